Source: an optimization exercise on an open RTL-to-GDS flow (aim: small area). Production flows keep margins and buffers that such runs may drop. Only simulation tests tie the RTL to the original design; equivalence was not proved. The runs stand in the order in which they began. Some may have run side by side, so a run need not build on the results above it, and the first need not be the original design. Not every run is shown, and edits may drop behaviour that the tests do not exercise. Power figures rest on the tool's default switching activity, not on a simulated workload.

$ cat flow/run.sh
#!/bin/bash
# synth_recipe.tcl (not shown) runs the flow's synth.tcl, then flattens the netlist and writes it again
# the make line also repeats each setting of config.mk as NAME=value (left out here)
make -C /OpenROAD-flow-scripts/flow DESIGN_CONFIG=/design/flow/config.mk WORK_HOME=/design/flow/orfs CLKGATE_MAP_FILE= SYNTH_SCRIPT=/design/flow/synth_recipe.tcl finish
$ cat flow/config.mk
export PLATFORM = sky130hd
export DESIGN_NAME = project
export DESIGN_NICKNAME = project
export VERILOG_FILES = /design/flow/design.v
export SDC_FILE = /design/flow/constraint.sdc
export NUM_CORES = 4
export LEC_CHECK = 0
export CAP_MARGIN = 20
export CORE_MARGIN = 2
export CORE_UTILIZATION = 40
export SLEW_MARGIN = 20
$ cat flow/constraint.sdc
create_clock -name core_clock -period 10.0 [get_ports {clk}]
set_input_delay 2.0000 -clock core_clock [delete_from_list [all_inputs] [get_ports {clk}]]
set_output_delay 2.0000 -clock core_clock [all_outputs]
set_load 0.01 [all_outputs]
$ cat flow/design.v
module alu (input signed [31:0] in1, input signed [31:0] in2, input [3:0] opCode, input [4:0] shiftAmt, output signed [31:0] result);
	assign result = opCode == 0 ? in1 + in2 :
			opCode == 1 ? in1 - in2 :
			opCode == 2 ? in1 & in2 :
			opCode == 3 ? in1 | in2 :
			opCode == 4 ? in1 << shiftAmt :
			opCode == 5 ? in1 >> shiftAmt :
			opCode == 6 ? in1 >>> shiftAmt :
			opCode == 7 ? in1 > in2 ? 1 : 0 :
			opCode == 8 ? in1 < in2 ? 1 : 0 : 0;
endmodule
module mux (input selCh, input [31:0] inCh0, input [31:0] inCh1, output [31:0] selData);
	assign selData = selCh == 0 ? inCh0 :
			  selCh == 1 ? inCh1 : 0;
endmodule
module registerFile (input wrEnable, input [4:0] wrReg, input [31:0] wrData, input [4:0] rdReg1, output [31:0] rdData1, input [4:0] rdReg2, output [31:0] rdData2, input clk);
	reg [31:0] regFile [31:0];
	assign rdData1 = regFile[rdReg1];
	assign rdData2 = regFile[rdReg2];
	always @(posedge clk) begin if (wrEnable) begin regFile[wrReg] <= wrData; end end
endmodule
module project (input wrEnable, input [4:0] wrReg, input [4:0] rdReg1, input [4:0] rdReg2, input clk, input [3:0] opCode, input [4:0] shiftAmt, output signed [31:0] result, input selCh, input [31:0] selData);
	wire [31:0] selected;
	wire signed [31:0] rdData1;
	wire signed [31:0] rdData2;
	registerFile regFile1 (wrEnable, wrReg, selected, rdReg1, rdData1, rdReg2, rdData2, clk);
	alu alu1 (rdData1, rdData2, opCode, shiftAmt, result);
	mux m1 (selCh, selData, result, selected);
endmodule
==> results_dict.tcl, run 1 <==
set metrics [dict create \
    biggest_register "regFile1.regFile" \
    yosysWarnings 1 \
    timing.critical_path.from_type "input port" \
    final-instance-count-excl-fill 6011 \
    hold_path_depth 9 \
    cpLargestDelayFamily "buffers and inverters" \
    final_cell_area_um2 65530 \
    setup-violations-final 0 \
    final_layout_size_suffix_gt1_frac 0.2736 \
    post_cts_clock_slew_at_the_launch_and_capture_registers_of_the_worst_setup_and_hold_paths_ns 0.06 \
    power.combinational.fraction 0.203 \
    p_sw_frac 0.2831 \
    worstHoldEndpoint "regFile1.regFile[0][22]$_DFFE_PP_" \
    setup_slack_ns 0.1904 \
    unrepaired_setup_endpoints_after_global_routing "no" \
    crit_chain "buf_8, buf_12, buf_4, mux4_2, mux4_2, mux2i_1, buf_4, ha_1, or4_1, nor4_1, buf_4, nand3_1, nor3_1, buf_4, nor4_1, a21oi_1, and2_1, o31ai_1, a221oi_2, buf_4, nor2_1, clkdlybuf4s50_1" \
    detailedRoute.firstIterationViolations 6084 \
    crit-reg2reg-capture "regFile1.regFile[25][31]$_DFFE_PP_" \
    registers_with_the_highest_flip_flop_counts "regFile1.regFile (1024)" \
    grt_first_pass_wirelength_mm 300.3 \
    placement_rows 137 \
    pwr_density_cell_nw_per_um2 169.3 \
    post_synth_instance_area_um2 56550 \
    synth-main-ff-cell "sky130_fd_sc_hd__edfxtp_1" \
    synth.avg_cell_area_um2 15.01 \
    die_height_um 380.0 \
    antenna_found_initial 8 \
    finClkSkew_ns 0.05499 \
    worst_pin_slew_ns 1.110 \
    cp.required_ns 8.00 \
    largest_register_ff_count 1024 \
    timing.final.crit_share 0.9810 \
    timing.setup.tns_ns 0 \
    yosys.area.top_type_share 0.5437 \
    cts_tree "yes" \
    crit_path_time_final_ns 9.810 \
    crit_slowest_cell "sky130_fd_sc_hd__or4_1" \
    synth_sequential_area_ratio 0.5437 \
    timing.critical_path.slowest_cell_delay_ns 0.70 \
    cellLeakagePower_nw 22.65 \
    drc 0 \
    postRouteWirelength_mm 214.8 \
    crit_arrival_ns 7.81 \
    critPathMaxFanout 31 \
    switchingPower_mw 3.141 \
    maxCapViolCount 0 \
    status "timing/DRC/antenna clean" \
    postCtsSetupBuffers 0 \
    cp-end-kind "output port" \
    port_buffers 90 \
    route.vias.total 40126 \
    postRouteAntennaNets 0 \
    avgViaCountPerCell 6.675 \
    cell_internal_pwr_mw 7.955 \
    clkPwrFrac 0.357 \
    rrSetupSlack_ns 4.13 \
    finalCoreUtilization 0.4685 \
    grt_remaining_overflow 0 \
    cts.root.buffer_cell "sky130_fd_sc_hd__clkbuf_16" \
    hold_path_startpoint "regFile1.regFile[10][22]$_DFFE_PP_" \
    placeableCoreArea_um2 139900 \
    clk_latency_ns 0.75 \
    maximum_clock_insertion_buffer_count 3 \
    origin_of_the_critical_flop_to_flop_path "regFile1.regFile[7][1]$_DFFE_PP_" \
    dp.cells 5811 \
    fmax_mhz 101.9 \
    rr_worst_depth 19 \
    sequential_cell_area_in_the_final_layout_um2 30750 \
    detail_route.first_pass.iterations 9 \
    seq_power_share 0.440 \
    number_of_buffers_inserted_during_clock_tree_synthesis 106 \
    die_area_um2 144400 \
    path_common_cell "sky130_fd_sc_hd__buf_4" \
    grt_usage 0.2920 \
    yosys.cell_types.count 89 \
    hold_class "reg -> reg" \
    gp_congestion 1.055 \
    post_synth_main_area_contributors "sky130_fd_sc_hd__edfxtp_1 54%, sky130_fd_sc_hd__mux4_2 18%, sky130_fd_sc_hd__mux2i_1 7.3%" \
    cell_taking_the_most_area_after_synthesis "sky130_fd_sc_hd__edfxtp_1" \
    final_net_count 4200 \
    multi_input_comb_area_um2 24390 \
    dpl.hpwl_mm 141.2 \
    synth_async_sr_flop_share 0 \
    routedWlPerCell_um 35.74 \
    drv_slew 0 \
    worstPathBufferInverterCount 8 \
    area_growth_syn_to_layout_pct 15.87 \
    top_level_ports 91 \
    pre_cts_ws_ns -0.04996 \
    die_x_um 380.0 \
    vdd_ir_drop_max_mv 0.1293 \
    grt_start_max_net_pins 61 \
    htree_num_levels 3 \
    worstSetupPathType "in -> out" \
    placedInstanceArea_um2 62020 \
    clock_tree_sinks 1024 \
    initial_core_util 0.4043 \
    synthesis.instances 3769 \
    synth-edff-count 1024 \
    yosys_reg_bits 1024 \
    hold_violations 0 \
    relSlewSlack 0.2579 \
    grt_pass1_vias 39025 \
    fill_cell_total_of_the_finished_layout 12251 \
]
[worst max path at each step]
stage / startpoint / end / slack [ns] / cells after the start
after global routing: rdReg2[0] / result[28] / 0.006 / 20
after CTS: rdReg1[4] / result[31] / 0.06 / 21
after detailed placement: rdReg1[4] / result[31] / -0.05 / 23
final: rdReg2[0] / result[0] / 0.19 / 22
after floorplan: rdReg2[0] / result[31] / 0.91 / 17
after global placement: rdReg1[3] / result[31] / -0.03 / 21
[per-layer routing]
metal | track usage | share of wire | up-vias
met5 | 0 | 0.00029 | -
met4 | 0.09392 | 0.035 | 10
li1 | - | - | 16048
met2 | 0.4394 | 0.45 | 2642
met3 | 0.06297 | 0.11 | 444
met1 | 0.4223 | 0.41 | 20982
[placed cells by master (no fill, tap or decap), types with 29 or more instances in the layout]
| cell type | n |
|---|---|
| sky130_fd_sc_hd__a21oi_1 | 116 |
| sky130_fd_sc_hd__clkdlybuf4s50_1 | 76 |
| sky130_fd_sc_hd__nand3_1 | 75 |
| sky130_fd_sc_hd__a22o_1 | 29 |
| sky130_fd_sc_hd__buf_12 | 38 |
| sky130_fd_sc_hd__nor2_4 | 34 |
| sky130_fd_sc_hd__ha_1 | 96 |
| sky130_fd_sc_hd__nor2_1 | 153 |
| sky130_fd_sc_hd__a22oi_1 | 177 |
| sky130_fd_sc_hd__nand2_1 | 168 |
| sky130_fd_sc_hd__a211oi_1 | 29 |
| sky130_fd_sc_hd__o22ai_1 | 44 |
| sky130_fd_sc_hd__inv_1 | 88 |
| sky130_fd_sc_hd__a31oi_1 | 42 |
| sky130_fd_sc_hd__mux4_2 | 447 |
| sky130_fd_sc_hd__o21ai_0 | 83 |
| sky130_fd_sc_hd__clkbuf_16 | 107 |
| sky130_fd_sc_hd__buf_4 | 337 |
| sky130_fd_sc_hd__mux2i_1 | 414 |
| sky130_fd_sc_hd__nor3_1 | 38 |
| sky130_fd_sc_hd__mux2_2 | 32 |
| sky130_fd_sc_hd__edfxtp_1 | 1024 |
[logic make-up (layout without fill, tap and decap cells)]
group,Yosys count,in the layout,synth area share
muxes,896,896,0.2584
adders and majority gates,98,98,0.02195
and+or+nand+nor,600,600,0.04916
buffers and inverters,398,763,0.03252
xor gates and xnor gates,31,31,0.004801
DFF,1024,1024,0.5437
AOI/OAI and AO/OA,722,722,0.08949
other,0,1,0
[worst register-to-register path, delay by kind of cell, from the launching register on]
family | cells | cell delay, ns
multiplexers | 4 | 1.65
AND/OR/NAND/NOR | 1 | 0.21
flip-flops | 1 | 0.39
adder cells (fa/ha/maj) | 1 | 0.29
AO/OA/AOI/OAI | 9 | 2.29
buffers and inverters | 4 | 0.75
[synth_stat cells, types with 44 or more instances]
library cell	number
sky130_fd_sc_hd__o21ai_0	84
sky130_fd_sc_hd__a21oi_1	116
sky130_fd_sc_hd__ha_1	96
sky130_fd_sc_hd__mux2i_1	415
sky130_fd_sc_hd__nor2_1	188
sky130_fd_sc_hd__a22oi_1	178
sky130_fd_sc_hd__nand2_1	169
sky130_fd_sc_hd__o22ai_1	44
sky130_fd_sc_hd__buf_1	48
sky130_fd_sc_hd__mux4_2	447
sky130_fd_sc_hd__nand3_1	75
sky130_fd_sc_hd__a31oi_1	46
sky130_fd_sc_hd__inv_1	91
sky130_fd_sc_hd__buf_2	56
sky130_fd_sc_hd__clkbuf_1	152
sky130_fd_sc_hd__edfxtp_1	1024
[layout make-up]
cell class	instances	area share
sequential	1024	0.4693
multi-input combinational	2347	0.3722
timing repair buffer	465	0.06416
clock buffer	123	0.04178
tap	1876	0.03582
clock inverter	76	0.01102
inverter	99	0.005671
antenna	1	0.00003819
[power by group through the flow]
| stage | combinational (mW) | clock, mW | sequential [mW] |
|---|---|---|---|
| floorplan | 1.25 | 0 | 4.96 |
| global placement | 2.19 | 0 | 4.97 |
| detailed placement | 2.19 | 0 | 4.97 |
| CTS | 2.20 | 4.01 | 4.88 |
| global route | 2.36 | 4.17 | 4.88 |
| finish | 2.25 | 3.97 | 4.88 |
[timing repair]
item,CTS,global route
gates resized for setup,5,9
setup endpoints to repair,1,4
endpoints found under the hold margin,0,0
hold buffers,0,0
[through the flow]
step,hold slack (ns),total power [mW]
after global routing,2.187,11.41
after global placement,2.042,7.162
final,2.046,11.10
after floorplan,1.712,6.213
after CTS,2.050,11.08
after detailed placement,2.036,7.160
==> run 2, diff against run 1 <==
--- a/flow/design.v
+++ b/flow/design.v
@@ -1,11 +1,70 @@
+module addBK (input [31:0] a, input [31:0] b, input cin, output [31:0] sum, output [31:0] g, output [31:0] p);
+	assign g = a & b;
+	assign p = a ^ b;
+	wire [31:0] gg [0:9];
+	wire [31:0] pp [0:9];
+	assign gg[0] = {g[31:1], g[0] | (p[0] & cin)};
+	assign pp[0] = p;
+	genvar l, i;
+	generate
+		for (l = 1; l <= 5; l = l + 1) begin : up
+			for (i = 0; i < 32; i = i + 1) begin : b
+				if (((i + 1) % (1 << l)) == 0) begin : c
+					assign gg[l][i] = gg[l-1][i] | (pp[l-1][i] & gg[l-1][i - (1 << (l-1))]);
+					assign pp[l][i] = pp[l-1][i] & pp[l-1][i - (1 << (l-1))];
+				end else begin : n
+					assign gg[l][i] = gg[l-1][i];
+					assign pp[l][i] = pp[l-1][i];
+				end
+			end
+		end
+		for (l = 6; l <= 9; l = l + 1) begin : dn
+			for (i = 0; i < 32; i = i + 1) begin : b
+				if (((i + 1) % (2 << (9 - l))) == (1 << (9 - l)) && i > (1 << (9 - l))) begin : c
+					assign gg[l][i] = gg[l-1][i] | (pp[l-1][i] & gg[l-1][i - (1 << (9 - l))]);
+					assign pp[l][i] = pp[l-1][i] & pp[l-1][i - (1 << (9 - l))];
+				end else begin : n
+					assign gg[l][i] = gg[l-1][i];
+					assign pp[l][i] = pp[l-1][i];
+				end
+			end
+		end
+	endgenerate
+	assign sum = p ^ {gg[9][30:0], cin};
+endmodule
+module shiftR (input [31:0] in, input fill, input [4:0] amt, output [31:0] out);
+	wire [31:0] s0 = amt[4] ? {{16{fill}}, in[31:16]} : in;
+	wire [31:0] s1 = amt[3] ? {{8{fill}}, s0[31:8]} : s0;
+	wire [31:0] s2 = amt[2] ? {{4{fill}}, s1[31:4]} : s1;
+	wire [31:0] s3 = amt[1] ? {{2{fill}}, s2[31:2]} : s2;
+	assign out     = amt[0] ? {fill, s3[31:1]} : s3;
+endmodule
 module alu (input signed [31:0] in1, input signed [31:0] in2, input [3:0] opCode, input [4:0] shiftAmt, output signed [31:0] result);
-	assign result = opCode == 0 ? in1 + in2 :
-			opCode == 1 ? in1 - in2 :
-			opCode == 2 ? in1 & in2 :
-			opCode == 3 ? in1 | in2 :
-			opCode == 4 ? in1 << shiftAmt :
-			opCode == 5 ? in1 >> shiftAmt :
-			opCode == 6 ? in1 >>> shiftAmt :
-			opCode == 7 ? in1 > in2 ? 1 : 0 :
-			opCode == 8 ? in1 < in2 ? 1 : 0 : 0;
+	wire isArith = (opCode == 4'd0) | (opCode == 4'd1);
+	wire sub     = (opCode == 4'd1) | (opCode == 4'd7) | (opCode == 4'd8);
+	wire isLogic = (opCode == 4'd2) | (opCode == 4'd3);
+	wire isOr    = (opCode == 4'd3);
+	wire isShl   = (opCode == 4'd4);
+	wire isShr   = (opCode == 4'd5) | (opCode == 4'd6);
+	wire isGt    = (opCode == 4'd7);
+	wire isLt    = (opCode == 4'd8);
+	wire [31:0] sum, g, p;
+	addBK add (.a(in1), .b(in2 ^ {32{sub}}), .cin(sub), .sum(sum), .g(g), .p(p));
+	wire lt = (in1[31] & ~in2[31]) | (~(in1[31] ^ in2[31]) & sum[31]);
+	wire eq = &p;
+	wire gt = ~lt & ~eq;
+	wire [31:0] arev, sh;
+	genvar i;
+	generate for (i = 0; i < 32; i = i + 1) begin : rev
+		assign arev[i] = in1[31 - i];
+	end endgenerate
+	shiftR shr (.in(isShl ? arev : in1), .fill((opCode == 4'd6) & in1[31]), .amt(shiftAmt), .out(sh));
+	generate for (i = 0; i < 32; i = i + 1) begin : outb
+		wire base = (isArith & sum[i]) | (isLogic & g[i]) | (isOr & p[i]) | (isShr & sh[i]) | (isShl & sh[31 - i]);
+		if (i == 0) begin : b0
+			assign result[i] = base | (isLt & lt) | (isGt & gt);
+		end else begin : bn
+			assign result[i] = base;
+		end
+	end endgenerate
 endmodule
@@ -15,7 +74,20 @@
 endmodule
+module rdPair (input q0, input s0n, input q1, input s1n, output y);
+	assign y = ~((q0 | s0n) & (q1 | s1n));
+endmodule
 module registerFile (input wrEnable, input [4:0] wrReg, input [31:0] wrData, input [4:0] rdReg1, output [31:0] rdData1, input [4:0] rdReg2, output [31:0] rdData2, input clk);
 	reg [31:0] regFile [31:0];
-	assign rdData1 = regFile[rdReg1];
-	assign rdData2 = regFile[rdReg2];
 	always @(posedge clk) begin if (wrEnable) begin regFile[wrReg] <= wrData; end end
+	wire [31:0] sel1n = ~(32'd1 << rdReg1);
+	wire [31:0] sel2n = ~(32'd1 << rdReg2);
+	genvar i, j;
+	generate for (j = 0; j < 32; j = j + 1) begin : bitcol
+		wire [15:0] y1, y2;
+		for (i = 0; i < 16; i = i + 1) begin : pr
+			rdPair p1 (.q0(regFile[2*i][j]), .s0n(sel1n[2*i]), .q1(regFile[2*i+1][j]), .s1n(sel1n[2*i+1]), .y(y1[i]));
+			rdPair p2 (.q0(regFile[2*i][j]), .s0n(sel2n[2*i]), .q1(regFile[2*i+1][j]), .s1n(sel2n[2*i+1]), .y(y2[i]));
+		end
+		assign rdData1[j] = ~|y1;
+		assign rdData2[j] = ~|y2;
+	end endgenerate
 endmodule
--- a/flow/config.mk
+++ b/flow/config.mk
@@ -11 +11,2 @@
 export SLEW_MARGIN = 20
+export SYNTH_HIERARCHICAL = 1
==> run 2 against run 1 <==
Critical path depth did not move. Worst hold slack better by 0.15 ns. Sequential power grew 1%.
==> results_dict.tcl, run 2 <==
set metrics [dict create \
    number_of_buffers_inserted_during_clock_tree_synthesis 100 \
    fin_worst_hold_slack_ns 2.195 \
    area_growth_syn_to_layout_pct 20.40 \
    synth_top_family_by_area "compound AO/OA/AOI/OAI gates" \
    relSlewSlack 0.2522 \
    die_height_um 344.8 \
    dp.cells 5147 \
    finalCoreUtilization 0.4832 \
    largest_register_ff_count 1024 \
    route.vias.total 37248 \
    synthesis.instances 3269 \
    crit_slowest_cell "sky130_fd_sc_hd__clkdlybuf4s50_1" \
    top_level_ports 91 \
    synth_sequential_area_ratio 0.6620 \
    port_buffers 90 \
    placeableCoreArea_um2 115700 \
    vdd_ir_drop_max_mv 0.1323 \
    initial_core_util 0.4013 \
    path_common_cell "sky130_fd_sc_hd__clkdlybuf4s50_1" \
    synth-edff-count 1024 \
    final_net_count 3834 \
    grt_pass1_vias 34024 \
    drv_slew 0 \
    antenna_found_initial 14 \
    synth_async_sr_flop_share 0 \
    status "timing/DRC/antenna clean" \
    worstPathBufferInverterCount 4 \
    synth.avg_cell_area_um2 14.21 \
    worst_pin_slew_ns 1.111 \
    grt_start_max_net_pins 64 \
    clock_tree_sinks 1024 \
    cell_types_with_the_highest_counts_after_synthesis "1025 x sky130_fd_sc_hd__o22ai_1, 1024 x sky130_fd_sc_hd__edfxtp_1, 257 x sky130_fd_sc_hd__nor4_1" \
    post_cts_clock_slew_at_the_launch_and_capture_registers_of_the_worst_setup_and_hold_paths_ns 0.06 \
    finClkSkew_ns 0.03604 \
    rrSetupSlack_ns 4.30 \
    detail_route.first_pass.iterations 8 \
    grt_first_pass_wirelength_mm 251.2 \
    maxCapViolCount 0 \
    crit_arrival_ns 7.92 \
    die_area_um2 118900 \
    cp-end-kind "output port" \
    worstSetupPathType "in -> out" \
    grt_usage 0.2953 \
    setup-violations-final 0 \
    die_x_um 344.8 \
    clk_latency_ns 0.69 \
    cpLargestDelayFamily "simple AND/OR/NAND/NOR gates" \
    origin_of_the_critical_flop_to_flop_path "regFile1.regFile[20][0]$_DFFE_PP_" \
    hold_violations 0 \
    yosys.area.top_type_share 0.6620 \
    post_synth_mux_area_share 0.04264 \
    avgViaCountPerCell 6.981 \
    fmax_mhz 100.8 \
    grt_remaining_overflow 0 \
    synth-xor-area-share 0.009240 \
    htree_num_levels 3 \
    registers_with_the_highest_flip_flop_counts "regFile1.regFile (1024)" \
    routedWlPerCell_um 34.03 \
    biggest_register "regFile1.regFile" \
    placement_rows 125 \
    hold_path_depth 8 \
    pre_cts_ws_ns 0.03725 \
    setup_slack_ns 0.07658 \
    crit_chain "clkdlybuf4s50_1, and3b_1, nand2_1, buf_12, o22ai_1, nor4_1, and4_1, buf_4, ha_1, a21oi_1, o21ai_4, a31o_4, a21oi_2, a221o_2, o21ai_1, fa_1, xor2_1, a21o_1, nor2_1, o211ai_1, nand3_1, clkdlybuf4s50_1" \
    cts.root.buffer_cell "sky130_fd_sc_hd__clkbuf_16" \
    cellLeakagePower_nw 18.22 \
    critPathMaxFanout 31 \
    unrepaired_setup_endpoints_after_global_routing "yes" \
    post_synth_instance_area_um2 46450 \
    crit-reg2reg-capture "regFile1.regFile[0][29]$_DFFE_PP_" \
    postRouteAntennaNets 0 \
    gp_congestion 0.9990 \
    yosysMostFrequentCell "sky130_fd_sc_hd__o22ai_1" \
    final_layout_size_suffix_gt1_frac 0.1865 \
    cts_tree "yes" \
    postRouteWirelength_mm 181.6 \
    drc 0 \
    hold_class "reg -> reg" \
    timing.critical_path.slowest_cell_delay_ns 0.72 \
    dpl.hpwl_mm 114.4 \
    layout.cells.most_common_list "1025 x sky130_fd_sc_hd__o22ai_1, 1024 x sky130_fd_sc_hd__edfxtp_1, 298 x sky130_fd_sc_hd__buf_4" \
    synth-simple-area-share 0.07809 \
    maximum_clock_insertion_buffer_count 3 \
    worstHoldEndpoint "regFile1.regFile[7][25]$_DFFE_PP_" \
    yosysWarnings 8 \
    pwr_density_cell_nw_per_um2 192.2 \
    timing.critical_path.from_type "input port" \
    design_power_total_mw 10.75 \
    yosys_reg_bits 1024 \
    yosys.cell_types.count 92 \
    timing.final.crit_share 0.9923 \
    post_synth_main_area_contributors "sky130_fd_sc_hd__edfxtp_1 66%, sky130_fd_sc_hd__o22ai_1 14%, sky130_fd_sc_hd__nor4_1 3.5%" \
    crit_path_time_final_ns 9.923 \
    detailedRoute.firstIterationViolations 6640 \
    fill_cell_total_of_the_finished_layout 9890 \
    cell_taking_the_most_area_after_synthesis "sky130_fd_sc_hd__edfxtp_1" \
    rr_worst_depth 22 \
    layout_commonest_cell "sky130_fd_sc_hd__o22ai_1" \
    fraction_of_the_mapped_netlist_area_in_adder_cells 0.01622 \
    cp.required_ns 8.00 \
    final-instance-count-excl-fill 5336 \
    synth-main-ff-cell "sky130_fd_sc_hd__edfxtp_1" \
    synth-compound-area-share 0.1741 \
    hold_path_startpoint "regFile1.regFile[12][25]$_DFFE_PP_" \
]
==> run 2: cell count changes after synthesis, sizes merged, moves of 48 or more <==
| cell | change |
|---|---|
| buf | -69 |
| ha | -63 |
| inv | -61 |
| nor4 | +249 |
| and4 | +65 |
| nor2 | -140 |
| mux4 | -420 |
| clkbuf | -129 |
| a22oi | -176 |
| o22ai | +981 |
| mux2 | +48 |
| mux2i | -383 |
| a21oi | -58 |
| nand3 | -64 |
==> run 2: cell families (layout without fill, tap and decap cells) <==
group	Yosys count	count (layout)
muxes	141	141
AOI/OAI and AO/OA	1257	1257
xor gates and xnor gates	49	49
buffers and inverters	138	676
DFF	1024	1024
adders and majority gates	50	50
and+or+nand+nor	610	610
other	0	5
==> run 2: modules after synthesis, one instance, submodules excluded, a selection <==
module | area (um^2) | cells inside | times used
mux | 544.3 | 36 | 1
addBK | 1388 | 154 | 1
registerFile | 33580 | 1483 | 1
rdPair | 6.256 | 1 | 1024
shiftR | 2494 | 288 | 1
alu | 2032 | 284 | 1
==> run 2: how the worst max path moves through the flow <==
stage / from / to / slack (ns) / cells past startpoint
6_report: rdReg1[3] / result[0] / 0.08 / 22
5_1_grt: rdReg1[0] / result[0] / -0.03 / 22
4_1_cts: rdReg2[4] / result[0] / 0.008 / 25
3_5_place_dp: rdReg2[4] / result[0] / 0.04 / 25
3_3_place_gp: rdReg2[4] / result[0] / 0.05 / 25
2_1_floorplan: rdReg2[0] / result[31] / 1.61 / 23
==> run 2: power by group <==
| group | switching, mW | internal, mW |
|---|---|---|
| logic | 1.13 | 0.689 |
| registers | 0.0172 | 4.91 |
| clock network | 1.65 | 2.36 |
| total | 2.79 | 7.96 |
==> run 2: repair_timing <==
action	4_1_cts	5_1_grt
gates resized for setup	0	21
buffers inserted	0	0
hold buffers	0	0
setup endpoints to repair	0	18
==> run 2: metrics by stage <==
step           instance area [um^2]   TNS, ns
2_1_floorplan                 46450         0
3_3_place_gp                  52370         0
3_5_place_dp                  52370         0
4_1_cts                       55830         0
5_1_grt                       55910  -0.02631
6_report                      55920         0
==> run 2: metal layers <==
metal | global-route usage | part of all wire | up-vias
li1 | - | - | 15254
met1 | 0.3995 | 0.36 | 18446
met2 | 0.4545 | 0.45 | 3145
met3 | 0.09438 | 0.16 | 395
met4 | 0.09019 | 0.033 | 8
met5 | 0 | 0.00028 | -
==> run 2: area by class of cell <==
| class | instances | area (um^2) | area share |
|---|---|---|---|
| Sequential cell | 1024 | 30750 | 0.5499 |
| Multi-Input combinational cell | 2107 | 15200 | 0.2718 |
| Timing Repair Buffer | 455 | 4462 | 0.07979 |
| Clock buffer | 116 | 2605 | 0.04658 |
| Tap cell | 1524 | 1907 | 0.03410 |
| Clock inverter | 68 | 849.6 | 0.01519 |
| Inverter | 37 | 138.9 | 0.002484 |
| Antenna cell | 5 | 12.51 | 0.0002237 |
==> run 2: tightest hold or removal path: stages (launching register included) <==
cell,delay [ns]
sky130_fd_sc_hd__edfxtp_1,0.35
sky130_fd_sc_hd__o22ai_1,0.08
sky130_fd_sc_hd__nor4_1,0.14
sky130_fd_sc_hd__and4_1,0.43
sky130_fd_sc_hd__ha_1,0.23
sky130_fd_sc_hd__a21oi_1,0.05
sky130_fd_sc_hd__o21ai_0,0.14
sky130_fd_sc_hd__a221o_1,0.15
sky130_fd_sc_hd__mux2_4,0.41
==> run 3, diff against run 2 <==
==> flow/flow/run.sh (new file) <==
#!/bin/bash
# The standard ORFS layout (standard.sh, with the standard synthesis), with
# these changes to how the layout is made:
#  - ports are buffered with buf_2 instead of the delay-cell buffer that
#    buffer_ports picks by default;
#  - clock tree synthesis uses clkbuf_8 for the tree and inserts no dummy
#    loads;
#  - after repair, non-critical gates are downsized (RECOVER_POWER).
# make's full output goes to flow_make.log here; ORFS writes each step's log
# under orfs/logs/.
set -euo pipefail
bash standard.sh \
  "BUFFER_PORTS_ARGS=-buffer_cell sky130_fd_sc_hd__buf_2" \
  "CTS_ARGS=-sink_clustering_enable -repair_clock_nets -dont_use_dummy_load -buf_list sky130_fd_sc_hd__clkbuf_8 -sink_clustering_size 18 -sink_clustering_max_diameter 60" \
  "RECOVER_POWER=100" \
  finish > flow_make.log 2>&1
==> flow/standard.sh (new file) <==
#!/bin/bash
# synth_recipe.tcl (not shown) runs the flow's synth.tcl, then flattens the netlist and writes it again
# the make line also repeats each setting of config.mk as NAME=value (left out here)
make -C /OpenROAD-flow-scripts/flow DESIGN_CONFIG=/design/flow/config.mk WORK_HOME=/design/flow/orfs CLKGATE_MAP_FILE= SYNTH_SCRIPT=/design/flow/synth_recipe.tcl "${@:-finish}"
removed: flow/run.sh
==> run 3 against run 2 <==
Global-route usage rose by 0.17 points. Power fell by 21%. Critical path depth fell by 2. Worst hold slack got worse by 0.17 ns. Sequential share of layout area rose by 5.2 points. Clock skew rose by 0.077 ns. The layout now fails its checks (max-capacitance violations, max-slew violations). Critical endpoint unchanged.
==> results_dict.tcl, run 3 <==
set metrics [dict create \
    antenna_found_initial 20 \
    grt_start_max_net_pins 41 \
    crit_arrival_ns 7.81 \
    cell_taking_the_most_area_after_synthesis "sky130_fd_sc_hd__edfxtp_1" \
    sequential_cell_area_in_the_final_layout_um2 30750 \
    largest_register_ff_count 1024 \
    hold_violations 0 \
    crit_path_time_final_ns 9.809 \
    htree_num_levels 3 \
    yosysMostFrequentCell "sky130_fd_sc_hd__o22ai_1" \
    grt_first_pass_wirelength_mm 251.6 \
    synth.avg_cell_area_um2 14.21 \
    post_synth_main_area_contributors "sky130_fd_sc_hd__edfxtp_1 66%, sky130_fd_sc_hd__o22ai_1 14%, sky130_fd_sc_hd__nor4_1 3.5%" \
    yosysWarnings 8 \
    timing.final.crit_share 0.9809 \
    grt_remaining_overflow 0 \
    grt_pass1_vias 33769 \
    number_of_buffers_inserted_during_clock_tree_synthesis 77 \
    drv_slew 1192 \
    synthesis.instances 3269 \
    fmax_mhz 101.9 \
    dpl.hpwl_mm 116.0 \
    area_growth_syn_to_layout_pct 9.978 \
    drc 0 \
    cell_types_with_the_highest_counts_after_synthesis "1025 x sky130_fd_sc_hd__o22ai_1, 1024 x sky130_fd_sc_hd__edfxtp_1, 257 x sky130_fd_sc_hd__nor4_1" \
    clkPwrFrac 0.233 \
    placedInstanceArea_um2 50310 \
    die_area_um2 118900 \
    cts.hold.buffers_added 0 \
    final_net_count 3650 \
    status "complete, but fails checks" \
    cts_tree "yes" \
    registers_with_the_highest_flip_flop_counts "regFile1.regFile (1024)" \
    clock_tree_sinks 1024 \
    hold_class "in -> reg" \
    biggest_register "regFile1.regFile" \
    unrepaired_setup_endpoints_after_global_routing "no" \
    die_x_um 344.8 \
    layout.cells.most_common_list "1025 x sky130_fd_sc_hd__o22ai_1, 1024 x sky130_fd_sc_hd__edfxtp_1, 254 x sky130_fd_sc_hd__nor4_1" \
    vdd_ir_drop_max_mv 0.09449 \
    cts_resized 0 \
    yosys.area.top_type_share 0.6620 \
    maxCapViolCount 37 \
    fill_cell_total_of_the_finished_layout 10416 \
    timing.critical_path.slowest_cell_delay_ns 0.88 \
    gp_congestion 0.9782 \
    yosys.cell_types.count 92 \
    postRouteAntennaNets 0 \
    cp-end-kind "output port" \
    synth-main-ff-cell "sky130_fd_sc_hd__edfxtp_1" \
    switchingPower_mw 2.395 \
    power.combinational.fraction 0.185 \
    routedWlPerCell_um 35.83 \
    postRouteWirelength_mm 181.6 \
    final_layout_size_suffix_gt1_frac 0.1226 \
    setup-violations-final 0 \
    cellLeakagePower_nw 15.76 \
    worstSetupPathType "in -> out" \
    grt_usage 0.2970 \
    pwr_density_cell_nw_per_um2 166.0 \
    post_cts_clock_slew_at_the_launch_and_capture_registers_of_the_worst_setup_and_hold_paths_ns 0.10 \
    synth_sequential_area_ratio 0.6620 \
    cell_internal_pwr_mw 6.086 \
    cts.root.buffer_cell "sky130_fd_sc_hd__clkbuf_8" \
    seq_power_share 0.582 \
    check.faults "max-capacitance violations, max-slew violations" \
    synth-edff-count 1024 \
    postCtsSetupBuffers 0 \
    port_buffers 90 \
    initial_core_util 0.4013 \
    critPathMaxFanout 11 \
    detailedRoute.firstIterationViolations 6146 \
    placeableCoreArea_um2 115700 \
    top_level_ports 91 \
    cp.required_ns 8.00 \
    worst_pin_slew_ns 3.106 \
    relSlewSlack -1.070 \
    synth_async_sr_flop_share 0 \
    avgViaCountPerCell 7.148 \
    crit_slowest_cell "sky130_fd_sc_hd__nor4_1" \
    final_cell_area_um2 51080 \
    multi_input_comb_area_um2 14990 \
    route.vias.total 36233 \
    die_height_um 344.8 \
    p_sw_frac 0.2824 \
    path_common_cell "sky130_fd_sc_hd__nor2_1" \
    maximum_clock_insertion_buffer_count 3 \
    timing.critical_path.from_type "input port" \
    detail_route.first_pass.iterations 6 \
    yosys_reg_bits 1024 \
    worstPathBufferInverterCount 2 \
    clk_latency_ns 0.76 \
    finClkSkew_ns 0.1134 \
    post_synth_instance_area_um2 46450 \
    layout_commonest_cell "sky130_fd_sc_hd__o22ai_1" \
    crit_chain "clkbuf_1, and3b_1, nand2_1, o22ai_1, nor4_1, and4_1, ha_1, nor3_1, nor2_1, a31o_4, a21oi_1, a221o_2, o21ai_1, fa_1, xor2_1, a21o_1, nor2_1, o211ai_1, nand3_1, buf_2" \
    timing.setup.tns_ns 0 \
    cpLargestDelayFamily "simple AND/OR/NAND/NOR gates" \
    placement_rows 125 \
]
==> run 3: power by group through the flow <==
stage | Sequential (mW) | Combinational, mW | Clock (mW)
finish | 4.93 | 1.57 | 1.98
global route | 4.94 | 1.65 | 2.13
CTS | 4.92 | 1.55 | 1.99
detailed placement | 5.02 | 1.54 | 0
global placement | 5.01 | 1.54 | 0
floorplan | 5.01 | 0.945 | 0
==> run 3: worst reg2reg max path: stages (launching register included) <==
cell                       delay [ns]
sky130_fd_sc_hd__edfxtp_1        0.42
sky130_fd_sc_hd__o22ai_1         0.09
sky130_fd_sc_hd__nor4_1          0.62
sky130_fd_sc_hd__and4_1          0.51
sky130_fd_sc_hd__xnor2_1         0.18
sky130_fd_sc_hd__inv_1           0.13
sky130_fd_sc_hd__fa_1            0.18
sky130_fd_sc_hd__inv_1           0.05
sky130_fd_sc_hd__fa_1            0.40
sky130_fd_sc_hd__a211oi_1        0.43
sky130_fd_sc_hd__o211ai_2        0.18
sky130_fd_sc_hd__a31o_4          0.28
sky130_fd_sc_hd__a21oi_1         0.21
sky130_fd_sc_hd__a221o_2         0.29
sky130_fd_sc_hd__o21ai_1         0.13
sky130_fd_sc_hd__fa_1            0.39
sky130_fd_sc_hd__xor2_1          0.18
sky130_fd_sc_hd__a21o_1          0.18
sky130_fd_sc_hd__nor2_1          0.09
sky130_fd_sc_hd__o211ai_1        0.11
sky130_fd_sc_hd__nand3_1         0.15
sky130_fd_sc_hd__mux2_1          1.07
==> run 3: Yosys stat by module, one instance, submodules excluded, a selection <==
| module | flip-flops and latches | cells inside |
|---|---|---|
| rdPair | 0 | 1 |
| registerFile | 1024 | 1483 |
| shiftR | 0 | 288 |
| alu | 0 | 284 |
| addBK | 0 | 154 |
| mux | 0 | 36 |
==> run 3: final timing paths <==
kind / slack [ns] / end / cells after the start / from
worst max register to register: 3.30 / regFile1.regFile[31][0]$_DFFE_PP_ / 21 / regFile1.regFile[21][0]$_DFFE_PP_
worst min-delay path: 2.02 / regFile1.regFile[12][10]$_DFFE_PP_ / 3 / wrReg[3]
worst max-delay path: 0.19 / result[0] / 20 / rdReg1[3]
worst min register to register: 2.74 / regFile1.regFile[10][0]$_DFFE_PP_ / 10 / regFile1.regFile[23][31]$_DFFE_PP_
==> run 3: layer usage <==
metal | up-vias | global-route usage | share of wire | routed length [um]
li1 | 14767 | - | - | -
met1 | 18055 | 0.3995 | 0.36 | 65810
met2 | 2942 | 0.4550 | 0.44 | 80280
met3 | 459 | 0.08762 | 0.15 | 27250
met4 | 10 | 0.1129 | 0.045 | 8231
met5 | - | 0 | 0.00037 | 67
==> run 3: area by class of cell <==
| cell class | instances | share of cell area |
|---|---|---|
| inverter | 37 | 0.002719 |
| multi-input combinational | 2107 | 0.2934 |
| antenna | 6 | 0.0002939 |
| clock buffer | 77 | 0.02075 |
| sequential | 1024 | 0.6020 |
| tap | 1524 | 0.03733 |
| timing repair buffer | 294 | 0.04353 |
==> run 3: kinds of logic (layout without fill, tap and decap cells) <==
| kind of cell | Yosys count | in the layout | synth area share |
|---|---|---|---|
| and+or+nand+nor | 610 | 610 | 0.07809 |
| DFF | 1024 | 1024 | 0.6620 |
| buffers and inverters | 138 | 408 | 0.01767 |
| adders and majority gates | 50 | 50 | 0.01622 |
| AOI/OAI and AO/OA | 1257 | 1257 | 0.1741 |
| other | 0 | 6 | 0 |
| xor gates and xnor gates | 49 | 49 | 0.009240 |
| muxes | 141 | 141 | 0.04264 |
==> run 3: metrics by stage <==
step | cells | setup slack (ns) | hold slack, ns | utilization | power [mW]
final | 5069 | 0.1911 | 2.021 | 0.4414 | 8.482
after global routing | 5065 | 0.1012 | 2.066 | 0.4413 | 8.725
after CTS | 5063 | 0.5660 | 1.861 | 0.4439 | 8.454
after detailed placement | 4986 | 0.5786 | 2.088 | 0.4347 | 6.561
after global placement | 4986 | 0.6172 | 2.095 | 0.4347 | 6.556
after floorplan | 3269 | 1.611 | 1.564 | - | 5.954
==> run 4, diff against run 3 <==
--- a/flow/design.v
+++ b/flow/design.v
@@ -1,2 +1,2 @@
-module addBK (input [31:0] a, input [31:0] b, input cin, output [31:0] sum, output [31:0] g, output [31:0] p);
+module addBK (input [31:0] a, input [31:0] b, input cin, output [31:0] sum, output [31:0] g, output [31:0] p, output [31:0] carry);
 	assign g = a & b;
@@ -32,10 +32,35 @@
 	endgenerate
+	assign carry = gg[9];
 	assign sum = p ^ {gg[9][30:0], cin};
 endmodule
-module shiftR (input [31:0] in, input fill, input [4:0] amt, output [31:0] out);
-	wire [31:0] s0 = amt[4] ? {{16{fill}}, in[31:16]} : in;
-	wire [31:0] s1 = amt[3] ? {{8{fill}}, s0[31:8]} : s0;
-	wire [31:0] s2 = amt[2] ? {{4{fill}}, s1[31:4]} : s1;
-	wire [31:0] s3 = amt[1] ? {{2{fill}}, s2[31:2]} : s2;
-	assign out     = amt[0] ? {fill, s3[31:1]} : s3;
+module mx2i (input a0, input a1, input s, output y);
+	assign y = ~(s ? a1 : a0);
+endmodule
+module ao21i (input a1, input a2, input b1, output y);
+	assign y = ~((a1 & a2) | b1);
+endmodule
+module shStage #(parameter N = 1) (input [31:0] x, input fill, input s, output [31:0] y);
+	wire sn = ~s;
+	wire sf = s & fill;
+	genvar i;
+	generate for (i = 0; i < 32; i = i + 1) begin : b
+		if (i + N < 32) begin : m
+			mx2i u (.a0(x[i]), .a1(x[i + N]), .s(s), .y(y[i]));
+		end else begin : f
+			ao21i u (.a1(sn), .a2(x[i]), .b1(sf), .y(y[i]));
+		end
+	end endgenerate
+endmodule
+module shifter (input [31:0] in, input rev, input fill, input [4:0] amt, output [31:0] out);
+	wire [31:0] x0, x1, x2, x3, x4;
+	genvar i;
+	generate for (i = 0; i < 32; i = i + 1) begin : r
+		mx2i u (.a0(in[i]), .a1(in[31 - i]), .s(rev), .y(x0[i]));
+	end endgenerate
+	wire fn = ~fill;
+	shStage #(16) s16 (.x(x0), .fill(fn),   .s(amt[4]), .y(x1));
+	shStage #(8)  s8  (.x(x1), .fill(fill), .s(amt[3]), .y(x2));
+	shStage #(4)  s4  (.x(x2), .fill(fn),   .s(amt[2]), .y(x3));
+	shStage #(2)  s2  (.x(x3), .fill(fill), .s(amt[1]), .y(x4));
+	shStage #(1)  s1  (.x(x4), .fill(fn),   .s(amt[0]), .y(out));
 endmodule
@@ -50,13 +75,11 @@
 	wire isLt    = (opCode == 4'd8);
-	wire [31:0] sum, g, p;
-	addBK add (.a(in1), .b(in2 ^ {32{sub}}), .cin(sub), .sum(sum), .g(g), .p(p));
-	wire lt = (in1[31] & ~in2[31]) | (~(in1[31] ^ in2[31]) & sum[31]);
-	wire eq = &p;
-	wire gt = ~lt & ~eq;
-	wire [31:0] arev, sh;
+	wire [31:0] sum, g, p, carry;
+	addBK add (.a(in1), .b(in2 ^ {32{sub}}), .cin(sub), .sum(sum), .g(g), .p(p), .carry(carry));
+	wire c31 = carry[30];
+	wire lt  = (in1[31] & ~in2[31]) | (in1[31] & ~c31) | (~in2[31] & ~c31);
+	wire eq  = &p;
+	wire gt  = ~lt & ~eq;
+	wire [31:0] sh;
+	shifter shr (.in(in1), .rev(isShl), .fill((opCode == 4'd6) & in1[31]), .amt(shiftAmt), .out(sh));
 	genvar i;
-	generate for (i = 0; i < 32; i = i + 1) begin : rev
-		assign arev[i] = in1[31 - i];
-	end endgenerate
-	shiftR shr (.in(isShl ? arev : in1), .fill((opCode == 4'd6) & in1[31]), .amt(shiftAmt), .out(sh));
 	generate for (i = 0; i < 32; i = i + 1) begin : outb
==> run 4 against run 3 <==
The layout still fails its checks (max-capacitance violations, max-slew violations). Synthesized area down 1.8%. Non-clock buffer count up 70. Global-route usage down 0.65 points. Register-to-register slack worse by 0.05 ns. Worst hold slack worse by 0.12 ns. Setup slack worse by 0.010 ns. Cell area down 0.43%. Combinational power down 4%. Power up 0.16%.
==> results_dict.tcl, run 4 <==
set metrics [dict create \
    placeableCoreArea_um2 112800 \
    crit_arrival_ns 7.82 \
    maximum_clock_insertion_buffer_count 3 \
    setup_slack_ns 0.1811 \
    drv_slew 1120 \
    routedWlPerCell_um 34.55 \
    htree_num_levels 3 \
    final_net_count 3676 \
    grt_first_pass_wirelength_mm 242.4 \
    biggest_register "regFile1.regFile" \
    cpLargestDelayFamily "simple AND/OR/NAND/NOR gates" \
    cts_tree "yes" \
    synthesis.instances 3184 \
    placedInstanceArea_um2 50030 \
    crit_path_time_final_ns 9.819 \
    grt_remaining_overflow 0 \
    crit_slowest_cell "sky130_fd_sc_hd__nor4_1" \
    antenna_found_initial 24 \
    area_growth_syn_to_layout_pct 11.53 \
    pwr_density_cell_nw_per_um2 167.0 \
    number_of_buffers_inserted_during_clock_tree_synthesis 82 \
    die_x_um 341.7 \
    hold_class "in -> reg" \
    crit_chain "buf_2, and2_0, nand2_1, o22ai_1, nor4_1, and4_1, xnor2_1, inv_1, fa_1, inv_1, fa_1, a211oi_1, o21ai_2, o211ai_2, nand3_1, a31o_1, nand4_1, and3b_1, fa_1, inv_1, o21ai_0, a221o_1, o211ai_1, clkbuf_1" \
    clock_tree_sinks 1024 \
    hold_violations 0 \
    cts.root.buffer_cell "sky130_fd_sc_hd__clkbuf_8" \
    check.faults "max-capacitance violations, max-slew violations" \
    clk_latency_ns 0.80 \
    relSlewSlack -1.129 \
    grt_pass1_vias 32833 \
    worstPathBufferInverterCount 5 \
    postRouteWirelength_mm 175.4 \
    unrepaired_setup_endpoints_after_global_routing "no" \
    final_layout_size_suffix_gt1_frac 0.1279 \
    port_buffers 90 \
    detailedRoute.firstIterationViolations 6339 \
    pre_cts_ws_ns 0.5935 \
    top_level_ports 91 \
    critPathMaxFanout 8 \
    grt_start_max_net_pins 35 \
    status "complete, but fails checks" \
    avgViaCountPerCell 6.972 \
    finalCoreUtilization 0.4509 \
    vdd_ir_drop_max_mv 0.08677 \
    placement_rows 123 \
    setup-violations-final 0 \
    registers_with_the_highest_flip_flop_counts "regFile1.regFile (1024)" \
    timing.critical_path.from_type "input port" \
    timing.final.crit_share 0.9819 \
    worstSetupPathType "in -> out" \
    yosysWarnings 8 \
    fill_cell_total_of_the_finished_layout 10056 \
    finClkSkew_ns 0.1011 \
    synth.avg_cell_area_um2 14.32 \
    dpl.hpwl_mm 114.1 \
    postCtsSetupBuffers 0 \
    gp_congestion 0.9951 \
    grt_usage 0.2905 \
    cp.required_ns 8.00 \
    largest_register_ff_count 1024 \
    timing.critical_path.slowest_cell_delay_ns 0.84 \
    final_cell_area_um2 50860 \
    cellLeakagePower_nw 16.24 \
    drc 0 \
    cts_resized 0 \
    post_synth_instance_area_um2 45600 \
    worst_pin_slew_ns 3.193 \
    route.vias.total 35399 \
    postRouteAntennaNets 0 \
    fmax_mhz 101.8 \
    maxCapViolCount 34 \
    cp-end-kind "output port" \
    post_cts_clock_slew_at_the_launch_and_capture_registers_of_the_worst_setup_and_hold_paths_ns 0.07 \
    cts.hold.buffers_added 0 \
    layout.cells.most_common_list "1024 x sky130_fd_sc_hd__o22ai_1, 1024 x sky130_fd_sc_hd__edfxtp_1, 256 x sky130_fd_sc_hd__nor4_1" \
    detail_route.first_pass.iterations 8 \
    timing.setup.tns_ns 0 \
    initial_core_util 0.4043 \
    die_area_um2 116700 \
    die_height_um 341.7 \
]
[run 4: power by group]
part	total [mW]	internal, mW	switching, mW
Sequential	4.94	4.92	0.0165
Combinational	1.51	0.459	1.05
Clock	2.05	0.734	1.32
Total	8.50	6.12	2.38
[run 4: through the flow]
step / hold WS (ns) / total power, mW / std cells
4_1_cts: 1.799 / 8.467 / 5066
6_report: 1.903 / 8.495 / 5077
3_5_place_dp: 2.036 / 6.503 / 4984
3_3_place_gp: 2.024 / 6.498 / 4984
2_1_floorplan: 1.449 / 5.915 / 3184
5_1_grt: 1.923 / 8.747 / 5070
[run 4: final timing paths]
path                                 startpoint                           endpoint  depth (start not counted)  slack [ns]
max                                   rdReg2[0]                          result[0]                         24        0.18
min                                    wrReg[0]  regFile1.regFile[1][10]$_DFFE_PP_                          4        1.90
max reg2reg   regFile1.regFile[20][0]$_DFFE_PP_  regFile1.regFile[17][0]$_DFFE_PP_                         22        3.25
min reg2reg  regFile1.regFile[13][31]$_DFFE_PP_  regFile1.regFile[29][0]$_DFFE_PP_                          8        2.66
[run 4: routing by layer]
layer  wire (um)  vias up  global-route usage
li1            -    14554                   -
met1       65280    17531              0.3948
met2       74490     2841              0.4254
met3       27280      449              0.1057
met4        8173       24              0.1084
met5         208        -                   0
[run 4: cell type report]
type,instances,area (um^2),area share
Antenna cell,11,27.53,0.0005412
Clock buffer,82,1129,0.02219
Inverter,71,266.5,0.005240
Multi-Input combinational cell,2025,14250,0.2802
Sequential cell,1024,30750,0.6046
Tap cell,1500,1877,0.03690
Timing Repair Buffer,364,2562,0.05038
[run 4: tightest hold or removal path, stage by stage]
cell and delay, ns:
sky130_fd_sc_hd__buf_2 0.11, sky130_fd_sc_hd__nand3b_1 0.08, sky130_fd_sc_hd__buf_4 0.22, sky130_fd_sc_hd__nor2_4 0.13
==> run 5, diff against run 4 <==
==> flow/design.v: back to that of run 2 <==
--- a/flow/flow/run.sh
+++ b/flow/flow/run.sh
@@ -7,3 +7,2 @@
 #    loads;
-#  - after repair, non-critical gates are downsized (RECOVER_POWER).
 # make's full output goes to flow_make.log here; ORFS writes each step's log
@@ -14,3 +13,2 @@
   "CTS_ARGS=-sink_clustering_enable -repair_clock_nets -dont_use_dummy_load -buf_list sky130_fd_sc_hd__clkbuf_8 -sink_clustering_size 18 -sink_clustering_max_diameter 60" \
-  "RECOVER_POWER=100" \
   finish > flow_make.log 2>&1
==> run 5 against run 4 <==
Now clean on timing, DRC and antenna. Sequential cell count did not move. Cell area rose by 1.1%. Non-clock buffer count decreased by 70. Global-route usage rose by 0.65 points. Worst hold slack worse by 0.0081 ns. Sequential share of layout area decreased by 0.65 points. Synthesized cell count increased by 2.7%. Register-to-register slack gained 0.93 ns. Synthesized area rose by 1.8%. Clock power fell by 3%. Critical path depth is 1 lower. Power rose by 0.19%. Critical path type unchanged. Largest power group unchanged.
==> results_dict.tcl, run 5 <==
set metrics [dict create \
    yosysMostFrequentCell "sky130_fd_sc_hd__o22ai_1" \
    cts.hold.buffers_added 0 \
    avgViaCountPerCell 7.153 \
    cell_types_with_the_highest_counts_after_synthesis "1025 x sky130_fd_sc_hd__o22ai_1, 1024 x sky130_fd_sc_hd__edfxtp_1, 257 x sky130_fd_sc_hd__nor4_1" \
    crit_arrival_ns 7.70 \
    relSlewSlack 0.1501 \
    yosys_reg_bits 1024 \
    worstSetupPathType "in -> out" \
    synth_sequential_area_ratio 0.6620 \
    final-instance-count-excl-fill 5070 \
    htree_num_levels 3 \
    synth-main-ff-cell "sky130_fd_sc_hd__edfxtp_1" \
    yosysWarnings 8 \
    crit_chain "buf_2, nor2b_1, nand2_1, buf_4, buf_4, o22ai_1, nor4_1, and4_1, xnor2_1, ha_1, o211ai_2, o211ai_2, a31o_4, a21oi_2, a221o_2, o21ai_1, fa_1, xor2_1, a21o_1, nor2_1, o211ai_1, nand3_1, buf_2" \
    hold_class "in -> reg" \
    worstHoldEndpoint "regFile1.regFile[8][17]$_DFFE_PP_" \
    dpl.hpwl_mm 116.0 \
    finClkSkew_ns 0.1234 \
    synth_async_sr_flop_share 0 \
    origin_of_the_critical_flop_to_flop_path "regFile1.regFile[21][0]$_DFFE_PP_" \
    rrSetupSlack_ns 4.18 \
    antenna_found_initial 20 \
    fill_cell_total_of_the_finished_layout 10325 \
    cellLeakagePower_nw 16.14 \
    hold_path_depth 2 \
    registers_with_the_highest_flip_flop_counts "regFile1.regFile (1024)" \
    detailedRoute.firstIterationViolations 6412 \
    synthesis.instances 3269 \
    synth.avg_cell_area_um2 14.21 \
    largest_register_ff_count 1024 \
    yosys.cell_types.count 92 \
    postCtsSetupBuffers 0 \
    cell_taking_the_most_area_after_synthesis "sky130_fd_sc_hd__edfxtp_1" \
    status "timing/DRC/antenna clean" \
    hold_path_startpoint "selData[17]" \
    detail_route.first_pass.iterations 8 \
    unrepaired_setup_endpoints_after_global_routing "no" \
    biggest_register "regFile1.regFile" \
    maxCapViolCount 0 \
    pre_cts_ws_ns 0.5786 \
    clk_latency_ns 0.77 \
    drc 0 \
    grt_start_max_net_pins 41 \
    crit_path_time_final_ns 9.702 \
    grt_usage 0.2970 \
    layout.cells.most_common_list "1025 x sky130_fd_sc_hd__o22ai_1, 1024 x sky130_fd_sc_hd__edfxtp_1, 254 x sky130_fd_sc_hd__nor4_1" \
    worstPathBufferInverterCount 4 \
    port_buffers 90 \
    number_of_buffers_inserted_during_clock_tree_synthesis 77 \
    use_met2 0.4550 \
    timing.critical_path.from_type "input port" \
    setup-violations-final 0 \
    fin_worst_hold_slack_ns 1.895 \
    top_level_ports 91 \
    die_height_um 344.8 \
    worst_pin_slew_ns 1.263 \
    placement_rows 125 \
    post_cts_clock_slew_at_the_launch_and_capture_registers_of_the_worst_setup_and_hold_paths_ns 0.11 \
    area_growth_syn_to_layout_pct 10.69 \
    final_layout_size_suffix_gt1_frac 0.1540 \
    setup_slack_ns 0.2981 \
    cp.required_ns 8.00 \
    crit_slowest_cell "sky130_fd_sc_hd__nor4_1" \
    synth-edff-count 1024 \
    final_cell_area_um2 51410 \
    postRouteAntennaNets 0 \
    initial_core_util 0.4013 \
    final_net_count 3650 \
    global_route.peak_usage_layer "met2" \
    timing.setup.tns_ns 0 \
    cts.root.buffer_cell "sky130_fd_sc_hd__clkbuf_8" \
    die_x_um 344.8 \
    postRouteWirelength_mm 181.6 \
    design_power_total_mw 8.512 \
    clock_tree_sinks 1024 \
    die_area_um2 118900 \
    fmax_mhz 103.1 \
    global_routing_usage_on_met3 0.08762 \
    finalCoreUtilization 0.4442 \
    dp.cells 4986 \
    placedInstanceArea_um2 50310 \
    route.vias.total 36265 \
    cpLargestDelayFamily "simple AND/OR/NAND/NOR gates" \
    layout_commonest_cell "sky130_fd_sc_hd__o22ai_1" \
    grt_pass1_vias 33769 \
    cp-end-kind "output port" \
    critPathMaxFanout 24 \
    post_synth_instance_area_um2 46450 \
    crit-reg2reg-capture "regFile1.regFile[26][31]$_DFFE_PP_" \
    grt_first_pass_wirelength_mm 251.6 \
    drv_slew 0 \
    cts_resized 0 \
    timing.final.crit_share 0.9702 \
    gp_congestion 0.9782 \
    post_synth_main_area_contributors "sky130_fd_sc_hd__edfxtp_1 66%, sky130_fd_sc_hd__o22ai_1 14%, sky130_fd_sc_hd__nor4_1 3.5%" \
    pwr_density_cell_nw_per_um2 165.6 \
    grt_remaining_overflow 0 \
    hold_violations 0 \
    routedWlPerCell_um 35.81 \
    globalRouteMet1Util 0.3995 \
    vdd_ir_drop_max_mv 0.09500 \
    yosys.area.top_type_share 0.6620 \
    cts_tree "yes" \
    rr_worst_depth 20 \
    maximum_clock_insertion_buffer_count 3 \
    placeableCoreArea_um2 115700 \
    timing.critical_path.slowest_cell_delay_ns 1.01 \
]
==> run 5: layer usage <==
metal / vias to the layer above / part of all wire
li1: 14755 / -
met3: 463 / 0.14
met4: 10 / 0.044
met2: 2924 / 0.44
met5: - / 0.00038
met1: 18113 / 0.37
==> run 5: per-module statistics from Yosys (local to each module, per instance), a selection <==
module        cell area, um^2  cells  flops+latches
addBK                    1388    154              0
alu                      2032    284              0
mux                     544.3     36              0
rdPair                  6.256      1              0
registerFile            33580   1483           1024
shiftR                   2494    288              0
==> run 5: cell families after synthesis <==
logic type      share of synthesized area
compound gates                     0.1741
simple gates                      0.07809
mux                               0.04264
xor+xnor                         0.009240
flops                              0.6620
buf+inv                           0.01767
fa+ha+maj                         0.01622
==> run 5: worst max-delay path by stage <==
stage	start	end	slack, ns	cells past startpoint
after floorplan	rdReg2[0]	result[31]	1.61	23
after global placement	rdReg2[2]	result[0]	0.62	23
after detailed placement	rdReg2[2]	result[0]	0.58	23
after CTS	rdReg2[2]	result[26]	0.57	21
after global routing	rdReg2[2]	result[0]	0.19	23
final	rdReg2[2]	result[0]	0.30	23
==> run 5: power breakdown <==
part | total, mW | internal, mW | switching (mW)
clock | 1.99 | 0.692 | 1.29
combinational | 1.61 | 0.509 | 1.10
sequential | 4.92 | 4.90 | 0.0168
total | 8.51 | 6.10 | 2.41
==> run 5: worst register-to-register path: stages (launching register included) <==
cell	delay (ns)
sky130_fd_sc_hd__edfxtp_1	0.41
sky130_fd_sc_hd__o22ai_1	0.09
sky130_fd_sc_hd__nor4_1	0.54
sky130_fd_sc_hd__and4_1	0.48
sky130_fd_sc_hd__xnor2_1	0.17
sky130_fd_sc_hd__inv_1	0.13
sky130_fd_sc_hd__fa_1	0.18
sky130_fd_sc_hd__inv_1	0.05
sky130_fd_sc_hd__fa_1	0.42
sky130_fd_sc_hd__a211oi_2	0.32
sky130_fd_sc_hd__o211ai_2	0.16
sky130_fd_sc_hd__a31o_4	0.28
sky130_fd_sc_hd__a21oi_2	0.16
sky130_fd_sc_hd__a221o_2	0.28
sky130_fd_sc_hd__o21ai_1	0.13
sky130_fd_sc_hd__fa_1	0.39
sky130_fd_sc_hd__xor2_1	0.18
sky130_fd_sc_hd__nand2_1	0.06
sky130_fd_sc_hd__o21ai_0	0.09
sky130_fd_sc_hd__a221o_1	0.29
sky130_fd_sc_hd__mux2_2	0.57
==> run 5: layout make-up <==
type,instances,area (um^2),share of cell area
Antenna cell,7,17.52,0.0003407
Tap cell,1524,1907,0.03709
Multi-Input combinational cell,2107,15140,0.2946
Sequential cell,1024,30750,0.5981
Timing Repair Buffer,294,2395,0.04658
Clock buffer,77,1060,0.02061
Inverter,37,138.9,0.002701
==> run 6, diff against run 5 <==
==> flow/design.v: back to that of run 4 <==
==> run 6 against run 5 <==
Via count decreased by 2.1%. Clock skew down 0.024 ns. Still clean on timing, DRC and antenna. Largest cell class unchanged. Worst hold slack worse by 0.051 ns. Largest power group unchanged. Setup slack improved by 0.049 ns. Critical endpoint unchanged.
==> results_dict.tcl, run 6 <==
set metrics [dict create \
    maxCapViolCount 0 \
    fmax_mhz 103.6 \
    timing.setup.tns_ns 0 \
    cts.hold.buffers_added 0 \
    timing.critical_path.from_type "input port" \
    detail_route.first_pass.iterations 8 \
    p_sw_frac 0.2800 \
    synthesis.instances 3184 \
    final-instance-count-excl-fill 5076 \
    postRouteAntennaNets 0 \
    hold_class "in -> reg" \
    seq_power_share 0.578 \
    fill_cell_total_of_the_finished_layout 9983 \
    route.vias.total 35513 \
    area_growth_syn_to_layout_pct 12.26 \
    timing.final.crit_share 0.9653 \
    layout.cells.most_common_list "1024 x sky130_fd_sc_hd__o22ai_1, 1024 x sky130_fd_sc_hd__edfxtp_1, 256 x sky130_fd_sc_hd__nor4_1" \
    rrSetupSlack_ns 4.09 \
    registers_with_the_highest_flip_flop_counts "regFile1.regFile (1024)" \
    grt_pass1_vias 32833 \
    setup-violations-final 0 \
    post_synth_instance_area_um2 45600 \
    switchingPower_mw 2.384 \
    synth.avg_cell_area_um2 14.32 \
    worstSetupPathType "in -> out" \
    grt_first_pass_wirelength_mm 242.4 \
    clkPwrFrac 0.241 \
    grt_start_max_net_pins 35 \
    biggest_register "regFile1.regFile" \
    postCtsSetupBuffers 0 \
    final_net_count 3676 \
    clock_tree_sinks 1024 \
    crit-reg2reg-capture "regFile1.regFile[17][0]$_DFFE_PP_" \
    relSlewSlack 0.1765 \
    maximum_clock_insertion_buffer_count 3 \
    worstHoldEndpoint "regFile1.regFile[10][2]$_DFFE_PP_" \
    origin_of_the_critical_flop_to_flop_path "regFile1.regFile[21][0]$_DFFE_PP_" \
    finClkSkew_ns 0.09937 \
    htree_num_levels 3 \
    rr_worst_depth 22 \
    worst_pin_slew_ns 1.224 \
    dpl.hpwl_mm 114.1 \
    pwr_density_cell_nw_per_um2 166.3 \
    die_height_um 341.7 \
    crit_arrival_ns 7.65 \
    status "timing/DRC/antenna clean" \
    cp-end-kind "output port" \
    final_layout_size_suffix_gt1_frac 0.1590 \
    hold_path_startpoint "selData[2]" \
    gp_congestion 0.9951 \
    antenna_found_initial 27 \
    hold_violations 0 \
    avgViaCountPerCell 6.996 \
    number_of_buffers_inserted_during_clock_tree_synthesis 82 \
    top_level_ports 91 \
    grt_usage 0.2905 \
    cts.root.buffer_cell "sky130_fd_sc_hd__clkbuf_8" \
    port_buffers 90 \
    yosysWarnings 8 \
    routedWlPerCell_um 34.54 \
    drc 0 \
    die_area_um2 116700 \
    power.combinational.fraction 0.181 \
    post_cts_clock_slew_at_the_launch_and_capture_registers_of_the_worst_setup_and_hold_paths_ns 0.10 \
    cts_resized 0 \
    dp.cells 4984 \
    clk_latency_ns 0.79 \
    cp.required_ns 8.00 \
    grt_remaining_overflow 0 \
    placeableCoreArea_um2 112800 \
    cell_internal_pwr_mw 6.131 \
    vdd_ir_drop_max_mv 0.08617 \
    detailedRoute.firstIterationViolations 6643 \
    drv_slew 0 \
    critPathMaxFanout 13 \
    die_x_um 341.7 \
    unrepaired_setup_endpoints_after_global_routing "no" \
    hold_path_depth 2 \
    largest_register_ff_count 1024 \
    placement_rows 123 \
    initial_core_util 0.4043 \
    cellLeakagePower_nw 16.63 \
    crit_path_time_final_ns 9.653 \
    postRouteWirelength_mm 175.3 \
    cts_tree "yes" \
]
## run 6: cell count changes in the layout (fill, tap and decap cells not counted), sizes merged, moves of 8 or more
cell and change:
a21oi +20, nand3 -8, buf +70, xnor2 +9, inv +36, o21ai -10
mux4 -27, xor2 -9, mux2 -49, and2 -8, nand2 -18, nor2 -11
mux2i +129
## run 6: worst max path at each step
stage / from / end / slack [ns] / cells after the start
6_report: rdReg1[0] / result[0] / 0.35 / 21
5_1_grt: rdReg2[0] / result[0] / 0.22 / 24
3_5_place_dp: rdReg2[0] / result[0] / 0.59 / 24
4_1_cts: rdReg2[0] / result[0] / 0.57 / 24
2_1_floorplan: rdReg2[0] / result[0] / 1.74 / 23
3_3_place_gp: rdReg2[0] / result[0] / 0.61 / 24
## run 6: layout make-up
cell class,instances,area (um^2),share of cell area
well taps,1500,1877,0.03666
clock buffers,82,1129,0.02204
inverters,71,266.5,0.005206
diodes,10,25.02,0.0004888
multi-input cells,2025,14410,0.2814
repair buffers,364,2745,0.05362
flip-flops and latches,1024,30750,0.6006
## run 6: metrics by stage
stage	cell area [um^2]	worst slack (ns)	power [mW]	utilization	hold WS, ns
floorplan	45600	1.740	5.915	-	1.449
global placement	50030	0.6106	6.498	0.4435	2.024
detailed placement	50030	0.5935	6.503	0.4435	2.036
CTS	51160	0.5667	8.467	0.4535	1.799
global route	51180	0.2168	8.763	0.4537	1.851
finish	51200	0.3474	8.516	0.4538	1.844
## run 6: critical path: stages
cell	delay, ns
sky130_fd_sc_hd__buf_2	0.16
sky130_fd_sc_hd__nor2b_1	0.69
sky130_fd_sc_hd__nand2_1	0.72
sky130_fd_sc_hd__buf_4	0.44
sky130_fd_sc_hd__o22ai_1	0.19
sky130_fd_sc_hd__nor4_1	0.07
sky130_fd_sc_hd__and4_1	0.28
sky130_fd_sc_hd__ha_1	0.48
sky130_fd_sc_hd__o21ai_1	0.11
sky130_fd_sc_hd__a21oi_1	0.21
sky130_fd_sc_hd__a41oi_1	0.18
sky130_fd_sc_hd__nor2b_1	0.23
sky130_fd_sc_hd__a31o_1	0.20
sky130_fd_sc_hd__nand4_1	0.10
sky130_fd_sc_hd__and3b_1	0.19
sky130_fd_sc_hd__fa_1	0.41
sky130_fd_sc_hd__inv_1	0.09
sky130_fd_sc_hd__o21ai_0	0.11
sky130_fd_sc_hd__a221o_1	0.34
sky130_fd_sc_hd__o211ai_1	0.21
sky130_fd_sc_hd__buf_2	0.21
## run 6: power by group through the flow
stage / Clock, mW / Combinational [mW] / Sequential, mW
floorplan: 0 / 0.901 / 5.01
global placement: 0 / 1.48 / 5.02
detailed placement: 0 / 1.48 / 5.02
CTS: 2.06 / 1.49 / 4.92
global route: 2.21 / 1.63 / 4.93
finish: 2.05 / 1.54 / 4.92
## run 6: layer usage
layer / track usage / vias to the layer above / wire length, um
li1: - / 14568 / -
met1: 0.3948 / 17562 / 65800
met2: 0.4254 / 2894 / 74780
met3: 0.1057 / 465 / 26990
met4: 0.1084 / 24 / 7554
met5: 0 / - / 189
==> run 7, diff against run 6 <==
--- a/flow/flow/run.sh
+++ b/flow/flow/run.sh
@@ -7,2 +7,5 @@
 #    loads;
+#  - the buffers that synthesis inserted are removed at floorplan, and global
+#    placement is not timing-driven, so buffers are only added where repair
+#    needs them;
 # make's full output goes to flow_make.log here; ORFS writes each step's log
@@ -13,2 +16,3 @@
   "CTS_ARGS=-sink_clustering_enable -repair_clock_nets -dont_use_dummy_load -buf_list sky130_fd_sc_hd__clkbuf_8 -sink_clustering_size 18 -sink_clustering_max_diameter 60" \
+  "REMOVE_ABC_BUFFERS=1" "GPL_TIMING_DRIVEN=0" \
   finish > flow_make.log 2>&1
==> run 7 against run 6 <==
Clock-buffer cell count did not move. Cell count fell by 2.8%. Highest routed layer unchanged. Global-route usage is 1.0 points higher. Via count grew 1.5%. Now fails the layout checks on negative setup slack.
==> results_dict.tcl, run 7 <==
set metrics [dict create \
    final_net_count 3532 \
    rrSetupSlack_ns 4.10 \
    crit_end "result[22]" \
    gp_congestion 0.9395 \
    cts.hold.buffers_added 0 \
    dpl.hpwl_mm 122.1 \
    detailedRoute.firstIterationViolations 7593 \
    synth.avg_cell_area_um2 14.32 \
    initial_core_util 0.4043 \
    detail_route.first_pass.iterations 6 \
    grt_remaining_overflow 0 \
    largest_register_ff_count 1024 \
    top_level_ports 91 \
    timing.critical_path.from_type "input port" \
    finClkSkew_ns 0.1518 \
    biggest_register "regFile1.regFile" \
    critPathMaxFanout 18 \
    registers_with_the_highest_flip_flop_counts "regFile1.regFile (1024)" \
    unrepaired_setup_endpoints_after_global_routing "no" \
    worstSetupPathType "in -> out" \
    cts.root.buffer_cell "sky130_fd_sc_hd__clkbuf_8" \
    avgViaCountPerCell 7.310 \
    die_area_um2 116700 \
    relSlewSlack 0.09771 \
    number_of_buffers_inserted_during_clock_tree_synthesis 82 \
    layout.cells.most_common_list "1024 x sky130_fd_sc_hd__o22ai_1, 1024 x sky130_fd_sc_hd__edfxtp_1, 219 x sky130_fd_sc_hd__nor4_1" \
    clk_latency_ns 0.79 \
    pre_cts_ws_ns -0.4342 \
    setup-violations-final 1 \
    crit_start "rdReg1[0]" \
    routedWlPerCell_um 36.99 \
    fmax_mhz 99.38 \
    grt_usage 0.3009 \
    cellLeakagePower_nw 16.87 \
    hold_path_startpoint "selData[28]" \
    grt_pass1_vias 32484 \
    crit_path_time_final_ns 10.06 \
    clock_tree_sinks 1024 \
    die_x_um 341.7 \
    rr_worst_depth 18 \
    postCtsSetupBuffers 0 \
    synthesis.instances 3184 \
    die_height_um 341.7 \
    antenna_found_initial 31 \
    placement_rows 123 \
    final_layout_size_suffix_gt1_frac 0.1560 \
    postRouteAntennaNets 0 \
    maximum_clock_insertion_buffer_count 3 \
    fill_cell_total_of_the_finished_layout 9717 \
    design_power_total_mw 8.497 \
    post_synth_instance_area_um2 45600 \
    status "complete, but fails checks" \
    cp-end-kind "output port" \
    worst_pin_slew_ns 1.341 \
    drc 0 \
    route.vias.total 36059 \
    cts_tree "yes" \
    vdd_ir_drop_max_mv 0.09298 \
    postRouteWirelength_mm 182.5 \
    post_cts_clock_slew_at_the_launch_and_capture_registers_of_the_worst_setup_and_hold_paths_ns 0.10 \
    maxCapViolCount 0 \
    check.faults "negative setup slack" \
    setup_slack_ns -0.06255 \
    grt_start_max_net_pins 41 \
    grt_first_pass_wirelength_mm 248.8 \
    port_buffers 90 \
    placeableCoreArea_um2 112800 \
    crit_arrival_ns 8.06 \
    cp.required_ns 8.00 \
    drv_slew 0 \
    origin_of_the_critical_flop_to_flop_path "regFile1.regFile[17][19]$_DFFE_PP_" \
    yosysWarnings 8 \
    hold_class "in -> reg" \
    pwr_density_cell_nw_per_um2 162.7 \
    htree_num_levels 3 \
    timing.final.crit_share 1.006 \
    area_growth_syn_to_layout_pct 14.49 \
    hold_violations 0 \
    crit-reg2reg-capture "regFile1.regFile[15][31]$_DFFE_PP_" \
]
-- run 7: through the flow --
step                        util  hold WS, ns  instance area, um^2  setup TNS (ns)  cells
after global routing      0.4627        1.856                52190               0   4926
after CTS                 0.4603        1.799                51920               0   4920
after floorplan                -        1.449                45150               0   3120
after global placement    0.4209        1.814                47480          -20.38   4710
final                     0.4628        1.847                52210        -0.06255   4933
after detailed placement  0.4500        1.817                50770          -3.937   4838
-- run 7: power breakdown --
part | switching, mW | total (mW) | leakage, nW | internal (mW)
clock | 1.32 | 2.05 | 0.590 | 0.733
combinational | 1.05 | 1.52 | 6.95 | 0.475
sequential | 0.0162 | 4.92 | 9.34 | 4.91
-- run 7: repair_timing --
action,4_1_cts,5_1_grt
endpoints found under the setup margin,18,10
gates resized for setup,7,25
cloned,0,0
-- run 7: how the worst min path moves through the flow --
stage,endpoint,slack [ns],cells after the start
finish,regFile1.regFile[13][28]$_DFFE_PP_,1.85,2
global route,regFile1.regFile[13][28]$_DFFE_PP_,1.86,2
CTS,regFile1.regFile[16][0]$_DFFE_PP_,1.80,7
detailed placement,regFile1.regFile[7][0]$_DFFE_PP_,1.82,7
global placement,regFile1.regFile[2][0]$_DFFE_PP_,1.81,7
floorplan,regFile1.regFile[0][0]$_DFFE_PP_,1.45,7
-- run 7: final cells by class --
class / instances / area, um^2 / share of cell area
repair buffers: 220 / 3244 / 0.06214
multi-input cells: 2025 / 14920 / 0.2857
diodes: 11 / 27.53 / 0.0005272
flip-flops and latches: 1024 / 30750 / 0.5890
well taps: 1500 / 1877 / 0.03595
clock buffers: 82 / 1129 / 0.02162
inverters: 71 / 266.5 / 0.005104
-- run 7: critical path, cell delays in order --
cell and delay [ns]:
sky130_fd_sc_hd__buf_2 0.18, sky130_fd_sc_hd__and2_1 0.35, sky130_fd_sc_hd__nand2_2 0.63, sky130_fd_sc_hd__buf_16 0.24, sky130_fd_sc_hd__o22ai_1 0.11, sky130_fd_sc_hd__nor4_1 0.94
sky130_fd_sc_hd__and4_1 0.67, sky130_fd_sc_hd__ha_1 0.38, sky130_fd_sc_hd__a21oi_1 0.15, sky130_fd_sc_hd__o21ai_0 0.09, sky130_fd_sc_hd__a21oi_1 0.23, sky130_fd_sc_hd__nand2_2 0.12
sky130_fd_sc_hd__or2_1 0.24, sky130_fd_sc_hd__a21o_1 0.18, sky130_fd_sc_hd__inv_2 0.07, sky130_fd_sc_hd__o21a_1 0.14, sky130_fd_sc_hd__fa_1 0.41, sky130_fd_sc_hd__inv_1 0.06
sky130_fd_sc_hd__nand2_1 0.04, sky130_fd_sc_hd__o21ai_0 0.07, sky130_fd_sc_hd__a221o_1 0.48, sky130_fd_sc_hd__buf_2 0.23
-- run 7: layer usage --
metal  GRT usage  wire length, um
met5    0.002859              209
met4     0.08847             7089
met2      0.4443            77710
met3      0.1214            31150
met1      0.4071            66300
==> run 8, diff against run 7 <==
--- a/flow/design.v
+++ b/flow/design.v
@@ -1,4 +1,4 @@
-module addBK (input [31:0] a, input [31:0] b, input cin, output [31:0] sum, output [31:0] g, output [31:0] p, output [31:0] carry);
-	assign g = a & b;
-	assign p = a ^ b;
+module addBK (input [31:0] an, input [31:0] bn, input cin, output [31:0] sum, output [31:0] g, output [31:0] p, output [31:0] carry);
+	assign g = ~(an | bn);
+	assign p = an ^ bn;
 	wire [31:0] gg [0:9];
@@ -53,3 +53,3 @@
 endmodule
-module shifter (input [31:0] in, input rev, input fill, input [4:0] amt, output [31:0] out);
+module shifter (input [31:0] inn, input rev, input fill, input [4:0] amt, output [31:0] outn);
 	wire [31:0] x0, x1, x2, x3, x4;
@@ -57,12 +57,12 @@
 	generate for (i = 0; i < 32; i = i + 1) begin : r
-		mx2i u (.a0(in[i]), .a1(in[31 - i]), .s(rev), .y(x0[i]));
+		mx2i u (.a0(inn[i]), .a1(inn[31 - i]), .s(rev), .y(x0[i]));
 	end endgenerate
 	wire fn = ~fill;
-	shStage #(16) s16 (.x(x0), .fill(fn),   .s(amt[4]), .y(x1));
-	shStage #(8)  s8  (.x(x1), .fill(fill), .s(amt[3]), .y(x2));
-	shStage #(4)  s4  (.x(x2), .fill(fn),   .s(amt[2]), .y(x3));
-	shStage #(2)  s2  (.x(x3), .fill(fill), .s(amt[1]), .y(x4));
-	shStage #(1)  s1  (.x(x4), .fill(fn),   .s(amt[0]), .y(out));
+	shStage #(16) s16 (.x(x0), .fill(fill), .s(amt[4]), .y(x1));
+	shStage #(8)  s8  (.x(x1), .fill(fn),   .s(amt[3]), .y(x2));
+	shStage #(4)  s4  (.x(x2), .fill(fill), .s(amt[2]), .y(x3));
+	shStage #(2)  s2  (.x(x3), .fill(fn),   .s(amt[1]), .y(x4));
+	shStage #(1)  s1  (.x(x4), .fill(fill), .s(amt[0]), .y(outn));
 endmodule
-module alu (input signed [31:0] in1, input signed [31:0] in2, input [3:0] opCode, input [4:0] shiftAmt, output signed [31:0] result);
+module alu (input [31:0] in1n, input [31:0] in2n, input [3:0] opCode, input [4:0] shiftAmt, output signed [31:0] result);
 	wire isArith = (opCode == 4'd0) | (opCode == 4'd1);
@@ -76,12 +76,14 @@
 	wire [31:0] sum, g, p, carry;
-	addBK add (.a(in1), .b(in2 ^ {32{sub}}), .cin(sub), .sum(sum), .g(g), .p(p), .carry(carry));
+	addBK add (.an(in1n), .bn(in2n ^ {32{sub}}), .cin(sub), .sum(sum), .g(g), .p(p), .carry(carry));
 	wire c31 = carry[30];
-	wire lt  = (in1[31] & ~in2[31]) | (in1[31] & ~c31) | (~in2[31] & ~c31);
+	wire a31 = ~in1n[31];
+	wire b31 = ~in2n[31];
+	wire lt  = (a31 & ~b31) | (a31 & ~c31) | (~b31 & ~c31);
 	wire eq  = &p;
 	wire gt  = ~lt & ~eq;
-	wire [31:0] sh;
-	shifter shr (.in(in1), .rev(isShl), .fill((opCode == 4'd6) & in1[31]), .amt(shiftAmt), .out(sh));
+	wire [31:0] shn;
+	shifter shr (.inn(in1n), .rev(isShl), .fill((opCode == 4'd6) & a31), .amt(shiftAmt), .outn(shn));
 	genvar i;
 	generate for (i = 0; i < 32; i = i + 1) begin : outb
-		wire base = (isArith & sum[i]) | (isLogic & g[i]) | (isOr & p[i]) | (isShr & sh[i]) | (isShl & sh[31 - i]);
+		wire base = (isArith & sum[i]) | (isLogic & g[i]) | (isOr & p[i]) | (isShr & ~shn[i]) | (isShl & ~shn[31 - i]);
 		if (i == 0) begin : b0
@@ -100,3 +102,3 @@
 endmodule
-module registerFile (input wrEnable, input [4:0] wrReg, input [31:0] wrData, input [4:0] rdReg1, output [31:0] rdData1, input [4:0] rdReg2, output [31:0] rdData2, input clk);
+module registerFile (input wrEnable, input [4:0] wrReg, input [31:0] wrData, input [4:0] rdReg1, output [31:0] rdData1n, input [4:0] rdReg2, output [31:0] rdData2n, input clk);
 	reg [31:0] regFile [31:0];
@@ -112,4 +114,4 @@
 		end
-		assign rdData1[j] = ~|y1;
-		assign rdData2[j] = ~|y2;
+		assign rdData1n[j] = |y1;
+		assign rdData2n[j] = |y2;
 	end endgenerate
@@ -118,6 +120,6 @@
 	wire [31:0] selected;
-	wire signed [31:0] rdData1;
-	wire signed [31:0] rdData2;
-	registerFile regFile1 (wrEnable, wrReg, selected, rdReg1, rdData1, rdReg2, rdData2, clk);
-	alu alu1 (rdData1, rdData2, opCode, shiftAmt, result);
+	wire [31:0] rdData1n;
+	wire [31:0] rdData2n;
+	registerFile regFile1 (wrEnable, wrReg, selected, rdReg1, rdData1n, rdReg2, rdData2n, clk);
+	alu alu1 (rdData1n, rdData2n, opCode, shiftAmt, result);
 	mux m1 (selCh, selData, result, selected);
--- a/flow/flow/run.sh
+++ b/flow/flow/run.sh
@@ -7,5 +7,2 @@
 #    loads;
-#  - the buffers that synthesis inserted are removed at floorplan, and global
-#    placement is not timing-driven, so buffers are only added where repair
-#    needs them;
 # make's full output goes to flow_make.log here; ORFS writes each step's log
@@ -16,3 +13,2 @@
   "CTS_ARGS=-sink_clustering_enable -repair_clock_nets -dont_use_dummy_load -buf_list sky130_fd_sc_hd__clkbuf_8 -sink_clustering_size 18 -sink_clustering_max_diameter 60" \
-  "REMOVE_ABC_BUFFERS=1" "GPL_TIMING_DRIVEN=0" \
   finish > flow_make.log 2>&1
==> run 8 against run 7 <==
The run now finishes clean. Clock skew decreased by 0.0073 ns. Setup slack improved by 0.14 ns. Core utilization decreased by 0.18 points. Critical path type unchanged. Non-clock buffer count increased by 175. Fmax increased by 1.4%. Largest power group unchanged. Largest cell class unchanged. Via count decreased by 1.8%.
==> results_dict.tcl, run 8 <==
set metrics [dict create \
    gp_congestion 0.9765 \
    vdd_ir_drop_max_mv 0.09484 \
    die_area_um2 116400 \
    die_x_um 341.2 \
    globalRouteMet1Util 0.3939 \
    crit_slowest_cell "sky130_fd_sc_hd__nor4_1" \
    initial_core_util 0.4038 \
    worstSetupPathType "in -> out" \
    rrSetupSlack_ns 4.05 \
    pre_cts_ws_ns 0.1399 \
    finClkSkew_ns 0.1445 \
    cts_tree "yes" \
    maxCapViolCount 0 \
    cellLeakagePower_nw 17.16 \
    htree_num_levels 3 \
    yosysWarnings 8 \
    registers_with_the_highest_flip_flop_counts "regFile1.regFile (1024)" \
    drc 0 \
    post_cts_clock_slew_at_the_launch_and_capture_registers_of_the_worst_setup_and_hold_paths_ns 0.10 \
    route.vias.total 35427 \
    detailedRoute.firstIterationViolations 6667 \
    worst_pin_slew_ns 1.297 \
    timing.final.crit_share 0.9924 \
    global_route.peak_usage_layer "met2" \
    placeableCoreArea_um2 112700 \
    routedWlPerCell_um 32.63 \
    fill_cell_total_of_the_finished_layout 9967 \
    detail_route.first_pass.iterations 8 \
    cp-end-kind "output port" \
    port_buffers 90 \
    grt_remaining_overflow 0 \
    seq_power_share 0.576 \
    largest_register_ff_count 1024 \
    cp.required_ns 8.00 \
    crit_arrival_ns 7.92 \
    final_layout_size_suffix_gt1_frac 0.1709 \
    pwr_density_cell_nw_per_um2 164.8 \
    maximum_clock_insertion_buffer_count 3 \
    setup_slack_ns 0.07598 \
    drv_slew 0 \
    dpl.hpwl_mm 111.2 \
    post_synth_instance_area_um2 45490 \
    die_height_um 341.2 \
    synth.avg_cell_area_um2 14.14 \
    clock_tree_sinks 1024 \
    cts.root.buffer_cell "sky130_fd_sc_hd__clkbuf_8" \
    timing.critical_path.from_type "input port" \
    critPathMaxFanout 31 \
    final_net_count 3743 \
    clkPwrFrac 0.241 \
    switchingPower_mw 2.378 \
    placement_rows 123 \
    synthesis.instances 3218 \
    hold_class "in -> reg" \
    unrepaired_setup_endpoints_after_global_routing "no" \
    hold_violations 0 \
    crit_path_time_final_ns 9.924 \
    setup-violations-final 0 \
    avgViaCountPerCell 6.896 \
    area_growth_syn_to_layout_pct 14.19 \
    p_sw_frac 0.2778 \
    clk_latency_ns 0.80 \
    path_common_cell "sky130_fd_sc_hd__inv_1" \
    cpLargestDelayFamily "simple AND/OR/NAND/NOR gates" \
    top_level_ports 91 \
    cell_internal_pwr_mw 6.182 \
    grt_usage 0.2772 \
    status "timing/DRC/antenna clean" \
    grt_pass1_vias 32760 \
    postRouteWirelength_mm 167.6 \
    worstPathBufferInverterCount 7 \
    grt_first_pass_wirelength_mm 234.9 \
    timing.critical_path.slowest_cell_delay_ns 0.71 \
    crit_chain "buf_2, and3b_1, nand2_1, buf_12, o22ai_1, nor4_1, nand4_1, xnor2_1, inv_1, ha_1, nor3_1, o31ai_1, buf_4, nand2_1, a31oi_2, o31ai_1, and2_1, fa_1, inv_1, inv_1, maj3_1, a2111oi_1, a2111o_1, buf_2" \
    fmax_mhz 100.8 \
    global_routing_usage_on_met3 0.08522 \
    number_of_buffers_inserted_during_clock_tree_synthesis 85 \
    relSlewSlack 0.1276 \
    grt_start_max_net_pins 37 \
    antenna_found_initial 11 \
    power.combinational.fraction 0.183 \
    timing.setup.tns_ns 0 \
    use_met2 0.4195 \
    biggest_register "regFile1.regFile" \
    layout.cells.most_common_list "1024 x sky130_fd_sc_hd__o22ai_1, 1024 x sky130_fd_sc_hd__edfxtp_1, 251 x sky130_fd_sc_hd__buf_4" \
    postRouteAntennaNets 0 \
]
## run 8: timing repair
item                       CTS  global route
setup endpoints to repair    0             1
resized for setup            0            24
setup buffers                0             0
hold buffers                 0             0
## run 8: metrics by stage
step,utilization,area (um^2),instances,hold WS [ns],power (mW)
2_1_floorplan,-,45490,3218,1.403,5.910
3_3_place_gp,0.4486,50530,5046,1.937,6.525
3_5_place_dp,0.4491,50590,5048,1.943,6.541
4_1_cts,0.4595,51760,5133,1.852,8.536
5_1_grt,0.4610,51930,5134,1.905,8.813
6_report,0.4611,51940,5137,1.904,8.560
## run 8: power groups by stage
stage / logic [mW] / registers (mW) / clock network [mW]
detailed placement: 1.52 / 5.02 / 0
finish: 1.57 / 4.93 / 2.07
global placement: 1.50 / 5.02 / 0
global route: 1.67 / 4.93 / 2.22
CTS: 1.52 / 4.93 / 2.09
floorplan: 0.894 / 5.02 / 0
## run 8: routing by layer
metal,routed length (um),part of all wire,vias to the layer above
met4,4036,0.024,14
met2,72950,0.44,2841
met5,90,0.00054,-
met1,63700,0.38,17544
met3,26860,0.16,324
li1,-,-,14704
## run 8: layout make-up
class                   instances  area (um^2)  area share
flip-flops and latches       1024        30750      0.5920
multi-input cells            2025        14330      0.2758
repair buffers                395         3418     0.06581
well taps                    1500         1877     0.03613
clock buffers                  85         1170     0.02252
inverters                     104        390.4    0.007516
diodes                          4        10.01   0.0001927
## run 8: worst paths after layout
path,end,start,cells past startpoint
worst max register to register,regFile1.regFile[28][0]$_DFFE_PP_,regFile1.regFile[18][0]$_DFFE_PP_,21
worst min-delay path,regFile1.regFile[17][12]$_DFFE_PP_,selData[12],2
worst max-delay path,result[0],rdReg2[3],24
worst min register to register,regFile1.regFile[7][27]$_DFFE_PP_,regFile1.regFile[27][26]$_DFFE_PP_,9
==> run 9, diff against run 8 <==
==> flow/design.v: back to that of run 4 <==
--- a/flow/config.mk
+++ b/flow/config.mk
@@ -7,6 +7,6 @@
 export LEC_CHECK = 0
-export CAP_MARGIN = 20
+export CAP_MARGIN = 0
 export CORE_MARGIN = 2
 export CORE_UTILIZATION = 40
-export SLEW_MARGIN = 20
+export SLEW_MARGIN = 0
 export SYNTH_HIERARCHICAL = 1
==> run 9 against run 8 <==
Fmax increased by 2.2%. Clock skew decreased by 0.037 ns. Combinational power about the same. Setup slack improved by 0.22 ns. Power decreased by 0.51%. Global-route usage increased by 1.3 points. Critical path depth unchanged. Cell count decreased by 1.2%. Sequential share of layout area increased by 0.88 points. Die area increased by 0.25%. Still clean on timing, DRC and antenna.
==> results_dict.tcl, run 9 <==
set metrics [dict create \
    fill_cell_total_of_the_finished_layout 9986 \
    cts.hold.buffers_added 0 \
    post_cts_clock_slew_at_the_launch_and_capture_registers_of_the_worst_setup_and_hold_paths_ns 0.10 \
    antenna_found_initial 27 \
    cts.root.buffer_cell "sky130_fd_sc_hd__clkbuf_8" \
    vdd_ir_drop_max_mv 0.08569 \
    p_sw_frac 0.2801 \
    registers_with_the_highest_flip_flop_counts "regFile1.regFile (1024)" \
    cts_resized 0 \
    htree_num_levels 3 \
    hold_violations 0 \
    placement_rows 123 \
    clkPwrFrac 0.241 \
    status "timing/DRC/antenna clean" \
    drc 0 \
    timing.critical_path.from_type "input port" \
    largest_register_ff_count 1024 \
    grt_start_max_net_pins 35 \
    relSlewSlack 0.04136 \
    timing.setup.tns_ns 0 \
    seq_power_share 0.578 \
    biggest_register "regFile1.regFile" \
    timing.final.crit_share 0.9709 \
    yosysWarnings 8 \
    clk_latency_ns 0.80 \
    avgViaCountPerCell 7.009 \
    critPathMaxFanout 8 \
    setup-violations-final 0 \
    post_synth_instance_area_um2 45600 \
    final_net_count 3676 \
    die_x_um 341.7 \
    cell_internal_pwr_mw 6.131 \
    grt_pass1_vias 32833 \
    maximum_clock_insertion_buffer_count 3 \
    routedWlPerCell_um 34.54 \
    design_power_total_mw 8.516 \
    die_height_um 341.7 \
    cp-end-kind "output port" \
    detail_route.first_pass.iterations 8 \
    cellLeakagePower_nw 16.62 \
    gp_congestion 0.9951 \
    port_buffers 90 \
    power.combinational.fraction 0.181 \
    clock_tree_sinks 1024 \
    area_growth_syn_to_layout_pct 12.22 \
    dpl.hpwl_mm 114.1 \
    placeableCoreArea_um2 112800 \
    route.vias.total 35556 \
    crit_arrival_ns 7.71 \
    layout.cells.most_common_list "1024 x sky130_fd_sc_hd__o22ai_1, 1024 x sky130_fd_sc_hd__edfxtp_1, 258 x sky130_fd_sc_hd__nor4_1" \
    maxCapViolCount 0 \
    detailedRoute.firstIterationViolations 6599 \
    fmax_mhz 103.0 \
    die_area_um2 116700 \
    grt_first_pass_wirelength_mm 242.4 \
    hold_class "in -> reg" \
    postRouteWirelength_mm 175.2 \
    cp.required_ns 8.00 \
    switchingPower_mw 2.385 \
    worst_pin_slew_ns 1.425 \
    pwr_density_cell_nw_per_um2 166.4 \
    synth.avg_cell_area_um2 14.32 \
    postCtsSetupBuffers 0 \
    cts_tree "yes" \
    drv_slew 0 \
    finClkSkew_ns 0.1070 \
    number_of_buffers_inserted_during_clock_tree_synthesis 82 \
    top_level_ports 91 \
    unrepaired_setup_endpoints_after_global_routing "no" \
    crit_path_time_final_ns 9.709 \
    grt_usage 0.2905 \
    grt_remaining_overflow 0 \
    worstSetupPathType "in -> out" \
    final_layout_size_suffix_gt1_frac 0.1584 \
    initial_core_util 0.4043 \
    synthesis.instances 3184 \
    postRouteAntennaNets 0 \
]
[run 9: power groups by stage]
stage / clock network, mW / logic (mW) / registers, mW
finish: 2.05 / 1.54 / 4.92
global route: 2.21 / 1.62 / 4.93
CTS: 2.06 / 1.49 / 4.92
detailed placement: 0 / 1.48 / 5.02
global placement: 0 / 1.48 / 5.02
floorplan: 0 / 0.901 / 5.01
[run 9: path summary, 6_finish.rpt]
check	cells past startpoint	slack [ns]	end	startpoint
worst max-delay path	24	0.29	result[0]	rdReg2[0]
worst min-delay path	2	1.84	regFile1.regFile[11][2]$_DFFE_PP_	selData[2]
worst max register to register	22	4.05	regFile1.regFile[17][0]$_DFFE_PP_	regFile1.regFile[20][0]$_DFFE_PP_
worst min register to register	8	2.02	regFile1.regFile[29][0]$_DFFE_PP_	regFile1.regFile[13][31]$_DFFE_PP_
[run 9: layout make-up]
class | count | area [um^2] | area share
sequential | 1024 | 30750 | 0.6009
multi-input combinational | 2025 | 14390 | 0.2812
timing repair buffer | 364 | 2745 | 0.05364
tap | 1500 | 1877 | 0.03667
clock buffer | 82 | 1129 | 0.02205
inverter | 71 | 266.5 | 0.005208
antenna | 7 | 17.52 | 0.0003423
[run 9: stage by stage]
step / util / std cells / hold slack, ns / cell area, um^2 / worst slack [ns]
3_5_place_dp: 0.4435 / 4984 / 2.036 / 50030 / 0.5935
3_3_place_gp: 0.4435 / 4984 / 2.024 / 50030 / 0.6106
5_1_grt: 0.4536 / 5070 / 1.851 / 51170 / 0.2167
6_report: 0.4537 / 5073 / 1.841 / 51180 / 0.2912
4_1_cts: 0.4535 / 5066 / 1.799 / 51160 / 0.5667
2_1_floorplan: - / 3184 / 1.449 / 45600 / 1.740
[run 9: worst max-delay path, stage by stage]
cell,delay [ns]
sky130_fd_sc_hd__buf_2,0.12
sky130_fd_sc_hd__and2_1,0.26
sky130_fd_sc_hd__nand2_1,0.37
sky130_fd_sc_hd__o22ai_1,0.15
sky130_fd_sc_hd__nor4_1,0.85
sky130_fd_sc_hd__and4_1,0.50
sky130_fd_sc_hd__xnor2_1,0.19
sky130_fd_sc_hd__inv_1,0.09
sky130_fd_sc_hd__fa_1,0.40
sky130_fd_sc_hd__inv_1,0.08
sky130_fd_sc_hd__fa_1,0.22
sky130_fd_sc_hd__a211oi_2,0.09
sky130_fd_sc_hd__o21ai_2,0.25
sky130_fd_sc_hd__o211ai_2,0.12
sky130_fd_sc_hd__nand3_1,0.16
sky130_fd_sc_hd__a31o_1,0.19
sky130_fd_sc_hd__nand4_1,0.09
sky130_fd_sc_hd__and3b_1,0.19
sky130_fd_sc_hd__fa_1,0.41
sky130_fd_sc_hd__inv_1,0.09
sky130_fd_sc_hd__o21ai_0,0.10
sky130_fd_sc_hd__a221o_1,0.34
sky130_fd_sc_hd__o211ai_1,0.21
sky130_fd_sc_hd__buf_2,0.21
[run 9: layer usage]
| metal | GRT usage | part of all wire | routed length (um) |
|---|---|---|---|
| met1 | 0.3948 | 0.37 | 65620 |
| met2 | 0.4254 | 0.43 | 75180 |
| met3 | 0.1057 | 0.15 | 27050 |
| met4 | 0.1084 | 0.041 | 7202 |
| met5 | 0 | 0.00095 | 166 |
==> run 10, diff against run 9 <==
--- a/flow/flow/run.sh
+++ b/flow/flow/run.sh
@@ -7,2 +7,4 @@
 #    loads;
+#  - after global routing, non-critical gates are downsized (RECOVER_POWER)
+#    and post_grt.tcl then repairs any slew or capacitance this leaves;
 # make's full output goes to flow_make.log here; ORFS writes each step's log
@@ -13,2 +15,3 @@
   "CTS_ARGS=-sink_clustering_enable -repair_clock_nets -dont_use_dummy_load -buf_list sky130_fd_sc_hd__clkbuf_8 -sink_clustering_size 18 -sink_clustering_max_diameter 60" \
+  "RECOVER_POWER=100" "POST_GLOBAL_ROUTE_TCL=$PWD/flow/post_grt.tcl" \
   finish > flow_make.log 2>&1
==> flow/flow/post_grt.tcl (new file) <==
# Runs at the end of ORFS's global route step, after power recovery
# (RECOVER_POWER) has downsized non-critical gates: repair any max slew and
# max capacitance that the downsizing left, then legalize and reroute the
# changed nets.
log_cmd global_route -start_incremental
repair_design_helper
log_cmd detailed_placement
log_cmd global_route -end_incremental
log_cmd estimate_parasitics -global_routing
report_check_types -max_slew -max_capacitance -violators
report_worst_slack -max
report_worst_slack -min
--- a/flow/config.mk
+++ b/flow/config.mk
@@ -7,6 +7,6 @@
 export LEC_CHECK = 0
-export CAP_MARGIN = 0
+export CAP_MARGIN = 20
 export CORE_MARGIN = 2
 export CORE_UTILIZATION = 40
-export SLEW_MARGIN = 0
+export SLEW_MARGIN = 20
 export SYNTH_HIERARCHICAL = 1
==> run 10 against run 9 <==
Still clean. Cell count rose by 0.65%. Non-clock buffer count rose by 29. Cell area rose by 0.65%. Routed wire length rose by 0.21%. Sequential cell count did not move. Sequential power barely moved. Power fell by 0.11%. Via count rose by 0.38%. Largest power group unchanged.
==> results_dict.tcl, run 10 <==
set metrics [dict create \
    status "timing/DRC/antenna clean" \
    top_level_ports 91 \
    final_cell_area_um2 51510 \
    cp.required_ns 8.00 \
    finClkSkew_ns 0.09710 \
    grt_remaining_overflow 0 \
    rr_worst_depth 22 \
    detail_route.first_pass.iterations 8 \
    postRouteAntennaNets 0 \
    placement_rows 123 \
    dp.cells 4984 \
    yosysWarnings 8 \
    relSlewSlack 0.1815 \
    placeableCoreArea_um2 112800 \
    worst_pin_slew_ns 1.217 \
    crit_start "rdReg2[0]" \
    pwr_density_cell_nw_per_um2 165.2 \
    crit-reg2reg-capture "regFile1.regFile[17][0]$_DFFE_PP_" \
    crit_path_time_final_ns 9.786 \
    cellLeakagePower_nw 16.59 \
    postRouteWirelength_mm 175.6 \
    detailedRoute.firstIterationViolations 6596 \
    route.vias.total 35690 \
    maximum_clock_insertion_buffer_count 3 \
    clock_tree_sinks 1024 \
    cp-end-kind "output port" \
    biggest_register "regFile1.regFile" \
    worstSetupPathType "in -> out" \
    post_synth_instance_area_um2 45600 \
    cts.root.buffer_cell "sky130_fd_sc_hd__clkbuf_8" \
    cts_tree "yes" \
    final-instance-count-excl-fill 5106 \
    hold_violations 0 \
    gp_congestion 0.9951 \
    registers_with_the_highest_flip_flop_counts "regFile1.regFile (1024)" \
    rrSetupSlack_ns 3.66 \
    post_cts_clock_slew_at_the_launch_and_capture_registers_of_the_worst_setup_and_hold_paths_ns 0.09 \
    grt_start_max_net_pins 35 \
    largest_register_ff_count 1024 \
    drc 0 \
    number_of_buffers_inserted_during_clock_tree_synthesis 82 \
    cts_resized 0 \
    routedWlPerCell_um 34.39 \
    hold_path_depth 2 \
    die_area_um2 116700 \
    final_net_count 3705 \
    fmax_mhz 102.2 \
    grt_usage 0.2905 \
    dpl.hpwl_mm 114.1 \
    critPathMaxFanout 8 \
    origin_of_the_critical_flop_to_flop_path "regFile1.regFile[26][0]$_DFFE_PP_" \
    timing.critical_path.from_type "input port" \
    hold_class "in -> reg" \
    vdd_ir_drop_max_mv 0.08561 \
    grt_pass1_vias 32833 \
    drv_slew 0 \
    avgViaCountPerCell 6.990 \
    htree_num_levels 3 \
    cts.hold.buffers_added 0 \
    synth.avg_cell_area_um2 14.32 \
    timing.setup.tns_ns 0 \
    port_buffers 90 \
    grt_first_pass_wirelength_mm 242.4 \
    initial_core_util 0.4043 \
    synthesis.instances 3184 \
    clk_latency_ns 0.79 \
    setup-violations-final 0 \
    postCtsSetupBuffers 0 \
    die_x_um 341.7 \
    placedInstanceArea_um2 50030 \
    area_growth_syn_to_layout_pct 12.95 \
    hold_path_startpoint "selData[23]" \
    final_layout_size_suffix_gt1_frac 0.1527 \
    timing.final.crit_share 0.9786 \
    maxCapViolCount 0 \
    worstHoldEndpoint "regFile1.regFile[11][23]$_DFFE_PP_" \
    die_height_um 341.7 \
    antenna_found_initial 24 \
    crit_arrival_ns 7.79 \
    layout.cells.most_common_list "1024 x sky130_fd_sc_hd__o22ai_1, 1024 x sky130_fd_sc_hd__edfxtp_1, 256 x sky130_fd_sc_hd__nor4_1" \
]
[run 10: worst max path at each step]
| stage | endpoint | slack [ns] | cells after the start |
|---|---|---|---|
| after detailed placement | result[0] | 0.59 | 24 |
| after global placement | result[0] | 0.61 | 24 |
| final | result[0] | 0.21 | 24 |
| after CTS | result[0] | 0.57 | 24 |
| after floorplan | result[0] | 1.74 | 23 |
[run 10: area by class of cell]
class	instances	area [um^2]
timing repair buffer	393	3208
sequential	1024	30750
inverter	71	266.5
clock buffer	82	1129
antenna	11	27.53
tap	1500	1877
multi-input combinational	2025	14250
fill	9996	61300
[run 10: per-layer routing]
metal,vias to the layer above,GRT usage,share of wire
li1,14625,-,-
met1,17644,0.3948,0.37
met2,2919,0.4254,0.42
met3,482,0.1057,0.16
met4,20,0.1084,0.048
met5,-,0,0.00072
[run 10: critical path, cell delays in order]
cell                       delay, ns
sky130_fd_sc_hd__buf_2          0.12
sky130_fd_sc_hd__and2_0         0.33
sky130_fd_sc_hd__nand2_1        0.41
sky130_fd_sc_hd__o22ai_1        0.15
sky130_fd_sc_hd__nor4_1         0.83
sky130_fd_sc_hd__and4_1         0.51
sky130_fd_sc_hd__xnor2_1        0.19
sky130_fd_sc_hd__inv_1          0.09
sky130_fd_sc_hd__fa_1           0.40
sky130_fd_sc_hd__inv_1          0.08
sky130_fd_sc_hd__fa_1           0.20
sky130_fd_sc_hd__a211oi_1       0.10
sky130_fd_sc_hd__o21ai_2        0.25
sky130_fd_sc_hd__o211ai_2       0.12
sky130_fd_sc_hd__nand3_1        0.15
sky130_fd_sc_hd__a31o_1         0.19
sky130_fd_sc_hd__nand4_1        0.10
sky130_fd_sc_hd__and3b_1        0.19
sky130_fd_sc_hd__fa_1           0.41
sky130_fd_sc_hd__inv_1          0.09
sky130_fd_sc_hd__o21ai_0        0.10
sky130_fd_sc_hd__a221o_1        0.34
sky130_fd_sc_hd__o211ai_1       0.22
sky130_fd_sc_hd__clkbuf_1       0.20
[run 10: through the flow]
step | power [mW] | util | setup slack [ns] | hold WS [ns]
after floorplan | 5.915 | - | 1.740 | 1.449
after CTS | 8.467 | 0.4535 | 0.5667 | 1.799
final | 8.507 | 0.4566 | 0.2137 | 1.669
after detailed placement | 6.503 | 0.4435 | 0.5935 | 2.036
after global placement | 6.498 | 0.4435 | 0.6106 | 2.024
[run 10: where the power goes]
part	switching [mW]	leakage, nW	internal [mW]
Combinational	1.05	6.67	0.479
Sequential	0.0165	9.34	4.91
Clock	1.31	0.590	0.734
==> run 11, diff against run 10 <==
--- a/flow/design.v
+++ b/flow/design.v
@@ -1,4 +1,15 @@
+module xorG (input a, input b, output y);
+	assign y = a ^ b;
+endmodule
+module nandG (input a, input b, output y);
+	assign y = ~(a & b);
+endmodule
 module addBK (input [31:0] a, input [31:0] b, input cin, output [31:0] sum, output [31:0] g, output [31:0] p, output [31:0] carry);
-	assign g = a & b;
-	assign p = a ^ b;
+	wire [31:0] gn;
+	genvar k;
+	generate for (k = 0; k < 32; k = k + 1) begin : pg
+		nandG gk (.a(a[k]), .b(b[k]), .y(gn[k]));
+		xorG pk (.a(a[k]), .b(b[k]), .y(p[k]));
+	end endgenerate
+	assign g = ~gn;
 	wire [31:0] gg [0:9];
@@ -33,3 +44,6 @@
 	assign carry = gg[9];
-	assign sum = p ^ {gg[9][30:0], cin};
+	wire [31:0] cy = {gg[9][30:0], cin};
+	generate for (k = 0; k < 32; k = k + 1) begin : sm
+		xorG sk (.a(p[k]), .b(cy[k]), .y(sum[k]));
+	end endgenerate
 endmodule
@@ -66,2 +80,5 @@
 endmodule
+module cmpOut (input base, input lt, input isLt, input gtq, output y);
+	assign y = base | (lt ? isLt : gtq);
+endmodule
 module alu (input signed [31:0] in1, input signed [31:0] in2, input [3:0] opCode, input [4:0] shiftAmt, output signed [31:0] result);
@@ -80,3 +97,3 @@
 	wire eq  = &p;
-	wire gt  = ~lt & ~eq;
+	wire gtq = isGt & ~eq;
 	wire [31:0] sh;
@@ -87,3 +104,3 @@
 		if (i == 0) begin : b0
-			assign result[i] = base | (isLt & lt) | (isGt & gt);
+			cmpOut c (.base(base), .lt(lt), .isLt(isLt), .gtq(gtq), .y(result[i]));
 		end else begin : bn
--- a/flow/flow/run.sh
+++ b/flow/flow/run.sh
@@ -7,4 +7,2 @@
 #    loads;
-#  - after global routing, non-critical gates are downsized (RECOVER_POWER)
-#    and post_grt.tcl then repairs any slew or capacitance this leaves;
 # make's full output goes to flow_make.log here; ORFS writes each step's log
@@ -15,3 +13,2 @@
   "CTS_ARGS=-sink_clustering_enable -repair_clock_nets -dont_use_dummy_load -buf_list sky130_fd_sc_hd__clkbuf_8 -sink_clustering_size 18 -sink_clustering_max_diameter 60" \
-  "RECOVER_POWER=100" "POST_GLOBAL_ROUTE_TCL=$PWD/flow/post_grt.tcl" \
   finish > flow_make.log 2>&1
removed: flow/flow/post_grt.tcl
==> run 11 against run 10 <==
Register-to-register slack improved by 0.74 ns. Critical path type unchanged. Power decreased by 0.84%. Largest power group unchanged. Non-clock buffer count decreased by 37. Worst hold slack improved by 0.17 ns. Synthesized cell count about the same. Cell count decreased by 0.82%. Largest cell class unchanged. Sequential cell count unchanged. Routed wire length decreased by 2.4%. Clock power decreased by 3%. Synthesized area decreased by 0.17%.
==> results_dict.tcl, run 11 <==
set metrics [dict create \
    initial_core_util 0.4041 \
    postCtsSetupBuffers 0 \
    detail_route.first_pass.iterations 6 \
    cts.hold.buffers_added 0 \
    route.vias.total 35458 \
    yosysWarnings 8 \
    crit_path_time_final_ns 9.757 \
    top_level_ports 91 \
    relSlewSlack 0.1997 \
    routedWlPerCell_um 33.83 \
    port_buffers 90 \
    finClkSkew_ns 0.1053 \
    post_cts_clock_slew_at_the_launch_and_capture_registers_of_the_worst_setup_and_hold_paths_ns 0.11 \
    origin_of_the_critical_flop_to_flop_path "regFile1.regFile[10][2]$_DFFE_PP_" \
    setup-violations-final 0 \
    die_area_um2 116500 \
    rr_worst_depth 17 \
    htree_num_levels 3 \
    setup_slack_ns 0.2431 \
    crit_arrival_ns 7.76 \
    avgViaCountPerCell 7.002 \
    drc 0 \
    grt_usage 0.2832 \
    die_height_um 341.4 \
    detailedRoute.firstIterationViolations 6467 \
    finalCoreUtilization 0.4547 \
    cts.root.buffer_cell "sky130_fd_sc_hd__clkbuf_8" \
    post_synth_instance_area_um2 45530 \
    number_of_buffers_inserted_during_clock_tree_synthesis 76 \
    fmax_mhz 102.5 \
    timing.setup.tns_ns 0 \
    die_x_um 341.4 \
    largest_register_ff_count 1024 \
    hold_violations 0 \
    postRouteAntennaNets 0 \
    critPathMaxFanout 11 \
    grt_remaining_overflow 0 \
    antenna_found_initial 20 \
    crit-reg2reg-capture "regFile1.regFile[16][31]$_DFFE_PP_" \
    layout.cells.most_common_list "1024 x sky130_fd_sc_hd__o22ai_1, 1024 x sky130_fd_sc_hd__edfxtp_1, 254 x sky130_fd_sc_hd__nor4_1" \
    unrepaired_setup_endpoints_after_global_routing "no" \
    vdd_ir_drop_max_mv 0.08158 \
    cts_resized 0 \
    placeableCoreArea_um2 112700 \
    worstSetupPathType "in -> out" \
    hold_path_depth 2 \
    dpl.hpwl_mm 110.7 \
    gp_congestion 0.9796 \
    worst_pin_slew_ns 1.190 \
    fin_worst_hold_slack_ns 1.839 \
    final_layout_size_suffix_gt1_frac 0.1548 \
    cts_tree "yes" \
    pwr_density_cell_nw_per_um2 164.7 \
    grt_pass1_vias 32883 \
    hold_path_startpoint "selData[18]" \
    timing.critical_path.from_type "input port" \
    area_growth_syn_to_layout_pct 12.50 \
    drv_slew 0 \
    synth.avg_cell_area_um2 14.28 \
    timing.final.crit_share 0.9757 \
    pre_cts_ws_ns 0.5003 \
    clk_latency_ns 0.79 \
    postRouteWirelength_mm 171.3 \
    rrSetupSlack_ns 4.40 \
    placement_rows 123 \
    grt_first_pass_wirelength_mm 238.7 \
    final_net_count 3615 \
    maxCapViolCount 0 \
    hold_class "in -> reg" \
    synthesis.instances 3187 \
    cp-end-kind "output port" \
    fill_cell_total_of_the_finished_layout 9893 \
    status "timing/DRC/antenna clean" \
    worstHoldEndpoint "regFile1.regFile[8][18]$_DFFE_PP_" \
    registers_with_the_highest_flip_flop_counts "regFile1.regFile (1024)" \
    clock_tree_sinks 1024 \
    grt_start_max_net_pins 38 \
    cellLeakagePower_nw 16.63 \
    maximum_clock_insertion_buffer_count 3 \
    biggest_register "regFile1.regFile" \
    cp.required_ns 8.00 \
]
[run 11: cell types whose count changed in the layout (fill, tap and decap cells not counted), sizes merged, moves of 4 or more]
| cell | change |
|---|---|
| buf | +18 |
| xnor2 | -15 |
| ha | -32 |
| nor2 | -4 |
| clkbuf | -61 |
| fa | -17 |
| nand2 | +14 |
| xor2 | +64 |
| inv | -10 |
| o2bb2ai | +32 |
| o21ai | -27 |
| a21o | -6 |
[run 11: stage by stage]
stage | std cells | cell area [um^2] | power (mW)
6_report | 5064 | 51220 | 8.435
5_1_grt | 5056 | 51200 | 8.676
4_1_cts | 5054 | 51170 | 8.401
3_5_place_dp | 4978 | 50130 | 6.505
3_3_place_gp | 4977 | 50120 | 6.496
2_1_floorplan | 3187 | 45530 | 5.921
[run 11: worst max path at each step]
stage,slack (ns),cells after the start,end,startpoint
after floorplan,1.78,20,result[31],rdReg2[0]
after global placement,0.53,21,result[0],rdReg1[0]
after detailed placement,0.50,21,result[0],rdReg1[0]
after CTS,0.49,21,result[0],rdReg1[0]
after global routing,0.12,21,result[0],rdReg1[4]
final,0.24,20,result[0],rdReg1[0]
[run 11: per-layer routing]
metal | up-vias | GRT usage | share of wire
li1 | 14549 | - | -
met1 | 17501 | 0.4010 | 0.39
met2 | 2989 | 0.4301 | 0.44
met3 | 415 | 0.06283 | 0.14
met4 | 4 | 0.09884 | 0.037
met5 | - | 0 | 0.00016
[run 11: cell type report]
cell class	count	area [um^2]	area share
flip-flops and latches	1024	30750	0.6004
multi-input cells	2037	14350	0.2801
repair buffers	356	2945	0.05750
well taps	1500	1877	0.03664
clock buffers	76	1046	0.02042
inverters	61	229.0	0.004470
diodes	10	25.02	0.0004886
[run 11: critical path, cell delays in order]
cell and delay (ns):
sky130_fd_sc_hd__buf_2 0.12, sky130_fd_sc_hd__and2_1 0.28, sky130_fd_sc_hd__nand2_1 0.72, sky130_fd_sc_hd__buf_4 0.35, sky130_fd_sc_hd__o22ai_1 0.11, sky130_fd_sc_hd__nor4_1 0.76, sky130_fd_sc_hd__and4_1 0.48, sky130_fd_sc_hd__xor2_1 0.16
sky130_fd_sc_hd__nand4_1 0.14, sky130_fd_sc_hd__nor2_1 0.08, sky130_fd_sc_hd__a2111oi_4 0.55, sky130_fd_sc_hd__a2111oi_4 0.17, sky130_fd_sc_hd__o31ai_2 0.48, sky130_fd_sc_hd__o31ai_4 0.12, sky130_fd_sc_hd__a31oi_1 0.29, sky130_fd_sc_hd__o21ai_1 0.15
sky130_fd_sc_hd__o21ai_0 0.31, sky130_fd_sc_hd__nor2b_1 0.09, sky130_fd_sc_hd__a211o_1 0.24, sky130_fd_sc_hd__buf_2 0.14
[run 11: power by group]
part / switching [mW] / internal, mW
clock network: 1.29 / 0.683
registers: 0.0166 / 4.91
logic: 1.05 / 0.479
==> run 12, diff against run 11 <==
--- a/flow/config.mk
+++ b/flow/config.mk
@@ -9,3 +9,5 @@
 export CORE_MARGIN = 2
-export CORE_UTILIZATION = 40
+export CORE_UTILIZATION = 55
+export PLACE_DENSITY = 0.8
+export SETUP_SLACK_MARGIN = 0.1
 export SLEW_MARGIN = 20
==> run 12 against run 11 <==
Highest routed layer unchanged. Sequential cell count unchanged. Cell area down 2.1%. Power down 0.77%. Critical path type unchanged. Critical path depth up 1. Setup slack better by 0.042 ns.
==> results_dict.tcl, run 12 <==
set metrics [dict create \
    area_growth_syn_to_layout_pct 10.18 \
    port_buffers 90 \
    final-instance-count-excl-fill 4562 \
    crit_path_time_final_ns 9.715 \
    dpl.hpwl_mm 102.8 \
    placeableCoreArea_um2 81980 \
    vdd_ir_drop_max_mv 0.1002 \
    unrepaired_setup_endpoints_after_global_routing "no" \
    fill_cell_total_of_the_finished_layout 5983 \
    final_cell_area_um2 50160 \
    routedWlPerCell_um 35.13 \
    post_synth_instance_area_um2 45530 \
    final_layout_size_suffix_gt1_frac 0.1406 \
    critPathMaxFanout 13 \
    multi_input_comb_area_um2 14390 \
    grt_first_pass_wirelength_mm 224.8 \
    finalCoreUtilization 0.6119 \
    dr.max_layer_used "met5" \
    status "timing/DRC/antenna clean" \
    crit_arrival_ns 7.71 \
    worstSetupPathType "in -> out" \
    grt_pass1_vias 33769 \
    final_net_count 3546 \
    largest_register_ff_count 1024 \
    setup_slack_ns 0.2851 \
    detail_route.first_pass.iterations 9 \
    fin_worst_hold_slack_ns 1.912 \
    layout.cells.most_common_list "1024 x sky130_fd_sc_hd__o22ai_1, 1024 x sky130_fd_sc_hd__edfxtp_1, 250 x sky130_fd_sc_hd__nor4_1" \
    grt_usage 0.3618 \
    hold_path_depth 8 \
    maxCapViolCount 0 \
    worst_pin_slew_ns 1.321 \
    crit-reg2reg-capture "regFile1.regFile[12][31]$_DFFE_PP_" \
    rr_worst_depth 17 \
    timing.critical_path.from_type "input port" \
    pre_cts_ws_ns 0.5784 \
    registers_with_the_highest_flip_flop_counts "regFile1.regFile (1024)" \
    postRouteAntennaNets 0 \
    clock_tree_sinks 1024 \
    cp-end-kind "output port" \
    die_x_um 291.7 \
    placement_rows 105 \
    post_cts_clock_slew_at_the_launch_and_capture_registers_of_the_worst_setup_and_hold_paths_ns 0.11 \
    hold_class "reg -> reg" \
    pwr_density_cell_nw_per_um2 166.9 \
    fmax_mhz 102.9 \
    clk_latency_ns 0.75 \
    cp.required_ns 8.00 \
    crit_start "rdReg2[0]" \
    timing.final.crit_share 0.9715 \
    grt_remaining_overflow 0 \
    synth.avg_cell_area_um2 14.28 \
    sequential_cell_area_in_the_final_layout_um2 30750 \
    cellLeakagePower_nw 16.31 \
    hold_path_startpoint "regFile1.regFile[1][31]$_DFFE_PP_" \
    finClkSkew_ns 0.1148 \
    die_height_um 291.7 \
    initial_core_util 0.5553 \
    relSlewSlack 0.1109 \
    postRouteWirelength_mm 160.3 \
    biggest_register "regFile1.regFile" \
    number_of_buffers_inserted_during_clock_tree_synthesis 73 \
    synthesis.instances 3187 \
    route.vias.total 36209 \
    avgViaCountPerCell 7.937 \
    rrSetupSlack_ns 4.19 \
    cts.root.buffer_cell "sky130_fd_sc_hd__clkbuf_8" \
    timing.setup.tns_ns 0 \
    top_level_ports 91 \
    drc 0 \
    grt_start_max_net_pins 65 \
    hold_violations 0 \
    gp_congestion 1.045 \
    origin_of_the_critical_flop_to_flop_path "regFile1.regFile[18][5]$_DFFE_PP_" \
    yosysWarnings 8 \
    detailedRoute.firstIterationViolations 8062 \
    antenna_found_initial 21 \
    met2WireLength_mm 69.19 \
    dp.cells 4478 \
    htree_num_levels 3 \
    cts_tree "yes" \
    worstHoldEndpoint "regFile1.regFile[27][0]$_DFFE_PP_" \
    maximum_clock_insertion_buffer_count 3 \
    met3_wirelength_mm 30.82 \
    die_area_um2 85090 \
    postCtsSetupBuffers 0 \
    design_power_total_mw 8.370 \
    routedLengthMet1_mm 52.03 \
    cts.hold.buffers_added 0 \
    setup-violations-final 0 \
    placedInstanceArea_um2 49020 \
    drv_slew 0 \
]
run 12: worst max-delay path, stage by stage:
cell,delay (ns)
sky130_fd_sc_hd__buf_2,0.12
sky130_fd_sc_hd__and2_1,0.30
sky130_fd_sc_hd__nand2_1,0.66
sky130_fd_sc_hd__buf_4,0.34
sky130_fd_sc_hd__o22ai_1,0.11
sky130_fd_sc_hd__nor4_1,0.78
sky130_fd_sc_hd__and4_1,0.37
sky130_fd_sc_hd__xnor2_1,0.18
sky130_fd_sc_hd__xor2_1,0.25
sky130_fd_sc_hd__nand4_1,0.19
sky130_fd_sc_hd__or2_2,0.37
sky130_fd_sc_hd__a2111oi_4,0.28
sky130_fd_sc_hd__o31ai_2,0.21
sky130_fd_sc_hd__o31ai_4,0.30
sky130_fd_sc_hd__a31oi_1,0.19
sky130_fd_sc_hd__o21ai_1,0.29
sky130_fd_sc_hd__nand2_1,0.09
sky130_fd_sc_hd__nand2_1,0.07
sky130_fd_sc_hd__o21ai_0,0.11
sky130_fd_sc_hd__a211o_1,0.34
sky130_fd_sc_hd__buf_2,0.14
run 12: final cells by class:
type	count	area share
Clock buffer	73	0.02003
Multi-Input combinational cell	2037	0.2868
Tap cell	1070	0.02669
Timing Repair Buffer	290	0.04854
Antenna cell	7	0.0003492
Sequential cell	1024	0.6130
Inverter	61	0.004565
run 12: worst max-delay path by stage:
stage          slack, ns  cells after the start    endpoint
2_1_floorplan       1.78                     20  result[31]
3_3_place_gp        0.55                     20  result[31]
3_5_place_dp        0.58                     21   result[0]
4_1_cts             0.56                     20   result[0]
5_1_grt              0.1                     21   result[0]
6_report            0.29                     21   result[0]
run 12: timing repair:
item	4_1_cts	5_1_grt
gates resized for setup	0	6
setup endpoints to repair	0	1
hold endpoints to repair	0	0
run 12: per-layer routing:
metal,global-route usage,up-vias
met5,0,-
met3,0.1568,702
met2,0.5445,3857
li1,-,14418
met4,0.1375,24
met1,0.4655,17208
run 12: power by group:
part / switching [mW] / leakage [nW] / internal (mW)
combinational: 1.05 / 6.45 / 0.461
clock: 1.27 / 0.525 / 0.657
sequential: 0.0177 / 9.34 / 4.91
total: 2.34 / 16.3 / 6.03
==> run 13, diff against run 12 <==
--- a/flow/config.mk
+++ b/flow/config.mk
@@ -9,5 +9,4 @@
 export CORE_MARGIN = 2
-export CORE_UTILIZATION = 55
-export PLACE_DENSITY = 0.8
-export SETUP_SLACK_MARGIN = 0.1
+export CORE_UTILIZATION = 50
+export PLACE_DENSITY = 0.7
 export SLEW_MARGIN = 20
==> run 13 against run 12 <==
Largest cell class unchanged. Via count shrank 2.0%. Setup slack gained 0.017 ns. Still clean. Highest routed layer unchanged. Synthesized cell count is the same.
==> results_dict.tcl, run 13 <==
set metrics [dict create \
    area_growth_syn_to_layout_pct 10.42 \
    cts_tree "yes" \
    worstSetupPathType "in -> out" \
    synthesis.instances 3187 \
    placeableCoreArea_um2 90150 \
    finalCoreUtilization 0.5576 \
    final_net_count 3562 \
    layout.cells.most_common_list "1024 x sky130_fd_sc_hd__o22ai_1, 1024 x sky130_fd_sc_hd__edfxtp_1, 255 x sky130_fd_sc_hd__nor4_1" \
    maxCapViolCount 0 \
    detail_route.first_pass.iterations 9 \
    port_buffers 90 \
    fmax_mhz 103.1 \
    vdd_ir_drop_max_mv 0.08166 \
    placement_rows 110 \
    drv_slew 0 \
    largest_register_ff_count 1024 \
    grt_remaining_overflow 0 \
    post_cts_clock_slew_at_the_launch_and_capture_registers_of_the_worst_setup_and_hold_paths_ns 0.12 \
    timing.setup.tns_ns 0 \
    unrepaired_setup_endpoints_after_global_routing "no" \
    grt_usage 0.3274 \
    placedInstanceArea_um2 49240 \
    timing.critical_path.from_type "input port" \
    drc 0 \
    hold_class "in -> reg" \
    dp.cells 4604 \
    htree_num_levels 3 \
    top_level_ports 91 \
    biggest_register "regFile1.regFile" \
    cts.root.buffer_cell "sky130_fd_sc_hd__clkbuf_8" \
    detailedRoute.firstIterationViolations 7494 \
    pwr_density_cell_nw_per_um2 165.5 \
    postRouteAntennaNets 0 \
    relSlewSlack 0.1228 \
    fin_worst_hold_slack_ns 1.905 \
    maximum_clock_insertion_buffer_count 3 \
    die_height_um 305.8 \
    postCtsSetupBuffers 0 \
    hold_violations 0 \
    final-instance-count-excl-fill 4682 \
    cts.hold.buffers_added 0 \
    gp_congestion 1.017 \
    grt_first_pass_wirelength_mm 224.3 \
    initial_core_util 0.5050 \
    pre_cts_ws_ns 0.4920 \
    clk_latency_ns 0.76 \
    finClkSkew_ns 0.1188 \
    number_of_buffers_inserted_during_clock_tree_synthesis 73 \
    avgViaCountPerCell 7.579 \
    registers_with_the_highest_flip_flop_counts "regFile1.regFile (1024)" \
    routedWlPerCell_um 33.99 \
    crit_path_time_final_ns 9.698 \
    dpl.hpwl_mm 102.2 \
    synth.avg_cell_area_um2 14.28 \
    setup-violations-final 0 \
    antenna_found_initial 11 \
    final_cell_area_um2 50270 \
    design_power_total_mw 8.319 \
    crit_arrival_ns 7.70 \
    grt_start_max_net_pins 39 \
    die_x_um 305.8 \
    route.vias.total 35486 \
    grt_pass1_vias 32797 \
    clock_tree_sinks 1024 \
    final_layout_size_suffix_gt1_frac 0.1417 \
    die_area_um2 93480 \
    timing.final.crit_share 0.9698 \
    yosysWarnings 8 \
    setup_slack_ns 0.3021 \
    cp.required_ns 8.00 \
    worst_pin_slew_ns 1.304 \
    post_synth_instance_area_um2 45530 \
    cellLeakagePower_nw 16.34 \
    status "timing/DRC/antenna clean" \
    cp-end-kind "output port" \
    cts_resized 0 \
    postRouteWirelength_mm 159.1 \
    critPathMaxFanout 13 \
]
[run 13: cell count changes in the layout (fill, tap and decap cells not counted), moves of 2 or more]
cell                      previous run  this run
sky130_fd_sc_hd__nand2_2             4         0
sky130_fd_sc_hd__nand2_1           116       120
sky130_fd_sc_hd__nor4_2              8         3
sky130_fd_sc_hd__buf_4             161       185
sky130_fd_sc_hd__diode_2             7         5
sky130_fd_sc_hd__buf_12             37        31
sky130_fd_sc_hd__nor4_1            250       255
[run 13: path summary, 6_finish.rpt]
| path | from | end | slack, ns | cells past startpoint |
|---|---|---|---|---|
| setup / recovery | rdReg2[0] | result[0] | 0.30 | 22 |
| hold / removal | selData[13] | regFile1.regFile[15][13]$_DFFE_PP_ | 1.91 | 2 |
| setup reg to reg | regFile1.regFile[16][7]$_DFFE_PP_ | regFile1.regFile[29][31]$_DFFE_PP_ | 4.27 | 18 |
| hold reg to reg | regFile1.regFile[13][31]$_DFFE_PP_ | regFile1.regFile[2][0]$_DFFE_PP_ | 1.94 | 8 |
[run 13: critical path, stage by stage]
cell and delay [ns]:
sky130_fd_sc_hd__buf_2 0.21, sky130_fd_sc_hd__nor2b_1 0.53, sky130_fd_sc_hd__nand2_1 0.76, sky130_fd_sc_hd__buf_4 0.46, sky130_fd_sc_hd__o22ai_1 0.16, sky130_fd_sc_hd__nor4_1 0.07
sky130_fd_sc_hd__and4_1 0.23, sky130_fd_sc_hd__xnor2_1 0.24, sky130_fd_sc_hd__xor2_1 0.45, sky130_fd_sc_hd__nand4_1 0.18, sky130_fd_sc_hd__inv_1 0.13, sky130_fd_sc_hd__nand3_4 0.12
sky130_fd_sc_hd__a2111oi_4 0.43, sky130_fd_sc_hd__o31ai_2 0.18, sky130_fd_sc_hd__o31ai_4 0.29, sky130_fd_sc_hd__a31oi_1 0.14, sky130_fd_sc_hd__o21ai_1 0.29, sky130_fd_sc_hd__nand2_1 0.09
sky130_fd_sc_hd__nand2_1 0.07, sky130_fd_sc_hd__o21ai_0 0.14, sky130_fd_sc_hd__a211o_1 0.34, sky130_fd_sc_hd__buf_2 0.14
[run 13: routing by layer]
metal / wire length [um] / up-vias / track usage
met5: 13 / - / 0
met3: 25920 / 517 / 0.09484
met2: 70180 / 3372 / 0.5007
li1: - / 14442 / -
met4: 6563 / 2 / 0.1180
met1: 56450 / 17153 / 0.4472
[run 13: final cells by class]
type / count / area, um^2
diodes: 5 / 12.51
clock buffers: 73 / 1005
fillers: 7089 / 39880
inverters: 61 / 229.0
multi-input cells: 2037 / 14340
flip-flops and latches: 1024 / 30750
well taps: 1176 / 1471
repair buffers: 306 / 2460
[run 13: where the power goes]
part	switching (mW)	internal [mW]	leakage (nW)
logic	1.02	0.455	6.47
registers	0.0174	4.91	9.34
clock network	1.26	0.657	0.525
total	2.30	6.02	16.3
==> run 14, diff against run 13 <==
--- a/flow/config.mk
+++ b/flow/config.mk
@@ -9,4 +9,5 @@
 export CORE_MARGIN = 2
-export CORE_UTILIZATION = 50
-export PLACE_DENSITY = 0.7
+export CORE_UTILIZATION = 65
+export PLACE_DENSITY = 0.9
+export SETUP_SLACK_MARGIN = 0.1
 export SLEW_MARGIN = 20
==> run 14 against run 13 <==
Cell area fell by 0.60%. Via count rose by 8.0%. Cell count fell by 5.5%. Sequential cell count did not move. Non-clock buffer count fell by 32. Power fell by 0.11%. Clock skew rose by 0.0078 ns. Core utilization rose by 16 points. Critical path type unchanged. Critical endpoint unchanged.
==> results_dict.tcl, run 14 <==
set metrics [dict create \
    status "timing/DRC/antenna clean" \
    port_buffers 90 \
    registers_with_the_highest_flip_flop_counts "regFile1.regFile (1024)" \
    area_growth_syn_to_layout_pct 9.748 \
    antenna_found_initial 22 \
    critPathMaxFanout 17 \
    worstHoldEndpoint "regFile1.regFile[9][10]$_DFFE_PP_" \
    origin_of_the_critical_flop_to_flop_path "regFile1.regFile[20][4]$_DFFE_PP_" \
    biggest_register "regFile1.regFile" \
    post_synth_instance_area_um2 45530 \
    met2WireLength_mm 68.46 \
    drc 0 \
    postCtsSetupBuffers 0 \
    rrSetupSlack_ns 4.15 \
    cts.hold.buffers_added 0 \
    htree_num_levels 3 \
    avgViaCountPerCell 8.657 \
    yosysWarnings 8 \
    timing.setup.tns_ns 0 \
    number_of_buffers_inserted_during_clock_tree_synthesis 69 \
    dpl.hpwl_mm 102.6 \
    gp_congestion 1.032 \
    final_net_count 3526 \
    final_layout_size_suffix_gt1_frac 0.1336 \
    placeableCoreArea_um2 69660 \
    routedWlPerCell_um 37.41 \
    worstPathBufferInverterCount 3 \
    relSlewSlack 0.06819 \
    layout.cells.most_common_list "1024 x sky130_fd_sc_hd__o22ai_1, 1024 x sky130_fd_sc_hd__edfxtp_1, 252 x sky130_fd_sc_hd__nor4_1" \
    grt_pass1_vias 35931 \
    hold_violations 0 \
    setup-violations-final 0 \
    hold_path_depth 2 \
    initial_core_util 0.6535 \
    maximum_clock_insertion_buffer_count 3 \
    cpLargestDelayFamily "simple AND/OR/NAND/NOR gates" \
    clock_tree_sinks 1024 \
    grt_usage 0.4476 \
    die_x_um 268.7 \
    synth.avg_cell_area_um2 14.28 \
    crit_slowest_cell "sky130_fd_sc_hd__nor4_1" \
    cp-end-kind "output port" \
    hold_class "in -> reg" \
    design_power_total_mw 8.310 \
    cts_tree "yes" \
    path_common_cell "sky130_fd_sc_hd__nand2_1" \
    postRouteAntennaNets 0 \
    cts.root.buffer_cell "sky130_fd_sc_hd__clkbuf_8" \
    clk_latency_ns 0.74 \
    postRouteWirelength_mm 165.6 \
    worst_pin_slew_ns 1.385 \
    route.vias.total 38318 \
    cts_resized 0 \
    fmax_mhz 102.2 \
    timing.critical_path.slowest_cell_delay_ns 0.79 \
    largest_register_ff_count 1024 \
    timing.final.crit_share 0.9781 \
    vdd_ir_drop_max_mv 0.09764 \
    post_cts_clock_slew_at_the_launch_and_capture_registers_of_the_worst_setup_and_hold_paths_ns 0.11 \
    placement_rows 97 \
    worstSetupPathType "in -> out" \
    drv_slew 0 \
    unrepaired_setup_endpoints_after_global_routing "no" \
    crit_arrival_ns 7.78 \
    maxCapViolCount 0 \
    dr.max_layer_used "met5" \
    hold_path_startpoint "selData[10]" \
    timing.critical_path.from_type "input port" \
    synthesis.instances 3187 \
    cellLeakagePower_nw 16.25 \
    cp.required_ns 8.00 \
    grt_start_max_net_pins 37 \
    grt_first_pass_wirelength_mm 232.1 \
    routedLengthMet1_mm 48.86 \
    grt_remaining_overflow 0 \
    finClkSkew_ns 0.1266 \
    top_level_ports 91 \
    pwr_density_cell_nw_per_um2 166.3 \
    rr_worst_depth 18 \
    met3_wirelength_mm 33.82 \
    die_height_um 268.7 \
    crit-reg2reg-capture "regFile1.regFile[12][31]$_DFFE_PP_" \
    crit_path_time_final_ns 9.781 \
    crit_chain "buf_2, and3b_1, nand2_1, buf_4, o22ai_1, nor4_1, and4_1, xnor2_1, xor2_1, nand2_1, o221ai_4, nand3_4, a2111oi_4, o31ai_2, o31ai_4, a31oi_1, o21ai_1, nand2_1, nand2_1, o21ai_0, a211o_1, buf_2" \
    die_area_um2 72170 \
    detailedRoute.firstIterationViolations 10360 \
    detail_route.first_pass.iterations 22 \
]
run 14: worst max path at each step:
stage / startpoint / endpoint / slack [ns] / cells past startpoint
after global placement: rdReg2[0] / result[0] / 0.80 / 22
after detailed placement: rdReg2[3] / result[0] / 0.69 / 22
after CTS: rdReg2[3] / result[0] / 0.68 / 22
after floorplan: rdReg2[0] / result[31] / 1.78 / 20
final: rdReg2[3] / result[0] / 0.22 / 22
after global routing: rdReg2[3] / result[0] / 0.14 / 22
run 14: final cells by class:
type / count / area, um^2
Fill cell: 4192 / 19700
Inverter: 61 / 229.0
Multi-Input combinational cell: 2037 / 14360
Antenna cell: 21 / 52.55
Sequential cell: 1024 / 30750
Clock buffer: 69 / 949.7
Tap cell: 940 / 1176
Timing Repair Buffer: 274 / 2447
run 14: where the power goes:
| group | switching (mW) | total (mW) | internal [mW] | leakage [nW] |
|---|---|---|---|---|
| clock | 1.27 | 1.89 | 0.623 | 0.496 |
| combinational | 1.04 | 1.49 | 0.448 | 6.41 |
| sequential | 0.0195 | 4.93 | 4.91 | 9.34 |
| total | 2.33 | 8.31 | 5.98 | 16.2 |
run 14: through the flow:
| stage | worst slack, ns | cell area (um^2) | std cells | hold WS (ns) | utilization |
|---|---|---|---|---|---|
| 2_1_floorplan | 1.776 | 45530 | 3187 | 1.477 | - |
| 3_3_place_gp | 0.8037 | 48690 | 4325 | 1.825 | 0.6989 |
| 3_5_place_dp | 0.6916 | 48800 | 4330 | 1.843 | 0.7005 |
| 4_1_cts | 0.6791 | 49750 | 4399 | 1.872 | 0.7142 |
| 5_1_grt | 0.1380 | 49920 | 4408 | 1.961 | 0.7166 |
| 6_report | 0.2189 | 49960 | 4426 | 1.937 | 0.7172 |
run 14: per-layer routing:
metal  global-route usage  vias to the layer above
met4               0.2429                       26
li1                     -                    14385
met1               0.5335                    17531
met3               0.2401                     1469
met2               0.6509                     4907
met5              0.03514                        -
==> run 15, diff against run 14 <==
--- a/flow/flow/run.sh
+++ b/flow/flow/run.sh
@@ -5,3 +5,3 @@
 #    buffer_ports picks by default;
-#  - clock tree synthesis uses clkbuf_8 for the tree and inserts no dummy
+#  - clock tree synthesis uses clkbuf_4 for the tree and inserts no dummy
 #    loads;
@@ -12,3 +12,3 @@
   "BUFFER_PORTS_ARGS=-buffer_cell sky130_fd_sc_hd__buf_2" \
-  "CTS_ARGS=-sink_clustering_enable -repair_clock_nets -dont_use_dummy_load -buf_list sky130_fd_sc_hd__clkbuf_8 -sink_clustering_size 18 -sink_clustering_max_diameter 60" \
+  "CTS_ARGS=-sink_clustering_enable -repair_clock_nets -dont_use_dummy_load -buf_list sky130_fd_sc_hd__clkbuf_4 -sink_clustering_size 10 -sink_clustering_max_diameter 40" \
   finish > flow_make.log 2>&1
--- a/flow/config.mk
+++ b/flow/config.mk
@@ -9,5 +9,4 @@
 export CORE_MARGIN = 2
-export CORE_UTILIZATION = 65
-export PLACE_DENSITY = 0.9
-export SETUP_SLACK_MARGIN = 0.1
+export CORE_UTILIZATION = 50
+export PLACE_DENSITY = 0.7
 export SLEW_MARGIN = 20
==> run 15 against run 14 <==
Fmax about the same. Clock skew up 0.0019 ns. Sequential cell count unchanged. Register-to-register slack better by 0.15 ns. Clock power up 3%. Worst hold slack worse by 0.36 ns. Cell count up 7.3%. Power up 0.39%. Still clean. First-iteration DRC count down 30%. Via count down 6.7%. Global-route usage down 12 points. Sequential power about the same.
==> results_dict.tcl, run 15 <==
set metrics [dict create \
    status "timing/DRC/antenna clean" \
    p_sw_frac 0.2814 \
    finClkSkew_ns 0.1284 \
    pwr_density_cell_nw_per_um2 165.9 \
    registers_with_the_highest_flip_flop_counts "regFile1.regFile (1024)" \
    fill_cell_total_of_the_finished_layout 7148 \
    dp.cells 4604 \
    fin_worst_hold_slack_ns 1.574 \
    detailedRoute.firstIterationViolations 7237 \
    dpl.hpwl_mm 102.2 \
    worst_pin_slew_ns 1.303 \
    yosysWarnings 8 \
    clock_tree_sinks 1024 \
    relSlewSlack 0.1231 \
    worstPathBufferInverterCount 4 \
    avgViaCountPerCell 7.531 \
    die_height_um 305.8 \
    largest_register_ff_count 1024 \
    port_buffers 90 \
    pre_cts_ws_ns 0.4920 \
    hold_violations 0 \
    maxCapViolCount 0 \
    htree_num_levels 4 \
    synthesis.instances 3187 \
    vdd_ir_drop_max_mv 0.1105 \
    multi_input_comb_area_um2 14340 \
    grt_remaining_overflow 0 \
    crit_chain "buf_2, nor2b_1, nand2_1, buf_4, o22ai_1, nor4_1, and4_1, xnor2_1, xor2_1, buf_4, nand4_1, nor2_1, a2111oi_4, a2111oi_4, o31ai_2, o31ai_4, a31oi_1, o21ai_1, o21ai_0, nor2b_1, a211o_1, buf_2" \
    power.combinational.fraction 0.176 \
    placement_rows 110 \
    crit_arrival_ns 7.78 \
    antenna_found_initial 10 \
    hold_class "in -> reg" \
    cts_tree "yes" \
    cp.required_ns 8.00 \
    die_area_um2 93480 \
    cpLargestDelayFamily "compound AO/OA/AOI/OAI gates" \
    drc 0 \
    route.vias.total 35763 \
    postRouteWirelength_mm 159.7 \
    biggest_register "regFile1.regFile" \
    post_cts_clock_slew_at_the_launch_and_capture_registers_of_the_worst_setup_and_hold_paths_ns 0.10 \
    grt_first_pass_wirelength_mm 226.1 \
    cell_internal_pwr_mw 5.995 \
    grt_pass1_vias 33292 \
    drv_slew 0 \
    clkPwrFrac 0.233 \
    die_x_um 305.8 \
    grt_start_max_net_pins 39 \
    placeableCoreArea_um2 90150 \
    final_layout_size_suffix_gt1_frac 0.1571 \
    cp-end-kind "output port" \
    cts.hold.buffers_added 0 \
    final_net_count 3626 \
    critPathMaxFanout 12 \
    seq_power_share 0.591 \
    grt_usage 0.3310 \
    initial_core_util 0.5050 \
    postRouteAntennaNets 0 \
    worstSetupPathType "in -> out" \
    final-instance-count-excl-fill 4749 \
    area_growth_syn_to_layout_pct 10.48 \
    gp_congestion 1.017 \
    number_of_buffers_inserted_during_clock_tree_synthesis 137 \
    rrSetupSlack_ns 4.30 \
    sequential_cell_area_in_the_final_layout_um2 30750 \
    cts.root.buffer_cell "sky130_fd_sc_hd__clkbuf_4" \
    setup_slack_ns 0.2190 \
    timing.setup.tns_ns 0 \
    top_level_ports 91 \
    crit_path_time_final_ns 9.781 \
    postCtsSetupBuffers 0 \
    layout.cells.most_common_list "1024 x sky130_fd_sc_hd__o22ai_1, 1024 x sky130_fd_sc_hd__edfxtp_1, 255 x sky130_fd_sc_hd__nor4_1" \
    timing.final.crit_share 0.9781 \
    unrepaired_setup_endpoints_after_global_routing "no" \
    fmax_mhz 102.2 \
    post_synth_instance_area_um2 45530 \
    synth.avg_cell_area_um2 14.28 \
    switchingPower_mw 2.348 \
    cellLeakagePower_nw 16.44 \
    routedWlPerCell_um 33.63 \
    cts_resized 0 \
    detail_route.first_pass.iterations 7 \
    crit_slowest_cell "sky130_fd_sc_hd__nand2_1" \
    clk_latency_ns 1.08 \
    maximum_clock_insertion_buffer_count 3 \
    timing.critical_path.from_type "input port" \
    timing.critical_path.slowest_cell_delay_ns 0.80 \
    setup-violations-final 0 \
]
run 15: layout make-up:
class / count / area share
multi-input cells: 2037 / 0.2851
well taps: 1176 / 0.02925
flip-flops and latches: 1024 / 0.6113
diodes: 8 / 0.0003980
inverters: 61 / 0.004552
repair buffers: 306 / 0.04890
clock buffers: 137 / 0.02045
run 15: path summary, 6_finish.rpt:
kind | startpoint | end | cells past startpoint
hold / removal | selData[13] | regFile1.regFile[6][13]$_DFFE_PP_ | 2
hold reg to reg | regFile1.regFile[13][31]$_DFFE_PP_ | regFile1.regFile[11][0]$_DFFE_PP_ | 8
setup reg to reg | regFile1.regFile[16][7]$_DFFE_PP_ | regFile1.regFile[19][31]$_DFFE_PP_ | 18
setup / recovery | rdReg2[2] | result[0] | 22
run 15: worst register-to-register path, cell delays in order, from the launching register on:
cell and delay, ns:
sky130_fd_sc_hd__edfxtp_1 0.38, sky130_fd_sc_hd__o22ai_1 0.09, sky130_fd_sc_hd__nor4_1 0.82, sky130_fd_sc_hd__and4_1 0.45
sky130_fd_sc_hd__xnor2_1 0.14, sky130_fd_sc_hd__xor2_1 0.20, sky130_fd_sc_hd__buf_4 0.18, sky130_fd_sc_hd__nand4_1 0.09
sky130_fd_sc_hd__nor2_1 0.08, sky130_fd_sc_hd__a2111oi_4 0.52, sky130_fd_sc_hd__a2111oi_4 0.16, sky130_fd_sc_hd__o31ai_2 0.50
sky130_fd_sc_hd__o31ai_4 0.14, sky130_fd_sc_hd__a31oi_1 0.23, sky130_fd_sc_hd__o21ai_1 0.15, sky130_fd_sc_hd__xor2_1 0.18
sky130_fd_sc_hd__o2bb2ai_1 0.14, sky130_fd_sc_hd__a221o_1 0.30, sky130_fd_sc_hd__mux2_2 0.53
run 15: routing by layer:
| metal | global-route usage | routed length [um] |
|---|---|---|
| met1 | 0.4404 | 55620 |
| met2 | 0.5029 | 70190 |
| met3 | 0.1192 | 27500 |
| met4 | 0.1138 | 6386 |
| met5 | 0.01189 | 11 |
run 15: power by group through the flow:
stage	registers, mW	logic [mW]	clock network (mW)
global placement	5.02	1.39	0
finish	4.93	1.47	1.95
detailed placement	5.02	1.41	0
global route	4.93	1.54	2.10
floorplan	5.02	0.903	0
CTS	4.93	1.41	1.95
run 15: per-stage QoR:
step                      cell area, um^2    util  power, mW
after floorplan                     45530       -      5.921
after global placement              49230  0.5461      6.414
after detailed placement            49240  0.5462      6.435
after CTS                           50270  0.5576      8.287
after global routing                50290  0.5579      8.577
final                               50300  0.5580      8.342
==> run 16, diff against run 15 <==
--- a/flow/flow/run.sh
+++ b/flow/flow/run.sh
@@ -5,3 +5,3 @@
 #    buffer_ports picks by default;
-#  - clock tree synthesis uses clkbuf_4 for the tree and inserts no dummy
+#  - clock tree synthesis uses clkbuf_8 for the tree and inserts no dummy
 #    loads;
@@ -12,3 +12,3 @@
   "BUFFER_PORTS_ARGS=-buffer_cell sky130_fd_sc_hd__buf_2" \
-  "CTS_ARGS=-sink_clustering_enable -repair_clock_nets -dont_use_dummy_load -buf_list sky130_fd_sc_hd__clkbuf_4 -sink_clustering_size 10 -sink_clustering_max_diameter 40" \
+  "CTS_ARGS=-sink_clustering_enable -repair_clock_nets -dont_use_dummy_load -buf_list sky130_fd_sc_hd__clkbuf_8 -sink_clustering_size 18 -sink_clustering_max_diameter 60" \
   finish > flow_make.log 2>&1
--- a/flow/config.mk
+++ b/flow/config.mk
@@ -10,2 +10,3 @@
 export CORE_UTILIZATION = 50
+export GPL_ROUTABILITY_DRIVEN = 0
 export PLACE_DENSITY = 0.7
==> run 16 against run 15 <==
Still clean. Register-to-register slack worse by 0.16 ns. Fmax up 0.21%. Combinational power is essentially flat. Setup slack better by 0.021 ns. Worst hold slack improved by 0.32 ns. First-iteration DRC count up 4.4%. Critical path type unchanged.
==> results_dict.tcl, run 16 <==
set metrics [dict create \
    fill_cell_total_of_the_finished_layout 7105 \
    status "timing/DRC/antenna clean" \
    hold_path_startpoint "selData[13]" \
    maxCapViolCount 0 \
    yosysWarnings 8 \
    grt_pass1_vias 33082 \
    final-instance-count-excl-fill 4675 \
    fmax_mhz 102.5 \
    grt_start_max_net_pins 65 \
    postRouteAntennaNets 0 \
    path_common_cell "sky130_fd_sc_hd__buf_4" \
    placedInstanceArea_um2 49120 \
    number_of_buffers_inserted_during_clock_tree_synthesis 73 \
    worstHoldEndpoint "regFile1.regFile[14][13]$_DFFE_PP_" \
    unrepaired_setup_endpoints_after_global_routing "no" \
    synth.avg_cell_area_um2 14.28 \
    timing.final.crit_share 0.9760 \
    crit_path_time_final_ns 9.760 \
    hold_violations 0 \
    hold_class "in -> reg" \
    drc 0 \
    final_cell_area_um2 50160 \
    clock_tree_sinks 1024 \
    area_growth_syn_to_layout_pct 10.17 \
    crit-reg2reg-capture "regFile1.regFile[3][31]$_DFFE_PP_" \
    setup_slack_ns 0.2396 \
    origin_of_the_critical_flop_to_flop_path "regFile1.regFile[18][6]$_DFFE_PP_" \
    rr_worst_depth 19 \
    relSlewSlack 0.1869 \
    crit_slowest_cell "sky130_fd_sc_hd__nor2b_1" \
    sequential_cell_area_in_the_final_layout_um2 30750 \
    multi_input_comb_area_um2 14340 \
    placeableCoreArea_um2 90150 \
    clk_latency_ns 0.77 \
    crit_arrival_ns 7.76 \
    detail_route.first_pass.iterations 10 \
    avgViaCountPerCell 7.626 \
    die_x_um 305.8 \
    final_layout_size_suffix_gt1_frac 0.1405 \
    dpl.hpwl_mm 102.6 \
    pwr_density_cell_nw_per_um2 166.1 \
    rrSetupSlack_ns 4.14 \
    worst_pin_slew_ns 1.208 \
    detailedRoute.firstIterationViolations 7556 \
    critPathMaxFanout 18 \
    cts.root.buffer_cell "sky130_fd_sc_hd__clkbuf_8" \
    initial_core_util 0.5050 \
    finClkSkew_ns 0.1016 \
    antenna_found_initial 15 \
    synthesis.instances 3187 \
    routedWlPerCell_um 34.49 \
    cellLeakagePower_nw 16.27 \
    grt_remaining_overflow 0 \
    grt_first_pass_wirelength_mm 226.6 \
    cp.required_ns 8.00 \
    grt_usage 0.3336 \
    htree_num_levels 3 \
    finalCoreUtilization 0.5564 \
    cts_tree "yes" \
    post_cts_clock_slew_at_the_launch_and_capture_registers_of_the_worst_setup_and_hold_paths_ns 0.11 \
    pre_cts_ws_ns 0.3636 \
    cp-end-kind "output port" \
    die_area_um2 93480 \
    post_synth_instance_area_um2 45530 \
    timing.setup.tns_ns 0 \
    placement_rows 110 \
    vdd_ir_drop_max_mv 0.1098 \
    timing.critical_path.slowest_cell_delay_ns 0.66 \
    top_level_ports 91 \
    maximum_clock_insertion_buffer_count 3 \
    postRouteWirelength_mm 161.3 \
    largest_register_ff_count 1024 \
    biggest_register "regFile1.regFile" \
    drv_slew 0 \
    hold_path_depth 2 \
    port_buffers 90 \
    setup-violations-final 0 \
    crit_chain "buf_2, nor2b_1, nand2_1, buf_4, o22ai_1, nor4_1, buf_4, and4_1, xnor2_1, xor2_1, a21boi_4, o221ai_4, nand3_4, a2111oi_4, o31ai_2, o31ai_4, a31oi_1, o21ai_1, buf_4, xor2_1, o2bb2ai_1, a221o_1, buf_2" \
    final_net_count 3556 \
    worstSetupPathType "in -> out" \
    worstPathBufferInverterCount 5 \
    cpLargestDelayFamily "compound AO/OA/AOI/OAI gates" \
    layout.cells.most_common_list "1024 x sky130_fd_sc_hd__o22ai_1, 1024 x sky130_fd_sc_hd__edfxtp_1, 256 x sky130_fd_sc_hd__nor4_1" \
    route.vias.total 35651 \
    timing.critical_path.from_type "input port" \
    dp.cells 4598 \
    die_height_um 305.8 \
    registers_with_the_highest_flip_flop_counts "regFile1.regFile (1024)" \
    postCtsSetupBuffers 0 \
]
run 16: final cells by class:
type	instances	area share
Sequential cell	1024	0.6131
Multi-Input combinational cell	2037	0.2859
Tap cell	1176	0.02934
Antenna cell	4	0.0001996
Timing Repair Buffer	300	0.04690
Inverter	61	0.004565
Clock buffer	73	0.02003
run 16: worst reg2reg max path: cells and delay by family, from the launching register on:
kind / cells / cell delay (ns)
compound gates: 9 / 2.23
mux: 1 / 0.53
xor+xnor: 3 / 0.46
flops: 1 / 0.39
buf+inv: 2 / 0.35
simple gates: 4 / 1.47
run 16: how the worst max path moves through the flow:
stage | startpoint | endpoint | slack [ns] | depth (start not counted)
2_1_floorplan | rdReg2[0] | result[31] | 1.78 | 20
3_3_place_gp | rdReg2[2] | result[0] | 0.53 | 22
3_5_place_dp | rdReg2[2] | result[0] | 0.36 | 22
4_1_cts | rdReg2[2] | result[0] | 0.36 | 22
5_1_grt | rdReg2[2] | result[31] | 0.0007 | 23
6_report | rdReg2[2] | result[31] | 0.24 | 23
run 16: power by group:
group | leakage (nW) | internal [mW] | switching, mW
clock network | 0.525 | 0.657 | 1.28
logic | 6.41 | 0.448 | 1.02
registers | 9.34 | 4.91 | 0.0171
total | 16.3 | 6.02 | 2.32
run 16: metrics by stage:
stage	hold slack (ns)	total power, mW
2_1_floorplan	1.477	5.921
3_3_place_gp	1.868	6.408
3_5_place_dp	1.882	6.427
4_1_cts	1.865	8.264
5_1_grt	1.908	8.545
6_report	1.896	8.332
run 16: timing repair:
action                                  4_1_cts  5_1_grt
hold buffers                                  0        0
gates resized for setup                       0        2
endpoints found under the setup margin        0        2
run 16: metal layers:
metal / global-route usage / routed length [um] / vias to the layer above
li1: - / - / 14426
met1: 0.4486 / 56940 / 17320
met2: 0.5106 / 70870 / 3360
met3: 0.1091 / 26760 / 537
met4: 0.1164 / 6627 / 8
met5: 0 / 57 / -
==> run 17, diff against run 16 <==
--- a/flow/config.mk
+++ b/flow/config.mk
@@ -9,5 +9,6 @@
 export CORE_MARGIN = 2
-export CORE_UTILIZATION = 50
+export CORE_UTILIZATION = 55
 export GPL_ROUTABILITY_DRIVEN = 0
-export PLACE_DENSITY = 0.7
+export PLACE_DENSITY = 0.8
+export SETUP_SLACK_MARGIN = 0.1
 export SLEW_MARGIN = 20
==> run 17 against run 16 <==
Setup slack improved by 0.10 ns. Critical endpoint is now result[0]. Clock power barely moved. Sequential share of layout area fell by 0.11 points. Synthesized cell count unchanged. Register-to-register slack better by 0.21 ns. Largest cell class unchanged. Fmax increased by 1.1%. Still clean.
==> results_dict.tcl, run 17 <==
set metrics [dict create \
    status "timing/DRC/antenna clean" \
    fin_worst_hold_slack_ns 1.894 \
    detail_route.first_pass.iterations 10 \
    drv_slew 0 \
    dp.cells 4478 \
    timing.setup.tns_ns 0 \
    die_x_um 291.7 \
    worst_pin_slew_ns 1.210 \
    cts_resized 0 \
    registers_with_the_highest_flip_flop_counts "regFile1.regFile (1024)" \
    grt_start_max_net_pins 38 \
    grt_pass1_vias 34052 \
    post_cts_clock_slew_at_the_launch_and_capture_registers_of_the_worst_setup_and_hold_paths_ns 0.11 \
    biggest_register "regFile1.regFile" \
    timing.final.crit_share 0.9657 \
    synth.avg_cell_area_um2 14.28 \
    maxCapViolCount 0 \
    cts.root.buffer_cell "sky130_fd_sc_hd__clkbuf_8" \
    finClkSkew_ns 0.09585 \
    hold_path_depth 2 \
    routedWlPerCell_um 35.05 \
    avgViaCountPerCell 8.021 \
    clk_latency_ns 0.75 \
    cell_internal_pwr_mw 6.020 \
    final-instance-count-excl-fill 4565 \
    die_area_um2 85090 \
    critPathMaxFanout 16 \
    top_level_ports 91 \
    pwr_density_cell_nw_per_um2 166.4 \
    design_power_total_mw 8.361 \
    origin_of_the_critical_flop_to_flop_path "regFile1.regFile[24][0]$_DFFE_PP_" \
    route.vias.total 36617 \
    postRouteAntennaNets 0 \
    synthesis.instances 3187 \
    hold_path_startpoint "selData[13]" \
    maximum_clock_insertion_buffer_count 3 \
    dpl.hpwl_mm 103.5 \
    number_of_buffers_inserted_during_clock_tree_synthesis 73 \
    postCtsSetupBuffers 0 \
    placeableCoreArea_um2 81980 \
    layout.cells.most_common_list "1024 x sky130_fd_sc_hd__o22ai_1, 1024 x sky130_fd_sc_hd__edfxtp_1, 253 x sky130_fd_sc_hd__nor4_1" \
    cts_tree "yes" \
    clkPwrFrac 0.232 \
    htree_num_levels 3 \
    fmax_mhz 103.6 \
    final_layout_size_suffix_gt1_frac 0.1386 \
    initial_core_util 0.5553 \
    vdd_ir_drop_max_mv 0.09303 \
    seq_power_share 0.589 \
    crit_path_time_final_ns 9.657 \
    clock_tree_sinks 1024 \
    timing.critical_path.from_type "input port" \
    grt_first_pass_wirelength_mm 227.2 \
    crit-reg2reg-capture "regFile1.regFile[10][31]$_DFFE_PP_" \
    cts.hold.buffers_added 0 \
    post_synth_instance_area_um2 45530 \
    grt_usage 0.3633 \
    setup_slack_ns 0.3433 \
    crit_arrival_ns 7.66 \
    setup-violations-final 0 \
    cellLeakagePower_nw 16.35 \
    placement_rows 105 \
    relSlewSlack 0.1858 \
    final_net_count 3546 \
    detailedRoute.firstIterationViolations 8262 \
    pre_cts_ws_ns 0.5932 \
    port_buffers 90 \
    postRouteWirelength_mm 160.0 \
    hold_violations 0 \
    antenna_found_initial 25 \
    switchingPower_mw 2.342 \
    largest_register_ff_count 1024 \
    cp-end-kind "output port" \
    grt_remaining_overflow 0 \
    final_cell_area_um2 50250 \
    yosysWarnings 8 \
    worstSetupPathType "in -> out" \
    die_height_um 291.7 \
    p_sw_frac 0.2800 \
    drc 0 \
    placedInstanceArea_um2 49110 \
    worstHoldEndpoint "regFile1.regFile[5][13]$_DFFE_PP_" \
    power.combinational.fraction 0.178 \
    finalCoreUtilization 0.6129 \
    unrepaired_setup_endpoints_after_global_routing "no" \
    hold_class "in -> reg" \
    rr_worst_depth 16 \
    rrSetupSlack_ns 4.35 \
    cp.required_ns 8.00 \
    area_growth_syn_to_layout_pct 10.37 \
]
## run 17: layer usage
| layer | track usage | wire length [um] | vias up |
|---|---|---|---|
| met2 | 0.5483 | 68700 | 4116 |
| li1 | - | - | 14424 |
| met5 | 0.009643 | 253 | - |
| met1 | 0.4675 | 50770 | 17237 |
| met3 | 0.1571 | 31980 | 816 |
| met4 | 0.1331 | 8307 | 24 |
## run 17: how the worst max path moves through the flow
stage,start,end
floorplan,rdReg2[0],result[31]
global placement,rdReg2[3],result[0]
detailed placement,rdReg2[3],result[0]
CTS,rdReg2[3],result[0]
global route,rdReg2[3],result[0]
finish,rdReg2[3],result[0]
## run 17: worst max-delay path, stage by stage
cell and delay, ns:
sky130_fd_sc_hd__buf_2 0.15, sky130_fd_sc_hd__and3b_1 0.24, sky130_fd_sc_hd__nand2_1 0.45, sky130_fd_sc_hd__buf_4 0.35
sky130_fd_sc_hd__o22ai_1 0.12, sky130_fd_sc_hd__nor4_1 0.76, sky130_fd_sc_hd__and4_1 0.33, sky130_fd_sc_hd__xnor2_1 0.16
sky130_fd_sc_hd__xor2_1 0.45, sky130_fd_sc_hd__nand4_1 0.23, sky130_fd_sc_hd__or2_2 0.36, sky130_fd_sc_hd__a2111oi_4 0.29
sky130_fd_sc_hd__o31ai_2 0.19, sky130_fd_sc_hd__o31ai_4 0.30, sky130_fd_sc_hd__a31oi_1 0.15, sky130_fd_sc_hd__o21ai_1 0.34
sky130_fd_sc_hd__nand2_1 0.10, sky130_fd_sc_hd__nand2_1 0.08, sky130_fd_sc_hd__o21ai_0 0.11, sky130_fd_sc_hd__a211o_1 0.34
sky130_fd_sc_hd__buf_2 0.14
## run 17: power by group through the flow
stage	Clock [mW]	Sequential, mW	Combinational (mW)
2_1_floorplan	0	5.02	0.903
3_3_place_gp	0	5.02	1.38
3_5_place_dp	0	5.02	1.40
4_1_cts	1.91	4.93	1.41
5_1_grt	2.07	4.93	1.54
6_report	1.94	4.93	1.49
## run 17: cell type report
type | count | area (um^2)
multi-input combinational | 2037 | 14360
inverter | 61 | 229.0
sequential | 1024 | 30750
timing repair buffer | 290 | 2542
tap | 1070 | 1339
fill | 5879 | 31730
clock buffer | 73 | 1005
antenna | 10 | 25.02
==> run 18, diff against run 17 <==
--- a/flow/flow/run.sh
+++ b/flow/flow/run.sh
@@ -7,2 +7,5 @@
 #    loads;
+#  - ABC maps the logic for a load of 1 (ABC_LOAD_IN_FF) rather than the
+#    platform's 5, so it does not upsize gates that the layout's own repair
+#    sizes anyway (the registers are unchanged);
 # make's full output goes to flow_make.log here; ORFS writes each step's log
@@ -13,2 +16,3 @@
   "CTS_ARGS=-sink_clustering_enable -repair_clock_nets -dont_use_dummy_load -buf_list sky130_fd_sc_hd__clkbuf_8 -sink_clustering_size 18 -sink_clustering_max_diameter 60" \
+  "ABC_LOAD_IN_FF=1" \
   finish > flow_make.log 2>&1
--- a/flow/config.mk
+++ b/flow/config.mk
@@ -9,6 +9,5 @@
 export CORE_MARGIN = 2
-export CORE_UTILIZATION = 55
+export CORE_UTILIZATION = 50
 export GPL_ROUTABILITY_DRIVEN = 0
-export PLACE_DENSITY = 0.8
-export SETUP_SLACK_MARGIN = 0.1
+export PLACE_DENSITY = 0.7
 export SLEW_MARGIN = 20
==> run 18 against run 17 <==
Still clean. Core utilization decreased by 5.0 points. Register-to-register slack worse by 0.07 ns. Synthesized cell count unchanged. Clock skew grew 0.0082 ns. Die area is 9.1% higher. First-iteration DRC count is 13% lower. Sequential cell count unchanged. Global-route usage shrank 1.1 points. Power about the same. Clock-buffer cell count is 1 higher. Critical path depth is 1 lower. Critical path type unchanged. Critical endpoint unchanged. Largest cell class unchanged. Highest routed layer unchanged.
==> results_dict.tcl, run 18 <==
set metrics [dict create \
    top_level_ports 91 \
    detailedRoute.firstIterationViolations 7153 \
    route.vias.total 36354 \
    finClkSkew_ns 0.1041 \
    number_of_buffers_inserted_during_clock_tree_synthesis 74 \
    area_growth_syn_to_layout_pct 11.70 \
    clk_latency_ns 0.77 \
    final_layout_size_suffix_gt1_frac 0.1373 \
    routedLengthMet1_mm 59.06 \
    worst_pin_slew_ns 1.263 \
    switchingPower_mw 2.339 \
    grt_start_max_net_pins 48 \
    crit_arrival_ns 7.73 \
    final_net_count 3593 \
    worstSetupPathType "in -> out" \
    cell_internal_pwr_mw 6.031 \
    timing.final.crit_share 0.9729 \
    synthesis.instances 3187 \
    grt_usage 0.3519 \
    dr.max_layer_used "met5" \
    setup-violations-final 0 \
    p_sw_frac 0.2794 \
    maxCapViolCount 0 \
    postRouteAntennaNets 0 \
    cp.required_ns 8.00 \
    avgViaCountPerCell 7.702 \
    hold_class "reg -> reg" \
    initial_core_util 0.5037 \
    design_power_total_mw 8.369 \
    power.combinational.fraction 0.179 \
    postCtsSetupBuffers 0 \
    drv_slew 0 \
    detail_route.first_pass.iterations 17 \
    fin_worst_hold_slack_ns 1.920 \
    critPathMaxFanout 15 \
    crit_path_time_final_ns 9.729 \
    drc 0 \
    pre_cts_ws_ns 0.1782 \
    postRouteWirelength_mm 169.8 \
    post_synth_instance_area_um2 45200 \
    cp-end-kind "output port" \
    vdd_ir_drop_max_mv 0.08421 \
    fmax_mhz 102.8 \
    setup_slack_ns 0.2706 \
    cts.hold.buffers_added 0 \
    finalCoreUtilization 0.5627 \
    htree_num_levels 3 \
    met3_wirelength_mm 29.85 \
    largest_register_ff_count 1024 \
    cts.root.buffer_cell "sky130_fd_sc_hd__clkbuf_8" \
    unrepaired_setup_endpoints_after_global_routing "no" \
    grt_pass1_vias 33622 \
    clkPwrFrac 0.232 \
    clock_tree_sinks 1024 \
    layout.cells.most_common_list "1024 x sky130_fd_sc_hd__o22ai_1, 1024 x sky130_fd_sc_hd__edfxtp_1, 252 x sky130_fd_sc_hd__nor4_1" \
    timing.setup.tns_ns 0 \
    hold_violations 0 \
    status "timing/DRC/antenna clean" \
    grt_first_pass_wirelength_mm 235.5 \
    die_x_um 304.7 \
    seq_power_share 0.589 \
    placement_rows 110 \
    die_area_um2 92820 \
    post_cts_clock_slew_at_the_launch_and_capture_registers_of_the_worst_setup_and_hold_paths_ns 0.12 \
    die_height_um 304.7 \
    placeableCoreArea_um2 89740 \
    dpl.hpwl_mm 109.1 \
    yosysWarnings 8 \
    port_buffers 90 \
    maximum_clock_insertion_buffer_count 3 \
    antenna_found_initial 25 \
    relSlewSlack 0.1504 \
    grt_remaining_overflow 0 \
    routedWlPerCell_um 35.98 \
    cts_tree "yes" \
    cts_resized 0 \
    met2WireLength_mm 71.53 \
    synth.avg_cell_area_um2 14.18 \
    registers_with_the_highest_flip_flop_counts "regFile1.regFile (1024)" \
    cellLeakagePower_nw 16.46 \
    pwr_density_cell_nw_per_um2 165.8 \
    biggest_register "regFile1.regFile" \
    timing.critical_path.from_type "input port" \
]
run 18: final cells by class:
| class | instances | area, um^2 |
|---|---|---|
| Clock buffer | 74 | 1018 |
| Tap cell | 1176 | 1471 |
| Inverter | 61 | 229.0 |
| Antenna cell | 12 | 30.03 |
| Fill cell | 6988 | 39240 |
| Multi-Input combinational cell | 2037 | 14100 |
| Sequential cell | 1024 | 30750 |
| Timing Repair Buffer | 336 | 2898 |
run 18: worst paths after layout:
kind / start / end / slack, ns / cells after the start
max: rdReg1[4] / result[0] / 0.27 / 20
min: regFile1.regFile[17][31]$_DFFE_PP_ / regFile1.regFile[23][0]$_DFFE_PP_ / 1.92 / 9
max reg2reg: regFile1.regFile[16][14]$_DFFE_PP_ / regFile1.regFile[2][0]$_DFFE_PP_ / 4.28 / 18
min reg2reg: regFile1.regFile[17][31]$_DFFE_PP_ / regFile1.regFile[23][0]$_DFFE_PP_ / 1.92 / 9
run 18: worst max-delay path: stages:
cell and delay, ns:
sky130_fd_sc_hd__buf_2 0.14, sky130_fd_sc_hd__nor3b_1 0.23, sky130_fd_sc_hd__nand2_1 0.64, sky130_fd_sc_hd__buf_4 0.38
sky130_fd_sc_hd__o22ai_1 0.13, sky130_fd_sc_hd__nor4_1 0.74, sky130_fd_sc_hd__and4_1 0.43, sky130_fd_sc_hd__xor2_1 0.42
sky130_fd_sc_hd__nand4_1 0.32, sky130_fd_sc_hd__a2111oi_4 0.52, sky130_fd_sc_hd__o31ai_4 0.12, sky130_fd_sc_hd__o31ai_2 0.34
sky130_fd_sc_hd__a31oi_1 0.15, sky130_fd_sc_hd__o21ai_0 0.19, sky130_fd_sc_hd__buf_4 0.17, sky130_fd_sc_hd__nand2_1 0.06
sky130_fd_sc_hd__nand2_1 0.06, sky130_fd_sc_hd__o21ai_0 0.12, sky130_fd_sc_hd__a211o_1 0.36, sky130_fd_sc_hd__buf_2 0.16
run 18: routing by layer:
| metal | track usage | vias up |
|---|---|---|
| met3 | 0.1317 | 644 |
| met5 | 0 | - |
| li1 | - | 14508 |
| met4 | 0.1606 | 22 |
| met1 | 0.4710 | 17519 |
| met2 | 0.5111 | 3661 |
run 18: power groups by stage:
stage / Combinational, mW / Sequential [mW] / Clock, mW
4_1_cts: 1.42 / 4.93 / 1.93
2_1_floorplan: 0.871 / 5.02 / 0
3_3_place_gp: 1.40 / 5.03 / 0
5_1_grt: 1.56 / 4.93 / 2.09
6_report: 1.50 / 4.93 / 1.94
3_5_place_dp: 1.42 / 5.03 / 0
run 18: per-stage QoR:
| stage | instances | area, um^2 |
|---|---|---|
| detailed placement | 4634 | 49400 |
| CTS | 4708 | 50420 |
| finish | 4720 | 50490 |
| global route | 4709 | 50460 |
| global placement | 4633 | 49380 |
| floorplan | 3187 | 45200 |

[afterwards: timing with drivers on the ports]
How much do the figures lean on ideal ports? The routed layouts below were timed once more, with nothing changed but the port constraints.
Step 1: set_driving_cell puts a clkbuf_16 on clk and a buf_2 on each other input, an assumption about the parent block.
Step 2 moves the port delays by t, midway between the first and last clock arrival at a register: inputs arrive t later, outputs are due t later. That takes back most of the time a late clock gives input paths.
a / b / c = ideal / step 1 / step 2; a / b = the first two.
| run | t, ns | setup WS [ns] | pins driven straight from the clock port |
|---|---|---|---|
| run 1 | 0.803 | 0.190 / 0.141 / 0.141 | 1 |
| run 2 | 0.749 | 0.077 / -0.002 / -0.002 | 1 |
| run 3 | 0.768 | 0.191 / 0.146 / 0.146 | 1 |
| run 4 | 0.816 | 0.181 / 0.081 / 0.081 | 1 |
| run 5 | 0.777 | 0.298 / 0.171 / 0.171 | 1 |
| run 6 | 0.811 | 0.347 / 0.245 / 0.245 | 1 |
| run 7 | 0.778 | -0.063 / -0.127 / -0.127 | 1 |
| run 8 | 0.794 | 0.076 / -0.013 / -0.013 | 1 |
| run 9 | 0.811 | 0.291 / 0.195 / 0.195 | 1 |
| run 10 | 0.807 | 0.214 / 0.114 / 0.114 | 1 |
| run 11 | 0.801 | 0.243 / 0.126 / 0.126 | 1 |
| run 12 | 0.752 | 0.285 / 0.203 / 0.203 | 1 |
| run 13 | 0.765 | 0.302 / 0.277 / 0.277 | 1 |
| run 14 | 0.747 | 0.219 / 0.197 / 0.197 | 1 |
| run 15 | 1.083 | 0.219 / 0.189 / 0.189 | 1 |
| run 16 | 0.786 | 0.240 / 0.081 / 0.081 | 1 |
| run 17 | 0.762 | 0.343 / 0.237 / 0.237 | 1 |
| run 18 | 0.777 | 0.271 / 0.250 / 0.250 | 1 |
With both steps, setup timing fails in run 2 and run 8, where it was met with ideal ports. For run 16, which loses most, drivers alone change the setup slack by -0.159 ns; drivers and shift together by -0.159 ns.
